Context: an optimization exercise on an open-source flow, tuned for a short achievable clock period and few clock cycles. The choices shown serve that exercise and are no tape-out recipe. Where RTL was checked, it was by simulation tests only, not by an equivalence proof against the original. Order is by start time. A run may have started before the one above it ended, and the first run may already hold edits. The series may have gaps, and a smaller design here may also do less where the tests do not look. The RTL of run 3 was laid out without a check of its function. Power and IR drop assume default switching activity.

<file path="flow/config.mk">
export PLATFORM = sky130hd
export DESIGN_NAME = Top
export DESIGN_NICKNAME = Top
export VERILOG_FILES = /design/flow/design.v
export SDC_FILE = /design/flow/constraint.sdc
export NUM_CORES = 4
export LEC_CHECK = 0
export CAP_MARGIN = 20
export CORE_MARGIN = 2
export CORE_UTILIZATION = 30
export SLEW_MARGIN = 20
</file>
<file path="flow/constraint.sdc">
create_clock -name core_clock -period 13.0 [get_ports {clk}]
set_input_delay 2.6000 -clock core_clock [delete_from_list [all_inputs] [get_ports {clk}]]
set_output_delay 2.6000 -clock core_clock [all_outputs]
set_load 0.01 [all_outputs]
</file>
<file path="flow/design.v">
module Adder #(
    parameter N = 32
)(
    input [N-1:0] a, b,
    output [N-1:0] out
);
    assign out = a + b;
endmodule
module MUX2to1 #(
    parameter N = 32
)(
    input [N-1:0] input1, input2,
    input sel,
    output [N-1:0] out
);
    assign out = sel ? input2 : input1;
endmodule
module MUX4to1 #(
    parameter N = 32
)(
    input [N-1:0] input00, input01, input10, input11,
    input [1:0] sel,
    output [N-1:0] out
);
    assign out = (sel == 2'b00) ? input00 :
                 (sel == 2'b01) ? input01 :
                 (sel == 2'b10) ? input10 : input11;
endmodule
module Register #(
    parameter N = 32
)(
    input clk, rst,
    input [N-1:0] in,
    input ld,clr,
    output reg [N-1:0] out
);
    always @(posedge clk or posedge rst) begin
        if (rst)
            out <= {N{1'b0}};
        else if(clr)
            out <= {N{1'b0}};
        else if (ld)
            out <= in;
    end
endmodule
module RegisterNegEdge #(
    parameter N = 32
)(
    input clk, rst,
    input [N-1:0] in,
    input ld, clr,
    output reg [N-1:0] out
);
    always @(negedge clk or posedge rst) begin
        if (rst)
            out <= {N{1'b0}};
        else if (clr)
            out <= {N{1'b0}};
        else if (ld)
            out <= in;
    end
endmodule
module ALU #(
    parameter N = 32
)(
    input [N-1:0] a, b,
    input carryIn,
    input [3:0] EXE_CMD,
    output reg [N-1:0] out,
    output [3:0] status
);
    reg c, v;
    wire z, n;
    assign status = {n, z, c, v};
    assign z = ~|out;
    assign n = out[N-1];
    wire [N-1:0] carryExt, nCarryExt;
    assign carryExt = {{(N-1){1'b0}}, carryIn};
    assign nCarryExt = {{(N-1){1'b0}}, ~carryIn};
    always @(EXE_CMD or a or b or carryExt or nCarryExt) begin
        out = {N{1'b0}};
        c = 1'b0;
        case (EXE_CMD)
            4'b0001: out = b;                       
            4'b1001: out = ~b;                      
            4'b0010: {c, out} = a + b;              
            4'b0011: {c, out} = a + b + carryExt;   
            4'b0100: {c, out} = a - b;              
            4'b0101: {c, out} = a - b - nCarryExt;  
            4'b0110: out = a & b;                   
            4'b0111: out = a | b;                   
            4'b1000: out = a ^ b;                   
            default: out = {N{1'b0}};
        endcase
        v = 1'b0;
        if (EXE_CMD[3:1] == 3'b001) begin       
            v = (a[N-1] == b[N-1]) && (a[N-1] != out[N-1]);
        end
        else if (EXE_CMD[3:1] == 3'b010) begin  
            v = (a[N-1] != b[N-1]) && (a[N-1] != out[N-1]);
        end
    end
endmodule
module Val2Generator(
    input memInst, imm,
    input [31:0] valRm,
    input [11:0] shifterOperand,
    output reg [31:0] val2
);
    wire [4:0] immRot = {shifterOperand[11:8], 1'b0};
    wire [4:0] shAmt = shifterOperand[11:7];
    wire [31:0] immVal = {24'd0, shifterOperand[7:0]};
    wire [63:0] immRotated = {immVal, immVal} >> immRot;
    wire [63:0] rmRotated = {valRm, valRm} >> shAmt;
    always @(*) begin
        val2 = 32'd0;
        if (memInst) begin  
            val2 = {{20{shifterOperand[11]}}, shifterOperand};
        end
        else begin
            if (imm) begin  
                val2 = immRotated[31:0];
            end
            else begin  
                case (shifterOperand[6:5])
                    2'b00: val2 = valRm << shAmt;   
                    2'b01: val2 = valRm >> shAmt;   
                    2'b10: val2 = $signed(valRm) >>> shAmt;  
                    2'b11: val2 = rmRotated[31:0];  
                    default: val2 = 32'd0;
                endcase
            end
        end
    end
endmodule
module ConditionCheck(
    input [3:0] cond,
    input [3:0] status,
    output reg result
);
    wire n, z, c, v;
    assign {n, z, c, v} = status;
    always @(cond, n, z, c, v) begin
        result = 1'b0;
        case (cond)
            4'b0000: result = z;              
            4'b0001: result = ~z;             
            4'b0010: result = c;              
            4'b0011: result = ~c;             
            4'b0100: result = n;              
            4'b0101: result = ~n;             
            4'b0110: result = v;              
            4'b0111: result = ~v;             
            4'b1000: result = c & ~z;         
            4'b1001: result = ~c | z;         
            4'b1010: result = (n == v);       
            4'b1011: result = (n != v);       
            4'b1100: result = ~z & (n == v);  
            4'b1101: result = z & (n != v);   
            4'b1110: result = 1'b1;           
            default: result = 1'b0;
        endcase
    end
endmodule
module ControlUnit(
    input [1:0] mode,
    input [3:0] opcode,
    input sIn, 
    output reg [3:0] aluCmd,
    output reg memRead, memWrite,
    output reg wbEn, branch, sOut
);
    always @(mode, opcode, sIn) begin
        aluCmd = 4'd0;
        {memRead, memWrite} = 2'd0;
        {wbEn, branch, sOut} = 3'd0;
        case (opcode)
            4'b1101: aluCmd = 4'b0001;  
            4'b1111: aluCmd = 4'b1001;  
            4'b0100: aluCmd = 4'b0010;  
            4'b0101: aluCmd = 4'b0011;  
            4'b0010: aluCmd = 4'b0100;  
            4'b0110: aluCmd = 4'b0101;  
            4'b0000: aluCmd = 4'b0110;  
            4'b1100: aluCmd = 4'b0111;  
            4'b0001: aluCmd = 4'b1000;  
            4'b1010: aluCmd = 4'b0100;  
            4'b1000: aluCmd = 4'b0110;  
            default: aluCmd = 4'b0001;
        endcase
        case (mode)
            2'b00: begin
                sOut = sIn;
                wbEn = (opcode == 4'b1010 || opcode == 4'b1000 || opcode == 4'b0011) ? 1'b0 : 1'b1;
            end
            2'b01: begin
                wbEn = sIn;
                memRead = sIn;
                memWrite = ~sIn;
            end
            2'b10: branch = 1'b1;
            default:;
        endcase
    end
endmodule
module RegisterFile #(
    parameter WordLen = 32
)(
    input clk, rst,
    input [3:0] readRegister1, readRegister2, writeRegister,
    input [WordLen-1:0] writeData,
    input writeEn,   
    output [WordLen-1:0] readData1, readData2
 );
    reg [WordLen-1:0] regFile [0:14];
    assign readData1 = regFile[readRegister1];
    assign readData2 = regFile[readRegister2];
    integer i;
    always @(negedge clk or posedge rst) begin
        if (rst)
            for (i = 0; i < 15; i = i + 1)
                regFile[i] <= i;
        else if (writeEn && writeRegister != 4'd15)
            regFile[writeRegister] <= writeData;
    end
endmodule
module HazardUnit(
    input [3:0] rn, rdm,
    input twoSrc,
    input [3:0] destEx, destMem,
    input wbEnEx, wbEnMem, memREn,
    input forwardEn,
    output reg hazard
);
    always @(rn, rdm, destEx, destMem, wbEnEx, memREn, wbEnMem, twoSrc, forwardEn) begin
        hazard = 1'b0;
        if (forwardEn) begin
            if (memREn) begin
                if (rn == destEx || (twoSrc && rdm == destEx)) begin
                    hazard = 1'b1;
                end
        end
        end
        else begin
            if(wbEnEx) begin
                if (rn == destEx || (twoSrc && rdm == destEx)) begin
                    hazard = 1'b1;
                end
            end
            if (wbEnMem) begin
                if (rn == destMem || (twoSrc && rdm == destMem)) begin
                    hazard = 1'b1;
                end
            end
        end
    end
endmodule
module ForwardingUnit(
    input forwardEn,
    input [3:0] src1, src2,
    input wbEnMem, wbEnWb,
    input [3:0] destMem, destWb,
    output reg [1:0] selSrc1, selSrc2
);
    always @(forwardEn, src1, wbEnMem, wbEnWb, destMem, destWb) begin
        selSrc1 = 2'b00;
        if (forwardEn) begin
            if (wbEnMem && (destMem == src1)) begin
                selSrc1 = 2'b01;
            end
            else if (wbEnWb && (destWb == src1)) begin
                selSrc1 = 2'b10;
            end
        end
    end
    always @(forwardEn, src2, wbEnMem, wbEnWb, destMem, destWb) begin
        selSrc2 = 2'b00;
        if (forwardEn) begin
            if (wbEnMem && (destMem == src2)) begin
                selSrc2 = 2'b01;
            end
            else if (wbEnWb && (destWb == src2)) begin
                selSrc2 = 2'b10;
            end
        end
    end
endmodule
module SramController(
    input clk, rst,
    input wrEn, rdEn,
    input [31:0] address,
    input [31:0] writeData,
    output [63:0] readData,
    output reg ready,             
    input  [15:0] SRAM_DQ_in,     
    output [15:0] SRAM_DQ_out,    
    output reg [17:0] SRAM_ADDR,  
    output SRAM_UB_N,             
    output SRAM_LB_N,             
    output reg SRAM_WE_N,         
    output SRAM_CE_N,             
    output SRAM_OE_N              
);
    assign {SRAM_UB_N, SRAM_LB_N, SRAM_CE_N, SRAM_OE_N} = 4'b0000;
    wire [31:0] memAddr;
    assign memAddr = address - 32'd1024;
    wire [17:0] sramLowAddr, sramHighAddr, sramUpLowAddess, sramUpHighAddess;
    assign sramLowAddr = {memAddr[18:3], 2'd0};
    assign sramHighAddr = sramLowAddr + 18'd1;
    assign sramUpLowAddess = sramLowAddr + 18'd2;
    assign sramUpHighAddess = sramLowAddr + 18'd3;
    wire [17:0] sramLowAddrWrite, sramHighAddrWrite;
    assign sramLowAddrWrite = {memAddr[18:2], 1'b0};
    assign sramHighAddrWrite = sramLowAddrWrite + 18'd1;
    localparam Idle = 3'd0, DataLow = 3'd1, DataHigh = 3'd2, DataUpLow = 3'd3, DataUpHigh = 3'd4, Done = 3'd5;
    reg [2:0] ps, ns;
    reg [47:0] readBuf;
    assign readData = {SRAM_DQ_in, readBuf};
    assign SRAM_DQ_out = (ps == DataHigh) ? writeData[31:16] : writeData[15:0];
    always @(*) begin
        case (ps)
            Idle: ns = (wrEn == 1'b1 || rdEn == 1'b1) ? DataLow : Idle;
            DataLow: ns = DataHigh;
            DataHigh: ns = DataUpLow;
            DataUpLow: ns = DataUpHigh;
            DataUpHigh: ns = Done;
            Done: ns = Idle;
            default: ns = Idle;
        endcase
    end
    always @(*) begin
        SRAM_ADDR = 18'b0;
        SRAM_WE_N = 1'b1;
        ready = 1'b0;
        case (ps)
            Idle: ready = ~(wrEn | rdEn);
            DataLow: begin
                SRAM_WE_N = ~wrEn;
                if (rdEn)
                    SRAM_ADDR = sramLowAddr;
                else if (wrEn)
                    SRAM_ADDR = sramLowAddrWrite;
            end
            DataHigh: begin
                SRAM_WE_N = ~wrEn;
                if (rdEn)
                    SRAM_ADDR = sramHighAddr;
                else if (wrEn)
                    SRAM_ADDR = sramHighAddrWrite;
            end
            DataUpLow: begin
                if (rdEn)
                    SRAM_ADDR = sramUpLowAddess;
            end
            DataUpHigh: begin
                if (rdEn)
                    SRAM_ADDR = sramUpHighAddess;
            end
            Done: ready = 1'b1;
            default: ;
        endcase
    end
    always @(posedge clk) begin
        case (ps)
            DataHigh:   readBuf[15:0]  <= SRAM_DQ_in;
            DataUpLow:  readBuf[31:16] <= SRAM_DQ_in;
            DataUpHigh: readBuf[47:32] <= SRAM_DQ_in;
            default: ;
        endcase
    end
    always @(posedge clk or posedge rst) begin
        if (rst) ps <= Idle;
        else ps <= ns;
    end
endmodule
module CacheController(
    input clk, rst,
    input rdEn, wrEn,
    input [31:0] address,
    input [31:0] writeData,
    output [31:0] readData,
    output ready,
    input sramReady,
    input [63:0] sramReadData,
    output sramWrEn, sramRdEn
);
    reg [31:0] way0First  [0:15];
    reg [31:0] way0Second [0:15];
    reg [31:0] way1First  [0:15];
    reg [31:0] way1Second [0:15];
    reg [11:0] way0Tag [0:15];
    reg [11:0] way1Tag [0:15];
    reg [15:0] way0Valid;
    reg [15:0] way1Valid;
    reg [15:0] indexLru;
    wire [2:0] offset;
    wire [3:0] index;
    wire [11:0] tag;
    assign offset = address[2:0];
    assign index = address[6:3];
    assign tag = address[18:7];
    wire [31:0] cacheHitDataWay0, cacheHitDataWay1;
    wire [11:0] tagWay0, tagWay1;
    wire validWay0, validWay1;
    assign cacheHitDataWay0 = (offset[2] == 1'b0) ? way0First[index] : way0Second[index];
    assign cacheHitDataWay1 = (offset[2] == 1'b0) ? way1First[index] : way1Second[index];
    assign tagWay0 = way0Tag[index];
    assign tagWay1 = way1Tag[index];
    assign validWay0 = way0Valid[index];
    assign validWay1 = way1Valid[index];
    wire hit;
    wire hitWay0, hitWay1;
    assign hitWay0 = (tagWay0 == tag && validWay0 == 1'b1);
    assign hitWay1 = (tagWay1 == tag && validWay1 == 1'b1);
    assign hit = hitWay0 | hitWay1;
    wire [31:0] cacheHitData;
    wire [31:0] hitData;
    assign cacheHitData = hitWay0 ? cacheHitDataWay0 : cacheHitDataWay1;
    assign hitData = hit ? cacheHitData :
                     (offset[2] == 1'b0 ? sramReadData[31:0] : sramReadData[63:32]);
    assign readData = hitData;
    assign ready = sramReady | (rdEn & hit);
    assign sramRdEn = ~hit & rdEn;
    assign sramWrEn = wrEn;
    wire fill = rdEn & ~hit & sramReady;
    always @(posedge clk) begin
        if (fill) begin
            if (indexLru[index] == 1'b1) begin
                way0First[index] <= sramReadData[31:0];
                way0Second[index] <= sramReadData[63:32];
                way0Tag[index] <= tag;
            end
            else begin
                way1First[index] <= sramReadData[31:0];
                way1Second[index] <= sramReadData[63:32];
                way1Tag[index] <= tag;
            end
        end
    end
    always @(posedge clk or posedge rst) begin
        if (rst) begin
            way0Valid <= 16'd0;
            way1Valid <= 16'd0;
            indexLru <= 16'd0;
        end
        else begin
            if (wrEn) begin
                if (hitWay0) begin
                    way0Valid[index] <= 1'b0;
                    indexLru[index] <= 1'b1;
                end
                else if (hitWay1) begin
                    way1Valid[index] <= 1'b0;
                    indexLru[index] <= 1'b0;
                end
            end
            else if (rdEn) begin
                if (hit) begin
                    indexLru[index] <= hitWay0 ? 1'b0 : 1'b1;
                end
                else if (sramReady) begin
                    if (indexLru[index] == 1'b1) begin
                        way0Valid[index] <= 1'b1;
                        indexLru[index] <= 1'b0;
                    end
                    else begin
                        way1Valid[index] <= 1'b1;
                        indexLru[index] <= 1'b1;
                    end
                end
            end
        end
    end
endmodule
module RegIFID (
    input clk,rst,
    input freeze, flush,
    input [31:0] pcIn, instructionIn,
    output [31:0] pcOut, instructionOut,
    output validOut
);
    Register #(32) pcReg(
        .clk(clk), .rst(rst),
        .in(pcIn), .ld(~freeze), .clr(flush),
        .out(pcOut)
    );
    Register #(32) instReg(
        .clk(clk), .rst(rst),
        .in(instructionIn), .ld(~freeze), .clr(flush),
        .out(instructionOut)
    );
    Register #(1) validReg(
        .clk(clk), .rst(rst),
        .in(1'b1), .ld(~freeze), .clr(flush),
        .out(validOut)
    );
endmodule
module RegIDEX(
    input clk, rst,
    input [31:0] pcIn,
    input [3:0] aluCmdIn,
    input memReadIn, memWriteIn, wbEnIn, branchIn, sIn,
    input [31:0] regRnIn, regRmIn,
    input immIn,
    input [11:0] shiftOperandIn,
    input signed [23:0] imm24In,
    input [3:0] destIn,
    input [3:0] src1In, src2In,
    input flush, freeze,
    output [31:0] pcOut,
    output [3:0] aluCmdOut,
    output memReadOut, memWriteOut, wbEnOut, branchOut, sOut,
    output [31:0] regRnOut, regRmOut,
    output immOut,
    output [11:0] shiftOperandOut,
    output signed [23:0] imm24Out,
    output [3:0] destOut,
    output [3:0] src1Out, src2Out
);
    Register #(32) pcReg(
        .clk(clk), .rst(rst),
        .in(pcIn), .ld(~freeze), .clr(flush),
        .out(pcOut)
    );
    Register #(4) aluCmdReg(
        .clk(clk), .rst(rst),
        .in(aluCmdIn), .ld(~freeze), .clr(flush),
        .out(aluCmdOut)
    );
    Register #(1) memReadReg(
        .clk(clk), .rst(rst),
        .in(memReadIn), .ld(~freeze), .clr(flush),
        .out(memReadOut)
    );
    Register #(1) memWriteReg(
        .clk(clk), .rst(rst),
        .in(memWriteIn), .ld(~freeze), .clr(flush),
        .out(memWriteOut)
    );
    Register #(1) wbEnReg(
        .clk(clk), .rst(rst),
        .in(wbEnIn), .ld(~freeze), .clr(flush),
        .out(wbEnOut)
    );
    Register #(1) branchReg(
        .clk(clk), .rst(rst),
        .in(branchIn), .ld(~freeze), .clr(flush),
        .out(branchOut)
    );
    Register #(1) sReg(
        .clk(clk), .rst(rst),
        .in(sIn), .ld(~freeze), .clr(flush),
        .out(sOut)
    );
    Register #(32) regRn(
        .clk(clk), .rst(rst),
        .in(regRnIn), .ld(~freeze), .clr(flush),
        .out(regRnOut)
    );
    Register #(32) regRm(
        .clk(clk), .rst(rst),
        .in(regRmIn), .ld(~freeze), .clr(flush),
        .out(regRmOut)
    );
    Register #(1) immReg(
        .clk(clk), .rst(rst),
        .in(immIn), .ld(~freeze), .clr(flush),
        .out(immOut)
    );
    Register #(12) shiftOperandReg(
        .clk(clk), .rst(rst),
        .in(shiftOperandIn), .ld(~freeze), .clr(flush),
        .out(shiftOperandOut)
    );
    Register #(24) imm24Reg(
        .clk(clk), .rst(rst),
        .in(imm24In), .ld(~freeze), .clr(flush),
        .out(imm24Out)
    );
    Register #(4) destReg(
        .clk(clk), .rst(rst),
        .in(destIn), .ld(~freeze), .clr(flush),
        .out(destOut)
    );
    Register #(4) src1Reg(
        .clk(clk), .rst(rst),
        .in(src1In), .ld(~freeze), .clr(flush),
        .out(src1Out)
    );
     Register #(4) src2Reg(
        .clk(clk), .rst(rst),
        .in(src2In), .ld(~freeze), .clr(flush),
        .out(src2Out)
    );
endmodule
module RegsExMem(
    input clk, rst,
    input wbEnIn, memREnIn, memWEnIn,
    input [31:0] aluResIn, valRmIn,
    input [3:0] destIn,
    input freeze,
    output wbEnOut, memREnOut, memWEnOut,
    output [31:0] aluResOut, valRmOut,
    output [3:0] destOut
);
    Register #(1) wbEn(
        .clk(clk), .rst(rst),
        .in(wbEnIn), .ld(~freeze), .clr(1'b0),
        .out(wbEnOut)
    );
    Register #(1) memREn(
        .clk(clk), .rst(rst),
        .in(memREnIn), .ld(~freeze), .clr(1'b0),
        .out(memREnOut)
    );
    Register #(1) memWEn(
        .clk(clk), .rst(rst),
        .in(memWEnIn), .ld(~freeze), .clr(1'b0),
        .out(memWEnOut)
    );
    Register #(32) aluRes(
        .clk(clk), .rst(rst),
        .in(aluResIn), .ld(~freeze), .clr(1'b0),
        .out(aluResOut)
    );
    Register #(32) valRm(
        .clk(clk), .rst(rst),
        .in(valRmIn), .ld(~freeze), .clr(1'b0),
        .out(valRmOut)
    );
    Register #(4) dest(
        .clk(clk), .rst(rst),
        .in(destIn), .ld(~freeze), .clr(1'b0),
        .out(destOut)
    );
endmodule
module RegsMemWb(
    input clk, rst,
    input wbEnIn, memREnIn,
    input [31:0] aluResIn, memDataIn,
    input [3:0] destIn,
    input freeze,
    output wbEnOut, memREnOut,
    output [31:0] aluResOut, memDataOut,
    output [3:0] destOut
);
    Register #(1) wbEnReg(
        .clk(clk), .rst(rst),
        .in(wbEnIn), .ld(~freeze), .clr(1'b0),
        .out(wbEnOut)
    );
    Register #(1) memREnReg(
        .clk(clk), .rst(rst),
        .in(memREnIn), .ld(~freeze), .clr(1'b0),
        .out(memREnOut)
    );
    Register #(32) aluResReg(
        .clk(clk), .rst(rst),
        .in(aluResIn), .ld(~freeze), .clr(1'b0),
        .out(aluResOut)
    );
    Register #(32) memDataReg(
        .clk(clk), .rst(rst),
        .in(memDataIn), .ld(~freeze), .clr(1'b0),
        .out(memDataOut)
    );
    Register #(4) destReg(
        .clk(clk), .rst(rst),
        .in(destIn), .ld(~freeze), .clr(1'b0),
        .out(destOut)
    );
endmodule
module StageIF (
    input clk,rst,
    input freeze, branchTaken,
    input[31:0] branchAddr,
    output [31:0] pc, instruction,
    output [31:0] instAddr,
    input [31:0] instData
);
    wire clr = 1'b0;
    wire [31:0] pcRegOut, lastPc, pcAdderOut, instructionOut;
    MUX2to1 #(32) PC_Mux(
        .input1(pcAdderOut),
        .input2(branchAddr),
        .sel(branchTaken),
        .out(lastPc)
    );
    Register #(32) PC_Reg(
        .clk(clk),
        .rst(rst),
        .in(lastPc),
        .ld(~freeze),
        .clr(clr),
        .out(pcRegOut)
    );
    assign instAddr = pcRegOut;
    assign instructionOut = instData;
    Adder #(32) PC_Adder(
        .a(pcRegOut),
        .b(32'd4),
        .out(pcAdderOut)
    );
    assign pc = pcAdderOut;
    assign instruction = instructionOut;
endmodule
module StageId(
    input clk, rst,
    input [31:0] pcIn, inst,
    input instValid,
    input [3:0] status,
    input wbWbEn,
    input [31:0] wbValue,
    input [3:0] wbDest,
    input hazard,
    output [31:0] pcOut,
    output [3:0] aluCmd,
    output memRead, memWriteEn, wbEn, branch, s,
    output [31:0] regRn, regRm,
    output imm,
    output [11:0] shiftOperand,
    output signed [23:0] imm24,
    output [3:0] dest,
    output [3:0] src1, src2,
    output hazardTwoSrc, 
    output [3:0] hazardRn, hazardRdm
);
    wire cond, condFinal;
    wire [3:0] aluCmdCU, rn;
    wire [3:0] regfile2Inp;
    wire memReadCU, memWriteCU, wbEnCU, branchCU, sCU;
    assign pcOut = pcIn;
    assign imm = inst[25];
    assign shiftOperand = inst[11:0];
    assign imm24 = inst[23:0];
    assign dest = inst[15:12];
    assign src1 = inst[19:16];
    assign rn = inst[19:16];
    assign hazardRn = rn;
    assign hazardRdm = regfile2Inp;
    assign src2 = regfile2Inp;
    assign hazardTwoSrc = ~imm | memWriteCU;
    assign condFinal = ~cond | hazard | ~instValid;
    ConditionCheck cc(
        .cond(inst[31:28]),
        .status(status),
        .result(cond)
    );
    ControlUnit cu(
        .mode(inst[27:26]),
        .opcode(inst[24:21]),
        .sIn(inst[20]),
        .aluCmd(aluCmdCU),
        .memRead(memReadCU),
        .memWrite(memWriteCU),
        .wbEn(wbEnCU),
        .branch(branchCU),
        .sOut(sCU)
    );
    RegisterFile rf(
        .clk(clk),
        .rst(rst),
        .readRegister1(rn),
        .readRegister2(regfile2Inp),
        .writeRegister(wbDest),
        .writeData(wbValue),
        .writeEn(wbWbEn),
        .readData1(regRn),
        .readData2(regRm)
    );
    MUX2to1 #(9) muxCtrlUnit(
        .input1({aluCmdCU, memReadCU, memWriteCU, wbEnCU, branchCU, sCU}),
        .input2(9'd0),
        .sel(condFinal),
        .out({aluCmd, memRead, memWriteEn, wbEn, branch, s})
    );
    MUX2to1 #(4) muxRegfile(
        .input1(inst[3:0]),
        .input2(inst[15:12]),
        .sel(memWriteCU),
        .out(regfile2Inp)
    );
endmodule
module StageEx(
    input clk, rst,
    input wbEnIn, memREnIn, memWEnIn, branchTakenIn, ldStatus, imm, carryIn,
    input [3:0] exeCmd,
    input [31:0] val1, valRm, pc,
    input [11:0] shifterOperand,
    input [23:0] signedImm24,
    input [3:0] dest,
    input [1:0] selSrc1, selSrc2,
    input [31:0] valMem, valWb,
    input freeze,
    output wbEnOutEX, memREnOut, memWEnOut, branchTakenOut,
    output [31:0] aluRes, exeValRm, branchAddr,
    output [3:0] exeDest,
    output [3:0] status,
    output [3:0] statusNext
);
    assign wbEnOutEX = wbEnIn;
    assign memREnOut = memREnIn;
    assign memWEnOut = memWEnIn;
    assign branchTakenOut = branchTakenIn;
    assign exeDest = dest;
    wire [31:0] aluSrc1, aluSrc2, val2;
    assign exeValRm = aluSrc2;
    Val2Generator val2Generator(
        .memInst(memREnIn | memWEnIn),
        .imm(imm),
        .valRm(aluSrc2),
        .shifterOperand(shifterOperand),
        .val2(val2)
    );
    wire [3:0] statusBits;
    assign statusNext = statusBits;
    Register #(4) statusRegister(
        .clk(clk),
        .rst(rst),
        .ld(ldStatus & ~freeze),
        .clr(1'b0),
        .in(statusBits),
        .out(status)
    );
    ALU #(32) alu(
        .a(aluSrc1),
        .b(val2),
        .carryIn(carryIn),
        .EXE_CMD(exeCmd),
        .out(aluRes),
        .status(statusBits)
    );
    wire [31:0] imm24SignExt;
    assign imm24SignExt = {{6{signedImm24[23]}}, signedImm24, 2'b00};
    Adder #(32) branchCalculator(
        .a(pc),
        .b(imm24SignExt),
        .out(branchAddr)
    );
    MUX4to1 #(32) muxSrc1(
        .input00(val1),
        .input01(valMem),
        .input10(valWb),
        .input11(32'd0),
        .sel(selSrc1),
        .out(aluSrc1)
    );
    MUX4to1 #(32) muxSrc2(
        .input00(valRm),
        .input01(valMem),
        .input10(valWb),
        .input11(32'd0),
        .sel(selSrc2),
        .out(aluSrc2)
    );
endmodule
module StageMem(
    input clk, rst,
    input wbEnIn, memREnIn, memWEnIn,
    input [31:0] aluResIn, valRm,
    input [3:0] destIn,
    output wbEnOut, memREnOut,
    output [31:0] aluResOut, memOut,
    output [3:0] destOut,
    output freeze,
    input [15:0] SRAM_DQ_in,
    output [15:0] SRAM_DQ_out,
    output [17:0] SRAM_ADDR,
    output SRAM_UB_N,
    output SRAM_LB_N,
    output SRAM_WE_N,
    output SRAM_CE_N,
    output SRAM_OE_N
);
    wire sramReady;
    wire [63:0] sramReadData;
    wire sramWrEn, sramRdEn;
    assign memREnOut = memREnIn;
    assign aluResOut = aluResIn;
    assign destOut = destIn;
    wire ready;
    assign freeze = ~ready;
    SramController sramcontroller(
        .clk(clk), 
        .rst(rst),
        .wrEn(sramWrEn),
        .rdEn(sramRdEn),
        .address(aluResIn),
        .writeData(valRm),
        .readData(sramReadData),
        .ready(sramReady),
        .SRAM_DQ_in(SRAM_DQ_in),
        .SRAM_DQ_out(SRAM_DQ_out),
        .SRAM_ADDR(SRAM_ADDR),
        .SRAM_UB_N(SRAM_UB_N),
        .SRAM_LB_N(SRAM_LB_N),
        .SRAM_WE_N(SRAM_WE_N),
        .SRAM_CE_N(SRAM_CE_N),
        .SRAM_OE_N(SRAM_OE_N)
    );
    CacheController cacheController(
        .clk(clk), 
        .rst(rst),
        .rdEn(memREnIn), 
        .wrEn(memWEnIn),
        .address(aluResIn),
        .writeData(valRm),
        .readData(memOut),
        .ready(ready),
        .sramReady(sramReady),
        .sramReadData(sramReadData),
        .sramWrEn(sramWrEn), 
        .sramRdEn(sramRdEn)
    );
    MUX2to1 #(1) ramWbEn(
        .input1(wbEnIn),
        .input2(1'b0),
        .sel(freeze),
        .out(wbEnOut)
    );
endmodule
module Top(
    input clk, rst,
    input forwardingEn,
    output [31:0] instAddr,
    input [31:0] instData,
    output wbValid,
    output [3:0] wbDest,
    output [31:0] wbData,
    input [15:0] SRAM_DQ_in,
    output [15:0] SRAM_DQ_out,
    output [17:0] SRAM_ADDR,
    output SRAM_UB_N,
    output SRAM_LB_N,
    output SRAM_WE_N,
    output SRAM_CE_N,
    output SRAM_OE_N
);
    wire [31:0] pcOutIf,instOutIF,pcOutIfPipe,instOutIfpipe;
    wire instValidIfId;
    wire [31:0] pcOut,regRn,regRm;
    wire [3:0] aluCmd, dest, hazardRn, hazardRdm;
    wire memRead, memWriteEn, wbEn, branch, s,imm,hazardTwoSrc;
    wire [11:0] shiftOperand;
    wire [23:0] imm24;
    wire [3:0] src1OutId, src2OutId;
    wire [31:0] pcOutIdEx;
    wire [3:0] aluCmdOutIdEx;
    wire memReadOutIdEx, memWriteOutIdEx, wbEnOutIdEx, branchOutIdEx, sOutIdEx;
    wire [31:0] regRnOutIdEx, regRmOutIdEx;
    wire immOutIdEx;
    wire [11:0] shiftOperandOutIdEx;
    wire [23:0] imm24OutIdEx;
    wire [3:0] destOutIdEx;
    wire [3:0] src1OutIdEx, src2OutIdEx;
    wire memReadOutEx, memWriteOutEx, wbEnOutEx;
    wire branchTakenEX;
    wire [31:0] branchAddrEX;
    wire [31:0] aluResOutEx, reg2OutEx;
    wire [3:0] destOutEx;
    wire [3:0] statusEX;  
    wire [3:0] statusNextEX, statusCond;
    wire carryIn;
    assign carryIn = statusEX[1];
    assign statusCond = sOutIdEx ? statusNextEX : statusEX;
    wire memReadOutExMem, memWriteOutExMem, wbEnOutExMem;
    wire [31:0] aluResOutExMem, reg2OutExMem;
    wire [3:0] destOutExMem;
    wire wbEnOutMem, memREnOutMem;
    wire ramFreeze;
    wire [31:0] aluResOutMem, memOutMem;
    wire [3:0] destOutMem;
    wire wbEnOutMemWb, memREnOutMemWb;
    wire [31:0] aluResOutMemWb, memDataOutMemWb;
    wire [3:0] destOutMemWb;
    wire[31:0] WbValue;
    wire hazard;
    wire [1:0] selSrc1, selSrc2;
    wire branchFlush = branchTakenEX & ~ramFreeze;
    StageIF IF(
        .clk(clk),
        .rst(rst),
        .freeze(ramFreeze | (hazard & ~branchTakenEX)),
        .branchTaken(branchTakenEX),
        .branchAddr(branchAddrEX),
        .pc(pcOutIf),
        .instruction(instOutIF),
        .instAddr(instAddr),
        .instData(instData)
    );
    RegIFID regIFID(
        .clk(clk),
        .rst(rst),
        .freeze(hazard  | ramFreeze),
        .flush(branchFlush),
        .pcIn(pcOutIf),
        .instructionIn(instOutIF),
        .pcOut(pcOutIfPipe),
        .instructionOut(instOutIfpipe),
        .validOut(instValidIfId)
    );
    StageId Stageid(
        .clk(clk),
        .rst(rst),
        .pcIn(pcOutIfPipe),
        .inst(instOutIfpipe),
        .instValid(instValidIfId),
        .status(statusCond),
        .wbWbEn(wbEnOutMemWb),
        .wbValue(WbValue),
        .wbDest(destOutMemWb),
        .hazard(hazard),
        .pcOut(pcOut),
        .aluCmd(aluCmd),
        .memRead(memRead),
        .memWriteEn(memWriteEn),
        .wbEn(wbEn),
        .branch(branch),
        .s(s),
        .regRn(regRn),
        .regRm(regRm),
        .imm(imm),
        .shiftOperand(shiftOperand),
        .imm24(imm24),
        .dest(dest),
        .hazardTwoSrc(hazardTwoSrc),
        .hazardRn(hazardRn),
        .hazardRdm(hazardRdm),
        .src1(src1OutId), 
        .src2(src2OutId)
    );
    RegIDEX regIDEX(
        .clk(clk),
        .rst(rst),
        .pcIn(pcOut),
        .aluCmdIn(aluCmd),
        .memReadIn(memRead),
        .memWriteIn(memWriteEn),
        .wbEnIn(wbEn), 
        .branchIn(branch), 
        .sIn(s),
        .regRnIn(regRn), 
        .regRmIn(regRm),
        .immIn(imm), 
        .shiftOperandIn(shiftOperand), 
        .imm24In(imm24), 
        .destIn(dest),
        .src1In(src1OutId), 
        .src2In(src2OutId),
        .flush(branchFlush), 
        .freeze(ramFreeze),
        .pcOut(pcOutIdEx),
        .aluCmdOut(aluCmdOutIdEx), 
        .memReadOut(memReadOutIdEx), 
        .memWriteOut(memWriteOutIdEx),
        .wbEnOut(wbEnOutIdEx), 
        .branchOut(branchOutIdEx), 
        .sOut(sOutIdEx),
        .regRnOut(regRnOutIdEx), 
        .regRmOut(regRmOutIdEx),
        .immOut(immOutIdEx), 
        .shiftOperandOut(shiftOperandOutIdEx), 
        .imm24Out(imm24OutIdEx), 
        .destOut(destOutIdEx),        
        .src1Out(src1OutIdEx), 
        .src2Out(src2OutIdEx)
    );
    StageEx stageEx(
        .clk(clk),
        .rst(rst),
        .wbEnIn(wbEnOutIdEx),
        .memREnIn(memReadOutIdEx),
        .memWEnIn(memWriteOutIdEx),
        .branchTakenIn(branchOutIdEx),
        .ldStatus(sOutIdEx),
        .imm(immOutIdEx),
        .carryIn(carryIn),
        .exeCmd(aluCmdOutIdEx),
        .val1(regRnOutIdEx),
        .valRm(regRmOutIdEx),
        .pc(pcOutIdEx),
        .shifterOperand(shiftOperandOutIdEx),
        .signedImm24(imm24OutIdEx),
        .dest(destOutIdEx),
        .wbEnOutEX(wbEnOutEx),
        .memREnOut(memReadOutEx),
        .memWEnOut(memWriteOutEx),
        .branchTakenOut(branchTakenEX),
        .aluRes(aluResOutEx),
        .exeValRm(reg2OutEx),
        .branchAddr(branchAddrEX),
        .exeDest(destOutEx),
        .status(statusEX),
        .selSrc1(selSrc1), 
        .selSrc2(selSrc2),
        .valMem(aluResOutExMem),
        .valWb(WbValue),
        .freeze(ramFreeze),
        .statusNext(statusNextEX)
    );
    RegsExMem regsExMem(
        .clk(clk),
        .rst(rst),
        .wbEnIn(wbEnOutEx),
        .memREnIn(memReadOutEx),
        .memWEnIn(memWriteOutEx),
        .aluResIn(aluResOutEx),
        .valRmIn(reg2OutEx),
        .destIn(destOutEx),
        .freeze(ramFreeze),
        .wbEnOut(wbEnOutExMem),
        .memREnOut(memReadOutExMem),
        .memWEnOut(memWriteOutExMem),
        .aluResOut(aluResOutExMem),
        .valRmOut(reg2OutExMem),
        .destOut(destOutExMem)
    );
    StageMem stageMem(
        .clk(clk),
        .rst(rst),
        .wbEnIn(wbEnOutExMem),
        .memREnIn(memReadOutExMem),
        .memWEnIn(memWriteOutExMem),
        .aluResIn(aluResOutExMem),
        .valRm(reg2OutExMem),
        .destIn(destOutExMem),
        .wbEnOut(wbEnOutMem),
        .memREnOut(memREnOutMem),
        .aluResOut(aluResOutMem),
        .memOut(memOutMem),
        .destOut(destOutMem),
        .freeze(ramFreeze),
        .SRAM_ADDR(SRAM_ADDR),
        .SRAM_DQ_in(SRAM_DQ_in),
        .SRAM_DQ_out(SRAM_DQ_out),
        .SRAM_UB_N(SRAM_UB_N),
        .SRAM_LB_N(SRAM_LB_N),
        .SRAM_WE_N(SRAM_WE_N),
        .SRAM_CE_N(SRAM_CE_N),
        .SRAM_OE_N(SRAM_OE_N)
    );
    RegsMemWb regsMemWb(
        .clk(clk),
        .rst(rst),
        .wbEnIn(wbEnOutMem),
        .memREnIn(memREnOutMem),
        .aluResIn(aluResOutMem),
        .memDataIn(memOutMem),
        .destIn(destOutMem),
        .freeze(ramFreeze),
        .wbEnOut(wbEnOutMemWb),
        .memREnOut(memREnOutMemWb),
        .aluResOut(aluResOutMemWb),
        .memDataOut(memDataOutMemWb),
        .destOut(destOutMemWb)
    );
    MUX2to1 #(32) writeBackStage(
        .input1(aluResOutMemWb),
        .input2(memDataOutMemWb),
        .sel(memREnOutMemWb),
        .out(WbValue)
    );
    assign wbValid = wbEnOutMemWb & ~ramFreeze;
    assign wbDest = destOutMemWb;
    assign wbData = WbValue;
    HazardUnit hzrd(
        .rn(src1OutId), 
        .rdm(src2OutId),
        .twoSrc(hazardTwoSrc),
        .destEx(destOutEx), 
        .destMem(destOutMem),
        .wbEnEx(wbEnOutEx), 
        .wbEnMem(wbEnOutMem),
        .memREn(memReadOutEx),
        .forwardEn(forwardingEn),
        .hazard(hazard)
    );
    ForwardingUnit forwardUnit(
        .forwardEn(forwardingEn),
        .src1(src1OutIdEx),
        .src2(src2OutIdEx),
        .wbEnMem(wbEnOutExMem),
        .wbEnWb(wbEnOutMemWb),
        .destMem(destOutExMem),
        .destWb(destOutMemWb),
        .selSrc1(selSrc1),
        .selSrc2(selSrc2)
    );
endmodule
</file>
<file path="flow/run.sh">
#!/bin/bash
# synth_recipe.tcl (not shown) runs the flow's synth.tcl, then flattens the netlist and writes it again
# the make line also repeats each setting of config.mk as NAME=value (left out here)
make -C /OpenROAD-flow-scripts/flow DESIGN_CONFIG=/design/flow/config.mk WORK_HOME=/design/flow/orfs CLKGATE_MAP_FILE= SYNTH_SCRIPT=/design/flow/synth_recipe.tcl finish
</file>
==> run summary, run 1 <==
----------------------------------------------------
[Final layout]
  Synthesis-to-layout area growth ... 16.5%
  Total of fill cells in the finished design ... 48600
  Share of cells above drive strength 1 ... 20.8%
  Nets ... 11500

[Min path]
  Endpoint of the worst hold-timing path ... Stageid.rf.regFile[0][6]$_DFFE_NP0P_
  Worst min-delay path category ... flop to flop
  Cell count of the worst hold path ... 2
  Source of the worst hold timing path ... Stageid.rf.regFile[0][6]$_DFFE_NP0P_

[Global routing]
  Number of global-route vias before repair ... 101000
  Total routing resource utilization after global routing ... 20.9%
  Global-route wire length before repair ... 784000 um
  Initial antenna violation count ... 36
  Maximum number of pins on one net before global-route repair ... 180
  Grt ovf ... 0

[Timing]
  FMAX ... 80.9 MHz
  Final period util ... a little over nine tenths
  Max-slew headroom ... 18.4%
  Hold WS ... 0.456 ns
  # setup viols final ... 0
  RSZ-0062 raised after global routing ... false
  Shortest clock period the worst path allows after layout ... ~12 ns
  Final number of max-transition violations ... 0
  Worst clock skew on the final layout ... 0.158 ns
  Actual slew at the worst max-slew pin ... between 1 and 1.5 ns
  Final number of hold-violating endpoints ... 0

[Status]
  Status ... complete, no violations

[CTS]
  Worst-Skew Late Latency ... 1.00 ns
  Worst-case clock buffer depth ... 4
  Number of buffers inserted to repair setup after CTS ... 0
  Number of hold buffers added after cts ... 0
  Reg clk slew, reported paths ... 0.06 ns
  TritonCTS clock tree ... done
  TritonCTS Buffers ... 345
  Clock sink count ... 3387
  PostCTS Resize Cnt ... 0
  Root buffer cell ... clkbuf_16
  Number of levels the H-tree was split into ... 5

[Power]
  Largest vdd supply drop ... 196 uV
  Leakage power ... slightly above 0.06 uW
  Overall Power ... 48400 uW
  Power per cell area ... 271 mW/mm^2

[Yosys]
  Post-synth design cell area ... 0.153 sq mm
  Flip-flop and latch count after synthesis ... 3387
  Most instantiated library cell after synthesis ... edfxtp_1
  Mean Syn Cell Area ... 14.2 sq um
  Top cell type's share of synthesized area ... 48.6%
  Cell type with the highest aggregate area in the netlist ... edfxtp_1
  Distinct cell type count of the synthesized netlist ... 121
  Number of enable-type register cells in the synthesized netlist ... roughly 2500
  Fraction of the yosys area taken by sequential cells ... between 60% and 70%
  Fraction of registers with async set/reset ... 26.8%
  Instance count of the mapped netlist ... 10800
  Main area contributors after synthesis ... edfxtp_1 (49%), mux4_2 (12%), dfrtn_1 (7.4%)
  Synth warnings ... 15
  Leading cell types by count after synthesis ... edfxtp_1 (2480), nand2_1 (920), nor2_1 (916)
  Most used flip-flop cell after synthesis ... edfxtp_1

[Setup path]
  Critical Path End Type ... flop
  Largest incremental delay on the critical path ... between 1 and 1.5 ns
  Source of the worst register-to-register timing path ... regsMemWb.memREnReg.out$_DFFE_PP0N_
  Worst R2R Path Depth ... 37
  Register-to-Register Setup Slack ... 1.35 ns
  Most prevalent standard cell on the critical path ... buf_4
  Startpoint of the worst setup timing path ... forwardingEn
  Crit Reg-Reg Endpoint ... regIDEX.aluCmdReg.out[3]$_DFFE_PP0P_
  Start-to-end type of the worst setup path ... input pin to flop
  Standard cell with the maximum stage delay on the critical path ... o41ai_2
  Startpoint class of the critical path ... input pin
  Data arrival, critical path ... 13.14 ns
  WP data required ... about 14 ns
  Maximum fanout along the worst path ... 9

[Floorplanning]
  # rows ... 262
  Count of pins on the block boundary ... 159
  Core Area ... 0.509 sq mm
  Initial standard-cell utilization of the core ... 30.1%
  Die span in x ... a little over 700 um
  Die ar. ... around 0.52 sq mm
  Die H ... 719 um

[Run]
  Max-cap violations ... 0

[Drt]
  WL per Instance ... 30.5 um
  Detailed-route DRC error count ... 0
  Per-cell via count in the routed design ... roughly 5.7
  Total vias in the final route ... 104000
  DRT Pass-1 Iters ... 10
  Number of DRC markers in iteration 0 ... 14600
  Total wire length ... 560000 um
  Number of nets with antenna violations after detailed routing ... 0

[Placement]
  Detail Placement HPWL ... 342000 um
  Final weighted congestion in routability-driven placement ... 1.02
  Port Buf Inserts ... about 150

----------------------------------------------------
[critical path: cells and delay by family]
kind	cells	cell delay, ns
buf+inv	7	1.89
fa+ha+maj	1	0.25
mux	1	0.24
xor+xnor	1	0.11
compound gates	16	5.81
simple gates	9	2.21
[layer usage]
| layer | up-vias | part of all wire, % | GRT usage (%) |
|---|---|---|---|
| li1 | 43400 | - | - |
| met1 | 54100 | 41 | 29.0 |
| met2 | 5590 | 44 | 31.9 |
| met3 | 1141 | 9.4 | 4.34 |
| met4 | 12 | 4.9 | 8.57 |
| met5 | - | 0.015 | 0 |
[layout by cell type, fill, tap and decap left out, types with 42 or more instances in the layout]
master / instances
o22ai_1: 57
clkinv_1: 73
inv_1: 200
ha_1: 137
xor2_1: 51
clkbuf_16: 354
a31oi_1: 51
a22o_1: 89
or3_1: 43
mux2i_1: 77
a222oi_1: 64
a211oi_1: 58
a22oi_1: 312
o41ai_1: 73
xnor2_1: 186
a221oi_1: 74
nand4_1: 109
edfxtp_1: 2480
dfrtn_1: 452
nor2_1: 850
nand3_1: 169
o31ai_1: 42
o21ai_0: 491
o211ai_1: 60
clkbuf_1: 83
nor2_4: 56
clkinv_2: 53
mux4_2: 813
and2_1: 43
clkdlybuf4s50_1: 154
nand2_1: 915
a21oi_1: 663
nor3_1: 114
buf_4: 742
nand3b_1: 61
dfrtp_1: 411
[registers in the layout, summed over array words and instances, names as in the netlist, 48 cells and up, named ones only]
signal	count
stageMem.cacheController.way0Tag	192
Stageid.rf.regFile	480
stageMem.sramcontroller.readBuf	48
stageMem.cacheController.way0Second	512
stageMem.cacheController.way1Second	512
stageMem.cacheController.way1Tag	192
stageMem.cacheController.way1First	512
stageMem.cacheController.way0First	512
[worst max path at each step]
stage / end / slack, ns / depth (start not counted)
finish: regIDEX.aluCmdReg.out[3]$_DFFE_PP0P_ / 0.64 / 35
global route: regIDEX.aluCmdReg.out[3]$_DFFE_PP0P_ / 0.45 / 40
CTS: regIDEX.aluCmdReg.out[3]$_DFFE_PP0P_ / 0.94 / 36
detailed placement: regIDEX.aluCmdReg.out[3]$_DFFE_PP0P_ / -0.0007 / 38
global placement: regIDEX.aluCmdReg.out[3]$_DFFE_PP0P_ / -0.38 / 36
floorplan: Stageid.rf.regFile[0][0]$_DFFE_NP0P_ / -8.21 / 1
[area by class of cell]
type                            count  area, sq um  area share [%]
Sequential cell                  3387        97200            54.4
Multi-Input combinational cell   6456        53300            29.8
Clock buffer                      457         9450            5.29
Tap cell                         6732         8420            4.72
Timing Repair Buffer              932         7820            4.38
Clock inverter                    198         1750           0.981
Inverter                          183          691           0.387
Antenna cell                        7         17.5         0.00981
[logic make-up after synthesis]
| logic type | Yosys count | share of synthesized area, % |
|---|---|---|
| AOI/OAI and AO/OA | 2476 | 10.9 |
| xor gates and xnor gates | 237 | 1.35 |
| adders and majority gates | 140 | 1.16 |
| buffers and inverters | 985 | 2.49 |
| DFF | 3387 | 63.4 |
| muxes | 964 | 13.0 |
| other | 1 | 0.00245 |
| and+or+nand+nor | 2635 | 7.71 |
[through the flow]
step	setup WS, ns	setup TNS, ns	util, %	std cells	cell area, sq um
final	0.637	0	35.1	18400	179000
after global routing	0.445	0	35.1	18300	179000
after CTS	0.942	0	35.1	18300	179000
after detailed placement	-0.000684	-0.000684	32.9	17700	167000
after global placement	-0.382	-3.18	32.9	17700	167000
after floorplan	-8.21	-4725.28	-	10800	153000
[power breakdown]
| group | total [uW] | switching, uW | internal [uW] |
|---|---|---|---|
| Combinational | 23600 | 14400 | 9130 |
| Sequential | 14900 | 1600 | 13300 |
| Clock | 9900 | 4360 | 5540 |
| Total | 48400 | 20400 | 28000 |
Testbench counts, summed over its fixed seeds: cycles 31,201.
==> inputs of run 2 (changes only) <==
==> flow/design.v (replaced) <==
module Top(
    input clk, rst,
    input forwardingEn,
    output [31:0] instAddr,
    input [31:0] instData,
    output wbValid,
    output [3:0] wbDest,
    output [31:0] wbData,
    input [15:0] SRAM_DQ_in,
    output [15:0] SRAM_DQ_out,
    output [17:0] SRAM_ADDR,
    output SRAM_UB_N,
    output SRAM_LB_N,
    output SRAM_WE_N,
    output SRAM_CE_N,
    output SRAM_OE_N
);
    localparam CW = 6;               
    localparam CN = 1 << CW;         
    localparam TW = 17 - CW;         
    assign {SRAM_UB_N, SRAM_LB_N, SRAM_CE_N, SRAM_OE_N} = 4'b0000;
    localparam R_ARI = 3'd0, R_AND = 3'd1, R_ORR = 3'd2, R_EOR = 3'd3,
               R_MOV = 3'd4, R_MVN = 3'd5;
    function condPass(input [3:0] c, input [3:0] f);
        reg n, z, cf, v;
        begin
            {n, z, cf, v} = f;
            case (c)
                4'b0000: condPass = z;
                4'b0001: condPass = ~z;
                4'b0010: condPass = cf;
                4'b0011: condPass = ~cf;
                4'b0100: condPass = n;
                4'b0101: condPass = ~n;
                4'b0110: condPass = v;
                4'b0111: condPass = ~v;
                4'b1000: condPass = cf & ~z;
                4'b1001: condPass = ~cf | z;
                4'b1010: condPass = (n == v);
                4'b1011: condPass = (n != v);
                4'b1100: condPass = ~z & (n == v);
                4'b1101: condPass = z & (n != v);
                4'b1110: condPass = 1'b1;
                default: condPass = 1'b0;
            endcase
        end
    endfunction
    reg [31:0] pc;
    reg [31:0] ir, pcD;
    reg vD;
    reg vE;
    reg [3:0] eCond, eDest;
    reg eS, eWb, eLoad, eStore, eBr, ePred;
    reg [2:0] eRes;
    reg eSub, eUseC, eArith;
    reg [31:0] eA, eR, eImm, eAltPc;
    reg eUseImm;
    reg [1:0] eShT;
    reg [4:0] eShA;
    reg eFwdMA, eFwdWA, eFwdMR, eFwdWR;
    reg mWbV, mLoad, mStore;
    reg [3:0] mDest;
    reg [31:0] mRes, mSD;
    reg wV;
    reg [3:0] wDest;
    reg [31:0] wData;
    reg [3:0] flags;
    reg [31:0] rf [0:14];
    assign instAddr = pc;
    assign wbValid = wV;
    assign wbDest = wDest;
    assign wbData = wData;
    wire memStall;
    wire idStall;
    wire [3:0] dCond = ir[31:28];
    wire [1:0] dMode = ir[27:26];
    wire dI = ir[25];
    wire [3:0] dOpc = ir[24:21];
    wire dSb = ir[20];
    wire [3:0] dRn = ir[19:16];
    wire [3:0] dRd = ir[15:12];
    wire dIsDP = (dMode == 2'b00);
    wire dIsMem = (dMode == 2'b01);
    wire dIsBr = (dMode == 2'b10);
    wire dLoad = dIsMem & dSb;
    wire dStore = dIsMem & ~dSb;
    wire [3:0] dRs2 = dStore ? dRd : ir[3:0];
    reg [2:0] dRes;
    reg dSub, dUseC, dArith, dUsesA;
    always @(*) begin
        dRes = R_MOV; dSub = 1'b0; dUseC = 1'b0; dArith = 1'b0; dUsesA = 1'b1;
        if (dIsMem) begin
            dRes = R_ARI; dArith = 1'b1;
        end else begin
            case (dOpc)
                4'b0100: begin dRes = R_ARI; dArith = 1'b1; end                         
                4'b0101: begin dRes = R_ARI; dArith = 1'b1; dUseC = 1'b1; end           
                4'b0010, 4'b1010: begin dRes = R_ARI; dArith = 1'b1; dSub = 1'b1; end   
                4'b0110: begin dRes = R_ARI; dArith = 1'b1; dSub = 1'b1; dUseC = 1'b1; end  
                4'b0000, 4'b1000: dRes = R_AND;                                          
                4'b1100: dRes = R_ORR;
                4'b0001: dRes = R_EOR;
                4'b1111: begin dRes = R_MVN; dUsesA = 1'b0; end
                default: begin dRes = R_MOV; dUsesA = 1'b0; end                          
            endcase
        end
    end
    wire dWb = (dIsDP & ~(dOpc == 4'b1010 || dOpc == 4'b1000 || dOpc == 4'b0011)) | dLoad;
    wire dS = dIsDP & dSb;
    wire useA = vD & (dIsMem | (dIsDP & dUsesA));
    wire useR = vD & ((dIsDP & ~dI) | dStore);
    function [31:0] rfRead(input [3:0] r);
        rfRead = (r == 4'd15) ? 32'd0 : rf[r];
    endfunction
    wire [31:0] dA = (wV && wDest == dRn) ? wData : rfRead(dRn);
    wire [31:0] dR = (wV && wDest == dRs2) ? wData : rfRead(dRs2);
    wire [63:0] dRotD = {24'd0, ir[7:0], 24'd0, ir[7:0]} >> {ir[11:8], 1'b0};
    wire [31:0] dMemImm = {{20{ir[11]}}, ir[11:0]} - 32'd1024;
    wire [31:0] dImm = dIsMem ? dMemImm : dRotD[31:0];
    wire eWbCand = vE & eWb;
    wire dFwdMA = eWbCand & (eDest == dRn);
    wire dFwdMR = eWbCand & (eDest == dRs2);
    wire dFwdWA = mWbV & (mDest == dRn);
    wire dFwdWR = mWbV & (mDest == dRs2);
    wire hzE = vE & (eLoad | (~forwardingEn & eWb));
    wire hzM = ~forwardingEn & mWbV;
    assign idStall = (useA & ((hzE & eDest == dRn) | (hzM & mDest == dRn))) |
                     (useR & ((hzE & eDest == dRs2) | (hzM & mDest == dRs2)));
    wire flagsStable = ~(vE & eS);
    wire [31:0] dPcP4 = pcD + 32'd4;
    wire [31:0] dTarget = dPcP4 + {{6{ir[23]}}, ir[23:0], 2'b00};
    wire dPred = flagsStable ? condPass(dCond, flags)
                             : (dCond == 4'b1110 || (ir[23] && dCond != 4'b1111));
    wire dTaken = vD & dIsBr & dPred;
    wire [31:0] fa = (eFwdMA & mWbV) ? mRes : (eFwdWA & wV) ? wData : eA;
    wire [31:0] fr = (eFwdMR & mWbV) ? mRes : (eFwdWR & wV) ? wData : eR;
    reg [31:0] shv;
    wire [63:0] rorD = {fr, fr} >> eShA;
    always @(*) begin
        case (eShT)
            2'b00: shv = fr << eShA;
            2'b01: shv = fr >> eShA;
            2'b10: shv = $signed(fr) >>> eShA;
            default: shv = rorD[31:0];
        endcase
    end
    wire [31:0] b = eUseImm ? eImm : shv;
    wire [31:0] bx = eSub ? ~b : b;
    wire cin = eUseC ? flags[1] : eSub;
    wire [32:0] sum = {1'b0, fa} + {1'b0, bx} + {32'd0, cin};
    reg [31:0] res;
    always @(*) begin
        case (eRes)
            R_ARI: res = sum[31:0];
            R_AND: res = fa & b;
            R_ORR: res = fa | b;
            R_EOR: res = fa ^ b;
            R_MVN: res = ~b;
            default: res = b;
        endcase
    end
    wire fN = res[31];
    wire fZ = (res == 32'd0);
    wire fC = eArith & (sum[32] ^ eSub);
    wire fV = eArith & (fa[31] == bx[31]) & (res[31] != fa[31]);
    wire ePass = condPass(eCond, flags);
    wire eExec = vE & ePass;
    wire exRedirect = vE & eBr & (ePass ^ ePred) & ~memStall;
    wire exLoadGo = eExec & eLoad & ~memStall;    
    reg [31:0] cData [0:CN-1];
    reg [TW-1:0] cTag [0:CN-1];
    reg [CN-1:0] cValid;
    wire [16:0] mWord = mRes[18:2];
    wire [CW-1:0] mIdx = mWord[CW-1:0];
    wire [TW-1:0] mTag = mWord[16:CW];
    wire hit = cValid[mIdx] & (cTag[mIdx] == mTag);
    localparam SBN = 4;
    reg [16:0] sbAddr [0:SBN-1];
    reg [31:0] sbData [0:SBN-1];
    reg [1:0] sbHead, sbTail;
    reg [2:0] sbCount;
    reg wrHalf;
    wire sbFull = (sbCount == SBN);
    reg [SBN-1:0] sbValid;
    reg conflict;
    integer k;
    always @(*) begin
        conflict = 1'b0;
        for (k = 0; k < SBN; k = k + 1)
            if (sbValid[k] && sbAddr[k] == mWord)
                conflict = 1'b1;
    end
    reg [1:0] ldStep;
    reg specLo;           
    reg [15:0] loLatch;
    wire ldMiss0 = mLoad & (ldStep == 2'd0) & ~hit;
    assign memStall = (ldMiss0) | (mLoad & (ldStep == 2'd1 || ldStep == 2'd2)) |
                      (mStore & sbFull);
    wire ldDone = mLoad & ((ldStep == 2'd0 & hit) | ldStep == 2'd3);
    wire [31:0] ldData = (ldStep == 2'd3) ? {SRAM_DQ_in, loLatch} : cData[mIdx];
    wire ldIssue0 = ldMiss0 & ~conflict;            
    wire ldPortReq = ldIssue0 | (ldStep == 2'd1);
    wire ldPortHi = (ldIssue0 & specLo) | (ldStep == 2'd1);
    wire sbPush = mStore & ~sbFull;
    wire sbPop = ~ldPortReq & ~exLoadGo & (sbCount != 0) & wrHalf;
    reg [17:0] sAddr;
    reg [15:0] sDq;
    reg sWeN;
    assign SRAM_ADDR = sAddr;
    assign SRAM_DQ_out = sDq;
    assign SRAM_WE_N = sWeN;
    always @(posedge clk or posedge rst) begin
        if (rst) begin
            sWeN <= 1'b1;
            wrHalf <= 1'b0;
            ldStep <= 2'd0;
            specLo <= 1'b0;
            sbHead <= 2'd0;
            sbTail <= 2'd0;
            sbCount <= 3'd0;
            sbValid <= {SBN{1'b0}};
        end else begin
            specLo <= 1'b0;
            sWeN <= 1'b1;
            if (ldPortReq) begin
                sAddr <= {mWord, ldPortHi};
            end else if (exLoadGo) begin
                sAddr <= {res[18:2], 1'b0};
                specLo <= 1'b1;
            end else if (sbCount != 0) begin
                sAddr <= {sbAddr[sbHead], wrHalf};
                sDq <= wrHalf ? sbData[sbHead][31:16] : sbData[sbHead][15:0];
                sWeN <= 1'b0;
                wrHalf <= ~wrHalf;
            end
            if (mLoad) begin
                case (ldStep)
                    2'd0: if (ldIssue0) ldStep <= specLo ? 2'd2 : 2'd1;
                    2'd1: ldStep <= 2'd2;
                    2'd2: ldStep <= 2'd3;
                    default: ldStep <= 2'd0;
                endcase
            end
            if (sbPop) begin
                sbHead <= sbHead + 2'd1;
                sbValid[sbHead] <= 1'b0;
            end
            if (sbPush) begin
                sbTail <= sbTail + 2'd1;
                sbValid[sbTail] <= 1'b1;
            end
            sbCount <= sbCount + {2'd0, sbPush} - {2'd0, sbPop};
        end
    end
    always @(posedge clk) begin
        if (mLoad && ldStep == 2'd2) loLatch <= SRAM_DQ_in;
        if (sbPush) begin
            sbAddr[sbTail] <= mWord;
            sbData[sbTail] <= mSD;
        end
        if (sbPush) begin
            cData[mIdx] <= mSD;
            cTag[mIdx] <= mTag;
        end else if (mLoad && ldStep == 2'd3) begin
            cData[mIdx] <= ldData;
            cTag[mIdx] <= mTag;
        end
    end
    always @(posedge clk or posedge rst) begin
        if (rst) cValid <= {CN{1'b0}};
        else if (sbPush || (mLoad && ldStep == 2'd3)) cValid[mIdx] <= 1'b1;
    end
    always @(posedge clk or posedge rst) begin
        if (rst) begin
            pc <= 32'd0;
            vD <= 1'b0;
            vE <= 1'b0;
            mWbV <= 1'b0;
            mLoad <= 1'b0;
            mStore <= 1'b0;
            wV <= 1'b0;
            flags <= 4'd0;
        end else begin
            if (exRedirect) begin
                pc <= eAltPc;
                vD <= 1'b0;
            end else if (!(memStall || idStall)) begin
                if (dTaken) begin
                    pc <= dTarget;
                    vD <= 1'b0;
                end else begin
                    pc <= pc + 32'd4;
                    vD <= 1'b1;
                end
            end
            if (!memStall) vE <= vD & ~idStall & ~exRedirect;
            if (!memStall) begin
                mWbV <= eExec & eWb;
                mLoad <= eExec & eLoad;
                mStore <= eExec & eStore;
            end
            if (eExec && eS && !memStall) flags <= {fN, fZ, fC, fV};
            wV <= mWbV & ~memStall;
        end
    end
    always @(posedge clk) begin
        if (!(memStall || idStall) && !exRedirect) begin
            ir <= instData;
            pcD <= pc;
        end
        if (!memStall) begin
            eCond <= dCond;
            eDest <= dRd;
            eS <= dS;
            eWb <= dWb;
            eLoad <= dLoad;
            eStore <= dStore;
            eBr <= dIsBr;
            ePred <= dPred;
            eRes <= dRes;
            eSub <= dSub;
            eUseC <= dUseC;
            eArith <= dArith;
            eA <= dA;
            eR <= dR;
            eImm <= dImm;
            eUseImm <= dI | dIsMem;
            eShT <= ir[6:5];
            eShA <= ir[11:7];
            eFwdMA <= dFwdMA;
            eFwdWA <= dFwdWA;
            eFwdMR <= dFwdMR;
            eFwdWR <= dFwdWR;
            eAltPc <= dPred ? dPcP4 : dTarget;
        end else begin
            eA <= fa;
            eR <= fr;
            eFwdMA <= 1'b0;
            eFwdWA <= 1'b0;
            eFwdMR <= 1'b0;
            eFwdWR <= 1'b0;
        end
        if (!memStall) begin
            mDest <= eDest;
            mRes <= res;
            mSD <= fr;
        end
        wDest <= mDest;
        wData <= mLoad ? ldData : mRes;
    end
    integer i;
    always @(posedge clk or posedge rst) begin
        if (rst) begin
            for (i = 0; i < 15; i = i + 1)
                rf[i] <= i;
        end else if (wV && wDest != 4'd15) begin
            rf[wDest] <= wData;
        end
    end
endmodule
--- a/flow/config.mk
+++ b/flow/config.mk
@@ -5,7 +5,9 @@
 export SDC_FILE = /design/flow/constraint.sdc
 export NUM_CORES = 4
 export LEC_CHECK = 0
+export ABC_CLOCK_PERIOD_IN_PS = 3000
 export CAP_MARGIN = 20
 export CORE_MARGIN = 2
 export CORE_UTILIZATION = 30
+export SETUP_SLACK_MARGIN = 5
 export SLEW_MARGIN = 20
==> run 2 against run 1 <==
  * Die area increased by 12%
  * Combinational power decreased by 11%
  * Still clean
  * Register-to-register slack improved by 3.9 ns
  * Via count increased by 2.6%
  * Critical path type is now flop to flop
  * Cell count increased by 1.0%
  * Largest cell class unchanged
==> run summary, run 2 <==
----------------------------------------------------
[Final layout]
  Total of fill cells in the finished design ... 54100 (was 48600)
  Final core utilization ... 34.4% (was 35.1%)
  Nets ... 10900 (was 11500)
  Largest register FFs ... between 2000 and 2500
  Most flops, register ... cData
  Share of cells above drive strength 1 ... 24.5% (was 20.8%)
  Top flop regs ... cData (2048), cTag (704), rf (480)
  Final Cell Area ... 0.197 sq mm (was 0.179 sq mm)
  Synthesis-to-layout area growth ... 14.3% (was 16.5%)
  Most frequent standard cell in the layout excluding fill and tap cells ... edfxtp_1 (unchanged)
  Highest-count cells in the layout ignoring fill and taps ... edfxtp_1 (3222), mux4_2 (916), dfrtp_1 (569) (was edfxtp_1 (2480), nand2_1 (915), nor2_1 (850))

[Placement]
  Placed cell areas ... 0.184 sq mm (was 0.167 sq mm)
  Detail Placement HPWL ... 368000 um (was 342000 um)
  Final weighted congestion in routability-driven placement ... 0.990 (was 1.02)
  Port Buf Inserts ... 154 (unchanged)

[Setup path]
  Source of the worst register-to-register timing path ... mWbV$_DFFE_PP0N_ (was regsMemWb.memREnReg.out$_DFFE_PP0N_)
  Startpoint class of the critical path ... flop (was input pin)
  Register-to-Register Setup Slack ... 5.23 ns (was 1.35 ns)
  WP data required ... 13.92 ns (was 13.77 ns)
  Data arrival, critical path ... 8.69 ns (was 13.14 ns)
  Start-to-end type of the worst setup path ... flop to flop (was input pin to flop)
  Maximum fanout along the worst path ... 44 (was 9)
  Critical Path End Type ... flop (unchanged)
  Crit Reg-Reg Endpoint ... flags[2]$_DFFE_PP0P_ (was regIDEX.aluCmdReg.out[3]$_DFFE_PP0P_)
  Worst R2R Path Depth ... 26 (was 37)

[Timing]
  Final period util ... 59.8% (was 95.1%)
  # setup viols final ... 0 (unchanged)
  Actual slew at the worst max-slew pin ... 1.27 ns (was 1.21 ns)
  RSZ-0062 raised after global routing ... false (unchanged)
  FMAX ... 129 MHz (was 80.9 MHz)
  Shortest clock period the worst path allows after layout ... 7.77 ns (was 12.36 ns)
  Final number of hold-violating endpoints ... 0 (unchanged)
  Setup tns final ... 0 ns (unchanged)
  Final number of max-transition violations ... 0 (unchanged)
  Worst clock skew on the final layout ... 0.0690 ns (was 0.158 ns)
  Max-slew headroom ... 14.5% (was 18.4%)

[Min path]
  Endpoint of the worst hold-timing path ... eAltPc[0]$_DFFE_PN_ (was Stageid.rf.regFile[0][6]$_DFFE_NP0P_)
  Worst min-delay path category ... flop to flop (unchanged)
  Cell count of the worst hold path ... 0 (was 2)
  Source of the worst hold timing path ... pcD[0]$_DFFE_PP_ (was Stageid.rf.regFile[0][6]$_DFFE_NP0P_)

[Global routing]
  Total routing resource utilization after global routing ... 20.3% (was 20.9%)
  Initial antenna violation count ... 43 (was 36)
  Met2 track demand over resource in global routing ... 31.1% (was 31.9%)
  Busiest layer in global routing ... met2 (unchanged)
  Global-route wire length before repair ... 842000 um (was 784000 um)
  Number of global-route vias before repair ... 102000 (was 101000)
  Met1 track demand over resource in global routing ... 28.0% (was 29.0%)
  Maximum number of pins on one net before global-route repair ... 155 (was 180)
  Grt ovf ... 0 (unchanged)
  Met3 track demand over resource ... 4.64% (was 4.34%)

[Power]
  Largest vdd supply drop ... 267 uV (was 196 uV)
  Leakage power ... 0.0664 uW (was 0.0619 uW)
  Power per cell area ... 255 mW/mm^2 (was 271 mW/mm^2)

[Yosys]
  Mux contribution to synthesized area ... 17.3% (was 13.0%)
  Fraction of registers with async set/reset ... 15.3% (was 26.8%)
  Most instantiated library cell after synthesis ... edfxtp_1 (unchanged)
  Top cell type's share of synthesized area ... 56.2% (was 48.6%)
  Flip-flop and latch count after synthesis ... 3941 (was 3387)
  Combinational family with the most area after synthesis ... multiplexers (unchanged)
  Instance count of the mapped netlist ... 10400 (was 10800)
  Post-synth design cell area ... 0.172 sq mm (was 0.153 sq mm)
  Area share of xor/xnor cells in the synthesized design ... 1.35% (about the same)
  Simple-gate area share of the yosys netlist ... 4.49% (was 7.71%)
  Synthesized-area fraction occupied by adder cells ... 1.19% (was 1.16%)
  Leading cell types by count after synthesis ... edfxtp_1 (3222), mux4_2 (916), mux2_2 (591) (was edfxtp_1 (2480), nand2_1 (920), nor2_1 (916))
  Distinct cell type count of the synthesized netlist ... 105 (was 121)
  Main area contributors after synthesis ... edfxtp_1 (56%), mux4_2 (12%), dfrtp_1 (8.3%) (was edfxtp_1 (49%), mux4_2 (12%), dfrtn_1 (7.4%))
  Most used flip-flop cell after synthesis ... edfxtp_1 (unchanged)
  Mean Syn Cell Area ... 16.5 sq um (was 14.2 sq um)
  Synth warnings ... 2 (was 15)
  Fraction of the yosys area taken by sequential cells ... 66.3% (was 63.4%)
  Compound-Gate Fraction of Synth Area ... 7.25% (was 10.9%)
  Cell type with the highest aggregate area in the netlist ... edfxtp_1 (unchanged)
  Number of enable-type register cells in the synthesized netlist ... 3222 (was 2480)

[CTS]
  Worst-Skew Late Latency ... 1.04 ns (was 1.00 ns)
  TritonCTS clock tree ... done (unchanged)
  TritonCTS Buffers ... 386 (was 345)
  Clock sink count ... 3941 (was 3387)
  Number of levels the H-tree was split into ... 5 (unchanged)
  Worst-case clock buffer depth ... 4 (unchanged)
  Number of hold buffers added after cts ... 0 (unchanged)
  Root buffer cell ... clkbuf_16 (unchanged)
  Reg clk slew, reported paths ... 0.07 ns (was 0.06 ns)

[Floorplanning]
  Die span in x ... 762 um (was 719 um)
  Count of pins on the block boundary ... 159 (unchanged)
  Die ar. ... 0.580 sq mm (was 0.517 sq mm)
  Initial standard-cell utilization of the core ... 30.1% (about the same)
  Core Area ... 0.573 sq mm (was 0.509 sq mm)
  Die H ... 762 um (was 719 um)
  # rows ... 278 (was 262)

[Status]
  Status ... complete, no violations (unchanged)

[Drt]
  WL per Instance ... 33.0 um (was 30.5 um)
  Total vias in the final route ... 107000 (was 104000)
  DRT Pass-1 Iters ... 9 (was 10)
  Per-cell via count in the routed design ... 5.77 (was 5.68)
  Detailed-route DRC error count ... 0 (unchanged)
  Number of nets with antenna violations after detailed routing ... 0 (unchanged)
  Total wire length ... 613000 um (was 560000 um)
  Number of DRC markers in iteration 0 ... 15900 (was 14600)

[Run]
  Max-cap violations ... 0 (unchanged)

----------------------------------------------------
==> run 2: cell types whose count changed after synthesis, moves of 146 or more <==
cell      change
clkbuf_1    -202
mux2_2      +550
o21ai_0     -313
dfrtp_1     +146
edfxtp_1    +742
dfrtn_1     -452
nand2_1     -451
nor2_1      -427
a21oi_1     -267
==> run 2: worst max-delay path, cell delays in order (launching register included) <==
cell and delay [ns]:
dfrtp_1 0.34, buf_6 0.33, and2_4 0.32, o31ai_2 0.18, inv_1 0.30, mux2i_1 0.27
mux4_2 0.63, mux2_2 0.35, a2111oi_4 0.44, buf_4 0.22, nand2b_1 0.24, xnor2_1 0.12
fa_1 0.46, fa_1 0.47, nor2b_1 0.19, o31ai_1 0.17, a21o_1 0.23, a211o_1 0.32
a211oi_1 0.32, o21a_1 0.28, a211oi_1 0.11, o41a_1 0.41, xnor2_1 0.14, a22o_1 0.21
nor4_1 0.34, nand4_1 0.16, nand2_1 0.10
==> run 2: report_power, final <==
part | total, uW | internal (uW) | switching (uW)
clock network | 11100 | 6060 | 5020
registers | 18200 | 16500 | 1660
logic | 21000 | 7500 | 13500
total | 50200 | 30000 | 20200
==> run 2: cell type report <==
cell class,count,area (sq um),share of cell area (%)
Clock inverter,192,1830,0.930
Tap cell,7560,9460,4.80
Clock buffer,516,10400,5.29
Sequential cell,3941,114000,58.0
Antenna cell,19,47.5,0.0241
Multi-Input combinational cell,5614,55400,28.2
Timing Repair Buffer,538,4830,2.45
Inverter,161,623,0.316
==> run 2: worst max-delay path by stage <==
stage | start | endpoint | cells past startpoint
detailed placement | flop | flop | 20
CTS | mWbV$_DFFE_PP0N_ | flags[2]$_DFFE_PP0P_ | 25
global route | flop | flop | 20
global placement | eFwdWR$_SDFF_PP0_ | flags[2]$_DFFE_PP0P_ | 24
finish | mWbV$_DFFE_PP0N_ | flags[2]$_DFFE_PP0P_ | 26
floorplan | rst | cValid[0]$_DFFE_PP0P_ | 1
==> run 2: cell families (layout without fill, tap and decap cells) <==
logic type | count (synthesis) | after routing
xor+xnor | 266 | 266
flops | 3941 | 3941
compound gates | 1778 | 1778
mux | 1757 | 1757
buf+inv | 895 | 1407
fa+ha+maj | 161 | 161
other cells | 1 | 23
simple gates | 1646 | 1648
==> run 2: timing repair <==
| item | 4_1_cts | 5_1_grt |
|---|---|---|
| setup endpoints to repair | 85 | 18 |
| cloned | 2 | 1 |
| pin swaps | 1 | 2 |
| gates resized for setup | 7 | 19 |
| setup buffers | 2 | 8 |
| hold endpoints to repair | 0 | 0 |
==> run 2: routing by layer <==
| metal | part of all wire (%) | vias to the layer above |
|---|---|---|
| met5 | 0.039 | - |
| met4 | 4.8 | 36 |
| met3 | 11 | 1389 |
| met2 | 45 | 6501 |
| met1 | 40 | 56700 |
| li1 | - | 42400 |
==> run 2: per-stage QoR <==
step | power (uW) | setup WS, ns | hold slack (ns) | cells
finish | 50200 | 5.23 | 0.447 | 18500
global route | 51900 | 5.03 | 0.455 | 18500
CTS | 49900 | 5.01 | 0.449 | 18500
detailed placement | 38800 | 4.38 | 0.435 | 17800
global placement | 38800 | 4.19 | 0.429 | 17800
floorplan | 30200 | 2.21 | 0.409 | 10400
Testbench counts for the RTL of run 2, summed over its fixed seeds: cycles 20,440.
==> inputs of run 3 (changes only) <==
--- a/flow/design.v
+++ b/flow/design.v
@@ -15,7 +15,7 @@
     output SRAM_CE_N,
     output SRAM_OE_N
 );
-    localparam CW = 6;               
+    localparam CW = 4;               
     localparam CN = 1 << CW;         
     localparam TW = 17 - CW;         
     assign {SRAM_UB_N, SRAM_LB_N, SRAM_CE_N, SRAM_OE_N} = 4'b0000;
@@ -45,15 +45,33 @@
             endcase
         end
     endfunction
+    function [32:0] ksCarry(input [32:0] g, input [32:0] p);
+        integer l, j;
+        reg [32:0] gg, pp, ng, np;
+        begin
+            gg = g; pp = p;
+            for (l = 1; l < 33; l = l * 2) begin
+                ng = gg; np = pp;
+                for (j = l; j < 33; j = j + 1) begin
+                    ng[j] = gg[j] | (pp[j] & gg[j-l]);
+                    np[j] = pp[j] & pp[j-l];
+                end
+                gg = ng; pp = np;
+            end
+            ksCarry = gg;
+        end
+    endfunction
     reg [31:0] pc;
     reg [31:0] ir, pcD;
-    reg vD;
+    reg vD, dBtb;        
     reg vE;
     reg [3:0] eCond, eDest;
     reg eS, eWb, eLoad, eStore, eBr, ePred;
     reg [2:0] eRes;
     reg eSub, eUseC, eArith;
-    reg [31:0] eA, eR, eImm, eAltPc;
+    reg [31:0] eA, eR, eImm, eTgt, eP4;
+    reg eBadTgt;
+    reg [11:0] eBpc;
     reg eUseImm;
     reg [1:0] eShT;
     reg [4:0] eShA;
@@ -66,12 +84,36 @@
     reg [31:0] wData;
     reg [3:0] flags;
     reg [31:0] rf [0:14];
+    reg [14:0] rfW;      
     assign instAddr = pc;
     assign wbValid = wV;
     assign wbDest = wDest;
     assign wbData = wData;
     wire memStall;
     wire idStall;
+    localparam BW = 3;
+    localparam BN = 1 << BW;
+    localparam BT = 12 - BW;
+    reg [BN-1:0] bV;
+    reg [BT-1:0] bTag [0:BN-1];
+    reg [31:0] bTgt [0:BN-1];
+    wire [BW-1:0] fIdx = pc[BW+1:2];
+    wire fHit = bV[fIdx] & (bTag[fIdx] == pc[13:BW+2]);
+    wire [BW-1:0] eBIdx = eBpc[BW-1:0];
+    wire bUpd = vE & eBr & ~memStall;
+    always @(posedge clk or posedge rst) begin
+        if (rst) bV <= {BN{1'b0}};
+        else if (bUpd) begin
+            if (ePass) bV[eBIdx] <= 1'b1;
+            else if (bTag[eBIdx] == eBpc[11:BW]) bV[eBIdx] <= 1'b0;
+        end
+    end
+    always @(posedge clk) begin
+        if (bUpd && ePass) begin
+            bTag[eBIdx] <= eBpc[11:BW];
+            bTgt[eBIdx] <= eTgt;
+        end
+    end
     wire [3:0] dCond = ir[31:28];
     wire [1:0] dMode = ir[27:26];
     wire dI = ir[25];
@@ -110,7 +152,7 @@
     wire useA = vD & (dIsMem | (dIsDP & dUsesA));
     wire useR = vD & ((dIsDP & ~dI) | dStore);
     function [31:0] rfRead(input [3:0] r);
-        rfRead = (r == 4'd15) ? 32'd0 : rf[r];
+        rfRead = (r == 4'd15) ? 32'd0 : (rfW[r] ? rf[r] : {28'd0, r});
     endfunction
     wire [31:0] dA = (wV && wDest == dRn) ? wData : rfRead(dRn);
     wire [31:0] dR = (wV && wDest == dRs2) ? wData : rfRead(dRs2);
@@ -130,8 +172,11 @@
     wire [31:0] dPcP4 = pcD + 32'd4;
     wire [31:0] dTarget = dPcP4 + {{6{ir[23]}}, ir[23:0], 2'b00};
     wire dPred = flagsStable ? condPass(dCond, flags)
-                             : (dCond == 4'b1110 || (ir[23] && dCond != 4'b1111));
+                             : (dCond == 4'b1110 || ((ir[23] || dBtb) && dCond != 4'b1111));
     wire dTaken = vD & dIsBr & dPred;
+    wire idRedirect = vD & (dTaken ? ~dBtb : dBtb);
+    wire [31:0] idRedirPc = dTaken ? dTarget : dPcP4;
+    wire dBadTgt = (pc != dTarget);
     wire [31:0] fa = (eFwdMA & mWbV) ? mRes : (eFwdWA & wV) ? wData : eA;
     wire [31:0] fr = (eFwdMR & mWbV) ? mRes : (eFwdWR & wV) ? wData : eR;
     reg [31:0] shv;
@@ -147,7 +192,10 @@
     wire [31:0] b = eUseImm ? eImm : shv;
     wire [31:0] bx = eSub ? ~b : b;
     wire cin = eUseC ? flags[1] : eSub;
-    wire [32:0] sum = {1'b0, fa} + {1'b0, bx} + {32'd0, cin};
+    wire [32:0] kc = ksCarry({fa & bx, cin}, {fa ^ bx, 1'b0});
+    wire [31:0] px = fa ^ bx;
+    wire [32:0] sum = {kc[32], px ^ kc[31:0]};
+    wire zAri = &(~(px ^ {fa[30:0] | bx[30:0], cin}));
     reg [31:0] res;
     always @(*) begin
         case (eRes)
@@ -160,12 +208,13 @@
         endcase
     end
     wire fN = res[31];
-    wire fZ = (res == 32'd0);
+    wire fZ = (eRes == R_ARI) ? zAri : (res == 32'd0);
     wire fC = eArith & (sum[32] ^ eSub);
     wire fV = eArith & (fa[31] == bx[31]) & (res[31] != fa[31]);
     wire ePass = condPass(eCond, flags);
     wire eExec = vE & ePass;
-    wire exRedirect = vE & eBr & (ePass ^ ePred) & ~memStall;
+    wire exRedirect = vE & eBr & ((ePass ^ ePred) | (ePass & eBadTgt)) & ~memStall;
+    wire [31:0] exRedirPc = ePass ? eTgt : eP4;
     wire exLoadGo = eExec & eLoad & ~memStall;    
     reg [31:0] cData [0:CN-1];
     reg [TW-1:0] cTag [0:CN-1];
@@ -223,13 +272,9 @@
             specLo <= 1'b0;
             sWeN <= 1'b1;
             if (ldPortReq) begin
-                sAddr <= {mWord, ldPortHi};
             end else if (exLoadGo) begin
-                sAddr <= {res[18:2], 1'b0};
                 specLo <= 1'b1;
             end else if (sbCount != 0) begin
-                sAddr <= {sbAddr[sbHead], wrHalf};
-                sDq <= wrHalf ? sbData[sbHead][31:16] : sbData[sbHead][15:0];
                 sWeN <= 1'b0;
                 wrHalf <= ~wrHalf;
             end
@@ -253,6 +298,14 @@
         end
     end
     always @(posedge clk) begin
+        if (ldPortReq) begin
+            sAddr <= {mWord, ldPortHi};
+        end else if (exLoadGo) begin
+            sAddr <= {res[18:2], 1'b0};
+        end else if (sbCount != 0) begin
+            sAddr <= {sbAddr[sbHead], wrHalf};
+            sDq <= wrHalf ? sbData[sbHead][31:16] : sbData[sbHead][15:0];
+        end
         if (mLoad && ldStep == 2'd2) loLatch <= SRAM_DQ_in;
         if (sbPush) begin
             sbAddr[sbTail] <= mWord;
@@ -282,14 +335,14 @@
             flags <= 4'd0;
         end else begin
             if (exRedirect) begin
-                pc <= eAltPc;
+                pc <= exRedirPc;
                 vD <= 1'b0;
             end else if (!(memStall || idStall)) begin
-                if (dTaken) begin
-                    pc <= dTarget;
+                if (idRedirect) begin
+                    pc <= idRedirPc;
                     vD <= 1'b0;
                 end else begin
-                    pc <= pc + 32'd4;
+                    pc <= fHit ? bTgt[fIdx] : pc + 32'd4;
                     vD <= 1'b1;
                 end
             end
@@ -307,6 +360,7 @@
         if (!(memStall || idStall) && !exRedirect) begin
             ir <= instData;
             pcD <= pc;
+            dBtb <= fHit;
         end
         if (!memStall) begin
             eCond <= dCond;
@@ -331,7 +385,10 @@
             eFwdWA <= dFwdWA;
             eFwdMR <= dFwdMR;
             eFwdWR <= dFwdWR;
-            eAltPc <= dPred ? dPcP4 : dTarget;
+            eTgt <= dTarget;
+            eP4 <= dPcP4;
+            eBadTgt <= dBadTgt & dBtb;
+            eBpc <= pcD[13:2];
         end else begin
             eA <= fa;
             eR <= fr;
@@ -348,13 +405,11 @@
         wDest <= mDest;
         wData <= mLoad ? ldData : mRes;
     end
-    integer i;
+    always @(posedge clk) begin
+        if (wV && wDest != 4'd15) rf[wDest] <= wData;
+    end
     always @(posedge clk or posedge rst) begin
-        if (rst) begin
-            for (i = 0; i < 15; i = i + 1)
-                rf[i] <= i;
-        end else if (wV && wDest != 4'd15) begin
-            rf[wDest] <= wData;
-        end
+        if (rst) rfW <= 15'd0;
+        else if (wV && wDest != 4'd15) rfW[wDest] <= 1'b1;
     end
 endmodule
==> flow/flow/run.sh (new file) <==
#!/bin/bash
# The standard layout (standard.sh: standard synthesis, ORFS floorplan to
# finish), with ORFS's timing repair aimed below the clock period. The SDC and
# the clock period are unchanged; only repair_timing's setup margin is raised.
set -euo pipefail
bash standard.sh SETUP_SLACK_MARGIN=9 TNS_END_PERCENT=100 finish > standard_flow.log 2>&1
==> flow/standard.sh (new file) <==
#!/bin/bash
# synth_recipe.tcl (not shown) runs the flow's synth.tcl, then flattens the netlist and writes it again
# the make line also repeats each setting of config.mk as NAME=value (left out here)
make -C /OpenROAD-flow-scripts/flow DESIGN_CONFIG=/design/flow/config.mk WORK_HOME=/design/flow/orfs CLKGATE_MAP_FILE= SYNTH_SCRIPT=/design/flow/synth_recipe.tcl "${@:-finish}"
==> flow/config.mk (replaced) <==
export PLATFORM = sky130hd
export DESIGN_NAME = Top
export DESIGN_NICKNAME = Top
export VERILOG_FILES = /design/flow/design.v
export SDC_FILE = /design/flow/constraint.sdc
export NUM_CORES = 4
export LEC_CHECK = 0
export CAP_MARGIN = 20
export CORE_MARGIN = 2
export CORE_UTILIZATION = 40
export SLEW_MARGIN = 20
removed: flow/run.sh
==> run 3 against run 2 <==
  * Still clean on timing, DRC and antenna
  * Register-to-register slack improved by 1.2 ns
  * Wire length fell by 31%
  * Maximum frequency rose by 18%
  * First-iteration DRC count is 30% lower
  * Worst setup slack improved by 1.2 ns
  * Highest routed layer unchanged
==> run summary, run 3 <==
----------------------------------------------------
[Drt]
  Total vias in the final route ... 78100 (was 107000)
  Per-cell via count in the routed design ... 6.34 (was 5.77)
  Number of DRC markers in iteration 0 ... 11100 (was 15900)
  WL per Instance ... 34.3 um (was 33.0 um)
  Total wire length ... 423000 um (was 613000 um)
  Met3 routed wirelength ... 47800 um (was 65600 um)
  Detailed-route DRC error count ... 0 (unchanged)
  Met1 wire length ... 165000 um (was 244000 um)
  Highest metal layer with signal wires ... met5 (unchanged)
  Number of nets with antenna violations after detailed routing ... 0 (unchanged)
  Met2 wirelength from detailed routing ... 188000 um (was 274000 um)
  DRT Pass-1 Iters ... 7 (was 9)

[Yosys]
  Most instantiated library cell after synthesis ... edfxtp_1 (unchanged)
  Instance count of the mapped netlist ... 7633 (was 10400)
  Fraction of the yosys area taken by sequential cells ... 60.5% (was 66.3%)
  Post-synth design cell area ... 0.109 sq mm (was 0.172 sq mm)
  Most used flip-flop cell after synthesis ... edfxtp_1 (unchanged)
  Main area contributors after synthesis ... edfxtp_1 (56%), mux4_2 (13%), mux2i_1 (2.5%) (was edfxtp_1 (56%), mux4_2 (12%), dfrtp_1 (8.3%))
  Mean Syn Cell Area ... 14.3 sq um (was 16.5 sq um)
  Fraction of registers with async set/reset ... 4.29% (was 15.3%)
  Synth warnings ... 1 (was 2)
  Distinct cell type count of the synthesized netlist ... 102 (was 105)
  Cell type with the highest aggregate area in the netlist ... edfxtp_1 (unchanged)
  Flip-flop and latch count after synthesis ... 2261 (was 3941)
  Top cell type's share of synthesized area ... 56.1% (was 56.2%)
  Number of enable-type register cells in the synthesized netlist ... 2042 (was 3222)
  Leading cell types by count after synthesis ... edfxtp_1 (2042), nand2_1 (714), mux4_2 (608) (was edfxtp_1 (3222), mux4_2 (916), mux2_2 (591))

[CTS]
  TritonCTS Buffers ... 244 (was 386)
  Root buffer cell ... clkbuf_16 (unchanged)
  Worst-Skew Late Latency ... 0.98 ns (was 1.04 ns)
  Reg clk slew, reported paths ... 0.07 ns (about the same)
  Clock sink count ... 2261 (was 3941)
  Worst-case clock buffer depth ... 4 (unchanged)
  Number of levels the H-tree was split into ... 4 (was 5)
  TritonCTS clock tree ... done (unchanged)

[Run]
  Max-cap violations ... 0 (unchanged)

[Setup path]
  Register-to-Register Setup Slack ... 6.44 ns (was 5.23 ns)
  Number of buffer and inverter stages on the critical path ... 3 (unchanged)
  Maximum fanout along the worst path ... 8 (was 44)
  Critical Path End Type ... flop (unchanged)
  Largest incremental delay on the critical path ... 0.51 ns (was 0.63 ns)
  Startpoint class of the critical path ... flop (unchanged)
  Crit Reg-Reg Endpoint ... flags[2]$_DFFE_PP0P_ (unchanged)
  Worst R2R Path Depth ... 25 (was 26)
  Startpoint of the worst setup timing path ... wV$_DFF_PP0_ (was mWbV$_DFFE_PP0N_)
  Standard cell with the maximum stage delay on the critical path ... mux4_2 (unchanged)
  Start-to-end type of the worst setup path ... flop to flop (unchanged)
  Cell type group with the largest total delay on the critical path ... compound AO/OA/AOI/OAI gates (unchanged)
  Source of the worst register-to-register timing path ... wV$_DFF_PP0_ (was mWbV$_DFFE_PP0N_)
  Data arrival, critical path ... 7.38 ns (was 8.69 ns)
  WP data required ... 13.82 ns (was 13.92 ns)

[Timing]
  Setup tns final ... 0 ns (unchanged)
  Final number of max-transition violations ... 0 (unchanged)
  # setup viols final ... 0 (unchanged)
  Final period util ... 50.5% (was 59.8%)
  Max-slew headroom ... 9.63% (was 14.5%)
  Worst clock skew on the final layout ... 0.152 ns (was 0.0690 ns)
  Shortest clock period the worst path allows after layout ... 6.56 ns (was 7.77 ns)
  Actual slew at the worst max-slew pin ... 1.32 ns (was 1.27 ns)
  Final number of hold-violating endpoints ... 0 (unchanged)
  RSZ-0062 raised after global routing ... true (was false)
  FMAX ... 152 MHz (was 129 MHz)

[Floorplanning]
  Die ar. ... 0.278 sq mm (was 0.580 sq mm)
  # rows ... 192 (was 278)
  Die H ... 527 um (was 762 um)
  Die span in x ... 527 um (was 762 um)
  Count of pins on the block boundary ... 159 (unchanged)
  Core Area ... 0.273 sq mm (was 0.573 sq mm)
  Initial standard-cell utilization of the core ... 40.1% (was 30.1%)

[Min path]
  Endpoint of the worst hold-timing path ... wDest[0]$_DFF_P_ (was eAltPc[0]$_DFFE_PN_)
  Source of the worst hold timing path ... mDest[0]$_DFFE_PN_ (was pcD[0]$_DFFE_PP_)
  Cell count of the worst hold path ... 0 (unchanged)
  Worst min-delay path category ... flop to flop (unchanged)

[Final layout]
  Nets ... 8774 (was 10900)
  Most frequent standard cell in the layout excluding fill and tap cells ... edfxtp_1 (unchanged)
  Footprint of the multi-input gates ... 0.0444 sq mm (was 0.0554 sq mm)
  Highest-count cells in the layout ignoring fill and taps ... edfxtp_1 (2042), nand2_1 (668), mux4_2 (608) (was edfxtp_1 (3222), mux4_2 (916), dfrtp_1 (569))
  Area of all sequential standard cells ... 0.0664 sq mm (was 0.114 sq mm)
  Total of fill cells in the finished design ... 22200 (was 54100)
  Most flops, register ... cData (unchanged)
  Synthesis-to-layout area growth ... 27.5% (was 14.3%)
  Top flop regs ... cData (512), rf (480), bTgt (256) (was cData (2048), cTag (704), rf (480))
  Share of cells above drive strength 1 ... 33.3% (was 24.5%)
  Largest register FFs ... 512 (was 2048)

[Placement]
  Port Buf Inserts ... 154 (unchanged)
  Detail Placement HPWL ... 240000 um (was 368000 um)
  Final weighted congestion in routability-driven placement ... 1.01 (was 0.990)

[Global routing]
  Global-route wire length before repair ... 583000 um (was 842000 um)
  Number of global-route vias before repair ... 75200 (was 102000)
  Maximum number of pins on one net before global-route repair ... 107 (was 155)
  Initial antenna violation count ... 41 (was 43)
  Total routing resource utilization after global routing ... 29.4% (was 20.3%)
  Grt ovf ... 0 (unchanged)

[Status]
  Status ... complete, no violations (unchanged)

----------------------------------------------------
run 3: how the worst max path moves through the flow:
stage | to | slack [ns] | depth (start not counted)
3_5_place_dp | flags[2]$_DFFE_PP0P_ | 4.89 | 27
6_report | flags[2]$_DFFE_PP0P_ | 6.44 | 25
4_1_cts | flags[2]$_DFFE_PP0P_ | 6.58 | 25
3_3_place_gp | flags[2]$_DFFE_PP0P_ | 5.07 | 24
5_1_grt | flags[2]$_DFFE_PP0P_ | 6.40 | 36
2_1_floorplan | sAddr[13]$_DFFE_PP_ | 7.40 | 24
run 3: cell families (layout without fill, tap and decap cells):
logic type / count (synthesis) / count (layout) / share of synthesized area (%)
mux: 977 / 979 / 16.0
other cells: 1 / 19 / 0.00343
fa+ha+maj: 204 / 204 / 2.35
flops: 2261 / 2261 / 60.5
compound gates: 1385 / 1385 / 8.50
simple gates: 1709 / 1710 / 7.12
buf+inv: 744 / 1824 / 2.69
xor+xnor: 352 / 352 / 2.82
run 3: stage by stage:
stage,setup slack [ns],area (sq um),cells,hold WS [ns],util (%)
5_1_grt,6.40,139000,12300,0.459,51.1
4_1_cts,6.58,137000,12200,0.443,50.1
2_1_floorplan,7.40,110000,7636,0.409,-
3_5_place_dp,4.89,116000,11100,0.429,42.6
6_report,6.44,139000,12300,0.446,51.1
3_3_place_gp,5.07,116000,11100,0.432,42.6
run 3: routing by layer:
metal	GRT usage (%)	vias up
met5	0	-
met4	12.5	32
met3	8.38	1021
met2	44.2	4690
met1	39.9	40700
li1	-	31700
run 3: timing repair:
action,in CTS,in global routing
pin swaps,167,134
hold buffers,0,0
buffers inserted,514,120
gates resized for setup,1533,262
cloned,142,18
setup endpoints to repair,947,973
run 3: area by class of cell:
class / instances / share of cell area, %
Clock inverter: 138 / 1.06
Inverter: 210 / 0.616
Tap cell: 3589 / 3.22
Sequential cell: 2261 / 47.6
Multi-Input combinational cell: 4634 / 31.8
Timing Repair inverter: 11 / 0.139
Timing Repair Buffer: 1157 / 10.8
Antenna cell: 15 / 0.0269
Clock buffer: 308 / 4.64
Power of run 3 is not shown: the default activity estimate is doubtful for this run.
==> inputs of run 4 (changes only) <==
--- a/flow/design.v
+++ b/flow/design.v
@@ -63,57 +63,45 @@
     endfunction
     reg [31:0] pc;
     reg [31:0] ir, pcD;
-    reg vD, dBtb;        
+    reg vD, dPred;       
+    reg [3:0] irRs2;     
     reg vE;
     reg [3:0] eCond, eDest;
     reg eS, eWb, eLoad, eStore, eBr, ePred;
     reg [2:0] eRes;
     reg eSub, eUseC, eArith;
-    reg [31:0] eA, eR, eImm, eTgt, eP4;
-    reg eBadTgt;
-    reg [11:0] eBpc;
-    reg eUseImm;
-    reg [1:0] eShT;
-    reg [4:0] eShA;
-    reg eFwdMA, eFwdWA, eFwdMR, eFwdWR;
+    reg [31:0] eA, eR, eB, eTgt, eP4;
+    reg eFwdMA, eFwdWA, eFwdMR, eFwdWR, eFwdMB, eFwdWB;
     reg mWbV, mLoad, mStore;
     reg [3:0] mDest;
     reg [31:0] mRes, mSD;
-    reg wV;
+    reg wV;              
     reg [3:0] wDest;
     reg [31:0] wData;
-    reg [3:0] flags;
+    reg oV;
+    reg [3:0] oDest;
+    reg [31:0] oData;
+    reg fN_q, fC_q, fV_q, zReg, zPend;
+    wire zNow = zPend ? (mRes == 32'd0) : zReg;
+    wire [3:0] flags = {fN_q, zNow, fC_q, fV_q};
     reg [31:0] rf [0:14];
     reg [14:0] rfW;      
-    assign instAddr = pc;
-    assign wbValid = wV;
-    assign wbDest = wDest;
-    assign wbData = wData;
+    reg [31:0] pcO;
+    assign instAddr = pcO;
+    assign wbValid = oV;
+    assign wbDest = oDest;
+    assign wbData = oData;
     wire memStall;
     wire idStall;
-    localparam BW = 3;
-    localparam BN = 1 << BW;
-    localparam BT = 12 - BW;
-    reg [BN-1:0] bV;
-    reg [BT-1:0] bTag [0:BN-1];
-    reg [31:0] bTgt [0:BN-1];
-    wire [BW-1:0] fIdx = pc[BW+1:2];
-    wire fHit = bV[fIdx] & (bTag[fIdx] == pc[13:BW+2]);
-    wire [BW-1:0] eBIdx = eBpc[BW-1:0];
-    wire bUpd = vE & eBr & ~memStall;
-    always @(posedge clk or posedge rst) begin
-        if (rst) bV <= {BN{1'b0}};
-        else if (bUpd) begin
-            if (ePass) bV[eBIdx] <= 1'b1;
-            else if (bTag[eBIdx] == eBpc[11:BW]) bV[eBIdx] <= 1'b0;
-        end
-    end
-    always @(posedge clk) begin
-        if (bUpd && ePass) begin
-            bTag[eBIdx] <= eBpc[11:BW];
-            bTgt[eBIdx] <= eTgt;
-        end
-    end
+    wire [31:0] pcNext;
+    wire [3:0] fCond = instData[31:28];
+    wire fIsBr = (instData[27:26] == 2'b10);
+    wire fStable = ~(vE & eS) & ~(vD & dS);
+    wire fTaken = fIsBr & (fStable ? condPass(fCond, flags)
+                                   : (fCond == 4'b1110 || (instData[23] && fCond != 4'b1111)));
+    wire [29:0] fOff = {{6{instData[23]}}, instData[23:0]};
+    wire [32:0] fCy = ksCarry({3'b0, pc[31:2] & fOff, 1'b1}, {3'b0, pc[31:2] ^ fOff, 1'b0});
+    wire [31:0] fTarget = {pc[31:2] ^ fOff ^ fCy[29:0], pc[1:0]};
     wire [3:0] dCond = ir[31:28];
     wire [1:0] dMode = ir[27:26];
     wire dI = ir[25];
@@ -126,7 +114,7 @@
     wire dIsBr = (dMode == 2'b10);
     wire dLoad = dIsMem & dSb;
     wire dStore = dIsMem & ~dSb;
-    wire [3:0] dRs2 = dStore ? dRd : ir[3:0];
+    wire [3:0] dRs2 = irRs2;      
     reg [2:0] dRes;
     reg dSub, dUseC, dArith, dUsesA;
     always @(*) begin
@@ -154,48 +142,56 @@
     function [31:0] rfRead(input [3:0] r);
         rfRead = (r == 4'd15) ? 32'd0 : (rfW[r] ? rf[r] : {28'd0, r});
     endfunction
-    wire [31:0] dA = (wV && wDest == dRn) ? wData : rfRead(dRn);
-    wire [31:0] dR = (wV && wDest == dRs2) ? wData : rfRead(dRs2);
+    wire mAluWb = mWbV & ~mLoad;
+    wire [31:0] dA = (mAluWb && mDest == dRn) ? mRes : (wV && wDest == dRn) ? wData : rfRead(dRn);
+    wire [31:0] dR = (mAluWb && mDest == dRs2) ? mRes : (wV && wDest == dRs2) ? wData : rfRead(dRs2);
     wire [63:0] dRotD = {24'd0, ir[7:0], 24'd0, ir[7:0]} >> {ir[11:8], 1'b0};
     wire [31:0] dMemImm = {{20{ir[11]}}, ir[11:0]} - 32'd1024;
     wire [31:0] dImm = dIsMem ? dMemImm : dRotD[31:0];
+    wire [1:0] dShT = ir[6:5];
+    wire [4:0] dShA = ir[11:7];
+    reg [31:0] dShv;
+    wire [63:0] dRorD = {dR, dR} >> dShA;
+    always @(*) begin
+        case (dShT)
+            2'b00: dShv = dR << dShA;
+            2'b01: dShv = dR >> dShA;
+            2'b10: dShv = $signed(dR) >>> dShA;
+            default: dShv = dRorD[31:0];
+        endcase
+    end
+    wire dUseImm = dI | dIsMem;
+    wire [31:0] dB = dUseImm ? dImm : dShv;
+    wire dShifted = dIsDP & ~dI & (dShA != 5'd0);
     wire eWbCand = vE & eWb;
     wire dFwdMA = eWbCand & (eDest == dRn);
     wire dFwdMR = eWbCand & (eDest == dRs2);
-    wire dFwdWA = mWbV & (mDest == dRn);
-    wire dFwdWR = mWbV & (mDest == dRs2);
-    wire hzE = vE & (eLoad | (~forwardingEn & eWb));
-    wire hzM = ~forwardingEn & mWbV;
+    wire dFwdWA = mWbV & mLoad & (mDest == dRn);
+    wire dFwdWR = mWbV & mLoad & (mDest == dRs2);
+    wire dFwdMB = dFwdMR & ~dUseImm;
+    wire dFwdWB = dFwdWR & ~dUseImm;
+    reg fwdEn;
+    always @(posedge clk) fwdEn <= forwardingEn;
+    wire hzE = vE & (eLoad | (~fwdEn & eWb));
+    wire hzM = ~fwdEn & mWbV;
     assign idStall = (useA & ((hzE & eDest == dRn) | (hzM & mDest == dRn))) |
-                     (useR & ((hzE & eDest == dRs2) | (hzM & mDest == dRs2)));
-    wire flagsStable = ~(vE & eS);
+                     (useR & ((hzE & eDest == dRs2) | (hzM & mDest == dRs2))) |
+                     (vD & dShifted & (dFwdMR | dFwdWR));
     wire [31:0] dPcP4 = pcD + 32'd4;
     wire [31:0] dTarget = dPcP4 + {{6{ir[23]}}, ir[23:0], 2'b00};
-    wire dPred = flagsStable ? condPass(dCond, flags)
-                             : (dCond == 4'b1110 || ((ir[23] || dBtb) && dCond != 4'b1111));
-    wire dTaken = vD & dIsBr & dPred;
-    wire idRedirect = vD & (dTaken ? ~dBtb : dBtb);
-    wire [31:0] idRedirPc = dTaken ? dTarget : dPcP4;
-    wire dBadTgt = (pc != dTarget);
+    wire dStable = ~(vE & eS);
+    wire dExact = condPass(dCond, flags);
+    wire idRedirect = vD & dIsBr & dStable & (dExact != dPred);
+    wire [31:0] idRedirPc = dExact ? dTarget : dPcP4;
+    wire dPredF = dStable ? dExact : dPred;
     wire [31:0] fa = (eFwdMA & mWbV) ? mRes : (eFwdWA & wV) ? wData : eA;
     wire [31:0] fr = (eFwdMR & mWbV) ? mRes : (eFwdWR & wV) ? wData : eR;
-    reg [31:0] shv;
-    wire [63:0] rorD = {fr, fr} >> eShA;
-    always @(*) begin
-        case (eShT)
-            2'b00: shv = fr << eShA;
-            2'b01: shv = fr >> eShA;
-            2'b10: shv = $signed(fr) >>> eShA;
-            default: shv = rorD[31:0];
-        endcase
-    end
-    wire [31:0] b = eUseImm ? eImm : shv;
+    wire [31:0] b = (eFwdMB & mWbV) ? mRes : (eFwdWB & wV) ? wData : eB;
     wire [31:0] bx = eSub ? ~b : b;
     wire cin = eUseC ? flags[1] : eSub;
     wire [32:0] kc = ksCarry({fa & bx, cin}, {fa ^ bx, 1'b0});
     wire [31:0] px = fa ^ bx;
     wire [32:0] sum = {kc[32], px ^ kc[31:0]};
-    wire zAri = &(~(px ^ {fa[30:0] | bx[30:0], cin}));
     reg [31:0] res;
     always @(*) begin
         case (eRes)
@@ -208,12 +204,11 @@
         endcase
     end
     wire fN = res[31];
-    wire fZ = (eRes == R_ARI) ? zAri : (res == 32'd0);
     wire fC = eArith & (sum[32] ^ eSub);
     wire fV = eArith & (fa[31] == bx[31]) & (res[31] != fa[31]);
     wire ePass = condPass(eCond, flags);
     wire eExec = vE & ePass;
-    wire exRedirect = vE & eBr & ((ePass ^ ePred) | (ePass & eBadTgt)) & ~memStall;
+    wire exRedirect = vE & eBr & (ePass ^ ePred) & ~memStall;
     wire [31:0] exRedirPc = ePass ? eTgt : eP4;
     wire exLoadGo = eExec & eLoad & ~memStall;    
     reg [31:0] cData [0:CN-1];
@@ -222,7 +217,9 @@
     wire [16:0] mWord = mRes[18:2];
     wire [CW-1:0] mIdx = mWord[CW-1:0];
     wire [TW-1:0] mTag = mWord[16:CW];
-    wire hit = cValid[mIdx] & (cTag[mIdx] == mTag);
+    reg mCV;
+    reg [TW-1:0] mCTag;
+    wire hit = mCV & (mCTag == mTag);
     localparam SBN = 4;
     reg [16:0] sbAddr [0:SBN-1];
     reg [31:0] sbData [0:SBN-1];
@@ -247,35 +244,46 @@
                       (mStore & sbFull);
     wire ldDone = mLoad & ((ldStep == 2'd0 & hit) | ldStep == 2'd3);
     wire [31:0] ldData = (ldStep == 2'd3) ? {SRAM_DQ_in, loLatch} : cData[mIdx];
+    wire cFill = mLoad & (ldStep == 2'd3);
+    wire cWr = sbPush | cFill;
+    wire [31:0] cWrData = sbPush ? mSD : ldData;
+    wire [CW-1:0] xIdx = res[CW+1:2];
+    wire xByp = cWr & (mIdx == xIdx);
+    wire xCV = xByp | cValid[xIdx];
+    wire [TW-1:0] xCTag = xByp ? mTag : cTag[xIdx];
     wire ldIssue0 = ldMiss0 & ~conflict;            
     wire ldPortReq = ldIssue0 | (ldStep == 2'd1);
     wire ldPortHi = (ldIssue0 & specLo) | (ldStep == 2'd1);
     wire sbPush = mStore & ~sbFull;
-    wire sbPop = ~ldPortReq & ~exLoadGo & (sbCount != 0) & wrHalf;
+    reg ldWait;
+    wire exLoadCand = vE & eLoad & ~ldWait & ~(mStore & sbFull);
+    wire sbPop = ~ldPortReq & ~exLoadCand & (sbCount != 0) & wrHalf;
     reg [17:0] sAddr;
     reg [15:0] sDq;
-    reg sWeN;
+    reg sWe;             
     assign SRAM_ADDR = sAddr;
     assign SRAM_DQ_out = sDq;
-    assign SRAM_WE_N = sWeN;
+    assign SRAM_WE_N = ~sWe;
     always @(posedge clk or posedge rst) begin
         if (rst) begin
-            sWeN <= 1'b1;
+            sWe <= 1'b0;
             wrHalf <= 1'b0;
             ldStep <= 2'd0;
             specLo <= 1'b0;
+            ldWait <= 1'b0;
             sbHead <= 2'd0;
             sbTail <= 2'd0;
             sbCount <= 3'd0;
             sbValid <= {SBN{1'b0}};
         end else begin
             specLo <= 1'b0;
-            sWeN <= 1'b1;
+            sWe <= 1'b0;
+            ldWait <= ldMiss0 & conflict;
             if (ldPortReq) begin
-            end else if (exLoadGo) begin
-                specLo <= 1'b1;
+            end else if (exLoadCand) begin
+                specLo <= exLoadGo;
             end else if (sbCount != 0) begin
-                sWeN <= 1'b0;
+                sWe <= 1'b1;
                 wrHalf <= ~wrHalf;
             end
             if (mLoad) begin
@@ -300,40 +308,51 @@
     always @(posedge clk) begin
         if (ldPortReq) begin
             sAddr <= {mWord, ldPortHi};
-        end else if (exLoadGo) begin
+        end else if (exLoadCand) begin
             sAddr <= {res[18:2], 1'b0};
         end else if (sbCount != 0) begin
             sAddr <= {sbAddr[sbHead], wrHalf};
-            sDq <= wrHalf ? sbData[sbHead][31:16] : sbData[sbHead][15:0];
+        end else begin
+            sAddr <= {sbAddr[sbHead], wrHalf};    
         end
+        sDq <= wrHalf ? sbData[sbHead][31:16] : sbData[sbHead][15:0];
         if (mLoad && ldStep == 2'd2) loLatch <= SRAM_DQ_in;
         if (sbPush) begin
             sbAddr[sbTail] <= mWord;
             sbData[sbTail] <= mSD;
         end
-        if (sbPush) begin
-            cData[mIdx] <= mSD;
-            cTag[mIdx] <= mTag;
-        end else if (mLoad && ldStep == 2'd3) begin
-            cData[mIdx] <= ldData;
+        if (cWr) begin
+            cData[mIdx] <= cWrData;
             cTag[mIdx] <= mTag;
         end
     end
     always @(posedge clk or posedge rst) begin
         if (rst) cValid <= {CN{1'b0}};
-        else if (sbPush || (mLoad && ldStep == 2'd3)) cValid[mIdx] <= 1'b1;
+        else if (cWr) cValid[mIdx] <= 1'b1;
     end
+    wire [31:0] pcP4 = pc + 32'd4;
+    assign pcNext = exRedirect ? exRedirPc :
+                    (memStall || idStall) ? pc :
+                    idRedirect ? idRedirPc :
+                    fTaken ? fTarget : pcP4;
     always @(posedge clk or posedge rst) begin
         if (rst) begin
             pc <= 32'd0;
+            pcO <= 32'd0;
             vD <= 1'b0;
             vE <= 1'b0;
             mWbV <= 1'b0;
             mLoad <= 1'b0;
             mStore <= 1'b0;
             wV <= 1'b0;
-            flags <= 4'd0;
+            oV <= 1'b0;
+            fN_q <= 1'b0;
+            fC_q <= 1'b0;
+            fV_q <= 1'b0;
+            zReg <= 1'b0;
+            zPend <= 1'b0;
         end else begin
+            pcO <= pcNext;
             if (exRedirect) begin
                 pc <= exRedirPc;
                 vD <= 1'b0;
@@ -342,7 +361,7 @@
                     pc <= idRedirPc;
                     vD <= 1'b0;
                 end else begin
-                    pc <= fHit ? bTgt[fIdx] : pc + 32'd4;
+                    pc <= fTaken ? fTarget : pcP4;
                     vD <= 1'b1;
                 end
             end
@@ -352,15 +371,25 @@
                 mLoad <= eExec & eLoad;
                 mStore <= eExec & eStore;
             end
-            if (eExec && eS && !memStall) flags <= {fN, fZ, fC, fV};
-            wV <= mWbV & ~memStall;
+            if (!memStall) begin
+                if (eExec && eS) begin
+                    {fN_q, fC_q, fV_q} <= {fN, fC, fV};
+                    zPend <= 1'b1;
+                end else begin
+                    zReg <= zNow;
+                    zPend <= 1'b0;
+                end
+            end
+            wV <= mWbV & ~memStall & (mDest != 4'd15);
+            oV <= mWbV & ~memStall;
         end
     end
     always @(posedge clk) begin
         if (!(memStall || idStall) && !exRedirect) begin
             ir <= instData;
+            irRs2 <= (instData[27:26] == 2'b01 && !instData[20]) ? instData[15:12] : instData[3:0];
             pcD <= pc;
-            dBtb <= fHit;
+            dPred <= fTaken;
         end
         if (!memStall) begin
             eCond <= dCond;
@@ -370,46 +399,52 @@
             eLoad <= dLoad;
             eStore <= dStore;
             eBr <= dIsBr;
-            ePred <= dPred;
+            ePred <= dPredF;
             eRes <= dRes;
             eSub <= dSub;
             eUseC <= dUseC;
             eArith <= dArith;
             eA <= dA;
             eR <= dR;
-            eImm <= dImm;
-            eUseImm <= dI | dIsMem;
-            eShT <= ir[6:5];
-            eShA <= ir[11:7];
+            eB <= dB;
             eFwdMA <= dFwdMA;
             eFwdWA <= dFwdWA;
             eFwdMR <= dFwdMR;
             eFwdWR <= dFwdWR;
+            eFwdMB <= dFwdMB;
+            eFwdWB <= dFwdWB;
             eTgt <= dTarget;
             eP4 <= dPcP4;
-            eBadTgt <= dBadTgt & dBtb;
-            eBpc <= pcD[13:2];
         end else begin
             eA <= fa;
             eR <= fr;
+            eB <= b;
             eFwdMA <= 1'b0;
             eFwdWA <= 1'b0;
             eFwdMR <= 1'b0;
             eFwdWR <= 1'b0;
+            eFwdMB <= 1'b0;
+            eFwdWB <= 1'b0;
         end
         if (!memStall) begin
             mDest <= eDest;
             mRes <= res;
             mSD <= fr;
+            mCV <= xCV;
+            mCTag <= xCTag;
+        end
+        if (mWbV && !memStall) begin
+            wDest <= mDest;
+            wData <= mLoad ? ldData : mRes;
         end
-        wDest <= mDest;
-        wData <= mLoad ? ldData : mRes;
+        oDest <= mDest;
+        oData <= mLoad ? ldData : mRes;
     end
     always @(posedge clk) begin
-        if (wV && wDest != 4'd15) rf[wDest] <= wData;
+        if (wV) rf[wDest] <= wData;
     end
     always @(posedge clk or posedge rst) begin
         if (rst) rfW <= 15'd0;
-        else if (wV && wDest != 4'd15) rfW[wDest] <= 1'b1;
+        else if (wV) rfW[wDest] <= 1'b1;
     end
 endmodule
==> run 4 against run 3 <==
  * Critical path depth shrank 6
  * First-iteration DRC count shrank 15%
  * Area after synthesis shrank 11%
  * Core utilization down 1.5 points
  * Non-clock buffer count shrank 292
  * Sequential share of layout area shrank 0.54 points
  * Final area decreased by 14%
  * Via count shrank 7.1%
  * Cell count fell by 6.9%
  * Worst setup slack better by 1.9 ns
  * Worst hold slack better by 0.014 ns
  * Critical path type unchanged
  * Critical endpoint is now mCTag[6]$_DFFE_PN_
  * Largest cell class unchanged
==> run summary, run 4 <==
----------------------------------------------------
[Final layout]
  Share of cells above drive strength 1 ... 30.7% (was 33.3%)
  Most flops, register ... cData (unchanged)
  Final Non-Filler Cells ... 11500 (was 12300)
  Total of fill cells in the finished design ... 20700 (was 22200)
  Nets ... 8317 (was 8774)
  Highest-count cells in the layout ignoring fill and taps ... edfxtp_1 (1681), nand2_1 (829), buf_4 (519) (was edfxtp_1 (2042), nand2_1 (668), mux4_2 (608))
  Top flop regs ... cData (512), rf (480), cTag (208) (was cData (512), rf (480), bTgt (256))
  Footprint of the multi-input gates ... 0.0432 sq mm (was 0.0444 sq mm)
  Most frequent standard cell in the layout excluding fill and tap cells ... edfxtp_1 (unchanged)
  Largest register FFs ... 512 (unchanged)
  Area of all sequential standard cells ... 0.0568 sq mm (was 0.0664 sq mm)
  Synthesis-to-layout area growth ... 23.4% (was 27.5%)

[Global routing]
  Maximum number of pins on one net before global-route repair ... 105 (was 107)
  Total routing resource utilization after global routing ... 29.1% (was 29.4%)
  Global-route wire length before repair ... 520000 um (was 583000 um)
  Initial antenna violation count ... 20 (was 41)
  Grt ovf ... 0 (unchanged)
  Number of global-route vias before repair ... 69700 (was 75200)

[Timing]
  Max-slew headroom ... 17.7% (was 9.63%)
  # setup viols final ... 0 (unchanged)
  Final period util ... 35.6% (was 50.5%)
  Actual slew at the worst max-slew pin ... 1.23 ns (was 1.32 ns)
  Setup tns final ... 0 ns (unchanged)
  Final number of hold-violating endpoints ... 0 (unchanged)
  Hold WS ... 0.460 ns (was 0.446 ns)
  Final number of max-transition violations ... 0 (unchanged)
  Shortest clock period the worst path allows after layout ... 4.62 ns (was 6.56 ns)
  FMAX ... 216 MHz (was 152 MHz)
  Worst clock skew on the final layout ... 0.0983 ns (was 0.152 ns)
  RSZ-0062 raised after global routing ... true (unchanged)

[Min path]
  Source of the worst hold timing path ... cValid[12]$_DFFE_PP0P_ (was mDest[0]$_DFFE_PN_)
  Worst min-delay path category ... flop to flop (unchanged)
  Endpoint of the worst hold-timing path ... cValid[12]$_DFFE_PP0P_ (was wDest[0]$_DFF_P_)
  Cell count of the worst hold path ... 1 (was 0)

[Drt]
  DRT Pass-1 Iters ... 7 (unchanged)
  Per-cell via count in the routed design ... 6.33 (was 6.34)
  Number of nets with antenna violations after detailed routing ... 0 (unchanged)
  Detailed-route DRC error count ... 0 (unchanged)
  Total wire length ... 375000 um (was 423000 um)
  Total vias in the final route ... 72600 (was 78100)
  Number of DRC markers in iteration 0 ... 9385 (was 11100)
  WL per Instance ... 32.7 um (was 34.3 um)

[Placement]
  Port Buf Inserts ... 154 (unchanged)
  Placed instance count ... 10600 (was 11100)
  Detail Placement HPWL ... 227000 um (was 240000 um)
  Final weighted congestion in routability-driven placement ... 0.996 (was 1.01)

[Floorplanning]
  # rows ... 181 (was 192)
  Die span in x ... 498 um (was 527 um)
  Initial standard-cell utilization of the core ... 40.2% (was 40.1%)
  Core Area ... 0.243 sq mm (was 0.273 sq mm)
  Die ar. ... 0.248 sq mm (was 0.278 sq mm)
  Die H ... 498 um (was 527 um)
  Count of pins on the block boundary ... 159 (unchanged)

[Setup path]
  Critical-path cell list ... buf_16 > nand2_8 > mux2i_2 > o21ai_2 > xor2_1 > ha_1 > and3_1 > a221o_1 > o21a_1 > nor2_1 > xnor2_1 > mux4_2 > o21ai_4 > buf_12 > buf_4 > buf_4 > a311oi_1 > a211oi_2 > a21o_1
  Number of buffer and inverter stages on the critical path ... 4 (was 3)
  Data arrival, critical path ... 5.39 ns (was 7.38 ns)
  Cell type group with the largest total delay on the critical path ... compound AO/OA/AOI/OAI gates (unchanged)
  Crit Reg-Reg Endpoint ... mCTag[6]$_DFFE_PN_ (was flags[2]$_DFFE_PP0P_)
  Most prevalent standard cell on the critical path ... buf_4
  Startpoint class of the critical path ... flop (unchanged)
  Worst R2R Path Depth ... 19 (was 25)
  WP data required ... 13.76 ns (was 13.82 ns)
  Start-to-end type of the worst setup path ... flop to flop (unchanged)
  Register-to-Register Setup Slack ... 8.38 ns (was 6.44 ns)
  Number of gates on the worst path with buffers counted ... 19 (was 25)
  Source of the worst register-to-register timing path ... wV$_DFF_PP0_ (unchanged)
  Standard cell with the maximum stage delay on the critical path ... dfrtp_4 (was mux4_2)
  Largest incremental delay on the critical path ... 0.58 ns (was 0.51 ns)
  Critical Path End Type ... flop (unchanged)
  Maximum fanout along the worst path ... 14 (was 8)

[Yosys]
  Fraction of registers with async set/reset ... 4.68% (was 4.29%)
  Fraction of the yosys area taken by sequential cells ... 57.9% (was 60.5%)
  Distinct cell type count of the synthesized netlist ... 92 (was 102)
  Synth warnings ... 1 (unchanged)
  Cell type with the highest aggregate area in the netlist ... edfxtp_1 (unchanged)
  Instance count of the mapped netlist ... 7519 (was 7633)
  Main area contributors after synthesis ... edfxtp_1 (52%), mux4_2 (11%), dfxtp_1 (3.9%) (was edfxtp_1 (56%), mux4_2 (13%), mux2i_1 (2.5%))
  Most used flip-flop cell after synthesis ... edfxtp_1 (unchanged)
  Most instantiated library cell after synthesis ... edfxtp_1 (unchanged)
  Flip-flop and latch count after synthesis ... 1965 (was 2261)
  Leading cell types by count after synthesis ... edfxtp_1 (1681), nand2_1 (857), mux4_2 (477) (was edfxtp_1 (2042), nand2_1 (714), mux4_2 (608))
  Number of enable-type register cells in the synthesized netlist ... 1681 (was 2042)
  Top cell type's share of synthesized area ... 51.6% (was 56.1%)
  Mean Syn Cell Area ... 13.0 sq um (was 14.3 sq um)
  Post-synth design cell area ... 0.0977 sq mm (was 0.109 sq mm)

[CTS]
  Worst-case clock buffer depth ... 3 (was 4)
  TritonCTS Buffers ... 207 (was 244)
  Worst-Skew Late Latency ... 0.94 ns (was 0.98 ns)
  Number of levels the H-tree was split into ... 4 (unchanged)
  TritonCTS clock tree ... done (unchanged)
  Root buffer cell ... clkbuf_16 (unchanged)
  Number of hold buffers added after cts ... 0 (unchanged)
  Clock sink count ... 1965 (was 2261)
  Reg clk slew, reported paths ... 0.06 ns (was 0.07 ns)

[Run]
  Max-cap violations ... 0 (unchanged)

[Status]
  Status ... complete, no violations (unchanged)

----------------------------------------------------
run 4: changes by cell type after synthesis, moves of 70 or more:
cell | previous run | this run
edfxtp_1 | 2042 | 1681
nand2_1 | 714 | 857
mux4_2 | 608 | 477
o211ai_1 | 34 | 128
o21ai_0 | 243 | 315
dfxtp_1 | 122 | 192
run 4: kinds of logic after synthesis:
group                      after synthesis  share of synthesized area, %
DFF                                   1965                          57.9
and+or+nand+nor                       1951                          8.94
AOI/OAI and AO/OA                     1593                          10.6
muxes                                  798                          14.4
buffers and inverters                  709                          2.81
xor gates and xnor gates               305                          2.75
adders and majority gates              197                          2.54
other                                    1                       0.00384
run 4: worst max-delay path by stage:
stage	start	endpoint	slack, ns
after floorplan	instData[11]	pc[30]$_DFFE_PP0P_	8.17
after global placement	eFwdWA$_SDFF_PP0_	mCTag[12]$_DFFE_PN_	6.70
after detailed placement	eFwdWA$_SDFF_PP0_	mCTag[5]$_DFFE_PN_	6.64
after CTS	wV$_DFF_PP0_	mCTag[6]$_DFFE_PN_	8.44
after global routing	wV$_DFF_PP0_	mCTag[1]$_DFFE_PN_	8.30
final	wV$_DFF_PP0_	mCTag[6]$_DFFE_PN_	8.38
run 4: metal layers:
| layer | up-vias | GRT usage (%) | wire length, um |
|---|---|---|---|
| li1 | 30100 | - | - |
| met1 | 37000 | 38.6 | 144000 |
| met2 | 4382 | 44.0 | 165000 |
| met3 | 1015 | 7.44 | 41900 |
| met4 | 14 | 15.0 | 23400 |
| met5 | - | 0 | 296 |
run 4: worst register-to-register path, delay by kind of cell, from the launching register on:
family	cells	cell delay (ns)
fa+ha+maj	1	0.36
mux	2	0.75
compound gates	7	1.39
flops	1	0.58
xor+xnor	2	0.22
simple gates	3	0.41
buf+inv	4	0.82
run 4: per-stage QoR:
stage / instance area [sq um] / util, % / setup WS (ns)
after floorplan: 98800 / - / 8.17
after global placement: 104000 / 42.7 / 6.70
after detailed placement: 104000 / 42.7 / 6.64
after CTS: 118000 / 48.4 / 8.44
after global routing: 121000 / 49.6 / 8.30
final: 121000 / 49.6 / 8.38
run 4: final cells by class:
type / count / share of cell area, %
antenna: 11 / 0.0228
timing repair buffer: 865 / 7.18
clock inverter: 129 / 1.31
timing repair inverter: 4 / 0.0290
inverter: 170 / 0.579
clock buffer: 265 / 4.67
sequential: 1965 / 47.1
tap: 3202 / 3.32
multi-input combinational: 4856 / 35.8
run 4: repair_timing:
| item | CTS | global route |
|---|---|---|
| endpoints found under the hold margin | 0 | 0 |
| setup buffers | 307 | 147 |
| endpoints found under the setup margin | 937 | 330 |
| pin swaps | 206 | 194 |
| gates resized for setup | 1337 | 322 |
| gates cloned | 34 | 13 |
Testbench counts for the RTL of run 4, summed over its fixed seeds: cycles 19,094.
Power of run 4 is not shown: the default activity estimate is doubtful for this run.
==> inputs of run 5 (changes only) <==
--- a/flow/design.v
+++ b/flow/design.v
@@ -15,9 +15,7 @@
     output SRAM_CE_N,
     output SRAM_OE_N
 );
-    localparam CW = 4;               
-    localparam CN = 1 << CW;         
-    localparam TW = 17 - CW;         
+    localparam CN = 16;              
     assign {SRAM_UB_N, SRAM_LB_N, SRAM_CE_N, SRAM_OE_N} = 4'b0000;
     localparam R_ARI = 3'd0, R_AND = 3'd1, R_ORR = 3'd2, R_EOR = 3'd3,
                R_MOV = 3'd4, R_MVN = 3'd5;
@@ -86,22 +84,28 @@
     wire [3:0] flags = {fN_q, zNow, fC_q, fV_q};
     reg [31:0] rf [0:14];
     reg [14:0] rfW;      
-    reg [31:0] pcO;
-    assign instAddr = pcO;
+    assign instAddr = pc;
     assign wbValid = oV;
     assign wbDest = oDest;
     assign wbData = oData;
     wire memStall;
     wire idStall;
-    wire [31:0] pcNext;
+    wire eExecWb;
     wire [3:0] fCond = instData[31:28];
     wire fIsBr = (instData[27:26] == 2'b10);
     wire fStable = ~(vE & eS) & ~(vD & dS);
-    wire fTaken = fIsBr & (fStable ? condPass(fCond, flags)
-                                   : (fCond == 4'b1110 || (instData[23] && fCond != 4'b1111)));
-    wire [29:0] fOff = {{6{instData[23]}}, instData[23:0]};
-    wire [32:0] fCy = ksCarry({3'b0, pc[31:2] & fOff, 1'b1}, {3'b0, pc[31:2] ^ fOff, 1'b0});
-    wire [31:0] fTarget = {pc[31:2] ^ fOff ^ fCy[29:0], pc[1:0]};
+    wire fNear = (instData[23:7] == 17'h00000) | (instData[23:7] == 17'h1ffff);
+    reg [31:0] fTab;
+    integer fk;
+    always @(*) begin
+        for (fk = 0; fk < 16; fk = fk + 1) begin
+            fTab[fk] = fStable ? condPass(fk[3:0], flags) : (fk == 14);           
+            fTab[fk + 16] = fStable ? condPass(fk[3:0], flags) : (fk != 15);      
+        end
+    end
+    wire fTaken = fIsBr & fNear & fTab[{instData[23], fCond}];
+    wire [7:0] fLow = pc[9:2] + instData[7:0] + 8'd1;
+    wire [31:0] fTarget = {pc[31:10], fLow, pc[1:0]};
     wire [3:0] dCond = ir[31:28];
     wire [1:0] dMode = ir[27:26];
     wire dI = ir[25];
@@ -163,11 +167,10 @@
     wire dUseImm = dI | dIsMem;
     wire [31:0] dB = dUseImm ? dImm : dShv;
     wire dShifted = dIsDP & ~dI & (dShA != 5'd0);
-    wire eWbCand = vE & eWb;
-    wire dFwdMA = eWbCand & (eDest == dRn);
-    wire dFwdMR = eWbCand & (eDest == dRs2);
-    wire dFwdWA = mWbV & mLoad & (mDest == dRn);
-    wire dFwdWR = mWbV & mLoad & (mDest == dRs2);
+    wire dFwdMA = eExecWb & (eDest == dRn);
+    wire dFwdMR = eExecWb & (eDest == dRs2);
+    wire dFwdWA = mWbV & mLoad & (mDest == dRn) & (mDest != 4'd15);
+    wire dFwdWR = mWbV & mLoad & (mDest == dRs2) & (mDest != 4'd15);
     wire dFwdMB = dFwdMR & ~dUseImm;
     wire dFwdWB = dFwdWR & ~dUseImm;
     reg fwdEn;
@@ -178,15 +181,19 @@
                      (useR & ((hzE & eDest == dRs2) | (hzM & mDest == dRs2))) |
                      (vD & dShifted & (dFwdMR | dFwdWR));
     wire [31:0] dPcP4 = pcD + 32'd4;
-    wire [31:0] dTarget = dPcP4 + {{6{ir[23]}}, ir[23:0], 2'b00};
+    wire [29:0] dOff = {{6{ir[23]}}, ir[23:0]};
+    wire [32:0] dCy = ksCarry({3'b0, pcD[31:2] & dOff, 1'b1}, {3'b0, pcD[31:2] ^ dOff, 1'b0});
+    wire [31:0] dTarget = {pcD[31:2] ^ dOff ^ dCy[29:0], pcD[1:0]};
     wire dStable = ~(vE & eS);
-    wire dExact = condPass(dCond, flags);
-    wire idRedirect = vD & dIsBr & dStable & (dExact != dPred);
-    wire [31:0] idRedirPc = dExact ? dTarget : dPcP4;
-    wire dPredF = dStable ? dExact : dPred;
-    wire [31:0] fa = (eFwdMA & mWbV) ? mRes : (eFwdWA & wV) ? wData : eA;
-    wire [31:0] fr = (eFwdMR & mWbV) ? mRes : (eFwdWR & wV) ? wData : eR;
-    wire [31:0] b = (eFwdMB & mWbV) ? mRes : (eFwdWB & wV) ? wData : eB;
+    wire dPredF = dStable ? condPass(dCond, flags)
+                          : (dCond == 4'b1110 || (ir[23] && dCond != 4'b1111));
+    wire [8:0] dLow = {1'b0, pcD[9:2]} + {1'b0, ir[7:0]} + 9'd1;
+    wire dPageX = (dLow[8] != ir[7]);
+    wire idRedirect = vD & dIsBr & ((dPredF != dPred) | (dPred & dPageX));
+    wire [31:0] idRedirPc = dPredF ? dTarget : dPcP4;
+    wire [31:0] fa = eFwdMA ? mRes : eFwdWA ? wData : eA;
+    wire [31:0] fr = eFwdMR ? mRes : eFwdWR ? wData : eR;
+    wire [31:0] b = eFwdMB ? mRes : eFwdWB ? wData : eB;
     wire [31:0] bx = eSub ? ~b : b;
     wire cin = eUseC ? flags[1] : eSub;
     wire [32:0] kc = ksCarry({fa & bx, cin}, {fa ^ bx, 1'b0});
@@ -208,18 +215,26 @@
     wire fV = eArith & (fa[31] == bx[31]) & (res[31] != fa[31]);
     wire ePass = condPass(eCond, flags);
     wire eExec = vE & ePass;
+    assign eExecWb = eExec & eWb;
     wire exRedirect = vE & eBr & (ePass ^ ePred) & ~memStall;
     wire [31:0] exRedirPc = ePass ? eTgt : eP4;
     wire exLoadGo = eExec & eLoad & ~memStall;    
     reg [31:0] cData [0:CN-1];
-    reg [TW-1:0] cTag [0:CN-1];
+    reg [16:0] cTag [0:CN-1];        
     reg [CN-1:0] cValid;
+    reg [3:0] cPtr;                  
     wire [16:0] mWord = mRes[18:2];
-    wire [CW-1:0] mIdx = mWord[CW-1:0];
-    wire [TW-1:0] mTag = mWord[16:CW];
-    reg mCV;
-    reg [TW-1:0] mCTag;
-    wire hit = mCV & (mCTag == mTag);
+    reg [CN-1:0] cMatch;
+    reg [31:0] cHitData;
+    integer ci;
+    always @(*) begin
+        cHitData = 32'd0;
+        for (ci = 0; ci < CN; ci = ci + 1) begin
+            cMatch[ci] = cValid[ci] & (cTag[ci] == mWord);
+            cHitData = cHitData | ({32{cMatch[ci]}} & cData[ci]);
+        end
+    end
+    wire hit = |cMatch;
     localparam SBN = 4;
     reg [16:0] sbAddr [0:SBN-1];
     reg [31:0] sbData [0:SBN-1];
@@ -243,21 +258,20 @@
     assign memStall = (ldMiss0) | (mLoad & (ldStep == 2'd1 || ldStep == 2'd2)) |
                       (mStore & sbFull);
     wire ldDone = mLoad & ((ldStep == 2'd0 & hit) | ldStep == 2'd3);
-    wire [31:0] ldData = (ldStep == 2'd3) ? {SRAM_DQ_in, loLatch} : cData[mIdx];
+    wire [31:0] ldData = (ldStep == 2'd3) ? {SRAM_DQ_in, loLatch} : cHitData;
     wire cFill = mLoad & (ldStep == 2'd3);
     wire cWr = sbPush | cFill;
     wire [31:0] cWrData = sbPush ? mSD : ldData;
-    wire [CW-1:0] xIdx = res[CW+1:2];
-    wire xByp = cWr & (mIdx == xIdx);
-    wire xCV = xByp | cValid[xIdx];
-    wire [TW-1:0] xCTag = xByp ? mTag : cTag[xIdx];
-    wire ldIssue0 = ldMiss0 & ~conflict;            
+    wire [CN-1:0] cWrSel = hit ? cMatch : ({{(CN-1){1'b0}}, 1'b1} << cPtr);
+    wire ldIssue0 = ldMiss0 & ~conflict & ~ldWait;   
     wire ldPortReq = ldIssue0 | (ldStep == 2'd1);
     wire ldPortHi = (ldIssue0 & specLo) | (ldStep == 2'd1);
     wire sbPush = mStore & ~sbFull;
     reg ldWait;
     wire exLoadCand = vE & eLoad & ~ldWait & ~(mStore & sbFull);
-    wire sbPop = ~ldPortReq & ~exLoadCand & (sbCount != 0) & wrHalf;
+    wire ldReserve = (mLoad & (ldStep == 2'd0) & ~ldWait) | (ldStep == 2'd1);
+    wire drain = ~ldReserve & ~exLoadCand & (sbCount != 0);
+    wire sbPop = drain & wrHalf;
     reg [17:0] sAddr;
     reg [15:0] sDq;
     reg sWe;             
@@ -279,10 +293,8 @@
             specLo <= 1'b0;
             sWe <= 1'b0;
             ldWait <= ldMiss0 & conflict;
-            if (ldPortReq) begin
-            end else if (exLoadCand) begin
-                specLo <= exLoadGo;
-            end else if (sbCount != 0) begin
+            specLo <= exLoadGo;
+            if (drain) begin
                 sWe <= 1'b1;
                 wrHalf <= ~wrHalf;
             end
@@ -321,24 +333,25 @@
             sbAddr[sbTail] <= mWord;
             sbData[sbTail] <= mSD;
         end
-        if (cWr) begin
-            cData[mIdx] <= cWrData;
-            cTag[mIdx] <= mTag;
-        end
+        for (ci = 0; ci < CN; ci = ci + 1)
+            if (cWr && cWrSel[ci]) begin
+                cData[ci] <= cWrData;
+                cTag[ci] <= mWord;
+            end
     end
     always @(posedge clk or posedge rst) begin
-        if (rst) cValid <= {CN{1'b0}};
-        else if (cWr) cValid[mIdx] <= 1'b1;
+        if (rst) begin
+            cValid <= {CN{1'b0}};
+            cPtr <= 4'd0;
+        end else if (cWr) begin
+            cValid <= cValid | cWrSel;
+            cPtr <= cPtr + 4'd1;
+        end
     end
     wire [31:0] pcP4 = pc + 32'd4;
-    assign pcNext = exRedirect ? exRedirPc :
-                    (memStall || idStall) ? pc :
-                    idRedirect ? idRedirPc :
-                    fTaken ? fTarget : pcP4;
     always @(posedge clk or posedge rst) begin
         if (rst) begin
             pc <= 32'd0;
-            pcO <= 32'd0;
             vD <= 1'b0;
             vE <= 1'b0;
             mWbV <= 1'b0;
@@ -352,7 +365,6 @@
             zReg <= 1'b0;
             zPend <= 1'b0;
         end else begin
-            pcO <= pcNext;
             if (exRedirect) begin
                 pc <= exRedirPc;
                 vD <= 1'b0;
@@ -430,8 +442,6 @@
             mDest <= eDest;
             mRes <= res;
             mSD <= fr;
-            mCV <= xCV;
-            mCTag <= xCTag;
         end
         if (mWbV && !memStall) begin
             wDest <= mDest;
==> run 5 against run 4 <==
  * Area after synthesis rose by 2.8%
  * Die area rose by 2.8%
  * Synthesized cell count rose by 3.1%
  * Clock skew fell by 0.0055 ns
  * Final area rose by 3.2%
==> run summary, run 5 <==
----------------------------------------------------
[Floorplanning]
  Initial standard-cell utilization of the core ... 40.1% (was 40.2%)
  Die span in x ... 505 um (was 498 um)
  Die ar. ... 0.255 sq mm (was 0.248 sq mm)
  Die H ... 505 um (was 498 um)
  Core Area ... 0.250 sq mm (was 0.243 sq mm)
  # rows ... 184 (was 181)
  Count of pins on the block boundary ... 159 (unchanged)

[Yosys]
  Post-synth design cell area ... 0.100 sq mm (was 0.0977 sq mm)
  Leading cell types by count after synthesis ... edfxtp_1 (1731), nand2_1 (648), xnor2_1 (439) (was edfxtp_1 (1681), nand2_1 (857), mux4_2 (477))
  Most instantiated library cell after synthesis ... edfxtp_1 (unchanged)
  Flip-flop and latch count after synthesis ... 2015 (was 1965)
  Most used flip-flop cell after synthesis ... edfxtp_1 (unchanged)
  Fraction of the yosys area taken by sequential cells ... 57.9% (about the same)
  Synth warnings ... 3 (was 1)
  Number of enable-type register cells in the synthesized netlist ... 1731 (was 1681)
  Distinct cell type count of the synthesized netlist ... 115 (was 92)
  Simple-gate area share of the yosys netlist ... 8.91% (was 8.94%)
  Combinational family with the most area after synthesis ... compound AO/OA/AOI/OAI gates (was multiplexers)
  Area share of xor/xnor cells in the synthesized design ... 4.79% (was 2.75%)
  Cell type with the highest aggregate area in the netlist ... edfxtp_1 (unchanged)
  Main area contributors after synthesis ... edfxtp_1 (52%), mux4_2 (6.3%), xnor2_1 (3.8%) (was edfxtp_1 (52%), mux4_2 (11%), dfxtp_1 (3.9%))
  Fraction of registers with async set/reset ... 4.76% (was 4.68%)
  Mux contribution to synthesized area ... 11.1% (was 14.4%)
  Compound-Gate Fraction of Synth Area ... 12.2% (was 10.6%)
  Instance count of the mapped netlist ... 7750 (was 7519)
  Synthesized-area fraction occupied by adder cells ... 2.23% (was 2.54%)
  Mean Syn Cell Area ... 13.0 sq um (about the same)
  Top cell type's share of synthesized area ... 51.7% (was 51.6%)

[Global routing]
  Initial antenna violation count ... 32 (was 20)
  Grt ovf ... 0 (unchanged)
  Total routing resource utilization after global routing ... 31.7% (was 29.1%)
  Maximum number of pins on one net before global-route repair ... 65 (was 105)
  Number of global-route vias before repair ... 72800 (was 69700)
  Global-route wire length before repair ... 577000 um (was 520000 um)

[CTS]
  Worst-case clock buffer depth ... 3 (unchanged)
  Root buffer cell ... clkbuf_16 (unchanged)
  Reg clk slew, reported paths ... 0.06 ns (about the same)
  Number of levels the H-tree was split into ... 4 (unchanged)
  Clock sink count ... 2015 (was 1965)
  TritonCTS Buffers ... 208 (was 207)
  Worst-Skew Late Latency ... 0.91 ns (was 0.94 ns)
  TritonCTS clock tree ... done (unchanged)

[Drt]
  DRT Pass-1 Iters ... 9 (was 7)
  Number of nets with antenna violations after detailed routing ... 0 (unchanged)
  Number of DRC markers in iteration 0 ... 11600 (was 9385)
  Total wire length ... 425000 um (was 375000 um)
  Per-cell via count in the routed design ... 6.51 (was 6.33)
  Detailed-route DRC error count ... 0 (unchanged)
  Total vias in the final route ... 77300 (was 72600)
  WL per Instance ... 35.8 um (was 32.7 um)

[Timing]
  Final number of hold-violating endpoints ... 0 (unchanged)
  Setup tns final ... 0 ns (unchanged)
  Final number of max-transition violations ... 0 (unchanged)
  Worst clock skew on the final layout ... 0.0928 ns (was 0.0983 ns)
  Shortest clock period the worst path allows after layout ... 4.46 ns (was 4.62 ns)
  Actual slew at the worst max-slew pin ... 1.18 ns (was 1.23 ns)
  Max-slew headroom ... 20.8% (was 17.7%)
  # setup viols final ... 0 (unchanged)
  FMAX ... 224 MHz (was 216 MHz)
  Final period util ... 34.3% (was 35.6%)
  RSZ-0062 raised after global routing ... true (unchanged)

[Min path]
  Cell count of the worst hold path ... 0 (was 1)
  Worst min-delay path category ... flop to flop (unchanged)

[Setup path]
  Critical Path End Type ... flop (unchanged)
  WP data required ... 13.70 ns (was 13.76 ns)
  Worst R2R Path Depth ... 18 (was 19)
  Startpoint class of the critical path ... flop (unchanged)
  Maximum fanout along the worst path ... 4 (was 14)
  Data arrival, critical path ... 5.16 ns (was 5.39 ns)
  Start-to-end type of the worst setup path ... flop to flop (unchanged)

[Final layout]
  Nets ... 8560 (was 8317)
  Largest register FFs ... 512 (unchanged)
  Total of fill cells in the finished design ... 21500 (was 20700)
  Most flops, register ... cData (unchanged)
  Synthesis-to-layout area growth ... 23.8% (was 23.4%)
  Highest-count cells in the layout ignoring fill and taps ... edfxtp_1 (1731), nand2_1 (603), buf_4 (464) (was edfxtp_1 (1681), nand2_1 (829), buf_4 (519))
  Most frequent standard cell in the layout excluding fill and tap cells ... edfxtp_1 (unchanged)
  Share of cells above drive strength 1 ... 28.2% (was 30.7%)
  Top flop regs ... cData (512), rf (480), cTag (272) (was cData (512), rf (480), cTag (208))

[Placement]
  Detail Placement HPWL ... 255000 um (was 227000 um)
  Final weighted congestion in routability-driven placement ... 1.07 (was 0.996)
  Port Buf Inserts ... 154 (unchanged)

[Status]
  Status ... complete, no violations (unchanged)

[Run]
  Max-cap violations ... 0 (unchanged)

----------------------------------------------------
run 5: changes by cell type after synthesis, moves of 101 or more:
cell	change
a22o_1	+143
mux4_2	-198
nand3_1	-101
nand2_1	-209
xnor2_1	+207
nand4_1	+140
a221oi_1	+120
run 5: path summary, 6_finish.rpt:
check	startpoint	end	slack (ns)
max in group asynchronous	rst	pc[29]$_DFFE_PP0P_	9.20
worst min-delay path	pcD[1]$_DFFE_PN_	eP4[1]$_DFFE_PN_	0.46
worst max-delay path	mRes[16]$_DFFE_PN_	flop	8.54
worst max register to register	mRes[16]$_DFFE_PN_	flop	8.54
worst min register to register	pcD[1]$_DFFE_PN_	eP4[1]$_DFFE_PN_	0.46
min in group asynchronous	rst	oV$_DFF_PP0_	2.29
run 5: kinds of logic after synthesis:
kind of cell               count (synthesis)
xor gates and xnor gates                 550
DFF                                     2015
buffers and inverters                    698
AOI/OAI and AO/OA                       1741
muxes                                    739
other                                      1
and+or+nand+nor                         1829
adders and majority gates                177
run 5: routing by layer:
metal | global-route usage [%] | part of all wire [%] | vias up
met5 | 0.244 | 0.047 | -
met4 | 19.7 | 8.1 | 20
met3 | 7.24 | 11 | 1326
met2 | 48.7 | 44 | 5589
met1 | 40.7 | 37 | 39000
li1 | - | - | 31400
run 5: final cells by class:
| class | count | area (sq um) | share of cell area (%) |
|---|---|---|---|
| flip-flops and latches | 2015 | 58300 | 46.9 |
| multi-input cells | 5047 | 43800 | 35.2 |
| repair buffers | 887 | 10100 | 8.12 |
| clock buffers | 288 | 5940 | 4.78 |
| well taps | 3348 | 4190 | 3.37 |
| clock inverters | 106 | 1340 | 1.08 |
| inverters | 170 | 678 | 0.545 |
| repair inverters | 3 | 40.0 | 0.0322 |
| diodes | 12 | 30.0 | 0.0241 |
run 5: timing repair:
item	in CTS	in global routing
buffers inserted	286	143
pin swaps	141	181
cloned	55	22
setup endpoints to repair	1982	1052
resized for setup	1316	459
hold buffers	0	0
run 5: worst max-delay path, stage by stage, from the launching register on:
cell,delay [ns]
edfxtp_1,0.42
buf_4,0.17
nor4_4,0.50
nand4_4,0.29
o31a_4,0.38
mux2i_1,0.17
a32o_2,0.28
mux2i_4,0.29
buf_12,0.16
a211oi_4,0.05
buf_12,0.16
buf_16,0.13
nor3_4,0.28
buf_12,0.16
mux2_4,0.34
buf_6,0.14
ha_4,0.16
o21ai_4,0.06
o311ai_1,0.10
run 5: through the flow:
| step | worst slack (ns) | area, sq um | cells | util (%) | hold WS, ns |
|---|---|---|---|---|---|
| 4_1_cts | 8.64 | 121000 | 11700 | 48.1 | 0.460 |
| 2_1_floorplan | 8.07 | 101000 | 7753 | - | 0.424 |
| 6_report | 8.54 | 124000 | 11900 | 49.7 | 0.458 |
| 5_1_grt | 8.53 | 124000 | 11900 | 49.7 | 0.482 |
| 3_3_place_gp | 6.53 | 106000 | 11000 | 42.5 | 0.435 |
| 3_5_place_dp | 6.48 | 106000 | 11000 | 42.5 | 0.445 |
Testbench counts for the RTL of run 5, summed over its fixed seeds: cycles 18,893.
Power of run 5 is not shown: the default activity estimate is doubtful for this run.
==> inputs of run 6 (changes only) <==
--- a/flow/design.v
+++ b/flow/design.v
@@ -184,7 +184,7 @@
     wire [29:0] dOff = {{6{ir[23]}}, ir[23:0]};
     wire [32:0] dCy = ksCarry({3'b0, pcD[31:2] & dOff, 1'b1}, {3'b0, pcD[31:2] ^ dOff, 1'b0});
     wire [31:0] dTarget = {pcD[31:2] ^ dOff ^ dCy[29:0], pcD[1:0]};
-    wire dStable = ~(vE & eS);
+    wire dStable = ~(vE & eS) | ~ePass;
     wire dPredF = dStable ? condPass(dCond, flags)
                           : (dCond == 4'b1110 || (ir[23] && dCond != 4'b1111));
     wire [8:0] dLow = {1'b0, pcD[9:2]} + {1'b0, ir[7:0]} + 9'd1;
@@ -193,26 +193,28 @@
     wire [31:0] idRedirPc = dPredF ? dTarget : dPcP4;
     wire [31:0] fa = eFwdMA ? mRes : eFwdWA ? wData : eA;
     wire [31:0] fr = eFwdMR ? mRes : eFwdWR ? wData : eR;
-    wire [31:0] b = eFwdMB ? mRes : eFwdWB ? wData : eB;
-    wire [31:0] bx = eSub ? ~b : b;
+    wire [31:0] bx = eFwdMB ? (mRes ^ {32{eSub}}) : eFwdWB ? (wData ^ {32{eSub}}) : eB;
     wire cin = eUseC ? flags[1] : eSub;
     wire [32:0] kc = ksCarry({fa & bx, cin}, {fa ^ bx, 1'b0});
     wire [31:0] px = fa ^ bx;
     wire [32:0] sum = {kc[32], px ^ kc[31:0]};
     reg [31:0] res;
+    reg [31:0] lres;     
     always @(*) begin
         case (eRes)
-            R_ARI: res = sum[31:0];
-            R_AND: res = fa & b;
-            R_ORR: res = fa | b;
-            R_EOR: res = fa ^ b;
-            R_MVN: res = ~b;
-            default: res = b;
+            R_AND: lres = fa & bx;       
+            R_ORR: lres = fa | bx;
+            R_EOR: lres = fa ^ bx;
+            R_MVN: lres = ~bx;
+            default: lres = bx;
         endcase
     end
+    always @(*) begin
+        res = (eRes == R_ARI) ? sum[31:0] : lres;
+    end
     wire fN = res[31];
     wire fC = eArith & (sum[32] ^ eSub);
-    wire fV = eArith & (fa[31] == bx[31]) & (res[31] != fa[31]);
+    wire fV = eArith & (kc[31] ^ kc[32]);    
     wire ePass = condPass(eCond, flags);
     wire eExec = vE & ePass;
     assign eExecWb = eExec & eWb;
@@ -418,7 +420,7 @@
             eArith <= dArith;
             eA <= dA;
             eR <= dR;
-            eB <= dB;
+            eB <= dSub ? ~dB : dB;
             eFwdMA <= dFwdMA;
             eFwdWA <= dFwdWA;
             eFwdMR <= dFwdMR;
@@ -430,7 +432,7 @@
         end else begin
             eA <= fa;
             eR <= fr;
-            eB <= b;
+            eB <= bx;
             eFwdMA <= 1'b0;
             eFwdWA <= 1'b0;
             eFwdMR <= 1'b0;
==> run 6 against run 5 <==
  * Still clean on timing, DRC and antenna
  * Critical path depth rose by 2
  * Via count is 0.55% lower
  * Clock skew is 0.023 ns lower
  * Cell count is 0.39% lower
  * Register-to-register slack lost 0.07 ns
  * Wire length shrank 4.3%
  * First-iteration DRC count down 12%
  * Largest cell class unchanged
  * Highest routed layer unchanged
==> run summary, run 6 <==
----------------------------------------------------
[Setup path]
  Maximum fanout along the worst path ... 5 (was 4)
  Startpoint class of the critical path ... flop (unchanged)
  Critical Path End Type ... flop (unchanged)
  Data arrival, critical path ... 5.27 ns (was 5.16 ns)
  WP data required ... 13.74 ns (was 13.70 ns)
  Start-to-end type of the worst setup path ... flop to flop (unchanged)

[Timing]
  FMAX ... 221 MHz (was 224 MHz)
  Final period util ... 34.9% (was 34.3%)
  # setup viols final ... 0 (unchanged)
  RSZ-0062 raised after global routing ... true (unchanged)
  Final number of hold-violating endpoints ... 0 (unchanged)
  Final number of max-transition violations ... 0 (unchanged)
  Setup tns final ... 0 ns (unchanged)
  Worst clock skew on the final layout ... 0.0696 ns (was 0.0928 ns)
  Max-slew headroom ... 9.59% (was 20.8%)
  Shortest clock period the worst path allows after layout ... 4.53 ns (was 4.46 ns)
  Actual slew at the worst max-slew pin ... 1.34 ns (was 1.18 ns)

[Floorplanning]
  Count of pins on the block boundary ... 159 (unchanged)
  Initial standard-cell utilization of the core ... 40.3% (was 40.1%)
  Die H ... 505 um (about the same)
  Die span in x ... 505 um (about the same)
  # rows ... 183 (was 184)
  Core Area ... 0.249 sq mm (was 0.250 sq mm)
  Die ar. ... 0.255 sq mm (about the same)

[CTS]
  Root buffer cell ... clkbuf_16 (unchanged)
  Worst-case clock buffer depth ... 3 (unchanged)
  TritonCTS clock tree ... done (unchanged)
  TritonCTS Buffers ... 213 (was 208)
  Number of hold buffers added after cts ... 0 (unchanged)
  Reg clk slew, reported paths ... 0.07 ns (was 0.06 ns)
  Worst-Skew Late Latency ... 0.93 ns (was 0.91 ns)
  Clock sink count ... 2015 (unchanged)
  Number of levels the H-tree was split into ... 4 (unchanged)

[Placement]
  Placed instance count ... 10800 (was 11000)
  Final weighted congestion in routability-driven placement ... 1.04 (was 1.07)
  Port Buf Inserts ... 154 (unchanged)
  Detail Placement HPWL ... 242000 um (was 255000 um)

[Global routing]
  Met3 track demand over resource ... 7.45% (was 7.24%)
  Number of global-route vias before repair ... 73100 (was 72800)
  Total routing resource utilization after global routing ... 30.6% (was 31.7%)
  Met1 track demand over resource in global routing ... 38.9% (was 40.7%)
  Busiest layer in global routing ... met2 (unchanged)
  Maximum number of pins on one net before global-route repair ... 80 (was 65)
  Initial antenna violation count ... 17 (was 32)
  Global-route wire length before repair ... 561000 um (was 577000 um)
  Grt ovf ... 0 (unchanged)
  Met2 track demand over resource in global routing ... 47.2% (was 48.7%)

[Yosys]
  Distinct cell type count of the synthesized netlist ... 125 (was 115)
  Fraction of registers with async set/reset ... 4.76% (unchanged)
  Top cell type's share of synthesized area ... 51.8% (was 51.7%)
  Number of enable-type register cells in the synthesized netlist ... 1731 (unchanged)
  Most instantiated library cell after synthesis ... edfxtp_1 (unchanged)
  Main area contributors after synthesis ... edfxtp_1 (52%), mux4_2 (6.8%), dfxtp_1 (3.8%) (was edfxtp_1 (52%), mux4_2 (6.3%), xnor2_1 (3.8%))
  Mean Syn Cell Area ... 13.1 sq um (was 13.0 sq um)
  Flip-flop and latch count after synthesis ... 2015 (unchanged)
  Fraction of the yosys area taken by sequential cells ... 58.0% (was 57.9%)
  Cell type with the highest aggregate area in the netlist ... edfxtp_1 (unchanged)
  Post-synth design cell area ... 0.100 sq mm (about the same)
  Instance count of the mapped netlist ... 7644 (was 7750)
  Most used flip-flop cell after synthesis ... edfxtp_1 (unchanged)
  Synth warnings ... 3 (unchanged)
  Leading cell types by count after synthesis ... edfxtp_1 (1731), nand2_1 (648), xnor2_1 (404) (was edfxtp_1 (1731), nand2_1 (648), xnor2_1 (439))

[Min path]
  Worst min-delay path category ... flop to flop (unchanged)

[Final layout]
  Nets ... 8493 (was 8560)
  Largest register FFs ... 512 (unchanged)
  Most flops, register ... cData (unchanged)
  Highest-count cells in the layout ignoring fill and taps ... edfxtp_1 (1731), nand2_1 (592), buf_4 (521) (was edfxtp_1 (1731), nand2_1 (603), buf_4 (464))
  Final Non-Filler Cells ... 11800 (was 11900)
  Share of cells above drive strength 1 ... 30.5% (was 28.2%)
  Synthesis-to-layout area growth ... 24.8% (was 23.8%)
  Most frequent standard cell in the layout excluding fill and tap cells ... edfxtp_1 (unchanged)
  Top flop regs ... cData (512), rf (480), cTag (272) (unchanged)
  Total of fill cells in the finished design ... 21000 (was 21500)

[Drt]
  Number of nets with antenna violations after detailed routing ... 0 (unchanged)
  WL per Instance ... 34.4 um (was 35.8 um)
  Number of DRC markers in iteration 0 ... 10200 (was 11600)
  Total vias in the final route ... 76900 (was 77300)
  Total wire length ... 407000 um (was 425000 um)
  Detailed-route DRC error count ... 0 (unchanged)
  DRT Pass-1 Iters ... 15 (was 9)
  Per-cell via count in the routed design ... 6.50 (was 6.51)

[Status]
  Status ... complete, no violations (unchanged)

[Run]
  Max-cap violations ... 0 (unchanged)

----------------------------------------------------
-- run 6: cell count changes in the layout (fill, tap and decap cells not counted), moves of 21 or more --
cell and delta:
a22oi_1 +31, buf_4 +57, buf_6 +69, ha_1 -39, mux2i_1 -49, mux4_2 +24, nand3_1 -21, o21ai_1 +21
xnor2_1 -43
-- run 6: what timing repair did --
action                                  4_1_cts  5_1_grt
gates resized for setup                    1499      439
pin swaps                                   212      247
cloned                                       49       15
endpoints found under the setup margin     1877     1438
setup buffers                               368      155
-- run 6: cell type report --
class / instances / area (sq um) / share of cell area [%]
timing repair buffer: 961 / 10400 / 8.30
multi-input combinational: 4950 / 44100 / 35.2
inverter: 154 / 632 / 0.505
sequential: 2015 / 58300 / 46.6
clock inverter: 127 / 1640 / 1.31
antenna: 12 / 30.0 / 0.0240
tap: 3330 / 4170 / 3.33
timing repair inverter: 3 / 36.3 / 0.0290
clock buffer: 278 / 5800 / 4.63
-- run 6: critical path, cell delays in order (launching register included) --
cell	delay (ns)
dfxtp_4	0.36
buf_12	0.12
clkinvlp_4	0.19
nand2_8	0.14
buf_12	0.11
o22ai_2	0.05
nand2_1	0.10
o21ai_2	0.08
a21o_1	0.24
ha_4	0.27
a21oi_4	0.14
o21bai_4	0.09
a2111oi_4	0.45
o31ai_4	0.10
o211ai_1	0.30
nand2_1	0.09
a21o_1	0.20
xor2_1	0.14
mux4_2	0.51
o211ai_1	0.49
o211ai_1	0.18
-- run 6: logic make-up (layout without fill, tap and decap cells) --
kind of cell	count (synthesis)	count (layout)	share of synthesized area, %
AO/OA/AOI/OAI	1799	1807	12.7
XOR/XNOR	515	515	4.50
other	1	16	0.00374
adder cells (fa/ha/maj)	144	144	1.83
AND/OR/NAND/NOR	1752	1758	8.53
flip-flops	2015	2015	58.0
buffers and inverters	699	1523	3.08
multiplexers	719	722	11.4
-- run 6: through the flow --
step	cell area (sq um)	util, %	worst slack [ns]	hold WS, ns
6_report	125000	50.3	8.47	0.465
4_1_cts	122000	48.9	8.60	0.462
3_3_place_gp	106000	42.5	6.87	0.435
3_5_place_dp	106000	42.5	6.82	0.449
2_1_floorplan	101000	-	8.01	0.424
5_1_grt	125000	50.3	8.37	0.484
-- run 6: worst paths after layout --
check / from / to / slack (ns) / depth (start not counted)
worst max-delay path: eFwdMB$_SDFF_PN0_ / sAddr[17]$_DFF_P_ / 8.47 / 20
worst min register to register: pcD[1]$_DFFE_PN_ / eP4[1]$_DFFE_PP_ / 0.47 / 0
max in group asynchronous: rst / sbHead[0]$_DFFE_PP0P_ / 9.16 / 4
worst min-delay path: pcD[1]$_DFFE_PN_ / eP4[1]$_DFFE_PP_ / 0.47 / 0
worst max register to register: eFwdMB$_SDFF_PN0_ / sAddr[17]$_DFF_P_ / 8.47 / 20
min in group asynchronous: rst / pc[0]$_DFFE_PP0P_ / 1.94 / 2
-- run 6: metal layers --
layer | share of wire [%] | vias to the layer above
met5 | 0.075 | -
met4 | 8.1 | 16
met3 | 11 | 1359
met2 | 45 | 5264
met1 | 37 | 39000
li1 | - | 31300
Testbench counts for the RTL of run 6, summed over its fixed seeds: cycles 18,879.
Power of run 6 is not shown: the default activity estimate is doubtful for this run.
==> inputs of run 7 (changes only) <==
--- a/flow/design.v
+++ b/flow/design.v
@@ -63,6 +63,7 @@
     reg [31:0] ir, pcD;
     reg vD, dPred;       
     reg [3:0] irRs2;     
+    reg [31:0] rdA, rdR;     
     reg vE;
     reg [3:0] eCond, eDest;
     reg eS, eWb, eLoad, eStore, eBr, ePred;
@@ -70,6 +71,9 @@
     reg eSub, eUseC, eArith;
     reg [31:0] eA, eR, eB, eTgt, eP4;
     reg eFwdMA, eFwdWA, eFwdMR, eFwdWR, eFwdMB, eFwdWB;
+    reg ePre, eEq, eLogN, eLogZ;
+    reg eLoIss;              
+    reg [16:0] eEW;          
     reg mWbV, mLoad, mStore;
     reg [3:0] mDest;
     reg [31:0] mRes, mSD;
@@ -92,6 +96,7 @@
     wire idStall;
     wire eExecWb;
     wire [3:0] fCond = instData[31:28];
+    wire [3:0] fRs2 = (instData[27:26] == 2'b01 && !instData[20]) ? instData[15:12] : instData[3:0];
     wire fIsBr = (instData[27:26] == 2'b10);
     wire fStable = ~(vE & eS) & ~(vD & dS);
     wire fNear = (instData[23:7] == 17'h00000) | (instData[23:7] == 17'h1ffff);
@@ -147,8 +152,8 @@
         rfRead = (r == 4'd15) ? 32'd0 : (rfW[r] ? rf[r] : {28'd0, r});
     endfunction
     wire mAluWb = mWbV & ~mLoad;
-    wire [31:0] dA = (mAluWb && mDest == dRn) ? mRes : (wV && wDest == dRn) ? wData : rfRead(dRn);
-    wire [31:0] dR = (mAluWb && mDest == dRs2) ? mRes : (wV && wDest == dRs2) ? wData : rfRead(dRs2);
+    wire [31:0] dA = (mAluWb && mDest == dRn) ? mRes : (wV && wDest == dRn) ? wData : rdA;
+    wire [31:0] dR = (mAluWb && mDest == dRs2) ? mRes : (wV && wDest == dRs2) ? wData : rdR;
     wire [63:0] dRotD = {24'd0, ir[7:0], 24'd0, ir[7:0]} >> {ir[11:8], 1'b0};
     wire [31:0] dMemImm = {{20{ir[11]}}, ir[11:0]} - 32'd1024;
     wire [31:0] dImm = dIsMem ? dMemImm : dRotD[31:0];
@@ -173,6 +178,19 @@
     wire dFwdWR = mWbV & mLoad & (mDest == dRs2) & (mDest != 4'd15);
     wire dFwdMB = dFwdMR & ~dUseImm;
     wire dFwdWB = dFwdWR & ~dUseImm;
+    wire dEarly = vD & dLoad & ~dFwdMA & ~dFwdWA;
+    wire [18:0] dEA = dA[18:0] + dMemImm[18:0];
+    wire dPre = dUseImm & ~dFwdMA & ~dFwdWA;
+    reg [31:0] dLres;
+    always @(*) begin
+        case (dRes)
+            R_AND: dLres = dA & dImm;
+            R_ORR: dLres = dA | dImm;
+            R_EOR: dLres = dA ^ dImm;
+            R_MVN: dLres = ~dImm;
+            default: dLres = dImm;
+        endcase
+    end
     reg fwdEn;
     always @(posedge clk) fwdEn <= forwardingEn;
     wire hzE = vE & (eLoad | (~fwdEn & eWb));
@@ -185,7 +203,13 @@
     wire [32:0] dCy = ksCarry({3'b0, pcD[31:2] & dOff, 1'b1}, {3'b0, pcD[31:2] ^ dOff, 1'b0});
     wire [31:0] dTarget = {pcD[31:2] ^ dOff ^ dCy[29:0], pcD[1:0]};
     wire dStable = ~(vE & eS) | ~ePass;
-    wire dPredF = dStable ? condPass(dCond, flags)
+    wire dLogicS = ~eArith & ePre;
+    wire dZSub = eSub & ~eUseC & ePre & (dCond[3:1] == 3'b000);    
+    wire [3:0] eFlagsLogic = {eLogN, eLogZ, 2'b00};
+    wire [3:0] eFlagsZSub = {flags[3], eEq, flags[1:0]};
+    wire dPredF = dStable ? condPass(dCond, flags) :
+                  dLogicS ? condPass(dCond, eFlagsLogic) :
+                  dZSub ? condPass(dCond, eFlagsZSub)
                           : (dCond == 4'b1110 || (ir[23] && dCond != 4'b1111));
     wire [8:0] dLow = {1'b0, pcD[9:2]} + {1'b0, ir[7:0]} + 9'd1;
     wire dPageX = (dLow[8] != ir[7]);
@@ -255,8 +279,10 @@
     end
     reg [1:0] ldStep;
     reg specLo;           
+    reg mEarly;           
     reg [15:0] loLatch;
     wire ldMiss0 = mLoad & (ldStep == 2'd0) & ~hit;
+    wire ldEarlyMiss = ldMiss0 & mEarly & ~conflict & ~ldWait;
     assign memStall = (ldMiss0) | (mLoad & (ldStep == 2'd1 || ldStep == 2'd2)) |
                       (mStore & sbFull);
     wire ldDone = mLoad & ((ldStep == 2'd0 & hit) | ldStep == 2'd3);
@@ -265,14 +291,18 @@
     wire cWr = sbPush | cFill;
     wire [31:0] cWrData = sbPush ? mSD : ldData;
     wire [CN-1:0] cWrSel = hit ? cMatch : ({{(CN-1){1'b0}}, 1'b1} << cPtr);
-    wire ldIssue0 = ldMiss0 & ~conflict & ~ldWait;   
+    wire ldIssue0 = ldMiss0 & ~conflict & ~ldWait & ~mEarly;   
     wire ldPortReq = ldIssue0 | (ldStep == 2'd1);
     wire ldPortHi = (ldIssue0 & specLo) | (ldStep == 2'd1);
     wire sbPush = mStore & ~sbFull;
     reg ldWait;
-    wire exLoadCand = vE & eLoad & ~ldWait & ~(mStore & sbFull);
-    wire ldReserve = (mLoad & (ldStep == 2'd0) & ~ldWait) | (ldStep == 2'd1);
-    wire drain = ~ldReserve & ~exLoadCand & (sbCount != 0);
+    wire portFree = ~ldWait & ~(mStore & sbFull);
+    wire eHiReq = vE & eLoad & eLoIss & portFree;
+    wire exLoadCand = vE & eLoad & ~eLoIss & portFree;
+    wire dLoReq = dEarly & portFree;
+    wire dLoGrant = dLoReq & ~ldPortReq & ~eHiReq & ~exLoadCand;
+    wire ldReserve = (mLoad & (ldStep == 2'd0) & ~ldWait & ~mEarly) | (ldStep == 2'd1);
+    wire drain = ~ldReserve & ~eHiReq & ~exLoadCand & ~dLoReq & (sbCount != 0);
     wire sbPop = drain & wrHalf;
     reg [17:0] sAddr;
     reg [15:0] sDq;
@@ -286,6 +316,7 @@
             wrHalf <= 1'b0;
             ldStep <= 2'd0;
             specLo <= 1'b0;
+            mEarly <= 1'b0;
             ldWait <= 1'b0;
             sbHead <= 2'd0;
             sbTail <= 2'd0;
@@ -295,14 +326,17 @@
             specLo <= 1'b0;
             sWe <= 1'b0;
             ldWait <= ldMiss0 & conflict;
-            specLo <= exLoadGo;
+            if (!memStall) mEarly <= eExec & eLoad & eLoIss;
+            else if (ldMiss0 & conflict) mEarly <= 1'b0;
+            specLo <= exLoadGo & ~eLoIss;
             if (drain) begin
                 sWe <= 1'b1;
                 wrHalf <= ~wrHalf;
             end
             if (mLoad) begin
                 case (ldStep)
-                    2'd0: if (ldIssue0) ldStep <= specLo ? 2'd2 : 2'd1;
+                    2'd0: if (ldEarlyMiss) ldStep <= 2'd3;
+                          else if (ldIssue0) ldStep <= specLo ? 2'd2 : 2'd1;
                     2'd1: ldStep <= 2'd2;
                     2'd2: ldStep <= 2'd3;
                     default: ldStep <= 2'd0;
@@ -322,15 +356,19 @@
     always @(posedge clk) begin
         if (ldPortReq) begin
             sAddr <= {mWord, ldPortHi};
+        end else if (eHiReq) begin
+            sAddr <= {eEW, 1'b1};
         end else if (exLoadCand) begin
             sAddr <= {res[18:2], 1'b0};
+        end else if (dLoReq) begin
+            sAddr <= {dEA[18:2], 1'b0};
         end else if (sbCount != 0) begin
             sAddr <= {sbAddr[sbHead], wrHalf};
         end else begin
             sAddr <= {sbAddr[sbHead], wrHalf};    
         end
         sDq <= wrHalf ? sbData[sbHead][31:16] : sbData[sbHead][15:0];
-        if (mLoad && ldStep == 2'd2) loLatch <= SRAM_DQ_in;
+        if ((mLoad && ldStep == 2'd2) || ldEarlyMiss) loLatch <= SRAM_DQ_in;
         if (sbPush) begin
             sbAddr[sbTail] <= mWord;
             sbData[sbTail] <= mSD;
@@ -401,9 +439,14 @@
     always @(posedge clk) begin
         if (!(memStall || idStall) && !exRedirect) begin
             ir <= instData;
-            irRs2 <= (instData[27:26] == 2'b01 && !instData[20]) ? instData[15:12] : instData[3:0];
+            irRs2 <= fRs2;
             pcD <= pc;
             dPred <= fTaken;
+            rdA <= (wV && wDest == instData[19:16]) ? wData : rfRead(instData[19:16]);
+            rdR <= (wV && wDest == fRs2) ? wData : rfRead(fRs2);
+        end else begin
+            if (wV && wDest == dRn) rdA <= wData;
+            if (wV && wDest == dRs2) rdR <= wData;
         end
         if (!memStall) begin
             eCond <= dCond;
@@ -421,6 +464,12 @@
             eA <= dA;
             eR <= dR;
             eB <= dSub ? ~dB : dB;
+            ePre <= dPre;
+            eLoIss <= dLoGrant;
+            eEW <= dEA[18:2];
+            eEq <= (dA == dImm);
+            eLogN <= dLres[31];
+            eLogZ <= (dLres == 32'd0);
             eFwdMA <= dFwdMA;
             eFwdWA <= dFwdWA;
             eFwdMR <= dFwdMR;
@@ -433,6 +482,7 @@
             eA <= fa;
             eR <= fr;
             eB <= bx;
+            eLoIss <= 1'b0;
             eFwdMA <= 1'b0;
             eFwdWA <= 1'b0;
             eFwdMR <= 1'b0;
==> run 7 against run 6 <==
  * Still clean
  * Die area increased by 4.8%
  * Maximum frequency shrank 2.7%
  * First-iteration DRC count up 31%
  * Sequential share of layout area is 2.4 points lower
  * Via count increased by 13%
  * Non-clock buffer count increased by 238
  * Critical path depth up 4
  * Register-to-register slack got worse by 0.12 ns
  * Final area grew 8.6%
  * Area after synthesis grew 4.9%
  * Global-route usage rose by 2.7 points
  * Critical path type unchanged
==> run summary, run 7 <==
----------------------------------------------------
[Status]
  Status ... complete, no violations (unchanged)

[Floorplanning]
  Count of pins on the block boundary ... 159 (unchanged)
  Die ar. ... 0.267 sq mm (was 0.255 sq mm)
  Die span in x ... 517 um (was 505 um)
  Core Area ... 0.262 sq mm (was 0.249 sq mm)
  Die H ... 517 um (was 505 um)
  Initial standard-cell utilization of the core ... 40.1% (was 40.3%)
  # rows ... 188 (was 183)

[Power]
  Power per cell area ... roughly 270 mW/mm^2
  Largest vdd supply drop ... 169 uV
  Share of total power in the clock network ... 17.8%
  Switching share of power ... 43.9%
  Sequential cell fraction of total power ... 27.3%
  Combinational power share ... 54.9%
  Internal Pwr Total ... 20400 uW
  Sw power ... ~16000 uW
  Leakage power ... 0.0488 uW

[Timing]
  Worst clock skew on the final layout ... 0.104 ns (was 0.0696 ns)
  RSZ-0062 raised after global routing ... true (unchanged)
  FMAX ... 215 MHz (was 221 MHz)
  Max-slew headroom ... 14.3% (was 9.59%)
  Final number of hold-violating endpoints ... 0 (unchanged)
  Shortest clock period the worst path allows after layout ... 4.66 ns (was 4.53 ns)
  Final number of max-transition violations ... 0 (unchanged)
  Setup tns final ... 0 ns (unchanged)
  Actual slew at the worst max-slew pin ... 1.27 ns (was 1.34 ns)
  # setup viols final ... 0 (unchanged)
  Final period util ... 35.8% (was 34.9%)

[CTS]
  Clock sink count ... 2094 (was 2015)
  Root buffer cell ... clkbuf_16 (unchanged)
  Number of hold buffers added after cts ... 0 (unchanged)
  Reg clk slew, reported paths ... 0.06 ns (was 0.07 ns)
  Worst-Skew Late Latency ... 0.94 ns (was 0.93 ns)
  TritonCTS Buffers ... 228 (was 213)
  Worst-case clock buffer depth ... 4 (was 3)
  Number of levels the H-tree was split into ... 4 (unchanged)
  TritonCTS clock tree ... done (unchanged)

[Min path]
  Worst min-delay path category ... flop to flop (unchanged)

[Yosys]
  Distinct cell type count of the synthesized netlist ... 112 (was 125)
  Cell type with the highest aggregate area in the netlist ... edfxtp_1 (unchanged)
  Fraction of registers with async set/reset ... 4.63% (was 4.76%)
  Number of enable-type register cells in the synthesized netlist ... 1752 (was 1731)
  Flip-flop and latch count after synthesis ... 2094 (was 2015)
  Synth warnings ... 3 (unchanged)
  Mean Syn Cell Area ... 11.9 sq um (was 13.1 sq um)
  Most instantiated library cell after synthesis ... edfxtp_1 (unchanged)
  Post-synth design cell area ... 0.105 sq mm (was 0.100 sq mm)
  Leading cell types by count after synthesis ... edfxtp_1 (1752), nand2_1 (1166), nor2_1 (420) (was edfxtp_1 (1731), nand2_1 (648), xnor2_1 (404))
  Most used flip-flop cell after synthesis ... edfxtp_1 (unchanged)
  Top cell type's share of synthesized area ... 50.0% (was 51.8%)
  Main area contributors after synthesis ... edfxtp_1 (50%), dfxtp_1 (4.7%), nand2_1 (4.2%) (was edfxtp_1 (52%), mux4_2 (6.8%), dfxtp_1 (3.8%))
  Fraction of the yosys area taken by sequential cells ... 57.0% (was 58.0%)
  Instance count of the mapped netlist ... 8840 (was 7644)

[Final layout]
  Share of cells above drive strength 1 ... 29.1% (was 30.5%)
  Synthesis-to-layout area growth ... 29.2% (was 24.8%)
  Most flops, register ... cData (unchanged)
  Total of fill cells in the finished design ... 21900 (was 21000)
  Nets ... 9940 (was 8493)
  Largest register FFs ... 512 (unchanged)
  Final core utilization ... 51.9% (was 50.3%)
  Top flop regs ... cData (512), rf (480), cTag (272) (unchanged)
  Most frequent standard cell in the layout excluding fill and tap cells ... edfxtp_1 (unchanged)
  Highest-count cells in the layout ignoring fill and taps ... edfxtp_1 (1752), nand2_1 (1073), buf_4 (599) (was edfxtp_1 (1731), nand2_1 (592), buf_4 (521))

[Drt]
  Number of DRC markers in iteration 0 ... 13300 (was 10200)
  Detailed-route DRC error count ... 0 (unchanged)
  WL per Instance ... 35.6 um (was 34.4 um)
  Per-cell via count in the routed design ... 6.51 (was 6.50)
  Total vias in the final route ... 87100 (was 76900)
  DRT Pass-1 Iters ... 9 (was 15)
  Total wire length ... 477000 um (was 407000 um)
  Number of nets with antenna violations after detailed routing ... 0 (unchanged)

[Global routing]
  Grt ovf ... 0 (unchanged)
  Maximum number of pins on one net before global-route repair ... 88 (was 80)
  Number of global-route vias before repair ... 79800 (was 73100)
  Initial antenna violation count ... 45 (was 17)
  Total routing resource utilization after global routing ... 33.4% (was 30.6%)
  Global-route wire length before repair ... 631000 um (was 561000 um)

[Setup path]
  Crit Reg-Reg Endpoint ... fC_q$_DFFE_PP0P_ (was sAddr[17]$_DFF_P_)
  Critical Path End Type ... flop (unchanged)
  Startpoint of the worst setup timing path ... eFwdMB$_SDFF_PN0_ (unchanged)
  WP data required ... 13.79 ns (was 13.74 ns)
  Register-to-Register Setup Slack ... 8.34 ns (was 8.47 ns)
  Maximum fanout along the worst path ... 6 (was 5)
  Worst R2R Path Depth ... 24 (was 20)
  Source of the worst register-to-register timing path ... eFwdMB$_SDFF_PN0_ (unchanged)
  Data arrival, critical path ... 5.45 ns (was 5.27 ns)
  Start-to-end type of the worst setup path ... flop to flop (unchanged)
  Endpoint of the most critical setup path ... fC_q$_DFFE_PP0P_ (was sAddr[17]$_DFF_P_)
  Startpoint class of the critical path ... flop (unchanged)

[Placement]
  Detail Placement HPWL ... 271000 um (was 242000 um)
  Port Buf Inserts ... 154 (unchanged)
  Final weighted congestion in routability-driven placement ... 1.01 (was 1.04)

[Run]
  Max-cap violations ... 0 (unchanged)

----------------------------------------------------
-- run 7: cells by family (layout without fill, tap and decap cells) --
| kind of cell | after synthesis | count (layout) | share of synthesized area (%) |
|---|---|---|---|
| AO/OA/AOI/OAI | 1895 | 1898 | 12.7 |
| XOR/XNOR | 549 | 549 | 4.58 |
| adder cells (fa/ha/maj) | 224 | 224 | 2.69 |
| buffers and inverters | 859 | 1848 | 3.32 |
| flip-flops | 2094 | 2094 | 57.0 |
| multiplexers | 627 | 627 | 8.27 |
| other | 1 | 18 | 0.00357 |
| AND/OR/NAND/NOR | 2591 | 2603 | 11.4 |
-- run 7: layout make-up --
class / count / area, sq um / area share, %
timing repair buffer: 1199 / 14200 / 10.5
clock inverter: 124 / 1150 / 0.847
tap: 3515 / 4400 / 3.24
inverter: 224 / 1030 / 0.755
antenna: 14 / 35.0 / 0.0258
timing repair inverter: 13 / 151 / 0.111
sequential: 2094 / 60000 / 44.2
multi-input combinational: 5905 / 48700 / 35.9
clock buffer: 288 / 6150 / 4.53
-- run 7: power by group through the flow --
| stage | sequential (uW) | combinational [uW] | clock (uW) |
|---|---|---|---|
| after floorplan | 9690 | 8180 | 0 |
| after global placement | 10100 | 13600 | 0 |
| after detailed placement | 10100 | 13700 | 0 |
| after CTS | 9840 | 16900 | 6480 |
| after global routing | 9960 | 20400 | 6740 |
| final | 9910 | 19900 | 6460 |
-- run 7: routing by layer --
layer,track usage (%),share of wire (%),vias up
met2,48.4,42,6568
met5,0,0.077,-
li1,-,-,35400
met4,19.4,7.3,28
met1,44.9,38,43500
met3,9.01,13,1603
-- run 7: through the flow --
| stage | hold WS, ns | worst slack, ns | cells | cell area [sq um] | power [uW] |
|---|---|---|---|---|---|
| after floorplan | 0.424 | 8.04 | 8843 | 106000 | 17900 |
| after global placement | 0.435 | 5.36 | 12200 | 112000 | 23700 |
| after detailed placement | 0.448 | 5.33 | 12200 | 112000 | 23800 |
| after CTS | 0.465 | 8.42 | 13100 | 129000 | 33200 |
| after global routing | 0.464 | 8.24 | 13400 | 136000 | 37100 |
| final | 0.461 | 8.34 | 13400 | 136000 | 36300 |
-- run 7: repair_timing --
item | 4_1_cts | 5_1_grt
cloned | 88 | 45
endpoints found under the setup margin | 2080 | 1191
resized for setup | 1618 | 789
hold endpoints to repair | 0 | 0
buffers inserted | 405 | 240
pin swaps | 218 | 316
-- run 7: worst min-delay path by stage --
stage | startpoint | endpoint | slack, ns | cells after the start
2_1_floorplan | ir[28]$_DFFE_PN_ | eCond[0]$_DFFE_PP_ | 0.42 | 0
3_3_place_gp | pcD[1]$_DFFE_PN_ | eP4[1]$_DFFE_PP_ | 0.43 | 0
3_5_place_dp | eP4[0]$_DFFE_PP_ | pc[0]$_DFFE_PP0P_ | 0.45 | 2
4_1_cts | pcD[1]$_DFFE_PN_ | eP4[1]$_DFFE_PP_ | 0.47 | 0
5_1_grt | pcD[1]$_DFFE_PN_ | eP4[1]$_DFFE_PP_ | 0.46 | 0
6_report | pcD[0]$_DFFE_PN_ | eP4[0]$_DFFE_PP_ | 0.46 | 0
-- run 7: critical path: stages, from the launching register on --
cell and delay (ns):
dfxtp_4 0.35, buf_12 0.11, clkinvlp_4 0.13, nand2_4 0.11, buf_12 0.13, o22ai_2 0.07
nand2_1 0.11, o21ai_2 0.06, a21oi_2 0.19, inv_2 0.07, ha_4 0.23, and3_4 0.14
a221o_1 0.33, or3_4 0.42, a31oi_4 0.17, a31oi_4 0.17, a311oi_4 0.36, o21ai_2 0.12
o41ai_4 0.38, buf_4 0.19, buf_6 0.11, o41ai_4 0.09, xnor2_1 0.19, buf_4 0.26
o22ai_2 0.09
Testbench counts for the RTL of run 7, summed over its fixed seeds: cycles 18,224.
==> inputs of run 8 (changes only) <==
==> flow/flow/run.sh (replaced) <==
#!/bin/bash
# The standard layout (standard.sh: standard synthesis, ORFS floorplan to
# finish), with ORFS's timing repair aimed below the clock period, port buffers
# of a regular buffer cell, and sizing not tied to the cell footprint. The SDC
# and the clock period are unchanged.
set -euo pipefail
bash standard.sh SETUP_SLACK_MARGIN=9 TNS_END_PERCENT=100 MATCH_CELL_FOOTPRINT=0 \
  'BUFFER_PORTS_ARGS=-buffer_cell sky130_fd_sc_hd__buf_4' finish > standard_flow.log 2>&1
--- a/flow/config.mk
+++ b/flow/config.mk
@@ -7,5 +7,5 @@
 export LEC_CHECK = 0
 export CAP_MARGIN = 20
 export CORE_MARGIN = 2
-export CORE_UTILIZATION = 40
+export CORE_UTILIZATION = 50
 export SLEW_MARGIN = 20
==> run 8 against run 7 <==
  * Maximum frequency down 2.7%
  * Combinational power down 5%
  * Cell count fell by 6.6%
  * Sequential share of layout area is 1.4 points higher
  * Non-clock buffer count decreased by 161
  * Synthesized cell count unchanged
  * Worst setup slack worse by 0.13 ns
  * Flip-flop and latch count is the same
  * Count of clock-buffer cells in the layout increased by 13
  * Die area fell by 20%
  * Register-to-register slack lost 0.13 ns
  * First-iteration DRC count about the same
  * Critical path type unchanged
  * Largest cell class unchanged
  * Largest power group unchanged
==> run summary, run 8 <==
----------------------------------------------------
[Global routing]
  Maximum number of pins on one net before global-route repair ... 122 (was 88)
  Total routing resource utilization after global routing ... 40.3% (was 33.4%)
  Grt ovf ... 0 (unchanged)
  Number of global-route vias before repair ... 78100 (was 79800)
  Initial antenna violation count ... 39 (was 45)
  Global-route wire length before repair ... 614000 um (was 631000 um)

[CTS]
  Reg clk slew, reported paths ... 0.06 ns (about the same)
  TritonCTS Buffers ... 216 (was 228)
  Number of levels the H-tree was split into ... 4 (unchanged)
  Worst-Skew Late Latency ... 0.90 ns (was 0.94 ns)
  Number of hold buffers added after cts ... 0 (unchanged)
  Worst-case clock buffer depth ... 3 (was 4)
  Root buffer cell ... clkbuf_16 (unchanged)
  Clock sink count ... 2094 (unchanged)
  TritonCTS clock tree ... done (unchanged)

[Yosys]
  Simple-gate area share of the yosys netlist ... 11.4% (unchanged)
  Instance count of the mapped netlist ... 8840 (unchanged)
  Synth warnings ... 3 (unchanged)
  Synthesized-area fraction occupied by adder cells ... 2.69% (unchanged)
  Number of enable-type register cells in the synthesized netlist ... 1752 (unchanged)
  Distinct cell type count of the synthesized netlist ... 112 (unchanged)
  Fraction of the yosys area taken by sequential cells ... 57.0% (unchanged)
  Post-synth design cell area ... 0.105 sq mm (unchanged)
  Fraction of registers with async set/reset ... 4.63% (unchanged)
  Area share of xor/xnor cells in the synthesized design ... 4.58% (unchanged)
  Combinational family with the most area after synthesis ... compound AO/OA/AOI/OAI gates (unchanged)
  Mux contribution to synthesized area ... 8.27% (unchanged)
  Flip-flop and latch count after synthesis ... 2094 (unchanged)
  Most used flip-flop cell after synthesis ... edfxtp_1 (unchanged)
  Leading cell types by count after synthesis ... edfxtp_1 (1752), nand2_1 (1166), nor2_1 (420) (unchanged)
  Mean Syn Cell Area ... 11.9 sq um (unchanged)
  Compound-Gate Fraction of Synth Area ... 12.7% (unchanged)
  Main area contributors after synthesis ... edfxtp_1 (50%), dfxtp_1 (4.7%), nand2_1 (4.2%) (unchanged)
  Most instantiated library cell after synthesis ... edfxtp_1 (unchanged)
  Cell type with the highest aggregate area in the netlist ... edfxtp_1 (unchanged)
  Top cell type's share of synthesized area ... 50.0% (unchanged)

[Power]
  Combinational power share ... 53.7% (was 54.9%)
  Largest vdd supply drop ... 181 uV (was 169 uV)
  Share of total power in the clock network ... 18.0% (was 17.8%)
  Internal Pwr Total ... 19800 uW (was 20400 uW)
  Overall Power ... 35400 uW (was 36300 uW)
  Leakage power ... 0.0473 uW (was 0.0488 uW)
  Sequential cell fraction of total power ... 28.3% (was 27.3%)
  Power per cell area ... 268 mW/mm^2 (was 267 mW/mm^2)
  Sw power ... 15600 uW (was 15900 uW)
  Switching share of power ... 44.1% (was 43.9%)

[Placement]
  Port Buf Inserts ... 154 (unchanged)
  Final weighted congestion in routability-driven placement ... 1.04 (was 1.01)
  Detail Placement HPWL ... 268000 um (was 271000 um)

[Floorplanning]
  # rows ... 168 (was 188)
  Die span in x ... 463 um (was 517 um)
  Die ar. ... 0.214 sq mm (was 0.267 sq mm)
  Die H ... 463 um (was 517 um)
  Core Area ... 0.209 sq mm (was 0.262 sq mm)
  Count of pins on the block boundary ... 159 (unchanged)
  Initial standard-cell utilization of the core ... 50.2% (was 40.1%)

[Final layout]
  Highest-count cells in the layout ignoring fill and taps ... edfxtp_1 (1752), nand2_1 (1089), buf_4 (631) (was edfxtp_1 (1752), nand2_1 (1073), buf_4 (599))
  Most frequent standard cell in the layout excluding fill and tap cells ... edfxtp_1 (unchanged)
  Share of cells above drive strength 1 ... 27.5% (was 29.1%)
  Largest register FFs ... 512 (unchanged)
  Most flops, register ... cData (unchanged)
  Synthesis-to-layout area growth ... 25.3% (was 29.2%)
  Nets ... 9756 (was 9940)
  Top flop regs ... cData (512), rf (480), cTag (272) (unchanged)

[Status]
  Status ... complete, no violations (unchanged)

[Run]
  Max-cap violations ... 0 (unchanged)

[Timing]
  Worst clock skew on the final layout ... 0.0750 ns (was 0.104 ns)
  RSZ-0062 raised after global routing ... true (unchanged)
  # setup viols final ... 0 (unchanged)
  FMAX ... 209 MHz (was 215 MHz)
  Setup tns final ... 0 ns (unchanged)
  Final number of hold-violating endpoints ... 0 (unchanged)
  Shortest clock period the worst path allows after layout ... 4.78 ns (was 4.66 ns)
  Final period util ... 36.8% (was 35.8%)
  Max-slew headroom ... 14.3% (about the same)
  Actual slew at the worst max-slew pin ... 1.27 ns (about the same)
  Final number of max-transition violations ... 0 (unchanged)

[Drt]
  Number of DRC markers in iteration 0 ... 13300 (about the same)
  Total wire length ... 458000 um (was 477000 um)
  Number of nets with antenna violations after detailed routing ... 0 (unchanged)
  Total vias in the final route ... 85900 (was 87100)
  Detailed-route DRC error count ... 0 (unchanged)
  Per-cell via count in the routed design ... 6.88 (was 6.51)
  WL per Instance ... 36.7 um (was 35.6 um)
  DRT Pass-1 Iters ... 9 (unchanged)

[Setup path]
  Start-to-end type of the worst setup path ... flop to flop (unchanged)
  Maximum fanout along the worst path ... 5 (was 6)
  Data arrival, critical path ... 5.55 ns (was 5.45 ns)
  Startpoint class of the critical path ... flop (unchanged)
  WP data required ... 13.76 ns (was 13.79 ns)
  Critical Path End Type ... flop (unchanged)

[Min path]
  Worst min-delay path category ... flop to flop (unchanged)

----------------------------------------------------
==> run 8: cell counts after synthesis <==
Identical to the previous run, type by type.
==> run 8: kinds of logic after synthesis <==
group,after synthesis
AOI/OAI and AO/OA,1895
xor gates and xnor gates,549
adders and majority gates,224
buffers and inverters,859
DFF,2094
muxes,627
other,1
and+or+nand+nor,2591
==> run 8: area by class of cell <==
cell class,instances,area (sq um)
antenna,17,42.5
clock buffer,301,5980
clock inverter,109,1240
fill,16200,77600
inverter,224,970
multi-input combinational,5900,48200
sequential,2094,60000
tap,2805,3510
timing repair buffer,1038,11700
timing repair inverter,7,73.8
==> run 8: worst paths after layout <==
check / startpoint / end / slack, ns / cells after the start
setup / recovery: mRes[10]$_DFFE_PP_ / sAddr[14]$_DFF_P_ / 8.22 / 23
setup reg to reg: mRes[10]$_DFFE_PP_ / sAddr[14]$_DFF_P_ / 8.22 / 23
min in group asynchronous: rst / cValid[1]$_DFFE_PP0N_ / 1.74 / 2
max in group asynchronous: rst / wV$_DFF_PP0_ / 9.89 / 3
hold / removal: pcD[1]$_DFFE_PN_ / eP4[1]$_DFFE_PP_ / 0.46 / 0
hold reg to reg: pcD[1]$_DFFE_PN_ / eP4[1]$_DFFE_PP_ / 0.46 / 0
==> run 8: through the flow <==
stage	hold WS, ns	std cells	setup slack [ns]	utilization, %	cell area [sq um]
global route	0.480	12500	8.22	62.9	132000
global placement	0.442	11400	6.21	52.6	110000
floorplan	0.424	8843	8.04	-	106000
finish	0.456	12500	8.22	62.9	132000
detailed placement	0.445	11400	6.16	52.6	110000
CTS	0.463	12300	8.38	60.2	126000
==> run 8: layer usage <==
layer  wire (um)  share of wire [%]  up-vias  track usage, %
met5          80              0.017        -               0
met4       28000                6.1       14            19.7
met3       59300                 13     1216            9.96
met2      191000                 42     6363            57.5
met1      180000                 39    43400            57.4
li1            -                  -    35000               -
==> run 8: power groups by stage <==
stage	combinational, uW	sequential (uW)	clock, uW
floorplan	8170	9690	0
global placement	13200	10100	0
detailed placement	13300	10200	0
CTS	16200	9940	6380
global route	19500	10100	6640
finish	19000	10000	6350
==> run 8: repair_timing <==
| action | CTS | global route |
|---|---|---|
| setup endpoints to repair | 2003 | 1418 |
| cloned | 67 | 31 |
| pin swaps | 193 | 340 |
| gates resized for setup | 1113 | 690 |
| setup buffers | 345 | 194 |
==> run 8: worst max-delay path, cell delays in order (launching register included) <==
cell,delay [ns]
edfxtp_1,0.41
buf_6,0.17
nor4_4,0.32
nand4_1,0.39
o31ai_4,0.54
buf_6,0.20
mux2i_1,0.20
a211o_1,0.24
nand3_4,0.11
buf_12,0.15
nand2b_4,0.06
nand4_1,0.17
buf_4,0.22
buf_6,0.10
buf_6,0.10
buf_6,0.10
buf_6,0.10
buf_6,0.10
buf_6,0.10
buf_8,0.13
clkbuf_16,0.17
mux2i_1,0.16
o21ai_1,0.10
mux2_4,0.28

[static timing again, ports no longer ideal]
How much do the figures lean on ideal ports? The routed layouts below were timed once more, with nothing changed but the port constraints.
Step 1: set_driving_cell puts a clkbuf_16 on clk and a buf_2 on each other input, an assumption about the parent block.
Step 2 also shifts input and output timing later by t, the mid clock arrival at the registers, as if the neighbouring blocks saw the same clock.
Slacks: no drivers / after step 1 / after step 2; pairs: no drivers / after step 1.
run | shift t [ns] | setup slack, ns | cell pins on the clock port's net
run 2 | 1.114 | 5.231 / 5.231 / 5.231 | 1
run 3 | 1.002 | 6.439 / 6.439 / 6.439 | 1
run 4 | 0.994 | 8.377 / 8.377 / 7.607 | 1
run 5 | 0.967 | 8.539 / 8.539 / 7.691 | 1
run 6 | 1.010 | 8.469 / 8.469 / 7.911 | 1
run 7 | 1.005 | 8.344 / 8.344 / 7.437 | 1
run 8 | 0.969 | 8.216 / 8.216 / 7.521 | 1
After both steps every run listed still meets setup and hold. The setup slack of run 7, which loses most, moves by 0.000 ns with the drivers and by -0.907 ns with both steps.
